From an optimization exercise on the open Yosys and OpenROAD flow, aimed at small area, a short achievable clock period and few clock cycles per item; shortcuts taken in it are not production practice. At most, simulation tests tie the RTL to the original design; equivalence was not proved. The runs stand in the order in which they began. Some may have run side by side, so a run need not build on the results above it, and the first need not be the original design. Not every run is shown, and edits may drop behaviour that the tests do not exercise. Function not checked in runs 1, 3, 5, 6, 9, 10, 12, 13 and 15: the RTL went through the layout flow alone.

`flow/design.v`:
```
`timescale 1ns / 1ps
module divider_48cycle
#(
 parameter DIVISION_WIDTH   = 32,
 parameter QUOTIENT_WIDTH   = 32,
 parameter FRACTIONAL_WIDTH = 16
)
(
 input                                     clk,
 input                                     rstn,
 input                                     start,
 input       signed [DIVISION_WIDTH-1  :0] dividend,
 input       signed [DIVISION_WIDTH-1  :0] divisor,
 output reg     signed  [QUOTIENT_WIDTH+FRACTIONAL_WIDTH-1:0] division_out_o,
 output reg                                finish
    );
    function integer clogb2(input integer data_width);
		begin
			clogb2 = 0;
			data_width = data_width - 1;
			if(data_width) begin
			for (clogb2=1;data_width>1;clogb2=clogb2+1)
				data_width = data_width>>1;
			end
		end
	endfunction
   localparam COUNT_WIDTH = clogb2(DIVISION_WIDTH<<1);
   localparam IDLE = 2'd1;
   localparam CALC = 2'd2;
   reg  				[DIVISION_WIDTH-2                 :0] dividend_f;
   reg  				[DIVISION_WIDTH-2                 :0] divisor_f;
   reg  				[DIVISION_WIDTH-2                 :0] dividend_r;
   reg  				[DIVISION_WIDTH+FRACTIONAL_WIDTH-2:0] division_out_r;
   reg  				[COUNT_WIDTH-1                    :0] calc_count;
   reg  				[1                                :0] state;
	 reg                                        				calc_valid;
   wire                                       				sign_flag;
   wire 				[1                                :0] msb_bits;
	 wire	signed  [QUOTIENT_WIDTH+FRACTIONAL_WIDTH-1:0] division_out;
	 wire	signed 	[QUOTIENT_WIDTH-1  								:0] quotient;
	 wire         [FRACTIONAL_WIDTH-1								:0] fractional;
   assign msb_bits = {dividend[DIVISION_WIDTH-1],divisor[DIVISION_WIDTH-1]};
   always @(posedge clk)
     begin
       if(!rstn) begin
					state <= IDLE;
					dividend_f <= 0;
					divisor_f <= 0;	
					dividend_r <= 0;
					division_out_r <= 0;
					calc_valid <= 1'b0;
       end
       else begin
         case(state)
					IDLE:
					begin
						if(start) begin
							case(msb_bits)
						2'b00: begin
							dividend_f <= dividend[DIVISION_WIDTH-2:0];
							divisor_f <= divisor[DIVISION_WIDTH-2:0];
						end
						2'b01: begin
							dividend_f <= dividend[DIVISION_WIDTH-2:0];
							divisor_f <= (~(divisor[DIVISION_WIDTH-2:0])) + 1'b1;
						end
						2'b10: begin
							dividend_f <= (~(dividend[DIVISION_WIDTH-2:0])) + 1'b1;
							divisor_f <= divisor[DIVISION_WIDTH-2:0];
						end
						2'b11: begin
							dividend_f <= (~(dividend[DIVISION_WIDTH-2:0])) + 1'b1;
							divisor_f <= (~(divisor[DIVISION_WIDTH-2:0])) + 1'b1;
									end
						default: begin
							dividend_f <= dividend_f;
							divisor_f <= divisor_f; 
						end
								endcase
								dividend_r <= dividend[DIVISION_WIDTH-2];
								state <= CALC;
								calc_valid <= 1'b1;
									end
					end
					CALC:
					begin
						if(!finish) begin
								division_out_r <= division_out_r<<1;
								dividend_f <= dividend_f<<1;		 
							if(dividend_r >= divisor_f) begin
								division_out_r[0] <= 1'b1;
								dividend_r <= (dividend_r - divisor_f)<<1;
							end
							else begin
								division_out_r[0] <= 1'b0;
								dividend_r <= dividend_r<<1;
							end
								dividend_r[0] <= dividend_f[DIVISION_WIDTH-2];
						end
						else begin
								calc_valid <= 1'b0;
								state <= IDLE;
						end
					end
					default:
					begin
						state <= IDLE;
					end
					endcase
							end       
						end	     
   always @(posedge clk)
    begin
      if(!rstn)
        begin
					calc_count <= 0;
					finish <= 1'b0;
				end
			else begin 
				if(calc_valid)
          begin
						if(calc_count == DIVISION_WIDTH + FRACTIONAL_WIDTH)
							begin
								calc_count <= 0;
								finish <= 1'b1;
							end
						else begin
								calc_count <= calc_count + 1'b1;
								finish <= 1'b0;
							end       
					end
				else begin
						calc_count <= 0;
						finish <= 1'b0;
					end   
        end
    end
  assign sign_flag = ((dividend[(DIVISION_WIDTH-1)])^(divisor[(DIVISION_WIDTH-1)]));
	assign division_out = (sign_flag==1'b1)?{sign_flag,(~(division_out_r) + 1'b1)}:{sign_flag,division_out_r};
	always @(posedge clk)
		begin
			division_out_o <= division_out;
		end
endmodule
`timescale 1ns / 1ps
module kalman_filter_v3(
	input		wire														clk,
	input		wire														rstn,
	input		wire														valid,
	input		wire	signed	[DATA_WIDTH-1:0]	I_data_x,
	output	wire	signed	[DATA_WIDTH-1:0]	O_filter_data_x,
	output	reg															finish
  );
	parameter	DATA_WIDTH				=	32;
	parameter	MATRIX_WIDTH			= 32;
	parameter	FIX_POINT_WIDTH		=	16;
	parameter Q_value						=	32'h0000_1999; 
	parameter	FIRST_STAGE_R			= 32'h03e8_0000;
	parameter	SECOND_STAGE_R		=	32'h07d0_0000;
	parameter	THIRD_STAGE_R			=	32'h0bb8_0000;
	parameter	FOURTH_STAGE_R		=	32'h0fa0_0000;
	parameter	FIFTH_STAGE_R			=	32'h1388_0000;
	localparam	IDLE						=	3'd1;
	localparam	ESTIMATE				=	3'd2;
	localparam	KCOE						=	3'd3;
	localparam	UPDATE					=	3'd4;
	localparam	UPDATE_IDLE			=	3'd1;
	localparam	UPDATE_STEP1		=	3'd2;
	localparam	UPDATE_STEP2		=	3'd3;
	localparam	UPDATE_STEP3		=	3'd4;
	localparam	UPDATE_STEP4		= 3'd5;
	localparam	UPDATE_END			=	3'd6;
	reg signed	[MATRIX_WIDTH-1:0]	x_est[0:1];
	reg	signed	[MATRIX_WIDTH-1:0]	xp_est[0:3];
	reg	signed	[MATRIX_WIDTH-1:0]	xk[0:1];
	reg signed	[MATRIX_WIDTH-1:0]	x_update[0:1];
	reg	signed	[MATRIX_WIDTH-1:0]	p_update[0:3];
	reg	[2:0] main_current_state;
	reg [2:0] main_next_state;
	reg [2:0]	update_current_state;
	reg [2:0] update_next_state;
	reg	[DATA_WIDTH-1:0]	R_value;
	wire																						update_start;
	reg																							update_finish;
	reg																							divider_start;
	wire																						k0_divider_finish;
	wire																						k1_divider_finish;
	wire	signed [MATRIX_WIDTH-1:0]	k0_dividend_in,k1_dividend_in;
	wire	signed [MATRIX_WIDTH-1:0]	k0_divisor_in,k1_divisor_in;
	wire	signed [MATRIX_WIDTH+FIX_POINT_WIDTH-1:0]	k0_division_result,k1_division_result;
	function	integer r_value(input integer data);
		begin
			r_value = 0;
				if(data>32'h0028_0000)
					r_value = FIRST_STAGE_R;
				else if((data>32'h001e_0000))
					r_value = SECOND_STAGE_R;
				else if((data>32'h0014_0000))
					r_value = SECOND_STAGE_R;
				else if((data>32'h000a_0000))
					r_value = THIRD_STAGE_R;
				else if((data>32'h0005_0000))
					r_value = FOURTH_STAGE_R;
				else if((data>32'h0000_0000))
					r_value = FIFTH_STAGE_R;
				else r_value = r_value;
			end
	endfunction
	function	[31:0] abs_value(input [31:0] data);
		begin
			abs_value = 0;
			if(data[31])
				abs_value = -data; 
			else	abs_value = data;	
		end
	endfunction
	wire [DATA_WIDTH-1:0] abs_r_value = abs_value(x_update[0]-I_data_x);
	wire [DATA_WIDTH-1:0] R = r_value(abs_r_value);
	always @(posedge clk)
		begin
			if(!rstn) 
				main_current_state <= IDLE;
			else 
				main_current_state <= main_next_state;
		end
	always @(*)
		begin
			main_next_state = IDLE;
			case(main_current_state)
				IDLE: 
					begin
						if(valid)
							main_next_state = ESTIMATE;
						else
							main_next_state = IDLE;
					end
				ESTIMATE: 
					begin
						main_next_state = KCOE;
					end
				KCOE:
					begin
						if(k0_divider_finish)
							main_next_state = UPDATE;
						else
							main_next_state = KCOE;
					end
				UPDATE:
					begin
						if(update_finish)
							main_next_state = IDLE;
						else
							main_next_state = UPDATE;
					end
			endcase		
		end
	always @(posedge clk)
		begin
			if(!rstn)
				begin
					divider_start <= 1'b0;
					x_update[0] <= 'h0;
					x_update[1] <= 'h0;
					p_update[0] <= 'h0005_0000;
					p_update[1] <= 'h0;
					p_update[2] <= 'h0;
					p_update[3] <= 'h0005_0000;
					R_value <= 'h03e8_0000;
					xp_est[0] <= 'h0;
					xp_est[1] <= 'h0;
					xk[0] <= 'h0;
					xk[1] <= 'h0;
					R_value <= 'h0000_0000;	
				end
			else begin
				case(main_next_state)
					IDLE:
						begin
							divider_start <= 1'b0;
						end
					ESTIMATE:
						begin
							divider_start <= 1'b1;
							R_value <= R;
							x_est[0] <= x_update[0] + x_update[1];
							x_est[1] <= x_update[1];
							xp_est[0] <= p_update[0] + p_update[1] + p_update[2] + p_update[3] + Q_value;
							xp_est[1] <= p_update[1] + p_update[3];
							xp_est[2] <= p_update[2] + p_update[3];
							xp_est[3] <= p_update[3] + Q_value;
						end
					KCOE:
						begin
							divider_start <= 1'b0;
							xk[0] <= k0_division_result[MATRIX_WIDTH-1:0];
							xk[1] <= k1_division_result[MATRIX_WIDTH-1:0];
						end
					UPDATE:
						begin
							x_update[0] <= x_update_r4[0];
							x_update[1] <= x_update_r4[1];
							p_update[0] <= p_update_r3[0];
							p_update[1] <= p_update_r3[1];
							p_update[2] <= p_update_r3[2];
							p_update[3] <= p_update_r3[3];							
						end
				endcase		
			end			
		end
		assign update_start = k0_divider_finish;
		assign k0_dividend_in = xp_est[0];
		assign k0_divisor_in = xp_est[0] + R_value;
		assign k1_dividend_in = xp_est[2];
		assign k1_divisor_in = xp_est[0] + R_value;
		divider_48cycle U_k0_divider(
			.clk(clk), 
			.rstn(rstn), 
			.start(divider_start), 
			.dividend(k0_dividend_in), 
			.divisor(k0_divisor_in), 
			.division_out_o(k0_division_result), 
			.finish(k0_divider_finish)
		); 
		divider_48cycle U_k1_divider(
			.clk(clk), 
			.rstn(rstn), 
			.start(divider_start), 
			.dividend(k1_dividend_in), 
			.divisor(k1_divisor_in), 
			.division_out_o(k1_division_result), 
			.finish(k1_divider_finish)
		); 
	always @(posedge clk)
		begin
			if(!rstn)
				update_current_state <= UPDATE_IDLE;
			else
				update_current_state <= update_next_state;
		end
	always @(*)
		begin
			update_next_state = UPDATE_IDLE;
			case(update_current_state)
				UPDATE_IDLE:
					begin
						if(update_start)
							update_next_state = UPDATE_STEP1;
						else
							update_next_state = UPDATE_IDLE;
					end
				UPDATE_STEP1:
					begin
							update_next_state = UPDATE_STEP2;
					end
				UPDATE_STEP2:
					begin
							update_next_state = UPDATE_STEP3;
					end
				UPDATE_STEP3:
					begin
							update_next_state = UPDATE_STEP4;
					end	
				UPDATE_STEP4:
					begin
						update_next_state = UPDATE_END;
					end
				UPDATE_END:
					begin
						update_next_state = UPDATE_IDLE;
					end
				endcase				
		end
		reg signed [MATRIX_WIDTH-1									:0] x_update_r1[0:1];
		reg signed [MATRIX_WIDTH*2-1								:0]	x_update_r2[0:1];
		reg	signed [MATRIX_WIDTH+FIX_POINT_WIDTH-1	:0]	x_update_r3[0:1];
		reg signed [MATRIX_WIDTH-1									:0]	x_update_r4[0:1];
		reg	signed [MATRIX_WIDTH*2-1								:0]	p_update_r1[0:3];
		reg signed [MATRIX_WIDTH+FIX_POINT_WIDTH-1	:0]	p_update_r2[0:3];
		reg signed [MATRIX_WIDTH-1									:0]	p_update_r3[0:3];
		reg	step[0:0];
	always @(posedge clk)
		begin
			if(!rstn)
				begin
					finish	<= 1'b0;
					update_finish <= 1'b0;
					step[0] <= 1'b0;
					x_update_r1[0] <=	'h0;
					x_update_r1[1] <= 'h0;
					x_update_r2[0] <=	'h0;
					x_update_r2[1] <= 'h0;
					x_update_r3[0] <=	'h0;
					x_update_r3[1] <= 'h0;
					x_update_r4[0] <=	'h0;
					x_update_r4[1] <= 'h0;
				end
			else begin
					case(update_next_state)
						UPDATE_IDLE:
							begin
								step[0] <= 1'b1;
								finish	<= 1'b0;
								update_finish <= 1'b0;
							end
						UPDATE_STEP1:
							begin
								x_update_r1[0] <= I_data_x - x_est[0]; 
								x_update_r1[1] <= I_data_x;
							end
						UPDATE_STEP2:
							begin
								x_update_r2[0] <= x_update_r1[0] * xk[0];
								x_update_r2[1] <= x_update_r1[0] * xk[1];
								p_update_r1[0] <= xp_est[0] * xk[0];
								p_update_r1[1] <= xp_est[1] * xk[0];
								p_update_r1[2] <= xp_est[0] * xk[1];
								p_update_r1[3] <= xp_est[1] * xk[1];
							end
						UPDATE_STEP3:
							begin
								x_update_r3[0] <= x_update_r2[0]>>>16;
								x_update_r3[1] <= x_update_r2[1]>>>16;
								p_update_r2[0] <= p_update_r1[0]>>>16;
								p_update_r2[1] <= p_update_r1[1]>>>16;
								p_update_r2[2] <= p_update_r1[2]>>>16;
								p_update_r2[3] <= p_update_r1[3]>>>16;
							end
						UPDATE_STEP4:
							begin
								x_update_r4[0] <= x_est[0] + x_update_r3[0][31:0];
								x_update_r4[1] <= x_est[1] + x_update_r3[1][31:0];
								p_update_r3[0] <= xp_est[0] - p_update_r2[0];
								p_update_r3[1] <= xp_est[1] - p_update_r2[1];
								p_update_r3[2] <= xp_est[2] - p_update_r2[2];
								p_update_r3[3] <= xp_est[3] - p_update_r2[3][31:0];
							end
						UPDATE_END:
							begin
								update_finish <= 1'b1;
								finish	<= 1'b1;
							end
						endcase
				end
		end
	assign O_filter_data_x = x_update_r4[0];		
endmodule
```
`flow/run.sh`:
```
#!/bin/bash
# synth_recipe.tcl (not shown) runs the flow's synth.tcl, then flattens the netlist and writes it again
# the make line also repeats each setting of config.mk as NAME=value (left out here)
make -C /OpenROAD-flow-scripts/flow DESIGN_CONFIG=/design/flow/config.mk WORK_HOME=/design/flow/orfs CLKGATE_MAP_FILE= SYNTH_SCRIPT=/design/flow/synth_recipe.tcl finish
```
`flow/config.mk`:
```
export PLATFORM = sky130hd
export DESIGN_NAME = kalman_filter_v3
export DESIGN_NICKNAME = kalman_filter_v3
export VERILOG_FILES = /design/flow/design.v
export SDC_FILE = /design/flow/constraint.sdc
export NUM_CORES = 4
export LEC_CHECK = 0
export CAP_MARGIN = 20
export CORE_MARGIN = 2
export CORE_UTILIZATION = 40
export PLACE_DENSITY = 0.6
export SLEW_MARGIN = 20
```
`flow/constraint.sdc`:
```
create_clock -name core_clock -period 12.0 [get_ports {clk}]
set_input_delay 2.4000 -clock core_clock [delete_from_list [all_inputs] [get_ports {clk}]]
set_output_delay 2.4000 -clock core_clock [all_outputs]
set_load 0.01 [all_outputs]
```
==> summary.md, run 1 <==
| Metric | Value |
|---|---|
| Least-Margin Pin Slew | `around 1400 ps` |
| Post-synthesis sequential area ratio | `13.7%` |
| Vias in the first global route | `190,000` |
| First-pass DRT Iterations | `6` |
| CP Max Fanout | `47` |
| Highest clock rate | `0.101 GHz` |
| GRT Total Usage | `between 20% and 30%` |
| Layout cells sized above 1 | `3.59%` |
| First-pass GRT wire length | `1,170,000 um` |
| Reg2Reg Depth | `26` |
| DRT antenna net count | `0` |
| Mapped Cells | `around 27,000` |
| Num ports | `68` |
| Die area | `0.614 mm2` |
| Skew final | `between 150 and 200 ps` |
| R2R Path End | `p_update_r1[1][47]$_DFFE_PP_` |
| Number of synthesized register bits | `around 1,400` |
| Mapped Area | `0.243 mm2` |
| Worst hold slack | `between 300 and 400 ps` |
| Hold_buf cts | `0` |
| Number of port buffers | `67` |
| Post_cts resized | `0` |
| Prevailing post-synth register cell | `dfxtp_1` |
| Clk sinks | `between 1,000 and 1,500` |
| Cell variety after synth | `approximately 100` |
| H-tree depth | `4` |
| Post-synth EDFFs | `512` |
| Largest net degree at the start of global routing | `145` |
| Initial antenna violation count | `between 40 and 50` |
| Max_cap viols | `0` |
| Vias | `177,000` |
| Period utilization | `between 80% and 90%` |
| Clock slew at reported path FFs | `70 ps` |
| Most used cell, CP | `fa_1` |
| Commonest cells post-synth | `5,142 x inv_1, 5,103 x fa_1, 4,158 x nand2_1, 2,637 x and2_1, 1,471 x ha_1` |
| Overflow after GRT | `0` |
| Nets@finish | `32,200` |
| Dpl hpwl | `581,000 um` |
| CP max-delay cell | `o31ai_1` |
| Root Driver | `clkbuf_16` |
| Avg Inst Size Synth | `9.17 um2` |
| Layout Area Growth over Synthesis | `5.96%` |
| Setup bufs post-CTS | `0` |
| CP arrival | `between 10,000 and 15,000 ps` |
| Crit path from | `xk[0][8]$_SDFFE_PN0N_` |
| Clk buf depth | `4` |
| Slew Limit Fails | `0` |
| Ys Warns | `15` |
| CP top delay family | `adder cells` |
| Setup_tns | `0 ps` |
| Slew HR | `8.78%` |
| Unrepaired setup endpoints after global routing | `no` |
| R2R Setup Slk | `2100 ps` |
| Syn Nets | `33,100` |
| WL final | `756,000 um` |
| DRC violations left | `0` |
| Worst Setup End Kind | `register` |
| Hold WC Path Type | `reg -> reg` |
| Final hold vios | `0` |
| Cell with the most instances after synthesis | `inv_1` |
| Drt initial violations | `around 13,000` |
| GPL Wtd Cong | `around 0.94` |
| Worst-Skew Late Latency | `1000 ps` |
| CP Class | `reg -> reg` |
| Cts bufs inserted | `~180` |
| Levels on crit path | `26` |
| Fill cells | `around 59,000` |
| Initial Util | `40.1%` |
| Area leader, netlist | `fa_1` |
| Vias per cell | `5.24` |
| WL/cell | `22.3 um` |
| Required time of the critical path | `12,660 ps` |
| Die X | `784 um` |
| Synth top area share | `42.0%` |
| Tmin final | `9900 ps` |
| TritonCTS clock tree | `done` |
| # rows | `286` |
| Buf+Inv Stages, Crit Path | `4` |
| Status | `timing/DRC/antenna clean` |
| Ranking of synthesized cells by area | `fa_1 42%, inv_1 7.9%, ha_1 7.6%` |
| Final setup vio count | `0` |
| Critical Path Sink | `p_update_r1[1][47]$_DFFE_PP_` |
| CP startpoint kind | `register` |
| Worst reg2reg path startpoint | `xk[0][8]$_SDFFE_PN0N_` |
| Ys async rst share | `0%` |
| Die height | `784 um` |
| Core area | `0.606 mm2` |
| CP max stage delay | `660 ps` |
## layout by cell type (no fill, tap or decap), drive strengths merged, types with 25 or more instances in the layout
master         instances
a31oi                 48
mux2i                 53
nand4                 42
clkbuf               242
dfxtp                894
clkinv                44
or3                  127
nor3                 178
nand3                168
and2                2638
or2                   25
o21bai                59
a21boi                35
nor2                 674
nand2b               136
and3                  78
inv                 5159
o31ai                 31
xnor2                664
o21a                 126
nor4                  36
nor2b                153
edfxtp               512
o211ai                38
a211oi               122
xor2                 276
a311oi                49
o21ai                424
a21o                 153
clkdlybuf4s50         66
fa                  5103
nand2               4158
ha                  1471
a21oi               1063
buf                  358
## how the worst min path moves through the flow
stage / start / endpoint / slack, ps / depth (start not counted)
3_3_place_gp: p_update_r1[0][22]$_DFFE_PP_ / p_update_r2[0][6]$_DFFE_PP_ / 400 / 0
2_1_floorplan: U_k1_divider.division_out_r[0]$_SDFFE_PN0P_ / U_k1_divider.division_out_o[0]$_DFF_P_ / 360 / 0
3_5_place_dp: p_update_r1[0][33]$_DFFE_PP_ / p_update_r2[0][17]$_DFFE_PP_ / 400 / 0
5_1_grt: p_update_r1[3][17]$_DFFE_PP_ / p_update_r2[3][1]$_DFFE_PP_ / 300 / 0
6_report: p_update_r1[3][16]$_DFFE_PP_ / p_update_r2[3][0]$_DFFE_PP_ / 310 / 0
4_1_cts: p_update_r1[3][17]$_DFFE_PP_ / p_update_r2[3][1]$_DFFE_PP_ / 300 / 0
## cell type report
type | instances | area [um2] | share of cell area, %
clock buffers | 242 | 5010 | 1.94
flip-flops and latches | 1406 | 33600 | 13.0
diodes | 18 | 45.0 | 0.0175
clock inverters | 86 | 1070 | 0.417
well taps | 8064 | 10100 | 3.91
multi-input cells | 18400 | 185000 | 71.8
inverters | 5143 | 19300 | 7.50
repair buffers | 424 | 3490 | 1.35
## cell families (layout without fill, tap and decap cells)
group	count (synthesis)	count (layout)	share of synthesized area, %
AO/OA/AOI/OAI	2368	2368	5.94
XOR/XNOR	940	940	3.39
adder cells (fa/ha/maj)	6574	6574	49.6
buffers and inverters	6672	5895	10.3
flip-flops	1406	1406	13.7
multiplexers	56	56	0.232
other	0	18	0
AND/OR/NAND/NOR	8509	8509	16.9
## per-stage QoR
| stage | setup slack, ps | instance area [um2] | util, % | cells |
|---|---|---|---|---|
| floorplan | 3000 | 243000 | - | 26500 |
| CTS | 2160 | 258000 | 42.5 | 33800 |
| global placement | 2170 | 252000 | 41.5 | 33500 |
| global route | 1610 | 258000 | 42.5 | 33800 |
| detailed placement | 2150 | 252000 | 41.5 | 33500 |
| finish | 2100 | 258000 | 42.5 | 33800 |
## sequential cells by signal, indices dropped and copies added, names as in the netlist, 32 cells and up
register and flops:
U_k0_divider.division_out_o 32, U_k0_divider.division_out_r 32, U_k1_divider.division_out_o 32, U_k1_divider.division_out_r 32, p_update 128, p_update_r1 128
p_update_r2 128, p_update_r3 128, x_est 64, x_update 64, x_update_r1 32, x_update_r2 64
x_update_r3 64, x_update_r4 64, xk 64, xp_est 128
## routing by layer
metal | GRT usage [%] | share of wire (%)
met1 | 33.9 | 42
met2 | 40.5 | 46
met3 | 4.88 | 8.2
met4 | 7.76 | 3.6
met5 | 0 | 0.0060
Power of run 1 is not shown: the default activity estimate is doubtful for this run.
==> run 2: changes to the inputs <==
==> flow/design.v (replaced) <==
module divider_48cycle (
  input  [30:0] rem,
  input  [30:0] divisor,
  input         bin,
  output        q,
  output [30:0] rem_next
);
  wire [31:0] diff = {1'b0, rem} - {1'b0, divisor};
  assign q = ~diff[31];
  assign rem_next = q ? {diff[29:0], bin} : {rem[29:0], bin};
endmodule
module kalman_filter_v3 (
  input  wire               clk,
  input  wire               rstn,
  input  wire               valid,
  input  wire signed [31:0] I_data_x,
  output wire signed [31:0] O_filter_data_x,
  output reg                finish
);
  localparam [31:0] QV = 32'h0000_1999;
  localparam [3:0] S_IDLE  = 4'd0;
  localparam [3:0] S_R     = 4'd1;
  localparam [3:0] S_V     = 4'd2;
  localparam [3:0] S_FAST  = 4'd3;
  localparam [3:0] S_SLOW1 = 4'd4;
  localparam [3:0] S_SLOW2 = 4'd5;
  localparam [3:0] S_F     = 4'd6;
  localparam [3:0] S_FIN   = 4'd7;
  reg [3:0]  st;
  reg [5:0]  t;
  reg [31:0] x0, xe0, xe1, pe0, pe1, pe2, pe3;
  reg [31:0] z, e;
  reg [2:0]  rc;
  reg [30:0] vd, rem0, rem2;
  reg        sg0, sg2, fastok;
  reg        u31_0, unz_0, u31_2, unz_2;
  reg [47:0] s_x0, c_x0, s_x1, c_x1;
  reg [47:0] s_p0, c_p0, s_p1, c_p1, s_p2, c_p2, s_p3, c_p3;
  wire [31:0] d = x0 - z;
  wire gt40 = d[31] ? (d < (32'h0 - 32'h0028_0000)) : (d > 32'h0028_0000);
  wire gt20 = d[31] ? (d < (32'h0 - 32'h0014_0000)) : (d > 32'h0014_0000);
  wire gt10 = d[31] ? (d < (32'h0 - 32'h000a_0000)) : (d > 32'h000a_0000);
  wire gt5  = d[31] ? (d < (32'h0 - 32'h0005_0000)) : (d > 32'h0005_0000);
  wire gt0  = |d;
  wire [2:0] rc_n = gt40 ? 3'd1 : gt20 ? 3'd2 : gt10 ? 3'd3 :
                    gt5  ? 3'd4 : gt0  ? 3'd5 : 3'd0;
  reg [31:0] rv, rvn;    
  always @(*) begin
    case (rc)
      3'd1:    begin rv = 32'h03e8_0000; rvn = 32'hfc18_0001; end
      3'd2:    begin rv = 32'h07d0_0000; rvn = 32'hf830_0001; end
      3'd3:    begin rv = 32'h0bb8_0000; rvn = 32'hf448_0001; end
      3'd4:    begin rv = 32'h0fa0_0000; rvn = 32'hf060_0001; end
      3'd5:    begin rv = 32'h1388_0000; rvn = 32'hec78_0001; end
      default: begin rv = 32'h0000_0000; rvn = 32'h0000_0001; end
    endcase
  end
  wire [31:0] dsum  = pe0 + rv;
  wire [31:0] dnsum = ~pe0 + rvn;             
  wire [30:0] vd_n  = dsum[31] ? dnsum[30:0] : dsum[30:0];
  wire [30:0] dm0 = pe0[31] ? (~pe0[30:0] + 31'd1) : pe0[30:0];
  wire [30:0] dm2 = pe2[31] ? (~pe2[30:0] + 31'd1) : pe2[30:0];
  wire [31:0] nv0 = {pe0[30], dm0};
  wire [31:0] nv2 = {pe2[30], dm2};
  wire slow = (st == S_SLOW1) | (st == S_SLOW2);
  wire bin0 = slow & ~t[5] & nv0[~t[4:0]];
  wire bin2 = slow & ~t[5] & nv2[~t[4:0]];
  wire q0, q2;
  wire [30:0] rn0, rn2;
  divider_48cycle u_d0 (.rem(rem0), .divisor(vd), .bin(bin0), .q(q0), .rem_next(rn0));
  divider_48cycle u_d2 (.rem(rem2), .divisor(vd), .bin(bin2), .q(q2), .rem_next(rn2));
  wire early = (st == S_SLOW2) & (t < 6'd16);
  wire dg0 = early ? u31_0 : q0;
  wire dg2 = early ? u31_2 : q2;
  wire sp0 = sg0 & ~(u31_0 & ~unz_0);
  wire sp2 = sg2 & ~(u31_2 & ~unz_2);
  function [95:0] acc_step;
    input [47:0] s;
    input [47:0] c;
    input [31:0] m;
    input        ng;
    input        dg;
    reg   [32:0] ms;
    reg   [47:0] a, b, r;
    begin
      ms = {m[31], m} ^ {33{ng}};
      r  = {15'b0, ~(dg & ms[32]), dg ? ms[31:0] : 32'b0};
      a  = {s[46:0], dg & ng};
      b  = {c[46:0], 1'b0};
      acc_step = {a ^ b ^ r, (((a & b) | (a & r) | (b & r)) << 1)};
    end
  endfunction
  wire clr = (st == S_V) | ((st == S_SLOW1) & (t == 6'd47));
  always @(posedge clk) begin
    if (clr) begin
      {s_x0, c_x0} <= 96'b0; {s_x1, c_x1} <= 96'b0;
      {s_p0, c_p0} <= 96'b0; {s_p1, c_p1} <= 96'b0;
      {s_p2, c_p2} <= 96'b0; {s_p3, c_p3} <= 96'b0;
    end else begin
      {s_x0, c_x0} <= acc_step(s_x0, c_x0, e,   sp0, dg0);
      {s_x1, c_x1} <= acc_step(s_x1, c_x1, e,   sp2, dg2);
      {s_p0, c_p0} <= acc_step(s_p0, c_p0, pe0, sp0, dg0);
      {s_p1, c_p1} <= acc_step(s_p1, c_p1, pe1, sp0, dg0);
      {s_p2, c_p2} <= acc_step(s_p2, c_p2, pe0, sp2, dg2);
      {s_p3, c_p3} <= acc_step(s_p3, c_p3, pe1, sp2, dg2);
    end
  end
  wire [16:0] l_x0 = {1'b0, s_x0[15:0]} + {1'b0, c_x0[15:0]};
  wire [16:0] l_x1 = {1'b0, s_x1[15:0]} + {1'b0, c_x1[15:0]};
  wire [16:0] l_p0 = {1'b0, s_p0[15:0]} + {1'b0, c_p0[15:0]};
  wire [16:0] l_p1 = {1'b0, s_p1[15:0]} + {1'b0, c_p1[15:0]};
  wire [16:0] l_p2 = {1'b0, s_p2[15:0]} + {1'b0, c_p2[15:0]};
  wire [16:0] l_p3 = {1'b0, s_p3[15:0]} + {1'b0, c_p3[15:0]};
  always @(posedge clk) begin
    if (!rstn) begin
      st  <= S_IDLE;
      t   <= 6'd0;
      finish <= 1'b0;
      x0  <= 32'h0;
      xe0 <= 32'h0;
      xe1 <= 32'h0;
      pe0 <= 32'h000a_1999;
      pe1 <= 32'h0005_0000;
      pe2 <= 32'h0005_0000;
      pe3 <= 32'h0005_1999;
    end else begin
      finish <= 1'b0;
      case (st)
        S_IDLE: if (valid) st <= S_R;
        S_R:    st <= S_V;
        S_V: begin
          st <= S_FAST;
          t  <= 6'd32;
        end
        S_FAST: begin
          if (t == 6'd32 && (!fastok || q0 || q2)) begin
            st <= S_SLOW1;
            t  <= 6'd0;
          end else begin
            t <= t + 6'd1;
            if (t == 6'd47) st <= S_F;
          end
        end
        S_SLOW1: begin
          t <= (t == 6'd47) ? 6'd0 : t + 6'd1;
          if (t == 6'd47) st <= S_SLOW2;
        end
        S_SLOW2: begin
          t <= t + 6'd1;
          if (t == 6'd47) st <= S_F;
        end
        S_F: begin
          st <= S_FIN;
          finish <= 1'b1;
          x0  <= xe0 + s_x0[47:16] + c_x0[47:16] + 32'h0001_0000 + {31'b0, l_x0[16]};
          xe1 <= xe1 + s_x1[47:16] + c_x1[47:16] + 32'h0001_0000 + {31'b0, l_x1[16]};
          pe0 <= pe0 + ~s_p0[47:16] + ~c_p0[47:16] + 32'hffff_0001 + {31'b0, ~l_p0[16]};
          pe1 <= pe1 + ~s_p1[47:16] + ~c_p1[47:16] + 32'hffff_0001 + {31'b0, ~l_p1[16]};
          pe2 <= pe2 + ~s_p2[47:16] + ~c_p2[47:16] + 32'hffff_0001 + {31'b0, ~l_p2[16]};
          pe3 <= pe3 + ~s_p3[47:16] + ~c_p3[47:16] + 32'hffff_0001 + {31'b0, ~l_p3[16]};
        end
        S_FIN: begin
          st  <= S_IDLE;
          xe0 <= x0 + xe1;
          pe0 <= pe0 + pe1 + pe2 + pe3 + QV;
          pe1 <= pe1 + pe3;
          pe2 <= pe2 + pe3;
          pe3 <= pe3 + QV;
        end
        default: st <= S_IDLE;
      endcase
    end
  end
  always @(posedge clk) begin
    if (st == S_IDLE) z <= I_data_x;
    if (st == S_R) begin
      rc <= rc_n;
      e  <= z - xe0;
    end
    if (st == S_V) begin
      vd     <= vd_n;
      sg0    <= pe0[31] ^ dsum[31];
      sg2    <= pe2[31] ^ dsum[31];
      fastok <= ~pe0[30] & ~pe2[30] & ~vd_n[30];
      u31_0  <= 1'b0;
      u31_2  <= 1'b0;
      unz_0  <= 1'b0;
      unz_2  <= 1'b0;
      rem0   <= dm0;
      rem2   <= dm2;
    end
    if (st == S_FAST || st == S_SLOW1 || st == S_SLOW2) begin
      rem0 <= rn0;
      rem2 <= rn2;
    end
    if ((st == S_FAST && t == 6'd32 && (!fastok || q0 || q2)) ||
        (st == S_SLOW1 && t == 6'd47)) begin
      rem0 <= 31'b0;
      rem2 <= 31'b0;
    end
    if (st == S_SLOW1) begin
      if (t == 6'd16) begin
        u31_0 <= q0;
        u31_2 <= q2;
      end
      if (t > 6'd16) begin
        unz_0 <= unz_0 | q0;
        unz_2 <= unz_2 | q2;
      end
    end
  end
  assign O_filter_data_x = x0;
endmodule
==> summary.md, run 2 <==
| Metric | Value |
|---|---|
| Placed Instances | `about 10,000` |
| Clk sinks | `972` |
| Skew final | `56.7 ps` |
| Layout cells sized above 1 | `under 10%` |
| Highest clock rate | `0.150 GHz` |
| Die area | `0.188 mm2` |
| Hold WC Path Type | `reg -> reg` |
| CP Max Fanout | `4` |
| Vias | `59,400` |
| Most used cell, CP | `a21o_1` |
| Prevailing post-synth register cell | `dfxtp_1` |
| Hold Path Sink | `xe1[16]$_SDFFE_PN0P_` |
| CP arrival | `7380 ps` |
| Initial Util | `40.3%` |
| Post-synthesis sequential area ratio | `27.7%` |
| Dpl hpwl | `156,000 um` |
| Setup_tns | `0 ps` |
| Cell with the most instances after synthesis | `dfxtp_1` |
| Slew HR | `about 22%` |
| CP startpoint kind | `register` |
| Tmin final | `around 6700 ps` |
| Ys async rst share | `0%` |
| Slew Limit Fails | `0` |
| Post_cts resized | `0` |
| Die height | `about 430 um` |
| H-tree depth | `3` |
| Hold_buf cts | `0` |
| Area leader, netlist | `dfxtp_1` |
| Max_cap viols | `0` |
| Worst reg2reg path startpoint | `s_p0[2]$_SDFF_PP0_` |
| Number of synthesized register bits | `972` |
| WL final | `213,000 um` |
| Clk buf depth | `3` |
| Number of port buffers | `67` |
| Unrepaired setup endpoints after global routing | `no` |
| Mapped Cells | `8,213` |
| Final hold vios | `0` |
| Hold depth | `2` |
| DRT antenna net count | `0` |
| Required time of the critical path | `roughly 13,000 ps` |
| Syn Nets | `9,553` |
| First-pass DRT Iterations | `6` |
| Worst-Skew Late Latency | `790 ps` |
| CP max-delay cell | `a311oi_1` |
| Reg2Reg Depth | `29` |
| Synth top area share | `a little under a quarter` |
| R2R Setup Slk | `5330 ps` |
| Worst Setup End Kind | `register` |
| Final setup vio count | `0` |
| GPL Wtd Cong | `0.882` |
| Period utilization | `a little under three fifths` |
| GRT Total Usage | `22.7%` |
| Worst Hold Launch | `xe1[16]$_SDFFE_PN0P_` |
| First-pass GRT wire length | `339,000 um` |
| Ranking of synthesized cells by area | `dfxtp_1 24%, ha_1 15%, fa_1 12%` |
| Initial antenna violation count | `4` |
| CP max stage delay | `roughly 600 ps` |
| WL/cell | `20.0 um` |
| Drt initial violations | `4,191` |
| # rows | `157` |
| Cts bufs inserted | `between 100 and 150` |
| Status | `timing/DRC/antenna clean` |
| Worst hold slack | `roughly 490 ps` |
| Root Driver | `clkbuf_16` |
| R2R Path End | `pe0[31]$_SDFFE_PN0P_` |
| Post-synth EDFFs | `between 100 and 150` |
| Nets@finish | `9,425` |
| Overflow after GRT | `0` |
| CP Class | `reg -> reg` |
| Most frequent cells in the layout | `870 x dfxtp_1, 858 x ha_1, 655 x nor2_1` |
| Least-Margin Pin Slew | `1170 ps` |
| Cell variety after synth | `between 90 and 100` |
| Clock slew at reported path FFs | `60 ps` |
| Avg Inst Size Synth | `9.00 um2` |
| Finished Layout Cells | `10,700` |
| Setup bufs post-CTS | `0` |
| Num ports | `68` |
| Core area | `approximately 0.18 mm2` |
| TritonCTS clock tree | `done` |
| Ys Warns | `1` |
| Die X | `434 um` |
| Mapped Area | `0.0739 mm2` |
| Buf+Inv Stages, Crit Path | `2` |
| Largest net degree at the start of global routing | `272` |
| Vias in the first global route | `59,100` |
| Commonest cells post-synth | `871 x dfxtp_1, 858 x ha_1, 658 x nor2_1, 593 x and3_1, 584 x a21oi_1` |
| CP top delay family | `compound AO/OA/AOI/OAI gates` |
| DRC violations left | `0` |
| Vias per cell | `about 5.6` |
| Most common cell after layout, fill and taps aside | `dfxtp_1` |
| Layout Area Growth over Synthesis | `9.52%` |
## run 2: changes by cell type in the layout (fill, tap and decap cells not counted), moves of 72 or more
cell      delta
xnor2_1    -255
nand2_1   -3655
edfxtp_1   -411
ha_1       -613
buf_4      -292
nor2b_1     -72
and2_1    -2611
a21oi_1    -476
dfxtp_2     -97
fa_1      -4656
dfxtp_1    +135
and3_1     +515
inv_1     -4558
## run 2: worst max-delay path by stage
stage               cells past startpoint                from                   end  slack, ps
floorplan                              30  s_p1[2]$_SDFF_PP0_  pe1[29]$_SDFFE_PN0P_       6350
global placement                       30  s_p0[2]$_SDFF_PP0_  pe0[25]$_SDFFE_PN0P_       5120
detailed placement                     29  s_p0[2]$_SDFF_PP0_  pe0[31]$_SDFFE_PN0P_       5310
CTS                                    29  s_p0[2]$_SDFF_PP0_  pe0[31]$_SDFFE_PN0P_       5290
global route                           30  s_p0[2]$_SDFF_PP0_  pe0[25]$_SDFFE_PN0P_       4800
finish                                 29  s_p0[2]$_SDFF_PP0_  pe0[31]$_SDFFE_PN0P_       5330
## run 2: per-stage QoR
step / cell area, um2 / util, % / setup slack [ps]
2_1_floorplan: 73900 / - / 6350
3_3_place_gp: 76900 / 42.0 / 5120
3_5_place_dp: 76900 / 42.0 / 5310
4_1_cts: 80900 / 44.2 / 5290
5_1_grt: 80900 / 44.2 / 4800
6_report: 81000 / 44.2 / 5330
## run 2: worst register-to-register path, delay by kind of cell (launching register included)
family | cells | cell delay [ps]
adder cells (fa/ha/maj) | 4 | 1330
XOR/XNOR | 1 | 150
AO/OA/AOI/OAI | 19 | 4370
flip-flops | 1 | 330
buffers and inverters | 2 | 140
AND/OR/NAND/NOR | 3 | 310
## run 2: cells by family (layout without fill, tap and decap cells)
family                   count (synthesis)  in the layout  share of synthesized area, %
other                                    1              2                       0.00507
adder cells (fa/ha/maj)               1305           1305                          26.6
multiplexers                            50             50                         0.840
buffers and inverters                  975            950                          4.98
AO/OA/AOI/OAI                         1857           1857                          16.0
AND/OR/NAND/NOR                       2415           2415                          16.3
flip-flops                             972            972                          27.7
XOR/XNOR                               638            638                          7.56
## run 2: cell type report
cell class / instances / area, um2
fillers: 17700 / 102000
multi-input cells: 6266 / 49900
flip-flops and latches: 972 / 20500
clock buffers: 158 / 3300
well taps: 2464 / 3080
inverters: 604 / 2270
repair buffers: 125 / 1150
clock inverters: 63 / 751
diodes: 1 / 2.50
## run 2: metal layers
layer,up-vias,part of all wire [%],GRT usage (%)
met4,2,3.3,7.46
met3,351,5.2,2.68
li1,28600,-,-
met1,28900,47,31.8
met2,1557,45,36.2
met5,-,0.0056,0
Testbench counts for the RTL of run 2, summed over its fixed seeds: cycles 50,400, items 2,400.
Power of run 2 is not shown: the default activity estimate is doubtful for this run.
==> run 3: changes to the inputs <==
==> flow/design.v (replaced) <==
module divider_48cycle (
  input  [30:0] rem,
  input  [30:0] divisor,
  input         b1,
  input         b2,
  output        q1,
  output        q2,
  output [30:0] rem_next
);
  wire [31:0] a  = {1'b0, rem} - {1'b0, divisor};
  wire [30:0] c0 = {rem[29:0], b1};
  wire [31:0] b0 = {1'b0, c0} - {1'b0, divisor};
  wire [33:0] e1 = {2'b0, rem, b1} - {2'b0, divisor, 1'b0} - {3'b0, divisor};
  assign q1 = ~a[31];
  wire q2_0 = ~b0[31];
  wire q2_1 = a[30] ? (~e1[33] & (e1[32] | e1[31])) : ~e1[33];
  assign q2 = q1 ? q2_1 : q2_0;
  reg [29:0] hi;
  always @(*) begin
    case ({q1, q2})
      2'b00:   hi = c0[29:0];
      2'b01:   hi = b0[29:0];
      2'b10:   hi = {a[28:0], b1};
      default: hi = e1[29:0];
    endcase
  end
  assign rem_next = {hi, b2};
endmodule
module kalman_filter_v3 (
  input  wire               clk,
  input  wire               rstn,
  input  wire               valid,
  input  wire signed [31:0] I_data_x,
  output wire signed [31:0] O_filter_data_x,
  output reg                finish
);
  localparam [31:0] QV = 32'h0000_1999;
  localparam [2:0] S_IDLE  = 3'd0;
  localparam [2:0] S_RV    = 3'd1;
  localparam [2:0] S_FAST  = 3'd2;
  localparam [2:0] S_VN    = 3'd3;
  localparam [2:0] S_SLOW1 = 3'd4;
  localparam [2:0] S_SLOW2 = 3'd5;
  localparam [2:0] S_F     = 3'd6;
  localparam [2:0] S_FIN   = 3'd7;
  reg [2:0]  st;
  reg [5:0]  t;
  reg [31:0] x0, xe0, xe1, pe0, pe1, pe2, pe3;
  reg        cx0, cx1, cp0, cp1, cp2, cp3;
  reg [31:0] d, e;
  reg [2:0]  rc;
  reg [30:0] vd, rem0, rem2;
  reg        sg0, sg2, fastok, neg;
  reg        u31_0, unz_0, u31_2, unz_2;
  reg [47:0] s_x0, c_x0, s_x1, c_x1;
  reg [47:0] s_p0, c_p0, s_p1, c_p1, s_p2, c_p2, s_p3, c_p3;
  wire gt40 = d[31] ? (d < (32'h0 - 32'h0028_0000)) : (d > 32'h0028_0000);
  wire gt20 = d[31] ? (d < (32'h0 - 32'h0014_0000)) : (d > 32'h0014_0000);
  wire gt10 = d[31] ? (d < (32'h0 - 32'h000a_0000)) : (d > 32'h000a_0000);
  wire gt5  = d[31] ? (d < (32'h0 - 32'h0005_0000)) : (d > 32'h0005_0000);
  wire gt0  = |d;
  wire [2:0] rc_n = gt40 ? 3'd1 : gt20 ? 3'd2 : gt10 ? 3'd3 :
                    gt5  ? 3'd4 : gt0  ? 3'd5 : 3'd0;
  wire       vn   = (st == S_VN);
  wire [2:0] code = vn ? rc : rc_n;
  reg  [31:0] rv;
  always @(*) begin
    case ({vn, code})
      4'h1:    rv = 32'h03e8_0000;
      4'h2:    rv = 32'h07d0_0000;
      4'h3:    rv = 32'h0bb8_0000;
      4'h4:    rv = 32'h0fa0_0000;
      4'h5:    rv = 32'h1388_0000;
      4'h9:    rv = 32'hfc18_0001;
      4'ha:    rv = 32'hf830_0001;
      4'hb:    rv = 32'hf448_0001;
      4'hc:    rv = 32'hf060_0001;
      4'hd:    rv = 32'hec78_0001;
      4'h8, 4'he, 4'hf: rv = 32'h0000_0001;
      default: rv = 32'h0000_0000;
    endcase
  end
  wire [31:0] dsum = (pe0 ^ {32{vn}}) + rv;
  wire [30:0] dm0 = pe0[31] ? (~pe0[30:0] + 31'd1) : pe0[30:0];
  wire [30:0] dm2 = pe2[31] ? (~pe2[30:0] + 31'd1) : pe2[30:0];
  wire [31:0] nv0 = {pe0[30], dm0};
  wire [31:0] nv2 = {pe2[30], dm2};
  wire slow = (st == S_SLOW1) | (st == S_SLOW2);
  wire b1_0 = slow & ~t[5] & nv0[{~t[4:1], 1'b1}];
  wire b2_0 = slow & ~t[5] & nv0[{~t[4:1], 1'b0}];
  wire b1_2 = slow & ~t[5] & nv2[{~t[4:1], 1'b1}];
  wire b2_2 = slow & ~t[5] & nv2[{~t[4:1], 1'b0}];
  wire q1_0, q2_0, q1_2, q2_2;
  wire [30:0] rn0, rn2;
  divider_48cycle u_d0 (.rem(rem0), .divisor(vd), .b1(b1_0), .b2(b2_0),
                        .q1(q1_0), .q2(q2_0), .rem_next(rn0));
  divider_48cycle u_d2 (.rem(rem2), .divisor(vd), .b1(b1_2), .b2(b2_2),
                        .q1(q1_2), .q2(q2_2), .rem_next(rn2));
  wire early = (st == S_SLOW2) & (t < 6'd16);
  wire da0 = early ? u31_0 : q1_0;
  wire db0 = early ? u31_0 : q2_0;
  wire da2 = early ? u31_2 : q1_2;
  wire db2 = early ? u31_2 : q2_2;
  wire sp0 = sg0 & ~(u31_0 & ~unz_0);
  wire sp2 = sg2 & ~(u31_2 & ~unz_2);
  function [95:0] acc_step;
    input [47:0] s;
    input [47:0] c;
    input [31:0] m;
    input        ng;
    input        da;
    input        db;
    reg   [32:0] ms;
    reg   [47:0] a, b, r, s1, c1, r2;
    begin
      ms = {m[31], m} ^ {33{ng}};
      r  = {14'b0, ~(da & ms[32]), da ? ms[31:0] : 32'b0, 1'b0};
      a  = {s[45:0], da & ng, db & ng};
      b  = {c[45:0], 2'b0};
      s1 = a ^ b ^ r;
      c1 = ((a & b) | (a & r) | (b & r)) << 1;
      r2 = {15'b0, ~(db & ms[32]), db ? ms[31:0] : 32'b0};
      acc_step = {s1 ^ c1 ^ r2, (((s1 & c1) | (s1 & r2) | (c1 & r2)) << 1)};
    end
  endfunction
  wire clr = (st == S_RV) | ((st == S_SLOW1) & (t == 6'd46));
  always @(posedge clk) begin
    if (clr) begin
      {s_x0, c_x0} <= 96'b0; {s_x1, c_x1} <= 96'b0;
      {s_p0, c_p0} <= 96'b0; {s_p1, c_p1} <= 96'b0;
      {s_p2, c_p2} <= 96'b0; {s_p3, c_p3} <= 96'b0;
    end else begin
      {s_x0, c_x0} <= acc_step(s_x0, c_x0, e,   sp0, da0, db0);
      {s_x1, c_x1} <= acc_step(s_x1, c_x1, e,   sp2, da2, db2);
      {s_p0, c_p0} <= acc_step(s_p0, c_p0, pe0, sp0, da0, db0);
      {s_p1, c_p1} <= acc_step(s_p1, c_p1, pe1, sp0, da0, db0);
      {s_p2, c_p2} <= acc_step(s_p2, c_p2, pe0, sp2, da2, db2);
      {s_p3, c_p3} <= acc_step(s_p3, c_p3, pe1, sp2, da2, db2);
    end
  end
  wire [16:0] l_x0 = {1'b0, s_x0[15:0]} + {1'b0, c_x0[15:0]};
  wire [16:0] l_x1 = {1'b0, s_x1[15:0]} + {1'b0, c_x1[15:0]};
  wire [16:0] l_p0 = {1'b0, s_p0[15:0]} + {1'b0, c_p0[15:0]};
  wire [16:0] l_p1 = {1'b0, s_p1[15:0]} + {1'b0, c_p1[15:0]};
  wire [16:0] l_p2 = {1'b0, s_p2[15:0]} + {1'b0, c_p2[15:0]};
  wire [16:0] l_p3 = {1'b0, s_p3[15:0]} + {1'b0, c_p3[15:0]};
  wire abort = (t == 6'd32) & (~fastok | q1_0 | q1_2);
  always @(posedge clk) begin
    if (!rstn) begin
      st  <= S_IDLE;
      t   <= 6'd0;
      finish <= 1'b0;
      x0  <= 32'h0;
      xe0 <= 32'h0;
      xe1 <= 32'h0;
      pe0 <= 32'h000a_1999;
      pe1 <= 32'h0005_0000;
      pe2 <= 32'h0005_0000;
      pe3 <= 32'h0005_1999;
      cx0 <= 1'b0;
    end else begin
      finish <= 1'b0;
      case (st)
        S_IDLE: if (valid) st <= S_RV;
        S_RV: begin
          st <= S_FAST;
          t  <= 6'd32;
        end
        S_FAST: begin
          if (abort) begin
            st <= neg ? S_VN : S_SLOW1;
            t  <= 6'd0;
          end else begin
            t <= t + 6'd2;
            if (t == 6'd46) st <= S_F;
          end
        end
        S_VN: st <= S_SLOW1;
        S_SLOW1: begin
          t <= (t == 6'd46) ? 6'd0 : t + 6'd2;
          if (t == 6'd46) st <= S_SLOW2;
        end
        S_SLOW2: begin
          t <= t + 6'd2;
          if (t == 6'd46) st <= S_F;
        end
        S_F: begin
          st <= S_FIN;
          finish <= 1'b1;
          x0  <= xe0 + s_x0[47:16] + c_x0[47:16] + 32'h0001_0000;
          xe1 <= xe1 + s_x1[47:16] + c_x1[47:16] + 32'h0001_0000;
          pe0 <= pe0 + ~s_p0[47:16] + ~c_p0[47:16] + 32'hffff_0001;
          pe1 <= pe1 + ~s_p1[47:16] + ~c_p1[47:16] + 32'hffff_0001;
          pe2 <= pe2 + ~s_p2[47:16] + ~c_p2[47:16] + 32'hffff_0001;
          pe3 <= pe3 + ~s_p3[47:16] + ~c_p3[47:16] + 32'hffff_0001;
          cx0 <= l_x0[16];
        end
        S_FIN: begin
          st  <= S_IDLE;
          x0  <= x0 + {31'b0, cx0};
          xe1 <= xe1 + {31'b0, cx1};
          xe0 <= x0 + xe1 + {31'b0, cx0} + {31'b0, cx1};
          pe0 <= pe0 + pe1 + pe2 + pe3 + QV + {31'b0, cp0} + {31'b0, cp1}
                 + {31'b0, cp2} + {31'b0, cp3};
          pe1 <= pe1 + pe3 + {31'b0, cp1} + {31'b0, cp3};
          pe2 <= pe2 + pe3 + {31'b0, cp2} + {31'b0, cp3};
          pe3 <= pe3 + QV + {31'b0, cp3};
          cx0 <= 1'b0;
        end
        default: st <= S_IDLE;
      endcase
    end
  end
  always @(posedge clk) begin
    if (st == S_IDLE) begin
      d <= x0 - I_data_x;
      e <= I_data_x - xe0;
    end
    if (st == S_RV) begin
      rc     <= rc_n;
      sg0    <= pe0[31] ^ dsum[31];
      sg2    <= pe2[31] ^ dsum[31];
      neg    <= dsum[31];
      fastok <= ~pe0[30] & ~pe2[30] & ~dsum[31] & ~dsum[30];
      u31_0  <= 1'b0;
      u31_2  <= 1'b0;
      unz_0  <= 1'b0;
      unz_2  <= 1'b0;
    end
    if (st == S_RV || st == S_VN) vd <= dsum[30:0];
    if (st == S_RV) begin
      rem0 <= dm0;
      rem2 <= dm2;
    end
    if (st == S_FAST || slow) begin
      rem0 <= rn0;
      rem2 <= rn2;
    end
    if ((st == S_FAST && abort) || (st == S_SLOW1 && t == 6'd46)) begin
      rem0 <= 31'b0;
      rem2 <= 31'b0;
    end
    if (st == S_SLOW1) begin
      if (t == 6'd16) begin
        u31_0 <= q1_0;
        u31_2 <= q1_2;
        unz_0 <= q2_0;
        unz_2 <= q2_2;
      end
      if (t > 6'd16) begin
        unz_0 <= unz_0 | q1_0 | q2_0;
        unz_2 <= unz_2 | q1_2 | q2_2;
      end
    end
    if (st == S_F) begin
      cx1 <= l_x1[16];
      cp0 <= ~l_p0[16];
      cp1 <= ~l_p1[16];
      cp2 <= ~l_p2[16];
      cp3 <= ~l_p3[16];
    end
  end
  assign O_filter_data_x = x0 + {31'b0, cx0};
endmodule
==> summary.md, run 3 <==
| Metric | Value |
|---|---|
| Design area | `0.0967 mm2` |
| Hold depth | `2` |
| Post-Synth Adder-Cell Area | `approximately 31%` |
| Final setup vio count | `0` |
| H-tree depth | `3` |
| Slew Limit Fails | `0` |
| Syn Nets | `11,900` |
| WL final | `273,000 um` |
| CP Class | `reg -> reg` |
| Reg2Reg Depth | `27` |
| Initial antenna violation count | `3` |
| Ys Warns | `2` |
| First-pass GRT wire length | `between 400,000 and 500,000 um` |
| GPL Wtd Cong | `~0.95` |
| Overflow after GRT | `0` |
| Die height | `475 um` |
| Most common cell after layout, fill and taps aside | `ha_1` |
| Worst Setup End Kind | `register` |
| Cell area after placement | `about 0.093 mm2` |
| Hold Path Sink | `xe0[16]$_SDFFE_PN0P_` |
| DRC violations left | `0` |
| Layout cells sized above 1 | `4.34%` |
| Number of synthesized register bits | `977` |
| Worst reg2reg path startpoint | `pe0[9]$_SDFFE_PN0P_` |
| Highest clock rate | `0.123 GHz` |
| CP arrival | `8760 ps` |
| Post-synthesis sequential area ratio | `between 20% and 30%` |
| Most frequent cells in the layout | `1,153 x ha_1, 954 x nor2_1, 868 x inv_1` |
| Drt initial violations | `about 4,900` |
| Dpl hpwl | `206,000 um` |
| Initial Util | `just over 40%` |
| Worst-Skew Late Latency | `800 ps` |
| R2R Path End | `s_x0[32]$_SDFF_PP0_` |
| # rows | `approximately 170` |
| First-pass DRT Iterations | `7` |
| Fill cells | `21,400` |
| Main combinational cell family by area after synthesis | `adder cells` |
| Setup_tns | `0 ps` |
| Synth top area share | `19.6%` |
| Tmin final | `8140 ps` |
| Die X | `475 um` |
| Cell variety after synth | `slightly below 100` |
| Commonest cells post-synth | `1,153 x ha_1, 957 x nor2_1, 872 x inv_1, 870 x dfxtp_1, 750 x nand2_1` |
| Clk sinks | `977` |
| Multiplexer share of the synthesized area | `1.06%` |
| Cell with the most instances after synthesis | `ha_1` |
| Avg Inst Size Synth | `roughly 8.9 um2` |
| Ranking of synthesized cells by area | `dfxtp_1 20%, ha_1 16%, fa_1 14%` |
| Vias in the first global route | `73,200` |
| Max_cap viols | `0` |
| Layout Area Growth over Synthesis | `8.92%` |
| CP Max Fanout | `46` |
| Vias per cell | `5.56` |
| XOR/XNOR Fraction of Synth Area | `8.17%` |
| Largest net degree at the start of global routing | `201` |
| Die area | `around 0.23 mm2` |
| Worst Hold Launch | `xe0[16]$_SDFFE_PN0P_` |
| Cts bufs inserted | `119` |
| Core area | `0.220 mm2` |
| WL/cell | `about 21 um` |
| Num ports | `68` |
| Clock slew at reported path FFs | `around 60 ps` |
| Nets@finish | `11,800` |
| Unrepaired setup endpoints after global routing | `no` |
| Placed Instances | `about 13,000` |
| CP startpoint kind | `register` |
| Prevailing post-synth register cell | `dfxtp_1` |
| Root Driver | `clkbuf_16` |
| Crit path from | `pe0[9]$_SDFFE_PN0P_` |
| Mapped Area | `0.0888 mm2` |
| Status | `timing/DRC/antenna clean` |
| Clk buf depth | `3` |
| Hold_buf cts | `0` |
| Slew HR | `14.9%` |
| Util after Layout | `between 40% and 50%` |
| Synth Area in Compound Gates | `16.9%` |
| Finished Layout Cells | `roughly 13,000` |
| Number of port buffers | `67` |
| Mapped Cells | `about 10,000` |
| Required time of the critical path | `about 13,000 ps` |
| Skew final | `36.3 ps` |
| Area leader, netlist | `dfxtp_1` |
| R2R Setup Slk | `3860 ps` |
| DRT antenna net count | `0` |
| Final hold vios | `0` |
| Simple-gate share of the synthesized area | `14.5%` |
| Vias | `72,300` |
| Ys async rst share | `0%` |
| Period utilization | `~68%` |
| Least-Margin Pin Slew | `between 1000 and 1500 ps` |
| Post-synth EDFFs | `107` |
| TritonCTS clock tree | `done` |
| Post_cts resized | `0` |
| Hold WC Path Type | `reg -> reg` |
| Setup bufs post-CTS | `0` |
| GRT Total Usage | `23.8%` |
-- run 3: final cells by class --
| class | count | area, um2 | share of cell area, % |
|---|---|---|---|
| timing repair buffer | 169 | 1470 | 1.52 |
| tap | 2958 | 3700 | 3.83 |
| antenna | 3 | 7.51 | 0.00777 |
| clock inverter | 48 | 649 | 0.672 |
| clock buffer | 175 | 3450 | 3.57 |
| sequential | 977 | 20600 | 21.3 |
| multi-input combinational | 7796 | 63400 | 65.6 |
| inverter | 879 | 3300 | 3.42 |
-- run 3: through the flow --
step / hold slack, ps / setup slack [ps]
after floorplan: 432 / 5640
after global placement: 444 / 4040
after detailed placement: 446 / 3960
after CTS: 461 / 3880
after global routing: 503 / 3300
final: 456 / 3860
-- run 3: worst max-delay path, stage by stage (launching register included) --
cell       delay (ps)
dfxtp_1           510
or3_1             510
or4_1             500
nor2_1            170
nand3_1           130
o41ai_1           340
xnor2_1           210
a211oi_1          110
a2111oi_0         520
nor3_1            150
inv_1              80
ha_1              250
nor2b_1            80
o21ai_0           310
o221ai_1          310
a211oi_1          600
o22ai_1           220
o41a_1            410
a21oi_1           190
a21oi_1           120
nand2_1           210
o21a_1            300
a21oi_4            80
buf_4             320
buf_4             410
nand2_1           230
fa_1              450
nor2b_1           140
-- run 3: cells by family (layout without fill, tap and decap cells) --
| group | Yosys count | in the layout |
|---|---|---|
| XOR/XNOR | 827 | 827 |
| flip-flops | 977 | 977 |
| adder cells (fa/ha/maj) | 1791 | 1791 |
| multiplexers | 87 | 87 |
| AO/OA/AOI/OAI | 2309 | 2309 |
| buffers and inverters | 1255 | 1271 |
| other | 0 | 3 |
| AND/OR/NAND/NOR | 2782 | 2782 |
-- run 3: worst max-delay path by stage --
stage                               end
global placement    s_x1[31]$_SDFF_PP0_
finish              s_x0[32]$_SDFF_PP0_
floorplan           s_p1[32]$_SDFF_PP0_
global route        s_x0[32]$_SDFF_PP0_
detailed placement  s_p3[32]$_SDFF_PP0_
CTS                 s_x0[32]$_SDFF_PP0_
-- run 3: per-layer routing --
metal | GRT usage (%) | up-vias | wire length, um
met5 | 0 | - | 33
met4 | 11.0 | 4 | 13800
met3 | 2.97 | 550 | 14700
met2 | 40.4 | 2072 | 129000
met1 | 30.1 | 35200 | 116000
li1 | - | 34500 | -
Power of run 3 is not shown: the default activity estimate is doubtful for this run.
==> run 4: changes to the inputs <==
--- a/flow/design.v
+++ b/flow/design.v
@@ -49,5 +49,4 @@
   reg        cx0, cx1, cp0, cp1, cp2, cp3;
   reg [31:0] d, e;
-  reg [2:0]  rc;
   reg [30:0] vd, rem0, rem2;
   reg        sg0, sg2, fastok, neg;
@@ -60,26 +59,8 @@
   wire gt5  = d[31] ? (d < (32'h0 - 32'h0005_0000)) : (d > 32'h0005_0000);
   wire gt0  = |d;
-  wire [2:0] rc_n = gt40 ? 3'd1 : gt20 ? 3'd2 : gt10 ? 3'd3 :
-                    gt5  ? 3'd4 : gt0  ? 3'd5 : 3'd0;
-  wire       vn   = (st == S_VN);
-  wire [2:0] code = vn ? rc : rc_n;
-  reg  [31:0] rv;
-  always @(*) begin
-    case ({vn, code})
-      4'h1:    rv = 32'h03e8_0000;
-      4'h2:    rv = 32'h07d0_0000;
-      4'h3:    rv = 32'h0bb8_0000;
-      4'h4:    rv = 32'h0fa0_0000;
-      4'h5:    rv = 32'h1388_0000;
-      4'h9:    rv = 32'hfc18_0001;
-      4'ha:    rv = 32'hf830_0001;
-      4'hb:    rv = 32'hf448_0001;
-      4'hc:    rv = 32'hf060_0001;
-      4'hd:    rv = 32'hec78_0001;
-      4'h8, 4'he, 4'hf: rv = 32'h0000_0001;
-      default: rv = 32'h0000_0000;
-    endcase
-  end
-  wire [31:0] dsum = (pe0 ^ {32{vn}}) + rv;
+  wire [15:0] rv_hi = gt40 ? 16'h03e8 : gt20 ? 16'h07d0 : gt10 ? 16'h0bb8 :
+                      gt5  ? 16'h0fa0 : gt0  ? 16'h1388 : 16'h0000;
+  wire [31:0] dsum = {pe0[31:16] + rv_hi, pe0[15:0]};
+  wire [30:0] vneg = ~vd + 31'd1;
   wire [30:0] dm0 = pe0[31] ? (~pe0[30:0] + 31'd1) : pe0[30:0];
   wire [30:0] dm2 = pe2[31] ? (~pe2[30:0] + 31'd1) : pe2[30:0];
@@ -87,8 +68,16 @@
   wire [31:0] nv2 = {pe2[30], dm2};
   wire slow = (st == S_SLOW1) | (st == S_SLOW2);
-  wire b1_0 = slow & ~t[5] & nv0[{~t[4:1], 1'b1}];
-  wire b2_0 = slow & ~t[5] & nv0[{~t[4:1], 1'b0}];
-  wire b1_2 = slow & ~t[5] & nv2[{~t[4:1], 1'b1}];
-  wire b2_2 = slow & ~t[5] & nv2[{~t[4:1], 1'b0}];
+  reg  bq1_0, bq2_0, bq1_2, bq2_2;
+  wire [5:0] tn = (slow && t != 6'd46) ? t + 6'd2 : 6'd0;
+  always @(posedge clk) begin
+    bq1_0 <= ~tn[5] & nv0[{~tn[4:1], 1'b1}];
+    bq2_0 <= ~tn[5] & nv0[{~tn[4:1], 1'b0}];
+    bq1_2 <= ~tn[5] & nv2[{~tn[4:1], 1'b1}];
+    bq2_2 <= ~tn[5] & nv2[{~tn[4:1], 1'b0}];
+  end
+  wire b1_0 = slow & bq1_0;
+  wire b2_0 = slow & bq2_0;
+  wire b1_2 = slow & bq1_2;
+  wire b2_2 = slow & bq2_2;
   wire q1_0, q2_0, q1_2, q2_2;
   wire [30:0] rn0, rn2;
@@ -218,5 +207,4 @@
     end
     if (st == S_RV) begin
-      rc     <= rc_n;
       sg0    <= pe0[31] ^ dsum[31];
       sg2    <= pe2[31] ^ dsum[31];
@@ -228,5 +216,6 @@
       unz_2  <= 1'b0;
     end
-    if (st == S_RV || st == S_VN) vd <= dsum[30:0];
+    if (st == S_RV) vd <= dsum[30:0];
+    if (st == S_VN) vd <= vneg;
     if (st == S_RV) begin
       rem0 <= dm0;
==> summary.md, run 4 <==
| Metric | Value |
|---|---|
| Status | `timing/DRC/antenna clean` |
| CP Max Fanout | `60` |
| Post-synth EDFFs | `104` |
| Clk buf depth | `3` |
| Die height | `476 um` |
| Clk sinks | `~980` |
| Commonest cells post-synth | `1,146 x ha_1, 980 x nor2_1, 882 x inv_1, 874 x dfxtp_1, 765 x nand2_1` |
| Worst Hold Launch | `rem2[30]$_SDFFE_PP0P_` |
| Skew final | `26.4 ps` |
| Most common cell after layout, fill and taps aside | `ha_1` |
| Vias in the first global route | `74,600` |
| GPL Wtd Cong | `0.938` |
| Max_cap viols | `0` |
| R2R Path End | `s_x0[31]$_SDFF_PP0_` |
| Unrepaired setup endpoints after global routing | `no` |
| Worst-path cell chain | `inv_1, ha_1, nor2b_1, o21a_1, o21ai_0, a21oi_1, a41oi_1, a21boi_0, o21a_1, nor2_1, xnor2_1, ha_1, nand4_1, a221oi_1, a31oi_1, o31a_1, o21ai_2, nand2_2, a31oi_4, buf_4, buf_4, nand2_1, fa_1, nor2_1` |
| Dpl hpwl | `211,000 um` |
| CP arrival | `8470 ps` |
| Core area | `0.222 mm2` |
| CP Class | `reg -> reg` |
| Number of synthesized register bits | `978` |
| Cell with the most instances after synthesis | `ha_1` |
| Largest net degree at the start of global routing | `155` |
| Ranking of synthesized cells by area | `dfxtp_1 20%, ha_1 16%, fa_1 14%` |
| Number of port buffers | `67` |
| Post-synthesis sequential area ratio | `23.2%` |
| DRC violations left | `0` |
| Least-Margin Pin Slew | `1120 ps` |
| Cell variety after synth | `98` |
| Overflow after GRT | `0` |
| Die area | `between 0.2 and 0.25 mm2` |
| Hold Path Sink | `rem2[30]$_SDFFE_PP0P_` |
| Die X | `476 um` |
| Worst-Skew Late Latency | `around 810 ps` |
| First-pass DRT Iterations | `6` |
| CP max-delay cell | `buf_4` |
| Ys async rst share | `0%` |
| Prevailing post-synth register cell | `dfxtp_1` |
| CP top delay family | `compound AO/OA/AOI/OAI gates` |
| Reg2Reg Depth | `24` |
| Vias per cell | `5.57` |
| H-tree depth | `4` |
| Initial antenna violation count | `7` |
| First-pass GRT wire length | `432,000 um` |
| Hold depth | `2` |
| Required time of the critical path | `12,660 ps` |
| Layout Area Growth over Synthesis | `9.57%` |
| WL/cell | `approximately 21 um` |
| Clock slew at reported path FFs | `60 ps` |
| Hold WC Path Type | `reg -> reg` |
| Nets@finish | `11,800` |
| Avg Inst Size Synth | `8.86 um2` |
| Syn Nets | `about 12,000` |
| Hold_buf cts | `0` |
| Setup_tns | `0 ps` |
| Worst Setup End Kind | `register` |
| TritonCTS clock tree | `done` |
| DRT antenna net count | `0` |
| Num ports | `68` |
| Initial Util | `40.1%` |
| Slew Limit Fails | `0` |
| Vias | `72,700` |
| R2R Setup Slk | `4190 ps` |
| Worst reg2reg path startpoint | `vd[1]$_DFFE_PP_` |
| Final setup vio count | `0` |
| Layout cells sized above 1 | `under 10%` |
| Highest clock rate | `0.128 GHz` |
| Period utilization | `65.1%` |
| Most frequent cells in the layout | `1,146 x ha_1, 975 x nor2_1, 881 x inv_1` |
| Ys Warns | `2` |
| CP startpoint kind | `register` |
| Buf+Inv Stages, Crit Path | `3` |
| Tmin final | `7810 ps` |
| Cts bufs inserted | `130` |
| GRT Total Usage | `24.6%` |
| Area leader, netlist | `dfxtp_1` |
| Synth top area share | `19.7%` |
| Slew HR | `24.4%` |
| Post_cts resized | `0` |
| Setup bufs post-CTS | `0` |
| Mapped Area | `0.0890 mm2` |
| # rows | `173` |
| Drt initial violations | `between 4,000 and 5,000` |
| Crit path from | `vd[1]$_DFFE_PP_` |
| WL final | `278,000 um` |
| Root Driver | `clkbuf_16` |
| Mapped Cells | `10,000` |
| Final hold vios | `0` |
| CP max stage delay | `700 ps` |
[run 4: how the worst max path moves through the flow]
stage | to | slack, ps | depth (start not counted)
2_1_floorplan | s_p1[32]$_SDFF_PP0_ | 6210 | 24
3_3_place_gp | s_x0[31]$_SDFF_PP0_ | 4390 | 24
3_5_place_dp | s_x0[31]$_SDFF_PP0_ | 4320 | 24
4_1_cts | s_p1[32]$_SDFF_PP0_ | 4300 | 24
5_1_grt | s_x0[31]$_SDFF_PP0_ | 3710 | 24
6_report | s_x0[31]$_SDFF_PP0_ | 4190 | 24
[run 4: final cells by class]
type / count / area (um2)
Antenna cell: 2 / 5.00
Clock buffer: 184 / 3780
Clock inverter: 53 / 785
Fill cell: 21600 / 124000
Inverter: 886 / 3330
Multi-Input combinational cell: 7808 / 63700
Sequential cell: 978 / 20600
Tap cell: 2975 / 3720
Timing Repair Buffer: 167 / 1470
[run 4: cell families after synthesis]
logic type / Yosys count / synth area share (%)
xor gates and xnor gates: 797 / 7.85
adders and majority gates: 1785 / 30.5
muxes: 131 / 1.67
and+or+nand+nor: 2839 / 14.8
buffers and inverters: 1251 / 5.36
DFF: 978 / 23.2
AOI/OAI and AO/OA: 2256 / 16.6
[run 4: worst register-to-register path: cells and delay by family, from the launching register on]
kind                       cells  cell delay, ps
AOI/OAI and AO/OA             11            3260
buffers and inverters          3            1580
adders and majority gates      3            1260
and+or+nand+nor                6            1000
DFF                            1             470
xor gates and xnor gates       1             100
[run 4: metrics by stage]
stage,area [um2],cells,utilization (%),hold slack [ps],worst slack (ps)
finish,97500,13100,44.0,496,4190
floorplan,89000,10000,-,439,6210
detailed placement,92900,12800,41.9,476,4320
global placement,92900,12800,41.9,475,4390
global route,97500,13100,44.0,521,3710
CTS,97400,13100,44.0,498,4300
[run 4: routing by layer]
| metal | up-vias | GRT usage (%) | share of wire [%] |
|---|---|---|---|
| li1 | 34600 | - | - |
| met4 | 0 | 12.0 | 5.2 |
| met1 | 35600 | 30.7 | 43 |
| met5 | - | 0 | 0 |
| met3 | 530 | 3.04 | 5.0 |
| met2 | 2007 | 41.8 | 47 |
Testbench counts for the RTL of run 4, summed over its fixed seeds: cycles 28,800, items 2,400.
Power of run 4 is not shown: the default activity estimate is doubtful for this run.
==> run 5: changes to the inputs <==
--- a/flow/design.v
+++ b/flow/design.v
@@ -43,9 +43,8 @@
   localparam [2:0] S_SLOW2 = 3'd5;
   localparam [2:0] S_F     = 3'd6;
-  localparam [2:0] S_FIN   = 3'd7;
   reg [2:0]  st;
   reg [5:0]  t;
   reg [31:0] x0, xe0, xe1, pe0, pe1, pe2, pe3;
-  reg        cx0, cx1, cp0, cp1, cp2, cp3;
+  reg        cp0, cp1, cp2, cp3, pend;
   reg [31:0] d, e;
   reg [30:0] vd, rem0, rem2;
@@ -135,4 +134,6 @@
   wire [16:0] l_p3 = {1'b0, s_p3[15:0]} + {1'b0, c_p3[15:0]};
   wire abort = (t == 6'd32) & (~fastok | q1_0 | q1_2);
+  wire [31:0] x0_n = xe0 + s_x0[47:16] + c_x0[47:16] + 32'h0001_0000 + {31'b0, l_x0[16]};
+  wire last = (t == 6'd46) & ((st == S_FAST) | (st == S_SLOW2));
   always @(posedge clk) begin
     if (!rstn) begin
@@ -140,4 +141,5 @@
       t   <= 6'd0;
       finish <= 1'b0;
+      pend <= 1'b0;
       x0  <= 32'h0;
       xe0 <= 32'h0;
@@ -147,9 +149,19 @@
       pe2 <= 32'h0005_0000;
       pe3 <= 32'h0005_1999;
-      cx0 <= 1'b0;
     end else begin
-      finish <= 1'b0;
+      finish <= last;
       case (st)
-        S_IDLE: if (valid) st <= S_RV;
+        S_IDLE: begin
+          if (valid) st <= S_RV;
+          if (pend) begin
+            pend <= 1'b0;
+            xe0 <= x0 + xe1;
+            pe0 <= pe0 + pe1 + pe2 + pe3 + QV + {31'b0, cp0} + {31'b0, cp1}
+                   + {31'b0, cp2} + {31'b0, cp3};
+            pe1 <= pe1 + pe3 + {31'b0, cp1} + {31'b0, cp3};
+            pe2 <= pe2 + pe3 + {31'b0, cp2} + {31'b0, cp3};
+            pe3 <= pe3 + QV + {31'b0, cp3};
+          end
+        end
         S_RV: begin
           st <= S_FAST;
@@ -175,25 +187,12 @@
         end
         S_F: begin
-          st <= S_FIN;
-          finish <= 1'b1;
-          x0  <= xe0 + s_x0[47:16] + c_x0[47:16] + 32'h0001_0000;
-          xe1 <= xe1 + s_x1[47:16] + c_x1[47:16] + 32'h0001_0000;
+          st   <= S_IDLE;
+          pend <= 1'b1;
+          x0  <= x0_n;
+          xe1 <= xe1 + s_x1[47:16] + c_x1[47:16] + 32'h0001_0000 + {31'b0, l_x1[16]};
           pe0 <= pe0 + ~s_p0[47:16] + ~c_p0[47:16] + 32'hffff_0001;
           pe1 <= pe1 + ~s_p1[47:16] + ~c_p1[47:16] + 32'hffff_0001;
           pe2 <= pe2 + ~s_p2[47:16] + ~c_p2[47:16] + 32'hffff_0001;
           pe3 <= pe3 + ~s_p3[47:16] + ~c_p3[47:16] + 32'hffff_0001;
-          cx0 <= l_x0[16];
-        end
-        S_FIN: begin
-          st  <= S_IDLE;
-          x0  <= x0 + {31'b0, cx0};
-          xe1 <= xe1 + {31'b0, cx1};
-          xe0 <= x0 + xe1 + {31'b0, cx0} + {31'b0, cx1};
-          pe0 <= pe0 + pe1 + pe2 + pe3 + QV + {31'b0, cp0} + {31'b0, cp1}
-                 + {31'b0, cp2} + {31'b0, cp3};
-          pe1 <= pe1 + pe3 + {31'b0, cp1} + {31'b0, cp3};
-          pe2 <= pe2 + pe3 + {31'b0, cp2} + {31'b0, cp3};
-          pe3 <= pe3 + QV + {31'b0, cp3};
-          cx0 <= 1'b0;
         end
         default: st <= S_IDLE;
@@ -204,5 +203,5 @@
     if (st == S_IDLE) begin
       d <= x0 - I_data_x;
-      e <= I_data_x - xe0;
+      e <= I_data_x - x0 - xe1;
     end
     if (st == S_RV) begin
@@ -243,5 +242,4 @@
     end
     if (st == S_F) begin
-      cx1 <= l_x1[16];
       cp0 <= ~l_p0[16];
       cp1 <= ~l_p1[16];
@@ -250,4 +248,4 @@
     end
   end
-  assign O_filter_data_x = x0 + {31'b0, cx0};
+  assign O_filter_data_x = x0_n;
 endmodule
--- a/flow/config.mk
+++ b/flow/config.mk
@@ -10,3 +10,5 @@
 export CORE_UTILIZATION = 40
 export PLACE_DENSITY = 0.6
+export SETUP_SLACK_MARGIN = 5
 export SLEW_MARGIN = 20
+export TNS_END_PERCENT = 100
==> summary.md, run 5 <==
| Metric | Value |
|---|---|
| GRT Total Usage | `23.2%` |
| Vias in the first global route | `between 70,000 and 80,000` |
| Area leader, netlist | `dfxtp_1` |
| Status | `timing/DRC/antenna clean` |
| Post-synth EDFFs | `103` |
| R2R Setup Slk | `5200 ps` |
| First-pass DRT Iterations | `13` |
| Mapped Area | `0.0874 mm2` |
| Initial antenna violation count | `11` |
| Worst Setup End Kind | `output port` |
| Post-Synth Adder-Cell Area | `31.7%` |
| Skew final | `40.2 ps` |
| Clk buf depth | `3` |
| Number of port buffers | `67` |
| Ys Warns | `2` |
| CP Max Fanout | `3` |
| Initial Util | `about two fifths` |
| Clock slew at reported path FFs | `60 ps` |
| Multiplexer share of the synthesized area | `0.464%` |
| Vias per cell | `5.50` |
| Util after Layout | `44.4%` |
| Tmin final | `8230 ps` |
| Clk sinks | `977` |
| H-tree depth | `3` |
| Overflow after GRT | `0` |
| # rows | `171` |
| TritonCTS clock tree | `done` |
| Hold WC Path Type | `reg -> reg` |
| Prevailing post-synth register cell | `dfxtp_1` |
| Unrepaired setup endpoints after global routing | `yes` |
| Mapped Cells | `around 9,800` |
| Root Driver | `clkbuf_16` |
| Period utilization | `between 60% and 70%` |
| Layout cells sized above 1 | `6.23%` |
| Worst-Skew Late Latency | `790 ps` |
| Cell variety after synth | `101` |
| Synth Area in Compound Gates | `16.2%` |
| Post-synthesis sequential area ratio | `23.6%` |
| Dpl hpwl | `195,000 um` |
| DRC violations left | `0` |
| Worst hold slack | `456 ps` |
| Simple-gate share of the synthesized area | `14.6%` |
| WL/cell | `just over 20 um` |
| CP startpoint kind | `register` |
| Required time of the critical path | `9600 ps` |
| Ranking of synthesized cells by area | `dfxtp_1 20%, ha_1 16%, fa_1 15%` |
| Avg Inst Size Synth | `8.88 um2` |
| Main combinational cell family by area after synthesis | `adder cells` |
| XOR/XNOR Fraction of Synth Area | `between 7 and 8%` |
| CP Class | `reg -> out` |
| CP max-delay cell | `dfxtp_4` |
| Slew Limit Fails | `0` |
| Largest net degree at the start of global routing | `roughly 200` |
| Commonest cells post-synth | `1,148 x ha_1, 921 x nor2_1, 897 x inv_1, 874 x dfxtp_1, 838 x nand2_1` |
| CP max stage delay | `between 300 and 400 ps` |
| Setup_tns | `0 ps` |
| Drt initial violations | `just over 5,000` |
| Layout Area Growth over Synthesis | `10.3%` |
| GPL Wtd Cong | `~0.9` |
| Die X | `between 400 and 500 um` |
| Cell with the most instances after synthesis | `ha_1` |
| Number of synthesized register bits | `between 900 and 1,000` |
| Ys async rst share | `0%` |
| Nets@finish | `11,700` |
| Die area | `0.222 mm2` |
| Die height | `471 um` |
| Core area | `0.217 mm2` |
| Hold_buf cts | `0` |
| Max_cap viols | `0` |
| Synth top area share | `20.0%` |
| Vias | `a little over 70,000` |
| Least-Margin Pin Slew | `approximately 1200 ps` |
| Most common cell after layout, fill and taps aside | `ha_1` |
| Final setup vio count | `0` |
| Final hold vios | `0` |
| Num ports | `between 60 and 70` |
| Cts bufs inserted | `about 120` |
| CP arrival | `5830 ps` |
| First-pass GRT wire length | `408,000 um` |
| WL final | `259,000 um` |
| Slew HR | `20.1%` |
| DRT antenna net count | `0` |
| Highest clock rate | `0.121 GHz` |
| Most frequent cells in the layout | `1,144 x ha_1, 917 x nor2_1, 894 x inv_1` |
| Syn Nets | `11,700` |
run 5: changes by cell type after synthesis, sizes merged, moves of 25 or more:
cell / previous run / this run
nand2: 767 / 839
mux2i: 79 / 18
nor2: 982 / 923
xnor2: 583 / 528
xor2: 214 / 266
a221oi: 61 / 11
mux2: 42 / 4
nand3: 147 / 114
o22ai: 26 / 57
fa: 639 / 668
or2: 59 / 87
o31ai: 58 / 31
a31oi: 93 / 68
run 5: worst paths after layout:
path                        start                    to  cells after the start
max            s_x0[2]$_SDFF_PP0_   O_filter_data_x[31]                     30
min          xe0[16]$_SDFFE_PN0P_  xe0[16]$_SDFFE_PN0P_                      2
max reg2reg       vd[0]$_DFFE_PP_   s_x1[24]$_SDFF_PP0_                     30
min reg2reg  xe0[16]$_SDFFE_PN0P_  xe0[16]$_SDFFE_PN0P_                      2
run 5: cells by family after synthesis:
kind of cell	count (synthesis)
multiplexers	30
flip-flops	977
buffers and inverters	1248
adder cells (fa/ha/maj)	1816
XOR/XNOR	794
AND/OR/NAND/NOR	2767
AO/OA/AOI/OAI	2208
run 5: layout make-up:
| cell class | count | area [um2] |
|---|---|---|
| timing repair buffer | 240 | 2100 |
| tap | 2854 | 3570 |
| clock buffer | 155 | 3320 |
| multi-input combinational | 7616 | 62800 |
| fill | 21100 | 121000 |
| inverter | 902 | 3400 |
| antenna | 4 | 10.0 |
| sequential | 977 | 20600 |
| clock inverter | 69 | 622 |
run 5: per-stage QoR:
stage          instances  instance area [um2]  worst slack (ps)
2_1_floorplan       9840                87400              5010
3_3_place_gp       12500                91200              2890
3_5_place_dp       12500                91200              3030
4_1_cts            12800                95700              3560
5_1_grt            12800                96400              3490
6_report           12800                96400              3770
run 5: timing repair:
action / 4_1_cts / 5_1_grt
pin swaps: 52 / 54
gates resized for setup: 168 / 79
buffers inserted: 27 / 40
gates cloned: 1 / 2
setup endpoints to repair: 413 / 369
run 5: worst max-delay path, delay by kind of cell, from the launching register on:
family / cells / cell delay [ps]
simple gates: 4 / 300
flops: 1 / 350
compound gates: 20 / 3220
fa+ha+maj: 4 / 930
buf+inv: 2 / 260
run 5: per-layer routing:
layer  track usage (%)  part of all wire, %  vias up
li1                  -                    -    33600
met1              31.8                   46    34500
met2              37.7                   45     1887
met3              2.69                  5.5      446
met4              7.70                  3.5        0
met5                 0                    0        -
Power of run 5 is not shown: the default activity estimate is doubtful for this run.
==> run 6: changes to the inputs <==
--- a/flow/config.mk
+++ b/flow/config.mk
@@ -8,6 +8,6 @@
 export CAP_MARGIN = 20
 export CORE_MARGIN = 2
-export CORE_UTILIZATION = 40
-export PLACE_DENSITY = 0.6
+export CORE_UTILIZATION = 55
+export PLACE_DENSITY = 0.7
 export SETUP_SLACK_MARGIN = 5
 export SLEW_MARGIN = 20
==> summary.md, run 6 <==
| Metric | Value |
|---|---|
| Status | `timing/DRC/antenna clean` |
| Final hold vios | `0` |
| Slew Limit Fails | `0` |
| Prevailing post-synth register cell | `dfxtp_1` |
| Synth top area share | `20.0%` |
| Drt initial violations | `roughly 5,600` |
| CP startpoint kind | `register` |
| Mapped Area | `0.0874 mm2` |
| Number of synthesized register bits | `around 1,000` |
| Final setup vio count | `0` |
| Ys async rst share | `0%` |
| Initial antenna violation count | `5` |
| Worst Hold Launch | `xe0[16]$_SDFFE_PN0P_` |
| Most common cell after layout, fill and taps aside | `ha_1` |
| Skew final | `46.9 ps` |
| Largest net degree at the start of global routing | `225` |
| Reg2Reg Depth | `55` |
| First-pass DRT Iterations | `8` |
| Post-synthesis sequential area ratio | `23.6%` |
| Synth Area in Compound Gates | `about 16%` |
| Hold depth | `2` |
| Routed met3 length | `~17,000 um` |
| Slew HR | `a little over a fifth` |
| Post-Synth Adder-Cell Area | `a little under a third` |
| Worst-Skew Late Latency | `780 ps` |
| Avg Inst Size Synth | `about 8.9 um2` |
| Hold Path Sink | `xe0[16]$_SDFFE_PN0P_` |
| Layout Area Growth over Synthesis | `9.68%` |
| Period utilization | `a little over 70%` |
| Max_cap viols | `0` |
| Commonest cells post-synth | `1,148 x ha_1, 921 x nor2_1, 897 x inv_1, 874 x dfxtp_1, 838 x nand2_1` |
| Vias in the first global route | `72,500` |
| Root Driver | `clkbuf_16` |
| First-pass GRT wire length | `400,000 um` |
| Tmin final | `8460 ps` |
| Setup_tns | `0 ps` |
| Vias | `71,100` |
| Hold WC Path Type | `reg -> reg` |
| Highest clock rate | `0.118 GHz` |
| Buf+Inv Stages, Crit Path | `27` |
| Clock slew at reported path FFs | `roughly 60 ps` |
| Nets@finish | `roughly 12,000` |
| Required time of the critical path | `about 13,000 ps` |
| Cell variety after synth | `101` |
| Worst reg2reg path startpoint | `s_x0[2]$_SDFF_PP0_` |
| Core area | `roughly 0.16 mm2` |
| Cts bufs inserted | `118` |
| DRT met1 WL | `111,000 um` |
| GPL Wtd Cong | `0.929` |
| Top routing layer in use | `met4` |
| # rows | `146` |
| CP Class | `reg -> reg` |
| Die height | `403 um` |
| CP max stage delay | `350 ps` |
| Met2 wire len | `114,000 um` |
| Layout cells sized above 1 | `6.42%` |
| Hold_buf cts | `0` |
| GRT Total Usage | `31.1%` |
| DRT antenna net count | `0` |
| CP max-delay cell | `a211o_1` |
| H-tree depth | `3` |
| CP arrival | `9090 ps` |
| Syn Nets | `11,700` |
| Die X | `between 400 and 500 um` |
| R2R Path End | `x0[27]$_SDFFE_PN0P_` |
| Clk buf depth | `3` |
| Number of port buffers | `67` |
| Main combinational cell family by area after synthesis | `adder cells` |
| CP Max Fanout | `2` |
| Unrepaired setup endpoints after global routing | `yes` |
| Simple-gate share of the synthesized area | `14.6%` |
| Dpl hpwl | `189,000 um` |
| Overflow after GRT | `0` |
| Num ports | `68` |
| WL final | `253,000 um` |
| Die area | `between 0.15 and 0.2 mm2` |
| Ranking of synthesized cells by area | `dfxtp_1 20%, ha_1 16%, fa_1 15%` |
| WL/cell | `~21 um` |
| Vias per cell | `5.90` |
| Area leader, netlist | `dfxtp_1` |
| TritonCTS clock tree | `done` |
| XOR/XNOR Fraction of Synth Area | `~8.0%` |
| Cell with the most instances after synthesis | `ha_1` |
| Mapped Cells | `9,840` |
| CP top delay family | `buffers and inverters` |
| Most used cell, CP | `buf_4` |
| Initial Util | `55.3%` |
| Least-Margin Pin Slew | `1180 ps` |
| Fill cells | `13,400` |
| Clk sinks | `977` |
| Most frequent cells in the layout | `1,142 x ha_1, 916 x nor2_1, 892 x inv_1` |
| Worst hold slack | `478 ps` |
| Multiplexer share of the synthesized area | `0.464%` |
| Ys Warns | `2` |
| DRC violations left | `0` |
| R2R Setup Slk | `3540 ps` |
| Worst Setup End Kind | `register` |
| Post-synth EDFFs | `just over 100` |
-- run 6: cell count changes in the layout (fill, tap and decap cells not counted), sizes merged --
cell,delta
buf,+20
diode,-3
clkinvlp,+11
clkinv,-12
bufinv,+7
inv,-5
clkdlybuf4s15,-1
a21o,-1
bufbuf,+1
-- run 6: cells by family (layout without fill, tap and decap cells) --
group,Yosys count,count (layout)
AO/OA/AOI/OAI,2208,2208
XOR/XNOR,794,794
adder cells (fa/ha/maj),1816,1816
buffers and inverters,1248,1387
flip-flops,977,977
multiplexers,30,30
other,0,1
AND/OR/NAND/NOR,2767,2767
-- run 6: final cells by class --
type                    count  area, um2  area share [%]
diodes                      1       2.50         0.00261
clock buffers             155       3340            3.48
clock inverters            70        881           0.919
inverters                 902       3410            3.56
multi-input cells        7615      62700            65.5
flip-flops and latches    977      20600            21.5
well taps                2072       2590            2.71
repair buffers            260       2290            2.39
-- run 6: per-stage QoR --
step	area, um2	cells	setup WS [ps]	utilization [%]
finish	95800	12100	3540	60.6
global route	95800	12100	3310	60.6
CTS	95200	12000	3610	60.2
detailed placement	90200	11700	3240	57.1
global placement	90200	11700	3170	57.1
floorplan	87400	9840	5010	-
-- run 6: worst min-delay path, cell delays in order, from the launching register on --
cell	delay, ps
dfxtp_1	310
nand2_1	60
a21oi_1	60
-- run 6: worst max path at each step --
stage	startpoint	depth (start not counted)	to
2_1_floorplan	s_x0[2]$_SDFF_PP0_	28	O_filter_data_x[31]
4_1_cts	s_x0[2]$_SDFF_PP0_	28	O_filter_data_x[31]
3_5_place_dp	s_x0[2]$_SDFF_PP0_	27	O_filter_data_x[30]
5_1_grt	s_x0[2]$_SDFF_PP0_	55	x0[27]$_SDFFE_PN0P_
6_report	s_x0[2]$_SDFF_PP0_	55	x0[27]$_SDFFE_PN0P_
3_3_place_gp	s_x0[2]$_SDFF_PP0_	27	O_filter_data_x[30]
-- run 6: repair_timing --
item                       in CTS  in global routing
pin swaps                      58                 58
resized for setup             169                 74
gates cloned                    1                  4
setup endpoints to repair     401                407
setup buffers                  63                 32
-- run 6: routing by layer --
layer	vias up	global-route usage [%]
met5	-	0
met4	0	12.7
met3	511	3.79
met2	2394	50.1
met1	34500	42.4
li1	33600	-
Power of run 6 is not shown: the default activity estimate is doubtful for this run.
==> run 7: changes to the inputs <==
==> flow/design.v: back to that of run 4 <==
--- a/flow/config.mk
+++ b/flow/config.mk
@@ -8,6 +8,6 @@
 export CAP_MARGIN = 20
 export CORE_MARGIN = 2
-export CORE_UTILIZATION = 55
-export PLACE_DENSITY = 0.7
+export CORE_UTILIZATION = 40
+export PLACE_DENSITY = 0.6
 export SETUP_SLACK_MARGIN = 5
 export SLEW_MARGIN = 20
==> summary.md, run 7 <==
| Metric | Value |
|---|---|
| Initial Util | `40.1%` |
| Initial antenna violation count | `7` |
| WL/cell | `21.3 um` |
| DRT antenna net count | `0` |
| GPL Wtd Cong | `0.938` |
| First-pass GRT wire length | `432,000 um` |
| H-tree depth | `4` |
| Tmin final | `6690 ps` |
| Util after Layout | `44.1%` |
| GRT Total Usage | `around 25%` |
| Commonest cells post-synth | `1,146 x ha_1, 980 x nor2_1, 882 x inv_1, 874 x dfxtp_1, 765 x nand2_1` |
| Final hold vios | `0` |
| Cell variety after synth | `98` |
| Hold WC Path Type | `reg -> reg` |
| Post-synthesis sequential area ratio | `23.2%` |
| CP startpoint kind | `register` |
| Mapped Area | `0.0890 mm2` |
| Worst Hold Launch | `rem2[30]$_SDFFE_PP0P_` |
| Layout Area Growth over Synthesis | `9.85%` |
| Slew Limit Fails | `0` |
| Most frequent cells in the layout | `1,146 x ha_1, 975 x nor2_1, 880 x inv_1` |
| Slew HR | `a little under a quarter` |
| Required time of the critical path | `12,640 ps` |
| Syn Nets | `11,900` |
| Prevailing post-synth register cell | `dfxtp_1` |
| Drt initial violations | `4,964` |
| Die X | `476 um` |
| Ranking of synthesized cells by area | `dfxtp_1 20%, ha_1 16%, fa_1 14%` |
| Largest net degree at the start of global routing | `155` |
| Skew final | `28.1 ps` |
| Area leader, netlist | `dfxtp_1` |
| CP Class | `reg -> reg` |
| WL final | `about 280,000 um` |
| Worst hold slack | `495 ps` |
| # rows | `173` |
| Avg Inst Size Synth | `8.86 um2` |
| Cts bufs inserted | `130` |
| Root Driver | `clkbuf_16` |
| Layout cells sized above 1 | `5.15%` |
| CP Max Fanout | `38` |
| Crit path from | `vd[1]$_DFFE_PP_` |
| Clk sinks | `978` |
| First-pass DRT Iterations | `6` |
| Clock slew at reported path FFs | `~60 ps` |
| TritonCTS clock tree | `done` |
| Status | `timing/DRC/antenna clean` |
| Dpl hpwl | `~210,000 um` |
| Core area | `about 0.22 mm2` |
| Synth top area share | `19.7%` |
| Period utilization | `55.7%` |
| Unrepaired setup endpoints after global routing | `no` |
| Worst Setup End Kind | `register` |
| Vias per cell | `5.58` |
| Vias in the first global route | `around 75,000` |
| Cell with the most instances after synthesis | `ha_1` |
| Worst-Skew Late Latency | `810 ps` |
| Setup_tns | `0 ps` |
| R2R Setup Slk | `between 5000 and 6000 ps` |
| Ys Warns | `2` |
| Ys async rst share | `0%` |
| CP arrival | `7330 ps` |
| Number of synthesized register bits | `slightly below 1,000` |
| Die area | `0.226 mm2` |
| Final setup vio count | `0` |
| Number of port buffers | `67` |
| Vias | `between 70,000 and 80,000` |
| CP max-delay cell | `fa_1` |
| Die height | `476 um` |
| Highest clock rate | `approximately 0.15 GHz` |
| Least-Margin Pin Slew | `1130 ps` |
| Overflow after GRT | `0` |
| Worst reg2reg path startpoint | `vd[1]$_DFFE_PP_` |
| CP max stage delay | `540 ps` |
| Mapped Cells | `10,000` |
| Post-synth EDFFs | `approximately 100` |
| Num ports | `68` |
| Nets@finish | `11,800` |
| Max_cap viols | `0` |
| Most common cell after layout, fill and taps aside | `ha_1` |
| DRC violations left | `0` |
| Clk buf depth | `3` |
[run 7: cell types whose count changed in the layout (fill, tap and decap cells not counted), moves of 33 or more]
cell      change
nor2_1       +59
mux2i_1      +61
o22ai_1      -33
xor2_1       -50
nand3_1      +33
xnor2_1      +65
nand2_1      -70
buf_4        -63
a221oi_1     +49
mux2_2       +38
[run 7: worst max-delay path: cells and delay by family (launching register included)]
family                   cells  cell delay (ps)
flip-flops                   1              480
AND/OR/NAND/NOR              5              840
adder cells (fa/ha/maj)      3             1380
multiplexers                 1              180
AO/OA/AOI/OAI               11             2320
XOR/XNOR                     1              180
buffers and inverters        5             1030
[run 7: repair_timing]
action | 4_1_cts | 5_1_grt
hold buffers | 0 | 0
gates cloned | 0 | 1
setup endpoints to repair | 322 | 325
pin swaps | 0 | 2
gates resized for setup | 11 | 17
setup buffers | 4 | 6
[run 7: final cells by class]
class                   count  area (um2)
fillers                 21600      124000
multi-input cells        7808       63800
flip-flops and latches    978       20600
clock buffers             184        3780
well taps                2975        3720
inverters                 886        3340
repair buffers            178        1640
clock inverters            53         785
diodes                      3        7.51
[run 7: path summary, 6_finish.rpt]
kind,depth (start not counted),endpoint
setup / recovery,26,s_x1[15]$_SDFF_PP0_
hold / removal,2,rem2[30]$_SDFFE_PP0P_
setup reg to reg,26,s_x1[15]$_SDFF_PP0_
hold reg to reg,2,rem2[30]$_SDFFE_PP0P_
[run 7: logic make-up after synthesis]
family	count (synthesis)	share of synthesized area, %
simple gates	2839	14.8
compound gates	2256	16.6
fa+ha+maj	1785	30.5
buf+inv	1251	5.36
flops	978	23.2
xor+xnor	797	7.85
mux	131	1.67
[run 7: stage by stage]
step	worst slack (ps)	area, um2	cells
after floorplan	6210	89000	10000
after global placement	4390	92900	12800
after detailed placement	4320	92900	12800
after CTS	5020	97500	13100
after global routing	4980	97700	13100
final	5310	97700	13100
[run 7: layer usage]
layer  global-route usage, %  wire length, um
met1                    30.7           118000
met2                    41.8           131000
met3                    3.02            14400
met4                    12.0            14500
met5                       0                0
Testbench counts for the RTL of run 7, summed over its fixed seeds: cycles 28,800, items 2,400.
Power of run 7 is not shown: the default activity estimate is doubtful for this run.
==> run 8: changes to the inputs <==
--- a/flow/design.v
+++ b/flow/design.v
@@ -43,9 +43,8 @@
   localparam [2:0] S_SLOW2 = 3'd5;
   localparam [2:0] S_F     = 3'd6;
-  localparam [2:0] S_FIN   = 3'd7;
   reg [2:0]  st;
   reg [5:0]  t;
   reg [31:0] x0, xe0, xe1, pe0, pe1, pe2, pe3;
-  reg        cx0, cx1, cp0, cp1, cp2, cp3;
+  reg        cp0, cp1, cp2, cp3, pend;
   reg [31:0] d, e;
   reg [30:0] vd, rem0, rem2;
@@ -135,4 +134,19 @@
   wire [16:0] l_p3 = {1'b0, s_p3[15:0]} + {1'b0, c_p3[15:0]};
   wire abort = (t == 6'd32) & (~fastok | q1_0 | q1_2);
+  wire [31:0] x0_n = xe0 + s_x0[47:16] + c_x0[47:16] + 32'h0001_0000 + {31'b0, l_x0[16]};
+  wire        fs = (st == S_F);
+  wire [31:0] sh_x  = (fs ? xe1 : x0) + (fs ? s_x1[47:16] : xe1)
+                    + (fs ? c_x1[47:16] : 32'h0)
+                    + (fs ? 32'h0001_0000 : 32'h0) + {31'b0, fs & l_x1[16]};
+  wire [31:0] sh_p0 = pe0 + (fs ? ~s_p0[47:16] : pe1) + (fs ? ~c_p0[47:16] : pe2)
+                    + (fs ? 32'h0 : pe3) + (fs ? 32'hffff_0001 : QV)
+                    + {29'b0, fs ? 3'd0 : ({2'b0, cp0} + {2'b0, cp1} + {2'b0, cp2} + {2'b0, cp3})};
+  wire [31:0] sh_p1 = pe1 + (fs ? ~s_p1[47:16] : pe3) + (fs ? ~c_p1[47:16] : 32'h0)
+                    + (fs ? 32'hffff_0001 : 32'h0) + {30'b0, fs ? 2'd0 : ({1'b0, cp1} + {1'b0, cp3})};
+  wire [31:0] sh_p2 = pe2 + (fs ? ~s_p2[47:16] : pe3) + (fs ? ~c_p2[47:16] : 32'h0)
+                    + (fs ? 32'hffff_0001 : 32'h0) + {30'b0, fs ? 2'd0 : ({1'b0, cp2} + {1'b0, cp3})};
+  wire [31:0] sh_p3 = pe3 + (fs ? ~s_p3[47:16] : QV) + (fs ? ~c_p3[47:16] : 32'h0)
+                    + (fs ? 32'hffff_0001 : 32'h0) + {31'b0, ~fs & cp3};
+  wire last = (t == 6'd46) & ((st == S_FAST) | (st == S_SLOW2));
   always @(posedge clk) begin
     if (!rstn) begin
@@ -140,4 +154,5 @@
       t   <= 6'd0;
       finish <= 1'b0;
+      pend <= 1'b0;
       x0  <= 32'h0;
       xe0 <= 32'h0;
@@ -147,9 +162,18 @@
       pe2 <= 32'h0005_0000;
       pe3 <= 32'h0005_1999;
-      cx0 <= 1'b0;
     end else begin
-      finish <= 1'b0;
+      finish <= (st == S_F);
       case (st)
-        S_IDLE: if (valid) st <= S_RV;
+        S_IDLE: begin
+          if (valid) st <= S_RV;
+          if (pend) begin
+            pend <= 1'b0;
+            xe0 <= sh_x;
+            pe0 <= sh_p0;
+            pe1 <= sh_p1;
+            pe2 <= sh_p2;
+            pe3 <= sh_p3;
+          end
+        end
         S_RV: begin
           st <= S_FAST;
@@ -175,25 +199,12 @@
         end
         S_F: begin
-          st <= S_FIN;
-          finish <= 1'b1;
-          x0  <= xe0 + s_x0[47:16] + c_x0[47:16] + 32'h0001_0000;
-          xe1 <= xe1 + s_x1[47:16] + c_x1[47:16] + 32'h0001_0000;
-          pe0 <= pe0 + ~s_p0[47:16] + ~c_p0[47:16] + 32'hffff_0001;
-          pe1 <= pe1 + ~s_p1[47:16] + ~c_p1[47:16] + 32'hffff_0001;
-          pe2 <= pe2 + ~s_p2[47:16] + ~c_p2[47:16] + 32'hffff_0001;
-          pe3 <= pe3 + ~s_p3[47:16] + ~c_p3[47:16] + 32'hffff_0001;
-          cx0 <= l_x0[16];
-        end
-        S_FIN: begin
-          st  <= S_IDLE;
-          x0  <= x0 + {31'b0, cx0};
-          xe1 <= xe1 + {31'b0, cx1};
-          xe0 <= x0 + xe1 + {31'b0, cx0} + {31'b0, cx1};
-          pe0 <= pe0 + pe1 + pe2 + pe3 + QV + {31'b0, cp0} + {31'b0, cp1}
-                 + {31'b0, cp2} + {31'b0, cp3};
-          pe1 <= pe1 + pe3 + {31'b0, cp1} + {31'b0, cp3};
-          pe2 <= pe2 + pe3 + {31'b0, cp2} + {31'b0, cp3};
-          pe3 <= pe3 + QV + {31'b0, cp3};
-          cx0 <= 1'b0;
+          st   <= S_IDLE;
+          pend <= 1'b1;
+          x0  <= x0_n;
+          xe1 <= sh_x;
+          pe0 <= sh_p0;
+          pe1 <= sh_p1;
+          pe2 <= sh_p2;
+          pe3 <= sh_p3;
         end
         default: st <= S_IDLE;
@@ -204,5 +215,5 @@
     if (st == S_IDLE) begin
       d <= x0 - I_data_x;
-      e <= I_data_x - xe0;
+      e <= I_data_x - x0 - xe1;
     end
     if (st == S_RV) begin
@@ -243,5 +254,4 @@
     end
     if (st == S_F) begin
-      cx1 <= l_x1[16];
       cp0 <= ~l_p0[16];
       cp1 <= ~l_p1[16];
@@ -250,4 +260,4 @@
     end
   end
-  assign O_filter_data_x = x0 + {31'b0, cx0};
+  assign O_filter_data_x = x0;
 endmodule
==> summary.md, run 8 <==
| Metric | Value |
|---|---|
| Required time of the critical path | `~13,000 ps` |
| First-pass DRT Iterations | `6` |
| Slew HR | `approximately a fifth` |
| Cell variety after synth | `96` |
| Area leader, netlist | `dfxtp_1` |
| Initial antenna violation count | `5` |
| Hold WC Path Type | `reg -> reg` |
| Most common cell after layout, fill and taps aside | `nand2_1` |
| Nets@finish | `10,900` |
| Drt initial violations | `4,415` |
| Vias | `65,700` |
| Num ports | `68` |
| Die X | `458 um` |
| Vias in the first global route | `around 66,000` |
| Cts bufs inserted | `114` |
| Synth top area share | `about a fifth` |
| Post-synth EDFFs | `roughly 100` |
| CP Max Fanout | `~60` |
| Vias per cell | `5.42` |
| Die height | `458 um` |
| Least-Margin Pin Slew | `1190 ps` |
| Period utilization | `between 50% and 60%` |
| WL final | `around 240,000 um` |
| Root Driver | `clkbuf_16` |
| Ranking of synthesized cells by area | `dfxtp_1 21%, fa_1 17%, ha_1 13%` |
| CP max stage delay | `570 ps` |
| DRT antenna net count | `0` |
| Clk buf depth | `3` |
| Hold_buf cts | `0` |
| Number of port buffers | `67` |
| # rows | `roughly 170` |
| DRC violations left | `0` |
| Syn Nets | `11,000` |
| GRT Total Usage | `approximately 23%` |
| Largest net degree at the start of global routing | `205` |
| Most frequent cells in the layout | `981 x nand2_1, 931 x nor2_1, 903 x inv_1` |
| Layout Area Growth over Synthesis | `9.36%` |
| Core area | `0.205 mm2` |
| Unrepaired setup endpoints after global routing | `no` |
| R2R Setup Slk | `5400 ps` |
| Worst Setup End Kind | `register` |
| Slew Limit Fails | `0` |
| CP startpoint kind | `register` |
| Commonest cells post-synth | `983 x nand2_1, 936 x nor2_1, 908 x inv_1, 874 x dfxtp_1, 847 x ha_1` |
| Tmin final | `~6600 ps` |
| CP max-delay cell | `fa_1` |
| Avg Inst Size Synth | `between 8 and 9 um2` |
| Ys async rst share | `0%` |
| GPL Wtd Cong | `0.959` |
| Final setup vio count | `0` |
| Layout cells sized above 1 | `just under 5%` |
| Prevailing post-synth register cell | `dfxtp_1` |
| WL/cell | `20.0 um` |
| Status | `timing/DRC/antenna clean` |
| Cell with the most instances after synthesis | `nand2_1` |
| Clk sinks | `977` |
| Post-synthesis sequential area ratio | `25.0%` |
| Max_cap viols | `0` |
| Mapped Area | `0.0825 mm2` |
| CP Class | `reg -> reg` |
| Mapped Cells | `about 9,400` |
| Dpl hpwl | `184,000 um` |
| H-tree depth | `3` |
| TritonCTS clock tree | `done` |
| Ys Warns | `2` |
| Final hold vios | `0` |
| Number of synthesized register bits | `977` |
| Overflow after GRT | `0` |
| Highest clock rate | `about 0.15 GHz` |
| Worst-Skew Late Latency | `770 ps` |
| Skew final | `52.5 ps` |
| CP arrival | `about 7200 ps` |
| Clock slew at reported path FFs | `roughly 60 ps` |
| Die area | `between 0.2 and 0.25 mm2` |
| First-pass GRT wire length | `377,000 um` |
| Worst-path cell chain | `clkinvlp_4, ha_1, a211oi_1, o21ai_0, a21oi_1, o31a_1, o31ai_1, a21bo_2, a21oi_1, o21ai_0, xor2_1, ha_1, nor2b_1, nor4b_1, a211oi_1, buf_4, nor3_1, buf_4, a21oi_4, a21o_2, buf_12, nand2_1, fa_1, nor2_1` |
| Setup_tns | `0 ps` |
| Initial Util | `between 40% and 50%` |
-- run 8: cell count changes after synthesis, sizes merged, moves of 45 or more --
cell	before	now
a221oi	61	15
xnor2	583	473
a21o	267	209
a21oi	644	577
nor2	982	937
nand2	767	983
nand3	147	90
o21ai	416	502
ha	1146	847
fa	639	707
-- run 8: final timing paths --
kind | from | to | cells past startpoint
worst max-delay path | vd[2]$_DFFE_PP_ | s_x1[31]$_SDFF_PP0_ | 24
worst min register to register | pe3[12]$_SDFFE_PN1P_ | pe3[12]$_SDFFE_PN1P_ | 2
worst max register to register | vd[2]$_DFFE_PP_ | s_x1[31]$_SDFF_PP0_ | 24
worst min-delay path | pe3[12]$_SDFFE_PN1P_ | pe3[12]$_SDFFE_PN1P_ | 2
-- run 8: per-layer routing --
metal | global-route usage, % | share of wire [%] | vias up | wire [um]
li1 | - | - | 31500 | -
met1 | 30.1 | 44 | 32000 | 106000
met2 | 37.5 | 46 | 1783 | 112000
met3 | 2.89 | 5.8 | 417 | 14100
met4 | 9.41 | 4.6 | 0 | 11200
met5 | 0 | 0 | - | 0
-- run 8: logic make-up after synthesis --
group	share of synthesized area (%)
AO/OA/AOI/OAI	15.7
flip-flops	25.0
multiplexers	0.699
buffers and inverters	5.98
XOR/XNOR	7.03
AND/OR/NAND/NOR	15.6
adder cells (fa/ha/maj)	30.0
-- run 8: final cells by class --
cell class | instances | area [um2]
inverter | 910 | 3440
clock inverter | 35 | 444
timing repair buffer | 181 | 1700
fill | 20000 | 115000
clock buffer | 172 | 3460
sequential | 977 | 20600
multi-input combinational | 7146 | 57200
tap | 2688 | 3360
antenna | 4 | 10.0
-- run 8: timing repair --
action | CTS | global route
cloned | 1 | 1
resized for setup | 13 | 35
pin swaps | 0 | 1
setup buffers | 2 | 8
endpoints found under the setup margin | 324 | 392
-- run 8: worst max-delay path: cells and delay by family, from the launching register on --
| kind | cells | cell delay [ps] |
|---|---|---|
| compound gates | 11 | 2840 |
| fa+ha+maj | 3 | 1430 |
| buf+inv | 4 | 1000 |
| simple gates | 5 | 550 |
| flops | 1 | 440 |
| xor+xnor | 1 | 120 |
-- run 8: metrics by stage --
step / hold WS, ps / utilization (%) / area (um2) / cells / setup slack (ps)
after detailed placement: 456 / 42.0 / 85900 / 11900 / 4440
after CTS: 470 / 43.9 / 90000 / 12100 / 5030
final: 474 / 44.1 / 90200 / 12100 / 5400
after floorplan: 439 / - / 82500 / 9426 / 5060
after global routing: 498 / 44.0 / 90200 / 12100 / 5000
after global placement: 451 / 42.0 / 85900 / 11900 / 4530
Testbench counts for the RTL of run 8, summed over its fixed seeds: cycles 28,800, items 2,400.
Power of run 8 is not shown: the default activity estimate is doubtful for this run.
==> run 9: changes to the inputs <==
--- a/flow/design.v
+++ b/flow/design.v
@@ -45,5 +45,5 @@
   reg [2:0]  st;
   reg [5:0]  t;
-  reg [31:0] x0, xe0, xe1, pe0, pe1, pe2, pe3;
+  reg [31:0] x0, xe1, pe0, pe1, pe2, pe3;
   reg        cp0, cp1, cp2, cp3, pend;
   reg [31:0] d, e;
@@ -134,9 +134,7 @@
   wire [16:0] l_p3 = {1'b0, s_p3[15:0]} + {1'b0, c_p3[15:0]};
   wire abort = (t == 6'd32) & (~fastok | q1_0 | q1_2);
-  wire [31:0] x0_n = xe0 + s_x0[47:16] + c_x0[47:16] + 32'h0001_0000 + {31'b0, l_x0[16]};
+  wire [31:0] x0_n = x0 + xe1 + s_x0[47:16] + c_x0[47:16] + 32'h0001_0000 + {31'b0, l_x0[16]};
   wire        fs = (st == S_F);
-  wire [31:0] sh_x  = (fs ? xe1 : x0) + (fs ? s_x1[47:16] : xe1)
-                    + (fs ? c_x1[47:16] : 32'h0)
-                    + (fs ? 32'h0001_0000 : 32'h0) + {31'b0, fs & l_x1[16]};
+  wire [31:0] sh_x  = xe1 + s_x1[47:16] + c_x1[47:16] + 32'h0001_0000 + {31'b0, l_x1[16]};
   wire [31:0] sh_p0 = pe0 + (fs ? ~s_p0[47:16] : pe1) + (fs ? ~c_p0[47:16] : pe2)
                     + (fs ? 32'h0 : pe3) + (fs ? 32'hffff_0001 : QV)
@@ -156,5 +154,4 @@
       pend <= 1'b0;
       x0  <= 32'h0;
-      xe0 <= 32'h0;
       xe1 <= 32'h0;
       pe0 <= 32'h000a_1999;
@@ -169,5 +166,4 @@
           if (pend) begin
             pend <= 1'b0;
-            xe0 <= sh_x;
             pe0 <= sh_p0;
             pe1 <= sh_p1;
==> summary.md, run 9 <==
| Metric | Value |
|---|---|
| Mapped Cells | `9,113` |
| # rows | `164` |
| Setup_tns | `0 ps` |
| Vias | `63,800` |
| Final setup vio count | `0` |
| Hold_buf cts | `0` |
| Design area | `0.0886 mm2` |
| Number of synthesized register bits | `945` |
| Number of port buffers | `67` |
| TritonCTS clock tree | `done` |
| Post-synth EDFFs | `103` |
| Cell with the most instances after synthesis | `nand2_1` |
| Drt initial violations | `4,070` |
| Worst-Skew Late Latency | `approximately 750 ps` |
| CP Max Fanout | `35` |
| Cell area after placement | `0.0839 mm2` |
| Worst hold slack | `455 ps` |
| Commonest cells post-synth | `958 x nand2_1, 920 x nor2_1, 850 x ha_1, 842 x dfxtp_1, 837 x inv_1` |
| R2R Path End | `s_p2[0]$_SDFF_PP0_` |
| Nets@finish | `between 10,000 and 15,000` |
| CP startpoint kind | `register` |
| Max_cap viols | `0` |
| Cell variety after synth | `92` |
| Hold Path Sink | `xe1[16]$_SDFFE_PN0P_` |
| Worst reg2reg path startpoint | `vd[0]$_DFFE_PP_` |
| Clock slew at reported path FFs | `60 ps` |
| Num ports | `68` |
| Initial Util | `slightly above 40%` |
| Ys Warns | `2` |
| Least-Margin Pin Slew | `1120 ps` |
| Final hold vios | `0` |
| Layout Area Growth over Synthesis | `9.98%` |
| Unrepaired setup endpoints after global routing | `no` |
| Required time of the critical path | `12,580 ps` |
| Cts bufs inserted | `115` |
| Syn Nets | `10,700` |
| Area leader, netlist | `dfxtp_1` |
| GPL Wtd Cong | `0.941` |
| Period utilization | `between 50% and 60%` |
| Ranking of synthesized cells by area | `dfxtp_1 21%, fa_1 18%, ha_1 13%` |
| CP Class | `reg -> reg` |
| Tmin final | `6900 ps` |
| Prevailing post-synth register cell | `dfxtp_1` |
| CP top delay family | `compound AO/OA/AOI/OAI gates` |
| Most common cell after layout, fill and taps aside | `nand2_1` |
| Worst Setup End Kind | `register` |
| Worst Hold Launch | `xe1[16]$_SDFFE_PN0P_` |
| Die X | `453 um` |
| Synth top area share | `around a fifth` |
| Reg2Reg Depth | `27` |
| Most frequent cells in the layout | `952 x nand2_1, 913 x nor2_1, 847 x ha_1` |
| WL/cell | `approximately 20 um` |
| R2R Setup Slk | `about 5100 ps` |
| Status | `timing/DRC/antenna clean` |
| Ys async rst share | `0%` |
| Overflow after GRT | `0` |
| Clk sinks | `945` |
| H-tree depth | `3` |
| CP arrival | `7480 ps` |
| First-pass DRT Iterations | `5` |
| Die height | `453 um` |
| CP max-delay cell | `edfxtp_1` |
| Initial antenna violation count | `9` |
| CP max stage delay | `450 ps` |
| Highest clock rate | `0.145 GHz` |
| Dpl hpwl | `174,000 um` |
| DRT antenna net count | `0` |
| Clk buf depth | `3` |
| Die area | `about 0.2 mm2` |
| WL final | `235,000 um` |
| GRT Total Usage | `22.5%` |
| DRC violations left | `0` |
| Buf+Inv Stages, Crit Path | `4` |
| Largest net degree at the start of global routing | `233` |
| Avg Inst Size Synth | `8.84 um2` |
| Vias per cell | `between 5 and 6` |
| Hold WC Path Type | `reg -> reg` |
| Mapped Area | `about 0.081 mm2` |
| Layout cells sized above 1 | `5.51%` |
| Root Driver | `clkbuf_16` |
| Slew Limit Fails | `0` |
| Slew HR | `24.8%` |
| Levels on crit path | `27` |
| Hold depth | `2` |
| First-pass GRT wire length | `365,000 um` |
| Core area | `0.200 mm2` |
| Skew final | `31.1 ps` |
| Most used cell, CP | `ha_1` |
| Post-synthesis sequential area ratio | `24.8%` |
| Fill cells | `19,500` |
| Vias in the first global route | `about 65,000` |
[run 9: kinds of logic after synthesis]
kind of cell / count (synthesis) / synth area share, %
AOI/OAI and AO/OA: 1904 / 14.7
xor gates and xnor gates: 684 / 7.44
adders and majority gates: 1587 / 31.5
buffers and inverters: 1224 / 5.88
DFF: 945 / 24.8
muxes: 41 / 0.544
and+or+nand+nor: 2728 / 15.2
[run 9: final cells by class]
class,count,area (um2),share of cell area [%]
multi-input cells,6944,56300,63.6
flip-flops and latches,945,20000,22.5
clock buffers,155,3350,3.78
well taps,2656,3320,3.75
inverters,840,3170,3.58
repair buffers,174,1730,1.95
clock inverters,65,727,0.820
diodes,3,7.51,0.00847
[run 9: metrics by stage]
stage / instances / setup WS, ps / utilization (%)
6_report: 11800 / 5100 / 44.3
4_1_cts: 11800 / 4980 / 44.1
5_1_grt: 11800 / 4960 / 44.3
2_1_floorplan: 9113 / 5150 / -
3_5_place_dp: 11500 / 3930 / 41.9
3_3_place_gp: 11500 / 4010 / 41.9
[run 9: worst max path at each step]
| stage | startpoint | endpoint | slack, ps |
|---|---|---|---|
| 2_1_floorplan | st[2]$_SDFFE_PN0P_ | pe2[31]$_SDFFE_PN0P_ | 5150 |
| 3_3_place_gp | vd[1]$_DFFE_PP_ | s_x0[31]$_SDFF_PP0_ | 4010 |
| 3_5_place_dp | vd[1]$_DFFE_PP_ | s_p1[31]$_SDFF_PP0_ | 3930 |
| 4_1_cts | vd[0]$_DFFE_PP_ | s_p1[32]$_SDFF_PP0_ | 4980 |
| 5_1_grt | vd[0]$_DFFE_PP_ | s_p0[23]$_SDFF_PP0_ | 4960 |
| 6_report | vd[0]$_DFFE_PP_ | s_p2[0]$_SDFF_PP0_ | 5100 |
[run 9: metal layers]
layer	global-route usage, %	wire (um)	vias to the layer above
met5	0	12	-
met4	8.16	8830	2
met3	2.56	12500	395
met2	38.5	112000	1748
met1	29.1	101000	31300
li1	-	-	30300
[run 9: what timing repair did]
item / 4_1_cts / 5_1_grt
resized for setup: 37 / 44
setup buffers: 7 / 13
cloned: 1 / 4
pin swaps: 1 / 16
endpoints found under the setup margin: 445 / 423
[run 9: tightest hold or removal path: stages (launching register included)]
cell and delay (ps):
dfxtp_1 310, nand2_1 50, a21oi_1 50
Power of run 9 is not shown: the default activity estimate is doubtful for this run.
==> run 10: changes to the inputs <==
==> flow/flow/run.sh (new file) <==
#!/bin/bash
# Standard layout, with timing repair aiming for 8 ns of setup slack (the
# clock period and all constraints are the design's).
set -euo pipefail
bash standard.sh SETUP_SLACK_MARGIN=8 finish > standard_flow.log 2>&1
==> flow/standard.sh (new file) <==
#!/bin/bash
# synth_recipe.tcl (not shown) runs the flow's synth.tcl, then flattens the netlist and writes it again
# the make line also repeats each setting of config.mk as NAME=value (left out here)
make -C /OpenROAD-flow-scripts/flow DESIGN_CONFIG=/design/flow/config.mk WORK_HOME=/design/flow/orfs CLKGATE_MAP_FILE= SYNTH_SCRIPT=/design/flow/synth_recipe.tcl "${@:-finish}"
--- a/flow/config.mk
+++ b/flow/config.mk
@@ -10,5 +10,4 @@
 export CORE_UTILIZATION = 40
 export PLACE_DENSITY = 0.6
-export SETUP_SLACK_MARGIN = 5
 export SLEW_MARGIN = 20
 export TNS_END_PERCENT = 100
removed: flow/run.sh
==> summary.md, run 10 <==
| Metric | Value |
|---|---|
| CP max-delay cell | `fa_2` |
| Clk buf depth | `3` |
| Number of synthesized register bits | `945` |
| Ys Warns | `2` |
| # rows | `164` |
| Unrepaired setup endpoints after global routing | `yes` |
| Status | `timing/DRC/antenna clean` |
| Synth top area share | `around a fifth` |
| Most frequent cells in the layout | `881 x nand2_1, 830 x nor2_1, 807 x inv_1` |
| Largest net degree at the start of global routing | `186` |
| Skew final | `58.5 ps` |
| Initial Util | `40.3%` |
| Least-Margin Pin Slew | `around 1100 ps` |
| CP startpoint kind | `register` |
| Post-synthesis sequential area ratio | `between 20% and 30%` |
| Overflow after GRT | `0` |
| Tmin final | `~6500 ps` |
| TritonCTS clock tree | `done` |
| Post-synth EDFFs | `103` |
| Hold WC Path Type | `reg -> reg` |
| Syn Nets | `10,700` |
| Nets@finish | `11,100` |
| Initial antenna violation count | `6` |
| Layout Area Growth over Synthesis | `24.9%` |
| Ranking of synthesized cells by area | `dfxtp_1 21%, fa_1 18%, ha_1 13%` |
| Commonest cells post-synth | `958 x nand2_1, 920 x nor2_1, 850 x ha_1, 842 x dfxtp_1, 837 x inv_1` |
| WL/cell | `21.8 um` |
| Vias per cell | `between 5 and 6` |
| Final setup vio count | `0` |
| Clk sinks | `around 950` |
| Slew Limit Fails | `0` |
| Slew HR | `23.2%` |
| Prevailing post-synth register cell | `dfxtp_1` |
| Avg Inst Size Synth | `8.84 um2` |
| Period utilization | `between 50% and 60%` |
| DRT antenna net count | `0` |
| GPL Wtd Cong | `around 0.93` |
| Multi-input gate area | `0.0625 mm2` |
| Final hold vios | `0` |
| Vias in the first global route | `69,200` |
| Vias | `67,700` |
| First-pass DRT Iterations | `6` |
| Root Driver | `clkbuf_16` |
| Clock slew at reported path FFs | `roughly 70 ps` |
| Die area | `0.205 mm2` |
| Cts bufs inserted | `109` |
| Mapped Cells | `9,113` |
| Fill cells | `17,900` |
| DRC violations left | `0` |
| CP Class | `reg -> reg` |
| CP Max Fanout | `6` |
| Dpl hpwl | `~170,000 um` |
| Worst-Skew Late Latency | `780 ps` |
| Cell variety after synth | `a little over 90` |
| Drt initial violations | `approximately 4,300` |
| Worst Setup End Kind | `register` |
| Cell with the most instances after synthesis | `nand2_1` |
| Core area | `between 0.2 and 0.25 mm2` |
| Number of port buffers | `67` |
| Num ports | `68` |
| Ys async rst share | `0%` |
| Highest clock rate | `roughly 0.15 GHz` |
| Die height | `about 450 um` |
| WL final | `approximately 270,000 um` |
| Most common cell after layout, fill and taps aside | `nand2_1` |
| Sequential cell area | `0.0200 mm2` |
| Die X | `453 um` |
| H-tree depth | `3` |
| Hold_buf cts | `0` |
| Setup_tns | `0 ps` |
| Area leader, netlist | `dfxtp_1` |
| CP arrival | `7180 ps` |
| Layout cells sized above 1 | `20.5%` |
| Mapped Area | `0.0806 mm2` |
| First-pass GRT wire length | `about 400,000 um` |
| GRT Total Usage | `25.1%` |
| CP max stage delay | `440 ps` |
| Required time of the critical path | `12,710 ps` |
| Max_cap viols | `0` |
[run 10: worst paths after layout]
kind	startpoint	endpoint	slack, ps	depth (start not counted)
min reg2reg	xe1[16]$_SDFFE_PN0P_	xe1[16]$_SDFFE_PN0P_	460	2
max	rem0[0]$_SDFFE_PP0P_	s_x0[26]$_SDFF_PP0_	5540	32
max reg2reg	rem0[0]$_SDFFE_PP0P_	s_x0[26]$_SDFF_PP0_	5540	32
min	xe1[16]$_SDFFE_PN0P_	xe1[16]$_SDFFE_PN0P_	460	2
[run 10: repair_timing]
| item | CTS | global route |
|---|---|---|
| pin swaps | 421 | 436 |
| buffers inserted | 307 | 158 |
| setup endpoints to repair | 838 | 763 |
| gates cloned | 54 | 11 |
| resized for setup | 933 | 583 |
[run 10: worst max-delay path: cells and delay by family, from the launching register on]
family          cells  cell delay, ps
compound gates     13            2920
buf+inv             8            1080
flops               1             340
xor+xnor            1             200
fa+ha+maj           4            1270
simple gates        6             530
[run 10: final cells by class]
cell class                      count  area share, %
Tap cell                         2656           3.30
Clock inverter                     52          0.572
Inverter                          840           3.21
Clock buffer                      151           3.19
Timing Repair Buffer              671           7.59
Timing Repair inverter              5         0.0920
Multi-Input combinational cell   6950           62.1
Sequential cell                   945           19.9
Antenna cell                        5         0.0124
[run 10: cells by family after synthesis]
| logic type | count (synthesis) | synth area share, % |
|---|---|---|
| compound gates | 1904 | 14.7 |
| xor+xnor | 684 | 7.44 |
| fa+ha+maj | 1587 | 31.5 |
| buf+inv | 1224 | 5.88 |
| flops | 945 | 24.8 |
| mux | 41 | 0.544 |
| simple gates | 2728 | 15.2 |
[run 10: per-layer routing]
layer / vias to the layer above / track usage (%) / wire [um]
met5: - / 0 / 15
met4: 2 / 13.2 / 16100
met3: 650 / 3.39 / 16100
met2: 2150 / 42.2 / 126000
met1: 33500 / 31.4 / 109000
li1: 31400 / - / -
[run 10: through the flow]
stage               util (%)  hold slack, ps  cells  area, um2  setup WS, ps
global route            50.3             496  12300     101000          5360
detailed placement      42.7             451  11500      85400          4040
finish                  50.3             462  12300     101000          5540
floorplan                  -             432   9113      82500          6210
global placement        42.7             441  11500      85400          4190
CTS                     48.3             469  12100      96600          5780
Power of run 10 is not shown: the default activity estimate is doubtful for this run.
==> run 11: changes to the inputs <==
--- a/flow/design.v
+++ b/flow/design.v
@@ -45,5 +45,5 @@
   reg [2:0]  st;
   reg [5:0]  t;
-  reg [31:0] x0, xe1, pe0, pe1, pe2, pe3;
+  reg [31:0] x0, xe0, xe1, pe0, pe1, pe2, pe3;
   reg        cp0, cp1, cp2, cp3, pend;
   reg [31:0] d, e;
@@ -134,7 +134,9 @@
   wire [16:0] l_p3 = {1'b0, s_p3[15:0]} + {1'b0, c_p3[15:0]};
   wire abort = (t == 6'd32) & (~fastok | q1_0 | q1_2);
-  wire [31:0] x0_n = x0 + xe1 + s_x0[47:16] + c_x0[47:16] + 32'h0001_0000 + {31'b0, l_x0[16]};
+  wire [31:0] x0_n = xe0 + s_x0[47:16] + c_x0[47:16] + 32'h0001_0000 + {31'b0, l_x0[16]};
   wire        fs = (st == S_F);
-  wire [31:0] sh_x  = xe1 + s_x1[47:16] + c_x1[47:16] + 32'h0001_0000 + {31'b0, l_x1[16]};
+  wire [31:0] sh_x  = (fs ? xe1 : x0) + (fs ? s_x1[47:16] : xe1)
+                    + (fs ? c_x1[47:16] : 32'h0)
+                    + (fs ? 32'h0001_0000 : 32'h0) + {31'b0, fs & l_x1[16]};
   wire [31:0] sh_p0 = pe0 + (fs ? ~s_p0[47:16] : pe1) + (fs ? ~c_p0[47:16] : pe2)
                     + (fs ? 32'h0 : pe3) + (fs ? 32'hffff_0001 : QV)
@@ -154,4 +156,5 @@
       pend <= 1'b0;
       x0  <= 32'h0;
+      xe0 <= 32'h0;
       xe1 <= 32'h0;
       pe0 <= 32'h000a_1999;
@@ -166,4 +169,5 @@
           if (pend) begin
             pend <= 1'b0;
+            xe0 <= sh_x;
             pe0 <= sh_p0;
             pe1 <= sh_p1;
==> flow/flow/run.sh (replaced) <==
#!/bin/bash
# Standard layout, with timing repair aiming for 9 ns of setup slack (the
# clock period and all constraints are the design's).
set -euo pipefail
bash standard.sh SETUP_SLACK_MARGIN=9 finish > standard_flow.log 2>&1
==> summary.md, run 11 <==
| Metric | Value |
|---|---|
| Cts bufs inserted | `117` |
| Post-synth EDFFs | `103` |
| WL/cell | `23.1 um` |
| First-pass GRT wire length | `434,000 um` |
| Clk sinks | `approximately 980` |
| Max_cap viols | `0` |
| Worst-Skew Late Latency | `800 ps` |
| Ys async rst share | `0%` |
| Slew HR | `29.1%` |
| Post-synthesis sequential area ratio | `25.0%` |
| Dpl hpwl | `187,000 um` |
| Vias per cell | `5.62` |
| Fill cells | `17,600` |
| Drt initial violations | `5,393` |
| Overflow after GRT | `0` |
| Multiplexer share of the synthesized area | `0.699%` |
| Cell variety after synth | `96` |
| Hold WC Path Type | `reg -> reg` |
| Largest net degree at the start of global routing | `110` |
| # rows | `between 150 and 200` |
| WL final | `298,000 um` |
| Vias | `72,500` |
| Final hold vios | `0` |
| Vias in the first global route | `approximately 73,000` |
| Unrepaired setup endpoints after global routing | `yes` |
| Root Driver | `clkbuf_16` |
| Required time of the critical path | `12,640 ps` |
| Number of synthesized register bits | `977` |
| Core area | `0.205 mm2` |
| Initial antenna violation count | `4` |
| CP arrival | `6480 ps` |
| Ranking of synthesized cells by area | `dfxtp_1 21%, fa_1 17%, ha_1 13%` |
| Clk buf depth | `3` |
| Slew Limit Fails | `0` |
| Sequential cell area | `a little over 0.02 mm2` |
| Number of port buffers | `67` |
| Nets@finish | `~12,000` |
| H-tree depth | `3` |
| Tmin final | `5840 ps` |
| GRT Total Usage | `26.7%` |
| Synth top area share | `a little over a fifth` |
| CP Class | `reg -> reg` |
| Main combinational cell family by area after synthesis | `adder cells` |
| Mapped Cells | `approximately 9,400` |
| DRC violations left | `0` |
| Prevailing post-synth register cell | `dfxtp_1` |
| CP max-delay cell | `fa_2` |
| Status | `timing/DRC/antenna clean` |
| CP startpoint kind | `register` |
| GPL Wtd Cong | `0.924` |
| Least-Margin Pin Slew | `roughly 1100 ps` |
| Worst Setup End Kind | `register` |
| Clock slew at reported path FFs | `roughly 70 ps` |
| Most common cell after layout, fill and taps aside | `inv_1` |
| Die height | `roughly 460 um` |
| Syn Nets | `11,000` |
| Highest clock rate | `0.171 GHz` |
| XOR/XNOR Fraction of Synth Area | `7.03%` |
| Layout cells sized above 1 | `28.5%` |
| Synth Area in Compound Gates | `15.7%` |
| DRT antenna net count | `0` |
| Skew final | `88.1 ps` |
| Layout Area Growth over Synthesis | `33.9%` |
| Cell area after placement | `0.0882 mm2` |
| Setup_tns | `0 ps` |
| CP Max Fanout | `7` |
| Die X | `458 um` |
| TritonCTS clock tree | `done` |
| Multi-input gate area | `0.0676 mm2` |
| Initial Util | `40.3%` |
| Period utilization | `48.6%` |
| First-pass DRT Iterations | `6` |
| Final setup vio count | `0` |
| Design area | `0.110 mm2` |
| Simple-gate share of the synthesized area | `around 16%` |
| Num ports | `68` |
| CP max stage delay | `510 ps` |
| Most frequent cells in the layout | `836 x inv_1, 829 x nor2_1, 820 x dfxtp_1` |
| Ys Warns | `2` |
| Mapped Area | `0.0825 mm2` |
| Hold_buf cts | `0` |
| Die area | `approximately 0.21 mm2` |
| Commonest cells post-synth | `983 x nand2_1, 936 x nor2_1, 908 x inv_1, 874 x dfxtp_1, 847 x ha_1` |
| Avg Inst Size Synth | `8.75 um2` |
| Cell with the most instances after synthesis | `nand2_1` |
| Post-Synth Adder-Cell Area | `30.0%` |
| Area leader, netlist | `dfxtp_1` |
run 11: metal layers:
| layer | GRT usage (%) | up-vias | share of wire [%] |
|---|---|---|---|
| met5 | 0 | - | 0.0044 |
| met4 | 14.4 | 2 | 6.5 |
| met3 | 3.59 | 737 | 6.1 |
| met2 | 44.4 | 2464 | 47 |
| met1 | 33.5 | 36200 | 41 |
| li1 | - | 33100 | - |
run 11: layout make-up:
cell class              count  share of cell area, %
clock inverters            55                  0.674
diodes                      2                0.00453
repair inverters            6                 0.0873
repair buffers            946                   9.91
multi-input cells        7153                   61.2
flip-flops and latches    977                   18.8
well taps                2688                   3.05
inverters                 910                   3.22
clock buffers             166                   3.07
run 11: timing repair:
item | in CTS | in global routing
endpoints found under the setup margin | 923 | 893
gates resized for setup | 1571 | 936
buffers inserted | 496 | 229
endpoints found under the hold margin | 0 | 0
gates cloned | 61 | 27
pin swaps | 615 | 676
run 11: path summary, 6_finish.rpt:
kind                                            from                   end  slack [ps]  cells after the start
worst max-delay path                 vd[1]$_DFFE_PP_   s_x1[11]$_SDFF_PP0_        6160                     25
worst min-delay path            pe3[12]$_SDFFE_PN1P_  pe3[12]$_SDFFE_PN1P_         480                      2
worst max register to register       vd[1]$_DFFE_PP_   s_x1[11]$_SDFF_PP0_        6160                     25
worst min register to register  pe3[12]$_SDFFE_PN1P_  pe3[12]$_SDFFE_PN1P_         480                      2
run 11: cells by family after synthesis:
group | after synthesis
compound gates | 2037
xor+xnor | 662
fa+ha+maj | 1554
buf+inv | 1303
flops | 977
mux | 56
simple gates | 2837
run 11: worst max-delay path, delay by kind of cell, from the launching register on:
kind            cells  cell delay [ps]
simple gates        5              640
compound gates     10             2190
buf+inv             6              920
xor+xnor            1              190
fa+ha+maj           3             1310
flops               1              400
run 11: metrics by stage:
stage	worst slack, ps	instances	util [%]	hold slack [ps]
floorplan	6490	9426	-	436
global placement	4870	11900	43.1	450
detailed placement	4710	11900	43.1	459
CTS	6310	12600	50.8	477
global route	5990	12900	53.9	503
finish	6160	12900	53.9	475
Testbench counts for the RTL of run 11, summed over its fixed seeds: cycles 28,800, items 2,400.
Power of run 11 is not shown: the default activity estimate is doubtful for this run.
==> run 12: changes to the inputs <==
--- a/flow/design.v
+++ b/flow/design.v
@@ -47,5 +47,5 @@
   reg [31:0] x0, xe0, xe1, pe0, pe1, pe2, pe3;
   reg        cp0, cp1, cp2, cp3, pend;
-  reg [31:0] d, e;
+  reg [31:0] e;
   reg [30:0] vd, rem0, rem2;
   reg        sg0, sg2, fastok, neg;
@@ -53,11 +53,14 @@
   reg [47:0] s_x0, c_x0, s_x1, c_x1;
   reg [47:0] s_p0, c_p0, s_p1, c_p1, s_p2, c_p2, s_p3, c_p3;
-  wire gt40 = d[31] ? (d < (32'h0 - 32'h0028_0000)) : (d > 32'h0028_0000);
-  wire gt20 = d[31] ? (d < (32'h0 - 32'h0014_0000)) : (d > 32'h0014_0000);
-  wire gt10 = d[31] ? (d < (32'h0 - 32'h000a_0000)) : (d > 32'h000a_0000);
-  wire gt5  = d[31] ? (d < (32'h0 - 32'h0005_0000)) : (d > 32'h0005_0000);
-  wire gt0  = |d;
-  wire [15:0] rv_hi = gt40 ? 16'h03e8 : gt20 ? 16'h07d0 : gt10 ? 16'h0bb8 :
-                      gt5  ? 16'h0fa0 : gt0  ? 16'h1388 : 16'h0000;
+  wire [31:0] dn = x0 - I_data_x;
+  wire [4:0] gt_n;
+  assign gt_n[4] = dn[31] ? (dn < (32'h0 - 32'h0028_0000)) : (dn > 32'h0028_0000);
+  assign gt_n[3] = dn[31] ? (dn < (32'h0 - 32'h0014_0000)) : (dn > 32'h0014_0000);
+  assign gt_n[2] = dn[31] ? (dn < (32'h0 - 32'h000a_0000)) : (dn > 32'h000a_0000);
+  assign gt_n[1] = dn[31] ? (dn < (32'h0 - 32'h0005_0000)) : (dn > 32'h0005_0000);
+  assign gt_n[0] = |dn;
+  reg  [4:0] gt;
+  wire [15:0] rv_hi = gt[4] ? 16'h03e8 : gt[3] ? 16'h07d0 : gt[2] ? 16'h0bb8 :
+                      gt[1] ? 16'h0fa0 : gt[0] ? 16'h1388 : 16'h0000;
   wire [31:0] dsum = {pe0[31:16] + rv_hi, pe0[15:0]};
   wire [30:0] vneg = ~vd + 31'd1;
@@ -214,5 +217,5 @@
   always @(posedge clk) begin
     if (st == S_IDLE) begin
-      d <= x0 - I_data_x;
+      gt <= gt_n;
       e <= I_data_x - x0 - xe1;
     end
==> flow/flow/run.sh (replaced) <==
#!/bin/bash
# Standard layout, with timing repair aiming for 7 ns of setup slack (the
# clock period and all constraints are the design's).
set -euo pipefail
bash standard.sh SETUP_SLACK_MARGIN=7 finish > standard_flow.log 2>&1
==> summary.md, run 12 <==
| Metric | Value |
|---|---|
| Most common cell after layout, fill and taps aside | `inv_1` |
| Tmin final | `around 6200 ps` |
| Initial antenna violation count | `5` |
| Multiplexer share of the synthesized area | `approximately 1.2%` |
| CP arrival | `6760 ps` |
| Unrepaired setup endpoints after global routing | `yes` |
| First-pass DRT Iterations | `10` |
| Die area | `0.208 mm2` |
| Syn Nets | `approximately 11,000` |
| Commonest cells post-synth | `1,007 x nand2_1, 901 x inv_1, 891 x nor2_1, 874 x dfxtp_1, 847 x ha_1` |
| TritonCTS clock tree | `done` |
| Synth top area share | `21.4%` |
| Post-synthesis sequential area ratio | `24.2%` |
| Simple-gate share of the synthesized area | `15.7%` |
| Cell with the most instances after synthesis | `nand2_1` |
| Post-synth EDFFs | `76` |
| Mapped Cells | `9,376` |
| Most used cell, CP | `buf_6` |
| Slew HR | `27.0%` |
| R2R Path End | `s_x0[19]$_SDFF_PP0_` |
| Vias per cell | `around 5.6` |
| Dpl hpwl | `179,000 um` |
| Ys Warns | `2` |
| Hold depth | `2` |
| H-tree depth | `3` |
| DRT antenna net count | `0` |
| Clk buf depth | `3` |
| Worst Setup End Kind | `register` |
| Layout Area Growth over Synthesis | `22.7%` |
| R2R Setup Slk | `between 5000 and 6000 ps` |
| CP max stage delay | `530 ps` |
| Least-Margin Pin Slew | `1090 ps` |
| Clock slew at reported path FFs | `60 ps` |
| Layout cells sized above 1 | `18.0%` |
| Hold Path Sink | `xe0[16]$_SDFFE_PN0P_` |
| Reg2Reg Depth | `26` |
| Vias | `69,100` |
| Period utilization | `51.3%` |
| Most frequent cells in the layout | `872 x inv_1, 862 x dfxtp_1, 849 x nand2_1` |
| Slew Limit Fails | `0` |
| Worst reg2reg path startpoint | `vd[1]$_DFFE_PP_` |
| Skew final | `54.5 ps` |
| Num ports | `between 60 and 70` |
| WL final | `266,000 um` |
| Cell variety after synth | `93` |
| Prevailing post-synth register cell | `dfxtp_1` |
| Worst-Skew Late Latency | `just under 800 ps` |
| Number of synthesized register bits | `950` |
| Post-Synth Adder-Cell Area | `a little under a third` |
| Mapped Area | `roughly 0.08 mm2` |
| Max_cap viols | `0` |
| CP startpoint kind | `register` |
| Ranking of synthesized cells by area | `dfxtp_1 21%, fa_1 17%, ha_1 13%` |
| Die height | `456 um` |
| Initial Util | `40.3%` |
| CP max-delay cell | `fa_2` |
| Clk sinks | `950` |
| GPL Wtd Cong | `0.962` |
| Highest clock rate | `about 0.16 GHz` |
| # rows | `165` |
| Worst Hold Launch | `xe0[16]$_SDFFE_PN0P_` |
| XOR/XNOR Fraction of Synth Area | `between 7 and 8%` |
| Synth Area in Compound Gates | `15.5%` |
| Required time of the critical path | `12,610 ps` |
| Nets@finish | `11,300` |
| Number of port buffers | `67` |
| Overflow after GRT | `0` |
| Avg Inst Size Synth | `about 8.7 um2` |
| Die X | `~460 um` |
| Ys async rst share | `0%` |
| Final hold vios | `0` |
| Setup_tns | `0 ps` |
| Drt initial violations | `5,398` |
| Area leader, netlist | `dfxtp_1` |
| Hold WC Path Type | `reg -> reg` |
| Core area | `0.203 mm2` |
| Hold_buf cts | `0` |
| WL/cell | `21.4 um` |
| CP Class | `reg -> reg` |
| Largest net degree at the start of global routing | `208` |
| Main combinational cell family by area after synthesis | `adder cells` |
| Root Driver | `clkbuf_16` |
| First-pass GRT wire length | `~400,000 um` |
| Vias in the first global route | `69,200` |
| CP Max Fanout | `8` |
| Status | `timing/DRC/antenna clean` |
| Cts bufs inserted | `113` |
| DRC violations left | `0` |
| Final setup vio count | `0` |
| GRT Total Usage | `24.3%` |
## run 12: cell count changes in the layout (fill, tap and decap cells not counted), moves of 47 or more
| cell | before | now |
|---|---|---|
| a21oi_1 | 361 | 446 |
| a21oi_2 | 181 | 90 |
| buf_4 | 473 | 310 |
| buf_6 | 261 | 59 |
| fa_1 | 503 | 586 |
| fa_2 | 204 | 121 |
| ha_1 | 640 | 728 |
| ha_4 | 179 | 77 |
| nand2_1 | 767 | 849 |
| o21ai_0 | 273 | 342 |
| o21ai_2 | 79 | 32 |
## run 12: area by class of cell
type | count | area [um2]
Antenna cell | 5 | 12.5
Tap cell | 2672 | 3340
Multi-Input combinational cell | 7118 | 62800
Sequential cell | 950 | 19800
Inverter | 905 | 3480
Fill cell | 18400 | 102000
Clock buffer | 163 | 3240
Timing Repair Buffer | 567 | 6760
Timing Repair inverter | 6 | 143
Clock inverter | 49 | 684
## run 12: critical path, delay by kind of cell (launching register included)
kind,cells,cell delay (ps)
AOI/OAI and AO/OA,8,2330
adders and majority gates,3,1060
buffers and inverters,7,1010
and+or+nand+nor,6,630
muxes,2,550
DFF,1,400
## run 12: through the flow
step                area [um2]  hold WS (ps)  utilization [%]  setup WS (ps)  instances
floorplan                82800           436                -           6460       9376
global placement         85900           445             42.4           4580      11800
detailed placement       85900           449             42.4           4410      11800
CTS                      96400           457             47.5           6010      12300
global route            100000           483             49.5           5720      12400
finish                  100000           460             49.5           5850      12400
## run 12: per-layer routing
layer  global-route usage [%]  part of all wire [%]  up-vias
met5                        0                 0.010        -
met4                     10.1                   4.9        4
met3                     2.92                   5.6      614
met2                     41.5                    48     2295
met1                     31.0                    42    34100
li1                         -                     -    32100
## run 12: cell families after synthesis
kind of cell	Yosys count
and+or+nand+nor	2828
AOI/OAI and AO/OA	1988
adders and majority gates	1554
buffers and inverters	1310
DFF	950
xor gates and xnor gates	657
muxes	89
## run 12: how the worst max path moves through the flow
| stage | from | end | slack [ps] |
|---|---|---|---|
| 2_1_floorplan | vd[1]$_DFFE_PP_ | s_x0[32]$_SDFF_PP0_ | 6460 |
| 3_3_place_gp | vd[1]$_DFFE_PP_ | s_p2[9]$_SDFF_PP0_ | 4580 |
| 3_5_place_dp | vd[1]$_DFFE_PP_ | s_x1[26]$_SDFF_PP0_ | 4410 |
| 4_1_cts | vd[1]$_DFFE_PP_ | s_x0[19]$_SDFF_PP0_ | 6010 |
| 5_1_grt | vd[1]$_DFFE_PP_ | s_x0[19]$_SDFF_PP0_ | 5720 |
| 6_report | vd[1]$_DFFE_PP_ | s_x0[19]$_SDFF_PP0_ | 5850 |
## run 12: what timing repair did
action	CTS	global route
setup endpoints to repair	683	577
pin swaps	527	303
gates resized for setup	899	534
cloned	45	16
setup buffers	210	145
Power of run 12 is not shown: the default activity estimate is doubtful for this run.
==> run 13: changes to the inputs <==
--- a/flow/design.v
+++ b/flow/design.v
@@ -37,5 +37,5 @@
   localparam [31:0] QV = 32'h0000_1999;
   localparam [2:0] S_IDLE  = 3'd0;
-  localparam [2:0] S_RV    = 3'd1;
+  localparam [2:0] S_GO    = 3'd1;    
   localparam [2:0] S_FAST  = 3'd2;
   localparam [2:0] S_VN    = 3'd3;
@@ -46,5 +46,6 @@
   reg [5:0]  t;
   reg [31:0] x0, xe0, xe1, pe0, pe1, pe2, pe3;
-  reg        cp0, cp1, cp2, cp3, pend;
+  reg  [1:0] cp0, cp1, cp2, cp3;
+  reg        pend;
   reg [31:0] e;
   reg [30:0] vd, rem0, rem2;
@@ -60,8 +61,13 @@
   assign gt_n[1] = dn[31] ? (dn < (32'h0 - 32'h0005_0000)) : (dn > 32'h0005_0000);
   assign gt_n[0] = |dn;
-  reg  [4:0] gt;
-  wire [15:0] rv_hi = gt[4] ? 16'h03e8 : gt[3] ? 16'h07d0 : gt[2] ? 16'h0bb8 :
-                      gt[1] ? 16'h0fa0 : gt[0] ? 16'h1388 : 16'h0000;
-  wire [31:0] dsum = {pe0[31:16] + rv_hi, pe0[15:0]};
+  wire [15:0] ph = pe0[31:16];
+  wire [15:0] ca1 = ph + 16'h03e8;
+  wire [15:0] ca2 = ph + 16'h07d0;
+  wire [15:0] ca3 = ph + 16'h0bb8;
+  wire [15:0] ca4 = ph + 16'h0fa0;
+  wire [15:0] ca5 = ph + 16'h1388;
+  wire [15:0] dsum_hi = gt_n[4] ? ca1 : gt_n[3] ? ca2 : gt_n[2] ? ca3 :
+                        gt_n[1] ? ca4 : gt_n[0] ? ca5 : ph;
+  wire [31:0] dsum = {dsum_hi, pe0[15:0]};
   wire [30:0] vneg = ~vd + 31'd1;
   wire [30:0] dm0 = pe0[31] ? (~pe0[30:0] + 31'd1) : pe0[30:0];
@@ -100,20 +106,36 @@
     input [31:0] m;
     input        ng;
+    input        dp;
     input        da;
-    input        db;
     reg   [32:0] ms;
     reg   [47:0] a, b, r, s1, c1, r2;
     begin
       ms = {m[31], m} ^ {33{ng}};
-      r  = {14'b0, ~(da & ms[32]), da ? ms[31:0] : 32'b0, 1'b0};
-      a  = {s[45:0], da & ng, db & ng};
-      b  = {c[45:0], 2'b0};
+      r  = {13'b0, ~(dp & ms[32]), dp ? ms[31:0] : 32'b0, da & ng, 1'b0};
+      a  = {s[45:0], dp & ng, 1'b0};
+      b  = {c[45:0], dp & ng, 1'b0};
       s1 = a ^ b ^ r;
       c1 = ((a & b) | (a & r) | (b & r)) << 1;
-      r2 = {15'b0, ~(db & ms[32]), db ? ms[31:0] : 32'b0};
+      r2 = {14'b0, ~(da & ms[32]), da ? ms[31:0] : 32'b0, 1'b0};
       acc_step = {s1 ^ c1 ^ r2, (((s1 & c1) | (s1 & r2) | (c1 & r2)) << 1)};
     end
   endfunction
-  wire clr = (st == S_RV) | ((st == S_SLOW1) & (t == 6'd46));
+  function [33:0] last_row;
+    input [31:0] m;
+    input        ng;
+    input        dg;
+    reg   [32:0] ms;
+    begin
+      ms = {m[31], m} ^ {33{ng}};
+      last_row = {dg & ng, ~(dg & ms[32]), dg ? ms[31:0] : 32'b0};
+    end
+  endfunction
+  wire go  = (st == S_IDLE) & valid;
+  wire clr = go | ((st == S_SLOW1) & (t == 6'd46));
+  reg dp0, dp2;
+  always @(posedge clk) begin
+    dp0 <= ~clr & db0;
+    dp2 <= ~clr & db2;
+  end
   always @(posedge clk) begin
     if (clr) begin
@@ -122,33 +144,43 @@
       {s_p2, c_p2} <= 96'b0; {s_p3, c_p3} <= 96'b0;
     end else begin
-      {s_x0, c_x0} <= acc_step(s_x0, c_x0, e,   sp0, da0, db0);
-      {s_x1, c_x1} <= acc_step(s_x1, c_x1, e,   sp2, da2, db2);
-      {s_p0, c_p0} <= acc_step(s_p0, c_p0, pe0, sp0, da0, db0);
-      {s_p1, c_p1} <= acc_step(s_p1, c_p1, pe1, sp0, da0, db0);
-      {s_p2, c_p2} <= acc_step(s_p2, c_p2, pe0, sp2, da2, db2);
-      {s_p3, c_p3} <= acc_step(s_p3, c_p3, pe1, sp2, da2, db2);
-    end
-  end
-  wire [16:0] l_x0 = {1'b0, s_x0[15:0]} + {1'b0, c_x0[15:0]};
-  wire [16:0] l_x1 = {1'b0, s_x1[15:0]} + {1'b0, c_x1[15:0]};
-  wire [16:0] l_p0 = {1'b0, s_p0[15:0]} + {1'b0, c_p0[15:0]};
-  wire [16:0] l_p1 = {1'b0, s_p1[15:0]} + {1'b0, c_p1[15:0]};
-  wire [16:0] l_p2 = {1'b0, s_p2[15:0]} + {1'b0, c_p2[15:0]};
-  wire [16:0] l_p3 = {1'b0, s_p3[15:0]} + {1'b0, c_p3[15:0]};
+      {s_x0, c_x0} <= acc_step(s_x0, c_x0, e,   sp0, dp0, da0);
+      {s_x1, c_x1} <= acc_step(s_x1, c_x1, e,   sp2, dp2, da2);
+      {s_p0, c_p0} <= acc_step(s_p0, c_p0, pe0, sp0, dp0, da0);
+      {s_p1, c_p1} <= acc_step(s_p1, c_p1, pe1, sp0, dp0, da0);
+      {s_p2, c_p2} <= acc_step(s_p2, c_p2, pe0, sp2, dp2, da2);
+      {s_p3, c_p3} <= acc_step(s_p3, c_p3, pe1, sp2, dp2, da2);
+    end
+  end
+  wire [33:0] f_x0 = last_row(e,   sp0, dp0);
+  wire [33:0] f_x1 = last_row(e,   sp2, dp2);
+  wire [33:0] f_p0 = last_row(pe0, sp0, dp0);
+  wire [33:0] f_p1 = last_row(pe1, sp0, dp0);
+  wire [33:0] f_p2 = last_row(pe0, sp2, dp2);
+  wire [33:0] f_p3 = last_row(pe1, sp2, dp2);
+  wire [17:0] l_x0 = {2'b0, s_x0[15:0]} + {2'b0, c_x0[15:0]} + {2'b0, f_x0[15:0]} + {17'b0, f_x0[33]};
+  wire [17:0] l_x1 = {2'b0, s_x1[15:0]} + {2'b0, c_x1[15:0]} + {2'b0, f_x1[15:0]} + {17'b0, f_x1[33]};
+  wire [17:0] l_p0 = {2'b0, s_p0[15:0]} + {2'b0, c_p0[15:0]} + {2'b0, f_p0[15:0]} + {17'b0, f_p0[33]};
+  wire [17:0] l_p1 = {2'b0, s_p1[15:0]} + {2'b0, c_p1[15:0]} + {2'b0, f_p1[15:0]} + {17'b0, f_p1[33]};
+  wire [17:0] l_p2 = {2'b0, s_p2[15:0]} + {2'b0, c_p2[15:0]} + {2'b0, f_p2[15:0]} + {17'b0, f_p2[33]};
+  wire [17:0] l_p3 = {2'b0, s_p3[15:0]} + {2'b0, c_p3[15:0]} + {2'b0, f_p3[15:0]} + {17'b0, f_p3[33]};
   wire abort = (t == 6'd32) & (~fastok | q1_0 | q1_2);
-  wire [31:0] x0_n = xe0 + s_x0[47:16] + c_x0[47:16] + 32'h0001_0000 + {31'b0, l_x0[16]};
+  wire [31:0] x0_n = xe0 + s_x0[47:16] + c_x0[47:16] + {15'b0, f_x0[32:16]} + 32'h0001_0000
+                   + {30'b0, l_x0[17:16]};
   wire        fs = (st == S_F);
   wire [31:0] sh_x  = (fs ? xe1 : x0) + (fs ? s_x1[47:16] : xe1)
-                    + (fs ? c_x1[47:16] : 32'h0)
-                    + (fs ? 32'h0001_0000 : 32'h0) + {31'b0, fs & l_x1[16]};
+                    + (fs ? c_x1[47:16] : 32'h0) + (fs ? {15'b0, f_x1[32:16]} : 32'h0)
+                    + (fs ? 32'h0001_0000 : 32'h0) + {30'b0, fs ? l_x1[17:16] : 2'b0};
   wire [31:0] sh_p0 = pe0 + (fs ? ~s_p0[47:16] : pe1) + (fs ? ~c_p0[47:16] : pe2)
-                    + (fs ? 32'h0 : pe3) + (fs ? 32'hffff_0001 : QV)
-                    + {29'b0, fs ? 3'd0 : ({2'b0, cp0} + {2'b0, cp1} + {2'b0, cp2} + {2'b0, cp3})};
+                    + (fs ? ~{15'b0, f_p0[32:16]} : pe3) + (fs ? 32'hffff_0003 : QV)
+                    - {28'b0, fs ? 4'd0 : ({2'b0, cp0} + {2'b0, cp1} + {2'b0, cp2} + {2'b0, cp3})};
   wire [31:0] sh_p1 = pe1 + (fs ? ~s_p1[47:16] : pe3) + (fs ? ~c_p1[47:16] : 32'h0)
-                    + (fs ? 32'hffff_0001 : 32'h0) + {30'b0, fs ? 2'd0 : ({1'b0, cp1} + {1'b0, cp3})};
+                    + (fs ? ~{15'b0, f_p1[32:16]} : 32'h0) + (fs ? 32'hffff_0003 : 32'h0)
+                    - {29'b0, fs ? 3'd0 : ({1'b0, cp1} + {1'b0, cp3})};
   wire [31:0] sh_p2 = pe2 + (fs ? ~s_p2[47:16] : pe3) + (fs ? ~c_p2[47:16] : 32'h0)
-                    + (fs ? 32'hffff_0001 : 32'h0) + {30'b0, fs ? 2'd0 : ({1'b0, cp2} + {1'b0, cp3})};
+                    + (fs ? ~{15'b0, f_p2[32:16]} : 32'h0) + (fs ? 32'hffff_0003 : 32'h0)
+                    - {29'b0, fs ? 3'd0 : ({1'b0, cp2} + {1'b0, cp3})};
   wire [31:0] sh_p3 = pe3 + (fs ? ~s_p3[47:16] : QV) + (fs ? ~c_p3[47:16] : 32'h0)
-                    + (fs ? 32'hffff_0001 : 32'h0) + {31'b0, ~fs & cp3};
+                    + (fs ? ~{15'b0, f_p3[32:16]} : 32'h0) + (fs ? 32'hffff_0003 : 32'h0)
+                    - {30'b0, fs ? 2'd0 : cp3};
   wire last = (t == 6'd46) & ((st == S_FAST) | (st == S_SLOW2));
   always @(posedge clk) begin
@@ -169,5 +201,8 @@
       case (st)
         S_IDLE: begin
-          if (valid) st <= S_RV;
+          if (valid) begin
+            st <= S_FAST;
+            t  <= 6'd32;
+          end
           if (pend) begin
             pend <= 1'b0;
@@ -178,8 +213,4 @@
             pe3 <= sh_p3;
           end
-        end
-        S_RV: begin
-          st <= S_FAST;
-          t  <= 6'd32;
         end
         S_FAST: begin
@@ -216,9 +247,6 @@
   end
   always @(posedge clk) begin
-    if (st == S_IDLE) begin
-      gt <= gt_n;
-      e <= I_data_x - x0 - xe1;
-    end
-    if (st == S_RV) begin
+    if (st == S_IDLE) e <= I_data_x - x0 - xe1;
+    if (go) begin
       sg0    <= pe0[31] ^ dsum[31];
       sg2    <= pe2[31] ^ dsum[31];
@@ -230,7 +258,7 @@
       unz_2  <= 1'b0;
     end
-    if (st == S_RV) vd <= dsum[30:0];
+    if (go) vd <= dsum[30:0];
     if (st == S_VN) vd <= vneg;
-    if (st == S_RV) begin
+    if (go) begin
       rem0 <= dm0;
       rem2 <= dm2;
@@ -257,8 +285,8 @@
     end
     if (st == S_F) begin
-      cp0 <= ~l_p0[16];
-      cp1 <= ~l_p1[16];
-      cp2 <= ~l_p2[16];
-      cp3 <= ~l_p3[16];
+      cp0 <= l_p0[17:16];
+      cp1 <= l_p1[17:16];
+      cp2 <= l_p2[17:16];
+      cp3 <= l_p3[17:16];
     end
   end
==> summary.md, run 13 <==
| Metric | Value |
|---|---|
| Status | `timing/DRC/antenna clean` |
| Clk sinks | `939` |
| First-pass GRT wire length | `449,000 um` |
| Period utilization | `62.6%` |
| Worst Hold Launch | `xe0[16]$_SDFFE_PN0P_` |
| DRC violations left | `0` |
| Slew Limit Fails | `0` |
| GRT Total Usage | `26.0%` |
| Cell with the most instances after synthesis | `ha_1` |
| Final setup vio count | `0` |
| Initial antenna violation count | `5` |
| Vias in the first global route | `74,200` |
| Vias | `73,700` |
| Worst-Skew Late Latency | `800 ps` |
| Ranking of synthesized cells by area | `dfxtp_1 20%, fa_1 19%, ha_1 14%` |
| Vias per cell | `5.54` |
| Highest clock rate | `0.133 GHz` |
| Initial Util | `40.3%` |
| TritonCTS clock tree | `done` |
| Dpl hpwl | `207,000 um` |
| R2R Path End | `x0[31]$_SDFFE_PN0P_` |
| Fill cells | `19,900` |
| Cell variety after synth | `about 120` |
| Most frequent cells in the layout | `888 x inv_1, 877 x ha_1, 854 x dfxtp_1` |
| Clk buf depth | `3` |
| Hold Path Sink | `xe0[16]$_SDFFE_PN0P_` |
| Num ports | `between 60 and 70` |
| WL final | `298,000 um` |
| Clock slew at reported path FFs | `60 ps` |
| First-pass DRT Iterations | `8` |
| GR Util met2 | `between 40% and 50%` |
| H-tree depth | `3` |
| CP Max Fanout | `3` |
| DRT antenna net count | `0` |
| Overflow after GRT | `0` |
| Mapped Cells | `~10,000` |
| CP max-delay cell | `fa_1` |
| Max_cap viols | `0` |
| Required time of the critical path | `approximately 13,000 ps` |
| Layout Area Growth over Synthesis | `22.8%` |
| Root Driver | `clkbuf_16` |
| Most common cell after layout, fill and taps aside | `inv_1` |
| Slew HR | `20.4%` |
| GR Util met1 | `between 30% and 40%` |
| Least-Margin Pin Slew | `between 1000 and 1500 ps` |
| Die area | `0.223 mm2` |
| Drt initial violations | `5,437` |
| Area leader, netlist | `dfxtp_1` |
| Number of synthesized register bits | `~940` |
| Core area | `around 0.22 mm2` |
| Skew final | `54.2 ps` |
| Worst Setup End Kind | `register` |
| Worst reg2reg path startpoint | `unz_0$_DFF_P_` |
| Die X | `472 um` |
| Hold depth | `2` |
| Number of port buffers | `67` |
| GRT busiest layer | `met2` |
| Tmin final | `7510 ps` |
| Ys Warns | `2` |
| Post-synth EDFFs | `75` |
| Nets@finish | `12,200` |
| GPL Wtd Cong | `0.951` |
| Layout cells sized above 1 | `18.0%` |
| CP startpoint kind | `register` |
| Syn Nets | `11,700` |
| CP max stage delay | `approximately 520 ps` |
| Avg Inst Size Synth | `8.86 um2` |
| WL/cell | `about 22 um` |
| Synth top area share | `19.8%` |
| Mapped Area | `0.0875 mm2` |
| Most used cell, CP | `a21o_1` |
| Reg2Reg Depth | `38` |
| Setup_tns | `0 ps` |
| Ys async rst share | `0%` |
| R2R Setup Slk | `roughly 4500 ps` |
| Met3 usage | `4.15%` |
| Ant diodes | `0` |
| Hold WC Path Type | `reg -> reg` |
| Commonest cells post-synth | `955 x ha_1, 929 x inv_1, 891 x nor2_1, 864 x dfxtp_1, 835 x fa_1` |
| Final hold vios | `0` |
| Crit path from | `unz_0$_DFF_P_` |
| Unrepaired setup endpoints after global routing | `yes` |
| Die height | `472 um` |
| Post-synthesis sequential area ratio | `22.3%` |
| Cts bufs inserted | `117` |
| CP arrival | `around 8200 ps` |
| # rows | `171` |
| Largest net degree at the start of global routing | `204` |
| CP Class | `reg -> reg` |
| Prevailing post-synth register cell | `dfxtp_1` |
-- run 13: changes by cell type after synthesis, sizes merged, moves of 20 or more --
cell	delta
nor2b	-101
ha	+108
and2	+543
a21o	-32
mux2	-23
nand2	-183
nand2b	+47
or2	-69
fa	+128
clkbuf	-20
inv	+30
nor3	+31
o221ai	+23
mux2i	-20
-- run 13: routing by layer --
metal	part of all wire, %	up-vias
met5	0.0037	-
met4	4.8	2
met3	6.7	642
met2	45	2418
met1	43	36500
li1	-	34100
-- run 13: layout make-up --
class                   count  area [um2]  area share (%)
multi-input cells        7599       68900            64.1
flip-flops and latches    939       19600            18.2
repair buffers            751        7840            7.30
inverters                 945        3620            3.37
well taps                2854        3570            3.32
clock buffers             167        3400            3.16
clock inverters            48         526           0.489
repair inverters            3        33.8          0.0314
-- run 13: worst max-delay path, delay by kind of cell (launching register included) --
| family | cells | cell delay [ps] |
|---|---|---|
| xor+xnor | 1 | 170 |
| compound gates | 23 | 4260 |
| buf+inv | 1 | 50 |
| fa+ha+maj | 5 | 1650 |
| mux | 1 | 150 |
| flops | 1 | 320 |
| simple gates | 7 | 770 |
-- run 13: through the flow --
stage	util, %	hold slack [ps]	std cells	area (um2)	setup slack (ps)
2_1_floorplan	-	434	9875	88900	4750
3_3_place_gp	42.3	451	12500	92000	3420
3_5_place_dp	42.3	452	12500	92000	3300
4_1_cts	47.8	460	13100	104000	4380
5_1_grt	49.5	492	13300	108000	4160
6_report	49.5	461	13300	108000	4490
-- run 13: how the worst max path moves through the flow --
stage,endpoint,cells after the start
floorplan,x0[31]$_SDFFE_PN0P_,39
global placement,x0[31]$_SDFFE_PN0P_,38
detailed placement,x0[31]$_SDFFE_PN0P_,37
CTS,x0[31]$_SDFFE_PN0P_,38
global route,x0[31]$_SDFFE_PN0P_,38
finish,x0[31]$_SDFFE_PN0P_,38
-- run 13: what timing repair did --
| action | in CTS | in global routing |
|---|---|---|
| setup buffers | 413 | 167 |
| hold buffers | 0 | 0 |
| gates resized for setup | 917 | 485 |
| endpoints found under the hold margin | 0 | 0 |
| setup endpoints to repair | 713 | 650 |
| pin swaps | 454 | 382 |
| cloned | 35 | 5 |
-- run 13: kinds of logic (layout without fill, tap and decap cells) --
family	count (synthesis)	count (layout)	synth area share, %
buffers and inverters	1347	1914	5.83
xor gates and xnor gates	668	668	6.68
and+or+nand+nor	3120	3129	17.3
AOI/OAI and AO/OA	1960	1961	14.4
adders and majority gates	1790	1790	32.8
DFF	939	939	22.3
muxes	51	51	0.742
Power of run 13 is not shown: the default activity estimate is doubtful for this run.
==> run 14: changes to the inputs <==
==> flow/design.v: back to that of run 8 <==
==> summary.md, run 14 <==
| Metric | Value |
|---|---|
| Nets@finish | `11,200` |
| Most common cell after layout, fill and taps aside | `nor2_1` |
| Reg2Reg Depth | `27` |
| # rows | `166` |
| Slew Limit Fails | `0` |
| Ys async rst share | `0%` |
| Vias | `68,800` |
| Finished Layout Cells | `12,400` |
| Final hold vios | `0` |
| Num ports | `68` |
| Die X | `458 um` |
| Tmin final | `between 5000 and 6000 ps` |
| Cell with the most instances after synthesis | `nand2_1` |
| Final setup vio count | `0` |
| Fill cells | `approximately 19,000` |
| CP max stage delay | `roughly 510 ps` |
| Unrepaired setup endpoints after global routing | `yes` |
| Clk sinks | `between 900 and 1,000` |
| Main combinational cell family by area after synthesis | `adder cells` |
| DRC violations left | `0` |
| Worst Setup End Kind | `register` |
| Die area | `0.210 mm2` |
| Highest clock rate | `0.171 GHz` |
| Clock slew at reported path FFs | `~60 ps` |
| Max_cap viols | `0` |
| Multiplexer share of the synthesized area | `0.699%` |
| First-pass GRT wire length | `406,000 um` |
| XOR/XNOR Fraction of Synth Area | `about 7%` |
| CP arrival | `6480 ps` |
| CP Max Fanout | `7` |
| Most used cell, CP | `buf_12` |
| Syn Nets | `11,000` |
| Least-Margin Pin Slew | `1210 ps` |
| Slew HR | `19.3%` |
| Layout Area Growth over Synthesis | `19.9%` |
| Worst-Skew Late Latency | `790 ps` |
| Number of port buffers | `67` |
| Period utilization | `48.6%` |
| Avg Inst Size Synth | `8.75 um2` |
| Commonest cells post-synth | `983 x nand2_1, 936 x nor2_1, 908 x inv_1, 874 x dfxtp_1, 847 x ha_1` |
| Area leader, netlist | `dfxtp_1` |
| Most frequent cells in the layout | `891 x nor2_1, 884 x inv_1, 866 x dfxtp_1` |
| Dpl hpwl | `187,000 um` |
| Placed Instances | `11,900` |
| H-tree depth | `3` |
| Cell variety after synth | `96` |
| Status | `timing/DRC/antenna clean` |
| Die height | `458 um` |
| Post-synthesis sequential area ratio | `25.0%` |
| Prevailing post-synth register cell | `dfxtp_1` |
| CP startpoint kind | `register` |
| Synth Area in Compound Gates | `15.7%` |
| Setup_tns | `0 ps` |
| Ys Warns | `2` |
| GRT Total Usage | `24.8%` |
| Hold depth | `2` |
| Initial antenna violation count | `3` |
| GPL Wtd Cong | `0.932` |
| Simple-gate share of the synthesized area | `15.6%` |
| Clk buf depth | `3` |
| Number of synthesized register bits | `977` |
| Ranking of synthesized cells by area | `dfxtp_1 21%, fa_1 17%, ha_1 13%` |
| CP max-delay cell | `fa_2` |
| Post-Synth Adder-Cell Area | `30.0%` |
| WL/cell | `between 20 and 25 um` |
| Cts bufs inserted | `approximately 120` |
| Skew final | `between 90 and 100 ps` |
| Largest net degree at the start of global routing | `155` |
| Required time of the critical path | `~13,000 ps` |
| Mapped Area | `0.0825 mm2` |
| Hold WC Path Type | `reg -> reg` |
| Hold_buf cts | `0` |
| Synth top area share | `about a fifth` |
| WL final | `272,000 um` |
| Root Driver | `clkbuf_16` |
| Initial Util | `40.3%` |
| Overflow after GRT | `0` |
| Vias per cell | `5.53` |
| R2R Setup Slk | `roughly 6000 ps` |
| Vias in the first global route | `a little under 70,000` |
| Core area | `0.205 mm2` |
| TritonCTS clock tree | `done` |
| Post-synth EDFFs | `between 100 and 150` |
| Layout cells sized above 1 | `15.6%` |
| DRT antenna net count | `0` |
| First-pass DRT Iterations | `5` |
| Drt initial violations | `4,987` |
| Mapped Cells | `roughly 9,400` |
| CP Class | `reg -> reg` |
run 14: cell families (layout without fill, tap and decap cells):
kind of cell | after synthesis | after routing
muxes | 56 | 56
other | 0 | 1
adders and majority gates | 1554 | 1554
DFF | 977 | 977
buffers and inverters | 1303 | 1626
xor gates and xnor gates | 662 | 662
and+or+nand+nor | 2837 | 2838
AOI/OAI and AO/OA | 2037 | 2037
run 14: path summary, 6_finish.rpt:
kind	start	endpoint
setup / recovery	vd[8]$_DFFE_PP_	s_p3[8]$_SDFF_PP0_
hold / removal	pe3[8]$_SDFFE_PN1P_	pe3[8]$_SDFFE_PN1P_
setup reg to reg	vd[8]$_DFFE_PP_	s_p3[8]$_SDFF_PP0_
hold reg to reg	pe3[8]$_SDFFE_PN1P_	pe3[8]$_SDFFE_PN1P_
run 14: metal layers:
metal,global-route usage [%],part of all wire [%],vias to the layer above
met2,41.6,47,2109
met1,31.9,42,34000
met4,11.2,5.3,4
li1,-,-,32100
met5,0,0.012,-
met3,3.14,5.7,552
run 14: layout make-up:
cell class	count	area [um2]	area share, %
Inverter	910	3510	3.55
Multi-Input combinational cell	7147	61400	62.1
Tap cell	2688	3360	3.40
Antenna cell	1	2.50	0.00253
Timing Repair Buffer	497	5770	5.83
Clock inverter	61	841	0.850
Timing Repair inverter	4	72.6	0.0734
Clock buffer	154	3290	3.33
Sequential cell	977	20600	20.8
run 14: critical path, delay by kind of cell (launching register included):
kind                     cells  cell delay (ps)
XOR/XNOR                     1              170
buffers and inverters        6              970
adder cells (fa/ha/maj)      3             1130
AO/OA/AOI/OAI               12             2430
flip-flops                   1              390
AND/OR/NAND/NOR              5              640
run 14: metrics by stage:
stage | setup slack (ps) | utilization (%) | hold slack (ps) | instance area, um2
final | 6160 | 48.3 | 473 | 98900
after global routing | 5990 | 48.3 | 505 | 98900
after CTS | 6260 | 46.6 | 476 | 95400
after detailed placement | 4640 | 42.2 | 462 | 86400
after global placement | 4730 | 42.2 | 451 | 86400
after floorplan | 6490 | - | 439 | 83200
run 14: repair_timing:
action	in CTS	in global routing
pin swaps	326	361
setup endpoints to repair	699	582
buffers inserted	172	119
resized for setup	607	573
gates cloned	33	16
Testbench counts for the RTL of run 14, summed over its fixed seeds: cycles 28,800, items 2,400.
Power of run 14 is not shown: the default activity estimate is doubtful for this run.
==> run 15: changes to the inputs <==
--- a/flow/design.v
+++ b/flow/design.v
@@ -46,6 +46,7 @@
   reg [5:0]  t;
   reg [31:0] x0, xe0, xe1, pe0, pe1, pe2, pe3;
-  reg        cp0, cp1, cp2, cp3, pend;
-  reg [31:0] d, e;
+  reg  [1:0] cp0, cp1, cp2, cp3;
+  reg        pend;
+  reg [31:0] e;
   reg [30:0] vd, rem0, rem2;
   reg        sg0, sg2, fastok, neg;
@@ -53,11 +54,14 @@
   reg [47:0] s_x0, c_x0, s_x1, c_x1;
   reg [47:0] s_p0, c_p0, s_p1, c_p1, s_p2, c_p2, s_p3, c_p3;
-  wire gt40 = d[31] ? (d < (32'h0 - 32'h0028_0000)) : (d > 32'h0028_0000);
-  wire gt20 = d[31] ? (d < (32'h0 - 32'h0014_0000)) : (d > 32'h0014_0000);
-  wire gt10 = d[31] ? (d < (32'h0 - 32'h000a_0000)) : (d > 32'h000a_0000);
-  wire gt5  = d[31] ? (d < (32'h0 - 32'h0005_0000)) : (d > 32'h0005_0000);
-  wire gt0  = |d;
-  wire [15:0] rv_hi = gt40 ? 16'h03e8 : gt20 ? 16'h07d0 : gt10 ? 16'h0bb8 :
-                      gt5  ? 16'h0fa0 : gt0  ? 16'h1388 : 16'h0000;
+  wire [31:0] dn = x0 - I_data_x;
+  wire [4:0] gt_n;
+  assign gt_n[4] = dn[31] ? (dn < (32'h0 - 32'h0028_0000)) : (dn > 32'h0028_0000);
+  assign gt_n[3] = dn[31] ? (dn < (32'h0 - 32'h0014_0000)) : (dn > 32'h0014_0000);
+  assign gt_n[2] = dn[31] ? (dn < (32'h0 - 32'h000a_0000)) : (dn > 32'h000a_0000);
+  assign gt_n[1] = dn[31] ? (dn < (32'h0 - 32'h0005_0000)) : (dn > 32'h0005_0000);
+  assign gt_n[0] = |dn;
+  reg  [4:0] gt;
+  wire [15:0] rv_hi = gt[4] ? 16'h03e8 : gt[3] ? 16'h07d0 : gt[2] ? 16'h0bb8 :
+                      gt[1] ? 16'h0fa0 : gt[0] ? 16'h1388 : 16'h0000;
   wire [31:0] dsum = {pe0[31:16] + rv_hi, pe0[15:0]};
   wire [30:0] vneg = ~vd + 31'd1;
@@ -97,20 +101,35 @@
     input [31:0] m;
     input        ng;
+    input        dp;
     input        da;
-    input        db;
     reg   [32:0] ms;
     reg   [47:0] a, b, r, s1, c1, r2;
     begin
       ms = {m[31], m} ^ {33{ng}};
-      r  = {14'b0, ~(da & ms[32]), da ? ms[31:0] : 32'b0, 1'b0};
-      a  = {s[45:0], da & ng, db & ng};
-      b  = {c[45:0], 2'b0};
+      r  = {13'b0, ~(dp & ms[32]), dp ? ms[31:0] : 32'b0, da & ng, 1'b0};
+      a  = {s[45:0], dp & ng, 1'b0};
+      b  = {c[45:0], dp & ng, 1'b0};
       s1 = a ^ b ^ r;
       c1 = ((a & b) | (a & r) | (b & r)) << 1;
-      r2 = {15'b0, ~(db & ms[32]), db ? ms[31:0] : 32'b0};
+      r2 = {14'b0, ~(da & ms[32]), da ? ms[31:0] : 32'b0, 1'b0};
       acc_step = {s1 ^ c1 ^ r2, (((s1 & c1) | (s1 & r2) | (c1 & r2)) << 1)};
+    end
+  endfunction
+  function [33:0] last_row;
+    input [31:0] m;
+    input        ng;
+    input        dg;
+    reg   [32:0] ms;
+    begin
+      ms = {m[31], m} ^ {33{ng}};
+      last_row = {dg & ng, ~(dg & ms[32]), dg ? ms[31:0] : 32'b0};
     end
   endfunction
   wire clr = (st == S_RV) | ((st == S_SLOW1) & (t == 6'd46));
+  reg dp0, dp2;
+  always @(posedge clk) begin
+    dp0 <= ~clr & db0;
+    dp2 <= ~clr & db2;
+  end
   always @(posedge clk) begin
     if (clr) begin
@@ -119,33 +138,43 @@
       {s_p2, c_p2} <= 96'b0; {s_p3, c_p3} <= 96'b0;
     end else begin
-      {s_x0, c_x0} <= acc_step(s_x0, c_x0, e,   sp0, da0, db0);
-      {s_x1, c_x1} <= acc_step(s_x1, c_x1, e,   sp2, da2, db2);
-      {s_p0, c_p0} <= acc_step(s_p0, c_p0, pe0, sp0, da0, db0);
-      {s_p1, c_p1} <= acc_step(s_p1, c_p1, pe1, sp0, da0, db0);
-      {s_p2, c_p2} <= acc_step(s_p2, c_p2, pe0, sp2, da2, db2);
-      {s_p3, c_p3} <= acc_step(s_p3, c_p3, pe1, sp2, da2, db2);
-    end
-  end
-  wire [16:0] l_x0 = {1'b0, s_x0[15:0]} + {1'b0, c_x0[15:0]};
-  wire [16:0] l_x1 = {1'b0, s_x1[15:0]} + {1'b0, c_x1[15:0]};
-  wire [16:0] l_p0 = {1'b0, s_p0[15:0]} + {1'b0, c_p0[15:0]};
-  wire [16:0] l_p1 = {1'b0, s_p1[15:0]} + {1'b0, c_p1[15:0]};
-  wire [16:0] l_p2 = {1'b0, s_p2[15:0]} + {1'b0, c_p2[15:0]};
-  wire [16:0] l_p3 = {1'b0, s_p3[15:0]} + {1'b0, c_p3[15:0]};
+      {s_x0, c_x0} <= acc_step(s_x0, c_x0, e,   sp0, dp0, da0);
+      {s_x1, c_x1} <= acc_step(s_x1, c_x1, e,   sp2, dp2, da2);
+      {s_p0, c_p0} <= acc_step(s_p0, c_p0, pe0, sp0, dp0, da0);
+      {s_p1, c_p1} <= acc_step(s_p1, c_p1, pe1, sp0, dp0, da0);
+      {s_p2, c_p2} <= acc_step(s_p2, c_p2, pe0, sp2, dp2, da2);
+      {s_p3, c_p3} <= acc_step(s_p3, c_p3, pe1, sp2, dp2, da2);
+    end
+  end
+  wire [33:0] f_x0 = last_row(e,   sp0, dp0);
+  wire [33:0] f_x1 = last_row(e,   sp2, dp2);
+  wire [33:0] f_p0 = last_row(pe0, sp0, dp0);
+  wire [33:0] f_p1 = last_row(pe1, sp0, dp0);
+  wire [33:0] f_p2 = last_row(pe0, sp2, dp2);
+  wire [33:0] f_p3 = last_row(pe1, sp2, dp2);
+  wire [17:0] l_x0 = {2'b0, s_x0[15:0]} + {2'b0, c_x0[15:0]} + {2'b0, f_x0[15:0]} + {17'b0, f_x0[33]};
+  wire [17:0] l_x1 = {2'b0, s_x1[15:0]} + {2'b0, c_x1[15:0]} + {2'b0, f_x1[15:0]} + {17'b0, f_x1[33]};
+  wire [17:0] l_p0 = {2'b0, s_p0[15:0]} + {2'b0, c_p0[15:0]} + {2'b0, f_p0[15:0]} + {17'b0, f_p0[33]};
+  wire [17:0] l_p1 = {2'b0, s_p1[15:0]} + {2'b0, c_p1[15:0]} + {2'b0, f_p1[15:0]} + {17'b0, f_p1[33]};
+  wire [17:0] l_p2 = {2'b0, s_p2[15:0]} + {2'b0, c_p2[15:0]} + {2'b0, f_p2[15:0]} + {17'b0, f_p2[33]};
+  wire [17:0] l_p3 = {2'b0, s_p3[15:0]} + {2'b0, c_p3[15:0]} + {2'b0, f_p3[15:0]} + {17'b0, f_p3[33]};
   wire abort = (t == 6'd32) & (~fastok | q1_0 | q1_2);
-  wire [31:0] x0_n = xe0 + s_x0[47:16] + c_x0[47:16] + 32'h0001_0000 + {31'b0, l_x0[16]};
+  wire [31:0] x0_n = xe0 + s_x0[47:16] + c_x0[47:16] + {15'b0, f_x0[32:16]} + 32'h0001_0000
+                   + {30'b0, l_x0[17:16]};
   wire        fs = (st == S_F);
   wire [31:0] sh_x  = (fs ? xe1 : x0) + (fs ? s_x1[47:16] : xe1)
-                    + (fs ? c_x1[47:16] : 32'h0)
-                    + (fs ? 32'h0001_0000 : 32'h0) + {31'b0, fs & l_x1[16]};
+                    + (fs ? c_x1[47:16] : 32'h0) + (fs ? {15'b0, f_x1[32:16]} : 32'h0)
+                    + (fs ? 32'h0001_0000 : 32'h0) + {30'b0, fs ? l_x1[17:16] : 2'b0};
   wire [31:0] sh_p0 = pe0 + (fs ? ~s_p0[47:16] : pe1) + (fs ? ~c_p0[47:16] : pe2)
-                    + (fs ? 32'h0 : pe3) + (fs ? 32'hffff_0001 : QV)
-                    + {29'b0, fs ? 3'd0 : ({2'b0, cp0} + {2'b0, cp1} + {2'b0, cp2} + {2'b0, cp3})};
+                    + (fs ? ~{15'b0, f_p0[32:16]} : pe3) + (fs ? 32'hffff_0003 : QV)
+                    - {28'b0, fs ? 4'd0 : ({2'b0, cp0} + {2'b0, cp1} + {2'b0, cp2} + {2'b0, cp3})};
   wire [31:0] sh_p1 = pe1 + (fs ? ~s_p1[47:16] : pe3) + (fs ? ~c_p1[47:16] : 32'h0)
-                    + (fs ? 32'hffff_0001 : 32'h0) + {30'b0, fs ? 2'd0 : ({1'b0, cp1} + {1'b0, cp3})};
+                    + (fs ? ~{15'b0, f_p1[32:16]} : 32'h0) + (fs ? 32'hffff_0003 : 32'h0)
+                    - {29'b0, fs ? 3'd0 : ({1'b0, cp1} + {1'b0, cp3})};
   wire [31:0] sh_p2 = pe2 + (fs ? ~s_p2[47:16] : pe3) + (fs ? ~c_p2[47:16] : 32'h0)
-                    + (fs ? 32'hffff_0001 : 32'h0) + {30'b0, fs ? 2'd0 : ({1'b0, cp2} + {1'b0, cp3})};
+                    + (fs ? ~{15'b0, f_p2[32:16]} : 32'h0) + (fs ? 32'hffff_0003 : 32'h0)
+                    - {29'b0, fs ? 3'd0 : ({1'b0, cp2} + {1'b0, cp3})};
   wire [31:0] sh_p3 = pe3 + (fs ? ~s_p3[47:16] : QV) + (fs ? ~c_p3[47:16] : 32'h0)
-                    + (fs ? 32'hffff_0001 : 32'h0) + {31'b0, ~fs & cp3};
+                    + (fs ? ~{15'b0, f_p3[32:16]} : 32'h0) + (fs ? 32'hffff_0003 : 32'h0)
+                    - {30'b0, fs ? 2'd0 : cp3};
   wire last = (t == 6'd46) & ((st == S_FAST) | (st == S_SLOW2));
   always @(posedge clk) begin
@@ -214,5 +243,5 @@
   always @(posedge clk) begin
     if (st == S_IDLE) begin
-      d <= x0 - I_data_x;
+      gt <= gt_n;
       e <= I_data_x - x0 - xe1;
     end
@@ -254,8 +283,8 @@
     end
     if (st == S_F) begin
-      cp0 <= ~l_p0[16];
-      cp1 <= ~l_p1[16];
-      cp2 <= ~l_p2[16];
-      cp3 <= ~l_p3[16];
+      cp0 <= l_p0[17:16];
+      cp1 <= l_p1[17:16];
+      cp2 <= l_p2[17:16];
+      cp3 <= l_p3[17:16];
     end
   end
==> summary.md, run 15 <==
| Metric | Value |
|---|---|
| Vias in the first global route | `74,200` |
| Fill cells | `19,400` |
| Unrepaired setup endpoints after global routing | `yes` |
| Mapped Area | `0.0866 mm2` |
| Setup_tns | `0 ps` |
| Post-synth EDFFs | `80` |
| Most common cell after layout, fill and taps aside | `nor2_1` |
| Nets@finish | `around 12,000` |
| Root Driver | `clkbuf_16` |
| Number of port buffers | `between 60 and 70` |
| First-pass GRT wire length | `approximately 420,000 um` |
| Drt initial violations | `roughly 4,900` |
| Synth top area share | `approximately a fifth` |
| CP max stage delay | `510 ps` |
| Syn Nets | `11,600` |
| Skew final | `48.9 ps` |
| Mapped Cells | `9,756` |
| Util after Layout | `49.4%` |
| R2R Setup Slk | `approximately 5400 ps` |
| H-tree depth | `3` |
| Status | `timing/DRC/antenna clean` |
| Ys Warns | `2` |
| DRC violations left | `0` |
| Final hold vios | `0` |
| Largest net degree at the start of global routing | `282` |
| Commonest cells post-synth | `964 x nor2_1, 953 x ha_1, 945 x inv_1, 864 x dfxtp_1, 836 x fa_1` |
| Dpl hpwl | `between 150,000 and 200,000 um` |
| GPL Wtd Cong | `0.931` |
| GRT Total Usage | `24.2%` |
| Cts bufs inserted | `114` |
| Layout cells sized above 1 | `between 15 and 20%` |
| Slew Limit Fails | `0` |
| Most used cell, CP | `a21o_1` |
| CP startpoint kind | `register` |
| CP Max Fanout | `3` |
| Highest clock rate | `0.151 GHz` |
| DRT met1 WL | `114,000 um` |
| TritonCTS clock tree | `done` |
| Top routing layer in use | `met5` |
| Initial antenna violation count | `6` |
| Clk buf depth | `3` |
| Worst-Skew Late Latency | `790 ps` |
| # rows | `170` |
| Hold WC Path Type | `reg -> reg` |
| Die X | `between 400 and 500 um` |
| Clk sinks | `roughly 940` |
| Post-synthesis sequential area ratio | `22.7%` |
| Ys async rst share | `0%` |
| Number of synthesized register bits | `944` |
| DRT antenna net count | `0` |
| CP arrival | `7270 ps` |
| Die area | `0.220 mm2` |
| Tmin final | `6620 ps` |
| Num ports | `a little under 70` |
| Multi-input gate area | `roughly 0.07 mm2` |
| Prevailing post-synth register cell | `dfxtp_1` |
| Area leader, netlist | `dfxtp_1` |
| Cell with the most instances after synthesis | `nor2_1` |
| Met2 wire len | `~130,000 um` |
| Layout Area Growth over Synthesis | `22.6%` |
| Routed met3 length | `approximately 13,000 um` |
| Avg Inst Size Synth | `approximately 8.9 um2` |
| Design area | `roughly 0.11 mm2` |
| Cell area after placement | `0.0909 mm2` |
| CP max-delay cell | `fa_1` |
| Final setup vio count | `0` |
| Vias | `71,400` |
| CP Class | `reg -> reg` |
| Slew HR | `20.5%` |
| Die height | `between 400 and 500 um` |
| Core area | `0.215 mm2` |
| Sequential cell area | `0.0197 mm2` |
| Overflow after GRT | `0` |
| Vias per cell | `5.44` |
| Ranking of synthesized cells by area | `dfxtp_1 20%, fa_1 19%, ha_1 14%` |
| WL final | `275,000 um` |
| WL/cell | `around 21 um` |
| Most frequent cells in the layout | `898 x nor2_1, 888 x inv_1, 854 x ha_1, 854 x dfxtp_1, 801 x fa_1` |
| Max_cap viols | `0` |
| First-pass DRT Iterations | `6` |
| Period utilization | `55.2%` |
| Cell variety after synth | `96` |
| Least-Margin Pin Slew | `1190 ps` |
| Required time of the critical path | `12,660 ps` |
| Worst Setup End Kind | `register` |
| Clock slew at reported path FFs | `60 ps` |
| Initial Util | `40.3%` |
-- run 15: layout make-up --
type / instances / share of cell area [%]
Sequential cell: 944 / 18.6
Timing Repair Buffer: 680 / 6.71
Timing Repair inverter: 3 / 0.0342
Antenna cell: 1 / 0.00236
Clock buffer: 147 / 3.05
Clock inverter: 64 / 0.786
Inverter: 952 / 3.44
Multi-Input combinational cell: 7492 / 64.1
Tap cell: 2838 / 3.34
-- run 15: final timing paths --
kind,cells after the start,end,from
max,34,xe1[31]$_SDFFE_PN0P_,unz_2$_DFF_P_
min,2,xe0[16]$_SDFFE_PN0P_,xe0[16]$_SDFFE_PN0P_
max reg2reg,34,xe1[31]$_SDFFE_PN0P_,unz_2$_DFF_P_
min reg2reg,2,xe0[16]$_SDFFE_PN0P_,xe0[16]$_SDFFE_PN0P_
-- run 15: critical path: cells and delay by family (launching register included) --
kind,cells,cell delay [ps]
and+or+nand+nor,7,830
adders and majority gates,5,1760
xor gates and xnor gates,1,140
DFF,1,330
buffers and inverters,3,210
AOI/OAI and AO/OA,18,3210
-- run 15: kinds of logic after synthesis --
logic type      count (synthesis)  share of synthesized area, %
buf+inv                      1331                          5.80
compound gates               2036                          15.0
simple gates                 2942                          16.1
flops                         944                          22.7
xor+xnor                      675                          6.83
mux                            39                         0.464
fa+ha+maj                    1789                          33.1
-- run 15: layer usage --
layer	track usage [%]	vias to the layer above
li1	-	33500
met1	30.1	35300
met2	41.9	2019
met3	2.46	564
met4	11.2	4
met5	0	-
-- run 15: per-stage QoR --
step                      std cells  worst slack, ps  hold slack, ps
after floorplan                9756             5690             436
after global placement        12300             4350             457
after detailed placement      12300             4240             456
after CTS                     13000             5330             465
after global routing          13100             5110             496
final                         13100             5380             464
-- run 15: what timing repair did --
action	in CTS	in global routing
pin swaps	473	407
endpoints found under the setup margin	591	507
buffers inserted	376	155
resized for setup	844	481
hold buffers	0	0
cloned	35	1
Power of run 15 is not shown: the default activity estimate is doubtful for this run.
==> run 16: changes to the inputs <==
--- a/flow/design.v
+++ b/flow/design.v
@@ -2,4 +2,5 @@
   input  [30:0] rem,
   input  [30:0] divisor,
+  input  [32:0] divisor3,
   input         b1,
   input         b2,
@@ -11,5 +12,5 @@
   wire [30:0] c0 = {rem[29:0], b1};
   wire [31:0] b0 = {1'b0, c0} - {1'b0, divisor};
-  wire [33:0] e1 = {2'b0, rem, b1} - {2'b0, divisor, 1'b0} - {3'b0, divisor};
+  wire [33:0] e1 = {2'b0, rem, b1} - {1'b0, divisor3};
   assign q1 = ~a[31];
   wire q2_0 = ~b0[31];
@@ -46,8 +47,8 @@
   reg [5:0]  t;
   reg [31:0] x0, xe0, xe1, pe0, pe1, pe2, pe3;
-  reg  [1:0] cp0, cp1, cp2, cp3;
-  reg        pend;
+  reg        cp0, cp1, cp2, cp3, pend;
   reg [31:0] e;
   reg [30:0] vd, rem0, rem2;
+  reg [32:0] v3;
   reg        sg0, sg2, fastok, neg;
   reg        u31_0, unz_0, u31_2, unz_2;
@@ -66,6 +67,18 @@
   wire [31:0] dsum = {pe0[31:16] + rv_hi, pe0[15:0]};
   wire [30:0] vneg = ~vd + 31'd1;
-  wire [30:0] dm0 = pe0[31] ? (~pe0[30:0] + 31'd1) : pe0[30:0];
-  wire [30:0] dm2 = pe2[31] ? (~pe2[30:0] + 31'd1) : pe2[30:0];
+  wire [30:0] v3in = (st == S_VN) ? vneg : dsum[30:0];
+  wire [32:0] v3_n = {2'b0, v3in} + {1'b0, v3in, 1'b0};
+  reg  [30:0] lo0, lo2;
+  integer j;
+  always @(*) begin
+    lo0[0] = 1'b0;
+    lo2[0] = 1'b0;
+    for (j = 1; j < 31; j = j + 1) begin
+      lo0[j] = lo0[j-1] | pe0[j-1];
+      lo2[j] = lo2[j-1] | pe2[j-1];
+    end
+  end
+  wire [30:0] dm0 = pe0[30:0] ^ ({31{pe0[31]}} & lo0);
+  wire [30:0] dm2 = pe2[30:0] ^ ({31{pe2[31]}} & lo2);
   wire [31:0] nv0 = {pe0[30], dm0};
   wire [31:0] nv2 = {pe2[30], dm2};
@@ -85,7 +98,7 @@
   wire q1_0, q2_0, q1_2, q2_2;
   wire [30:0] rn0, rn2;
-  divider_48cycle u_d0 (.rem(rem0), .divisor(vd), .b1(b1_0), .b2(b2_0),
+  divider_48cycle u_d0 (.rem(rem0), .divisor(vd), .divisor3(v3), .b1(b1_0), .b2(b2_0),
                         .q1(q1_0), .q2(q2_0), .rem_next(rn0));
-  divider_48cycle u_d2 (.rem(rem2), .divisor(vd), .b1(b1_2), .b2(b2_2),
+  divider_48cycle u_d2 (.rem(rem2), .divisor(vd), .divisor3(v3), .b1(b1_2), .b2(b2_2),
                         .q1(q1_2), .q2(q2_2), .rem_next(rn2));
   wire early = (st == S_SLOW2) & (t < 6'd16);
@@ -101,35 +114,20 @@
     input [31:0] m;
     input        ng;
-    input        dp;
     input        da;
+    input        db;
     reg   [32:0] ms;
     reg   [47:0] a, b, r, s1, c1, r2;
     begin
       ms = {m[31], m} ^ {33{ng}};
-      r  = {13'b0, ~(dp & ms[32]), dp ? ms[31:0] : 32'b0, da & ng, 1'b0};
-      a  = {s[45:0], dp & ng, 1'b0};
-      b  = {c[45:0], dp & ng, 1'b0};
+      r  = {14'b0, ~(da & ms[32]), da ? ms[31:0] : 32'b0, 1'b0};
+      a  = {s[45:0], da & ng, db & ng};
+      b  = {c[45:0], 2'b0};
       s1 = a ^ b ^ r;
       c1 = ((a & b) | (a & r) | (b & r)) << 1;
-      r2 = {14'b0, ~(da & ms[32]), da ? ms[31:0] : 32'b0, 1'b0};
+      r2 = {15'b0, ~(db & ms[32]), db ? ms[31:0] : 32'b0};
       acc_step = {s1 ^ c1 ^ r2, (((s1 & c1) | (s1 & r2) | (c1 & r2)) << 1)};
-    end
-  endfunction
-  function [33:0] last_row;
-    input [31:0] m;
-    input        ng;
-    input        dg;
-    reg   [32:0] ms;
-    begin
-      ms = {m[31], m} ^ {33{ng}};
-      last_row = {dg & ng, ~(dg & ms[32]), dg ? ms[31:0] : 32'b0};
     end
   endfunction
   wire clr = (st == S_RV) | ((st == S_SLOW1) & (t == 6'd46));
-  reg dp0, dp2;
-  always @(posedge clk) begin
-    dp0 <= ~clr & db0;
-    dp2 <= ~clr & db2;
-  end
   always @(posedge clk) begin
     if (clr) begin
@@ -138,43 +136,33 @@
       {s_p2, c_p2} <= 96'b0; {s_p3, c_p3} <= 96'b0;
     end else begin
-      {s_x0, c_x0} <= acc_step(s_x0, c_x0, e,   sp0, dp0, da0);
-      {s_x1, c_x1} <= acc_step(s_x1, c_x1, e,   sp2, dp2, da2);
-      {s_p0, c_p0} <= acc_step(s_p0, c_p0, pe0, sp0, dp0, da0);
-      {s_p1, c_p1} <= acc_step(s_p1, c_p1, pe1, sp0, dp0, da0);
-      {s_p2, c_p2} <= acc_step(s_p2, c_p2, pe0, sp2, dp2, da2);
-      {s_p3, c_p3} <= acc_step(s_p3, c_p3, pe1, sp2, dp2, da2);
-    end
-  end
-  wire [33:0] f_x0 = last_row(e,   sp0, dp0);
-  wire [33:0] f_x1 = last_row(e,   sp2, dp2);
-  wire [33:0] f_p0 = last_row(pe0, sp0, dp0);
-  wire [33:0] f_p1 = last_row(pe1, sp0, dp0);
-  wire [33:0] f_p2 = last_row(pe0, sp2, dp2);
-  wire [33:0] f_p3 = last_row(pe1, sp2, dp2);
-  wire [17:0] l_x0 = {2'b0, s_x0[15:0]} + {2'b0, c_x0[15:0]} + {2'b0, f_x0[15:0]} + {17'b0, f_x0[33]};
-  wire [17:0] l_x1 = {2'b0, s_x1[15:0]} + {2'b0, c_x1[15:0]} + {2'b0, f_x1[15:0]} + {17'b0, f_x1[33]};
-  wire [17:0] l_p0 = {2'b0, s_p0[15:0]} + {2'b0, c_p0[15:0]} + {2'b0, f_p0[15:0]} + {17'b0, f_p0[33]};
-  wire [17:0] l_p1 = {2'b0, s_p1[15:0]} + {2'b0, c_p1[15:0]} + {2'b0, f_p1[15:0]} + {17'b0, f_p1[33]};
-  wire [17:0] l_p2 = {2'b0, s_p2[15:0]} + {2'b0, c_p2[15:0]} + {2'b0, f_p2[15:0]} + {17'b0, f_p2[33]};
-  wire [17:0] l_p3 = {2'b0, s_p3[15:0]} + {2'b0, c_p3[15:0]} + {2'b0, f_p3[15:0]} + {17'b0, f_p3[33]};
+      {s_x0, c_x0} <= acc_step(s_x0, c_x0, e,   sp0, da0, db0);
+      {s_x1, c_x1} <= acc_step(s_x1, c_x1, e,   sp2, da2, db2);
+      {s_p0, c_p0} <= acc_step(s_p0, c_p0, pe0, sp0, da0, db0);
+      {s_p1, c_p1} <= acc_step(s_p1, c_p1, pe1, sp0, da0, db0);
+      {s_p2, c_p2} <= acc_step(s_p2, c_p2, pe0, sp2, da2, db2);
+      {s_p3, c_p3} <= acc_step(s_p3, c_p3, pe1, sp2, da2, db2);
+    end
+  end
+  wire [16:0] l_x0 = {1'b0, s_x0[15:0]} + {1'b0, c_x0[15:0]};
+  wire [16:0] l_x1 = {1'b0, s_x1[15:0]} + {1'b0, c_x1[15:0]};
+  wire [16:0] l_p0 = {1'b0, s_p0[15:0]} + {1'b0, c_p0[15:0]};
+  wire [16:0] l_p1 = {1'b0, s_p1[15:0]} + {1'b0, c_p1[15:0]};
+  wire [16:0] l_p2 = {1'b0, s_p2[15:0]} + {1'b0, c_p2[15:0]};
+  wire [16:0] l_p3 = {1'b0, s_p3[15:0]} + {1'b0, c_p3[15:0]};
   wire abort = (t == 6'd32) & (~fastok | q1_0 | q1_2);
-  wire [31:0] x0_n = xe0 + s_x0[47:16] + c_x0[47:16] + {15'b0, f_x0[32:16]} + 32'h0001_0000
-                   + {30'b0, l_x0[17:16]};
+  wire [31:0] x0_n = xe0 + s_x0[47:16] + c_x0[47:16] + 32'h0001_0000 + {31'b0, l_x0[16]};
   wire        fs = (st == S_F);
   wire [31:0] sh_x  = (fs ? xe1 : x0) + (fs ? s_x1[47:16] : xe1)
-                    + (fs ? c_x1[47:16] : 32'h0) + (fs ? {15'b0, f_x1[32:16]} : 32'h0)
-                    + (fs ? 32'h0001_0000 : 32'h0) + {30'b0, fs ? l_x1[17:16] : 2'b0};
+                    + (fs ? c_x1[47:16] : 32'h0)
+                    + (fs ? 32'h0001_0000 : 32'h0) + {31'b0, fs & l_x1[16]};
   wire [31:0] sh_p0 = pe0 + (fs ? ~s_p0[47:16] : pe1) + (fs ? ~c_p0[47:16] : pe2)
-                    + (fs ? ~{15'b0, f_p0[32:16]} : pe3) + (fs ? 32'hffff_0003 : QV)
-                    - {28'b0, fs ? 4'd0 : ({2'b0, cp0} + {2'b0, cp1} + {2'b0, cp2} + {2'b0, cp3})};
+                    + (fs ? 32'h0 : pe3) + (fs ? 32'hffff_0001 : QV)
+                    + {29'b0, fs ? 3'd0 : ({2'b0, cp0} + {2'b0, cp1} + {2'b0, cp2} + {2'b0, cp3})};
   wire [31:0] sh_p1 = pe1 + (fs ? ~s_p1[47:16] : pe3) + (fs ? ~c_p1[47:16] : 32'h0)
-                    + (fs ? ~{15'b0, f_p1[32:16]} : 32'h0) + (fs ? 32'hffff_0003 : 32'h0)
-                    - {29'b0, fs ? 3'd0 : ({1'b0, cp1} + {1'b0, cp3})};
+                    + (fs ? 32'hffff_0001 : 32'h0) + {30'b0, fs ? 2'd0 : ({1'b0, cp1} + {1'b0, cp3})};
   wire [31:0] sh_p2 = pe2 + (fs ? ~s_p2[47:16] : pe3) + (fs ? ~c_p2[47:16] : 32'h0)
-                    + (fs ? ~{15'b0, f_p2[32:16]} : 32'h0) + (fs ? 32'hffff_0003 : 32'h0)
-                    - {29'b0, fs ? 3'd0 : ({1'b0, cp2} + {1'b0, cp3})};
+                    + (fs ? 32'hffff_0001 : 32'h0) + {30'b0, fs ? 2'd0 : ({1'b0, cp2} + {1'b0, cp3})};
   wire [31:0] sh_p3 = pe3 + (fs ? ~s_p3[47:16] : QV) + (fs ? ~c_p3[47:16] : 32'h0)
-                    + (fs ? ~{15'b0, f_p3[32:16]} : 32'h0) + (fs ? 32'hffff_0003 : 32'h0)
-                    - {30'b0, fs ? 2'd0 : cp3};
+                    + (fs ? 32'hffff_0001 : 32'h0) + {31'b0, ~fs & cp3};
   wire last = (t == 6'd46) & ((st == S_FAST) | (st == S_SLOW2));
   always @(posedge clk) begin
@@ -250,5 +238,5 @@
       sg2    <= pe2[31] ^ dsum[31];
       neg    <= dsum[31];
-      fastok <= ~pe0[30] & ~pe2[30] & ~dsum[31] & ~dsum[30];
+      fastok <= ~pe0[31] & ~pe0[30] & ~pe2[31] & ~pe2[30] & ~dsum[31] & ~dsum[30];
       u31_0  <= 1'b0;
       u31_2  <= 1'b0;
@@ -258,7 +246,8 @@
     if (st == S_RV) vd <= dsum[30:0];
     if (st == S_VN) vd <= vneg;
+    if (st == S_RV || st == S_VN) v3 <= v3_n;
     if (st == S_RV) begin
-      rem0 <= dm0;
-      rem2 <= dm2;
+      rem0 <= pe0[30:0];
+      rem2 <= pe2[30:0];
     end
     if (st == S_FAST || slow) begin
@@ -283,8 +272,8 @@
     end
     if (st == S_F) begin
-      cp0 <= l_p0[17:16];
-      cp1 <= l_p1[17:16];
-      cp2 <= l_p2[17:16];
-      cp3 <= l_p3[17:16];
+      cp0 <= ~l_p0[16];
+      cp1 <= ~l_p1[16];
+      cp2 <= ~l_p2[16];
+      cp3 <= ~l_p3[16];
     end
   end
==> summary.md, run 16 <==
| Metric | Value |
|---|---|
| Multi-input gate area | `around 0.065 mm2` |
| Die height | `463 um` |
| Worst reg2reg path startpoint | `st[1]$_SDFFE_PN0P_` |
| Number of synthesized register bits | `approximately 980` |
| Reg2Reg Depth | `25` |
| R2R Path End | `pe0[31]$_SDFFE_PN0P_` |
| Worst Hold Launch | `pe1[4]$_SDFFE_PN0P_` |
| Drt initial violations | `around 5,000` |
| Nets@finish | `11,500` |
| Most frequent cells in the layout | `1,006 x inv_1, 876 x nand2_1, 862 x dfxtp_1` |
| Fill cells | `a little under 20,000` |
| Prevailing post-synth register cell | `dfxtp_1` |
| Post-synth EDFFs | `about 110` |
| # rows | `168` |
| First-pass GRT wire length | `423,000 um` |
| Buf+Inv Stages, Crit Path | `3` |
| Ranking of synthesized cells by area | `dfxtp_1 21%, fa_1 17%, ha_1 13%` |
| Final setup vio count | `0` |
| Most used cell, CP | `o21ai_2` |
| Skew final | `roughly 47 ps` |
| Util after Layout | `49.0%` |
| Most common cell after layout, fill and taps aside | `inv_1` |
| CP top delay family | `compound AO/OA/AOI/OAI gates` |
| Area leader, netlist | `dfxtp_1` |
| Layout Check Fails | `slew limit` |
| WL final | `279,000 um` |
| Root Driver | `clkbuf_16` |
| DRC violations left | `0` |
| Final hold vios | `0` |
| Synth top area share | `20.8%` |
| Worst-Skew Late Latency | `760 ps` |
| Avg Inst Size Synth | `8.75 um2` |
| Cell with the most instances after synthesis | `inv_1` |
| DRT antenna net count | `0` |
| Required time of the critical path | `12,640 ps` |
| Die area | `0.214 mm2` |
| Highest clock rate | `0.184 GHz` |
| Core area | `0.209 mm2` |
| CP max stage delay | `about 520 ps` |
| Slew Limit Fails | `120` |
| Hold Path Sink | `pe1[4]$_SDFFE_PN0P_` |
| Setup_tns | `0 ps` |
| Period utilization | `45.3%` |
| CP arrival | `6080 ps` |
| Ys Warns | `2` |
| Tmin final | `~5400 ps` |
| GRT Total Usage | `between 20% and 30%` |
| Commonest cells post-synth | `1,029 x inv_1, 895 x nand2_1, 879 x ha_1, 874 x dfxtp_1, 731 x nor2b_1` |
| Clock slew at reported path FFs | `60 ps` |
| Vias per cell | `approximately 5.5` |
| First-pass DRT Iterations | `7` |
| Mapped Area | `0.0842 mm2` |
| Layout Area Growth over Synthesis | `21.8%` |
| CP max-delay cell | `a2111o_1` |
| Initial antenna violation count | `11` |
| Ys async rst share | `0%` |
| WL/cell | `21.8 um` |
| Clk buf depth | `3` |
| Sequential cell area | `0.0208 mm2` |
| Layout cells sized above 1 | `17.0%` |
| Cts bufs inserted | `116` |
| Vias | `70,500` |
| Largest net degree at the start of global routing | `~170` |
| Dpl hpwl | `188,000 um` |
| R2R Setup Slk | `6570 ps` |
| Initial Util | `40.2%` |
| Syn Nets | `11,300` |
| CP Max Fanout | `6` |
| Vias in the first global route | `around 72,000` |
| Clk sinks | `982` |
| Hold depth | `2` |
| Num ports | `68` |
| Overflow after GRT | `0` |
| Max_cap viols | `0` |
| Mapped Cells | `just under 10,000` |
| GPL Wtd Cong | `0.941` |
| CP startpoint kind | `register` |
| Worst Setup End Kind | `register` |
| Status | `failed layout checks` |
| Hold WC Path Type | `reg -> reg` |
| Die X | `463 um` |
| TritonCTS clock tree | `done` |
| Least-Margin Pin Slew | `1850 ps` |
| Post-synthesis sequential area ratio | `24.6%` |
| Slew HR | `-23.2%` |
| H-tree depth | `3` |
| Unrepaired setup endpoints after global routing | `yes` |
| CP Class | `reg -> reg` |
| Cell variety after synth | `89` |
| Number of port buffers | `67` |
==> run 16: cell count changes in the layout (fill, tap and decap cells not counted), moves of 65 or more <==
cell	before	now
nor2b_1	46	462
o21ai_0	329	429
a21oi_2	130	62
fa_1	801	519
buf_6	169	59
nand2_1	725	876
nor2_1	898	567
nor2_4	27	92
inv_1	888	1006
nor2b_4	8	251
and2_1	577	45
fa_2	35	189
buf_4	366	245
==> run 16: final cells by class <==
type / instances / share of cell area (%)
multi-input cells: 7233 / 62.9
inverters: 1032 / 3.81
clock inverters: 37 / 0.528
repair inverters: 8 / 0.117
well taps: 2805 / 3.42
clock buffers: 178 / 3.36
diodes: 5 / 0.0122
flip-flops and latches: 982 / 20.2
repair buffers: 484 / 5.63
==> run 16: logic make-up (layout without fill, tap and decap cells) <==
kind of cell	after synthesis	count (layout)	synth area share (%)
xor gates and xnor gates	635	635	6.61
muxes	31	33	0.380
AOI/OAI and AO/OA	2093	2096	15.6
and+or+nand+nor	2879	2882	16.5
DFF	982	982	24.6
buffers and inverters	1424	1739	6.40
adders and majority gates	1587	1587	29.9
other	0	5	0
==> run 16: per-stage QoR <==
stage                     setup slack, ps  area [um2]  hold WS (ps)  std cells
after global routing                 6400      103000           499      12800
final                                6570      103000           475      12800
after detailed placement             4550       88100           462      12200
after CTS                            6590       99200           470      12700
after global placement               4670       88100           458      12200
after floorplan                      6480       84900           444       9631
==> run 16: timing repair <==
action / in CTS / in global routing
setup buffers: 195 / 103
setup endpoints to repair: 707 / 542
hold buffers: 0 / 0
cloned: 51 / 5
gates resized for setup: 1072 / 566
pin swaps: 454 / 316
==> run 16: per-layer routing <==
| metal | part of all wire [%] | wire length, um | track usage (%) |
|---|---|---|---|
| met3 | 6.3 | 17600 | 3.38 |
| met4 | 4.4 | 12300 | 9.96 |
| met1 | 42 | 117000 | 32.4 |
| met2 | 47 | 132000 | 42.5 |
| met5 | 0.018 | 51 | 0 |
==> run 16: worst register-to-register path: stages, from the launching register on <==
cell	delay [ps]
dfxtp_4	340
nor2b_4	200
nand2_8	130
buf_12	170
buf_16	140
nand2_4	70
o21ai_2	60
fa_1	500
fa_1	430
fa_1	500
ha_4	200
inv_2	50
fa_2	210
nor2b_4	50
o21ai_2	170
a21boi_2	90
o21ai_2	180
a31o_4	210
a21oi_4	70
a2111o_1	520
a31oi_4	290
nor2_2	70
a21oi_2	210
o21ai_2	100
and2_1	150
a311o_1	250
==> run 16: worst max path at each step <==
stage | end | slack, ps | depth (start not counted) | from
after floorplan | gt[1]$_DFFE_PP_ | 6480 | 15 | I_data_x[0]
after global placement | s_x1[31]$_SDFF_PP0_ | 4670 | 23 | st[2]$_SDFFE_PN0P_
after detailed placement | s_x1[31]$_SDFF_PP0_ | 4550 | 23 | st[2]$_SDFFE_PN0P_
after CTS | x0[29]$_SDFFE_PN0P_ | 6590 | 31 | s_x0[2]$_SDFF_PP0_
after global routing | pe0[31]$_SDFFE_PN0P_ | 6400 | 25 | st[1]$_SDFFE_PN0P_
final | pe0[31]$_SDFFE_PN0P_ | 6570 | 25 | st[1]$_SDFFE_PN0P_
Testbench counts for the RTL of run 16, summed over its fixed seeds: cycles 28,800, items 2,400.
Power of run 16 is not shown: the default activity estimate is doubtful for this run.
==> run 17: changes to the inputs <==
==> flow/flow/run.sh (replaced) <==
#!/bin/bash
# Standard layout, with timing repair aiming for 8 ns of setup slack (the
# clock period and all constraints are the design's).
set -euo pipefail
bash standard.sh SETUP_SLACK_MARGIN=8 finish > standard_flow.log 2>&1
==> summary.md, run 17 <==
| Metric | Value |
|---|---|
| H-tree depth | `3` |
| R2R Path End | `pe0[31]$_SDFFE_PN0P_` |
| Most frequent cells in the layout | `980 x inv_1, 857 x nand2_1, 835 x dfxtp_1` |
| Layout cells sized above 1 | `22.9%` |
| Routed met3 length | `roughly 15,000 um` |
| Die height | `463 um` |
| Ys Warns | `2` |
| DRT antenna net count | `0` |
| Initial antenna violation count | `5` |
| Initial Util | `40.2%` |
| Tmin final | `5470 ps` |
| Post-synth EDFFs | `108` |
| Root Driver | `clkbuf_16` |
| Hold depth | `2` |
| CP max-delay cell | `fa_1` |
| Highest clock rate | `around 0.18 GHz` |
| Hold_buf cts | `0` |
| Drt initial violations | `5,316` |
| Core area | `roughly 0.21 mm2` |
| Hold WC Path Type | `reg -> reg` |
| TritonCTS clock tree | `done` |
| Period utilization | `a little under half` |
| WL/cell | `22.1 um` |
| Mapped Cells | `9,631` |
| Layout Area Growth over Synthesis | `27.9%` |
| Sequential cell area | `0.0208 mm2` |
| Die X | `463 um` |
| Vias per cell | `between 5 and 6` |
| Met2 wire len | `between 100,000 and 150,000 um` |
| Worst Hold Launch | `pe1[4]$_SDFFE_PN0P_` |
| Avg Inst Size Synth | `8.75 um2` |
| Die area | `0.214 mm2` |
| Cell with the most instances after synthesis | `inv_1` |
| Largest net degree at the start of global routing | `110` |
| GRT Total Usage | `about a quarter` |
| Hold Path Sink | `pe1[4]$_SDFFE_PN0P_` |
| R2R Setup Slk | `roughly 6500 ps` |
| DRC violations left | `0` |
| Max_cap viols | `0` |
| Slew HR | `5.45%` |
| Ranking of synthesized cells by area | `dfxtp_1 21%, fa_1 17%, ha_1 13%` |
| Required time of the critical path | `12,620 ps` |
| Least-Margin Pin Slew | `1420 ps` |
| Vias in the first global route | `73,500` |
| Reg2Reg Depth | `25` |
| Number of synthesized register bits | `982` |
| Clock slew at reported path FFs | `70 ps` |
| CP arrival | `6100 ps` |
| CP Class | `reg -> reg` |
| Post-synthesis sequential area ratio | `24.6%` |
| Syn Nets | `11,300` |
| Worst reg2reg path startpoint | `st[1]$_SDFFE_PN0P_` |
| Final setup vio count | `0` |
| GPL Wtd Cong | `slightly above 0.9` |
| Area leader, netlist | `dfxtp_1` |
| Crit path from | `st[1]$_SDFFE_PN0P_` |
| Multi-input gate area | `~0.067 mm2` |
| Worst Setup End Kind | `register` |
| Cts bufs inserted | `between 100 and 150` |
| DRT met1 WL | `120,000 um` |
| CP top delay family | `adder cells` |
| Mapped Area | `0.0842 mm2` |
| # rows | `168` |
| CP Max Fanout | `8` |
| Top routing layer in use | `met5` |
| Worst-Skew Late Latency | `770 ps` |
| Unrepaired setup endpoints after global routing | `yes` |
| Slew Limit Fails | `0` |
| Vias | `71,000` |
| CP startpoint kind | `register` |
| Most common cell after layout, fill and taps aside | `inv_1` |
| Skew final | `35.3 ps` |
| Final hold vios | `0` |
| Overflow after GRT | `0` |
| Commonest cells post-synth | `1,029 x inv_1, 895 x nand2_1, 879 x ha_1, 874 x dfxtp_1, 731 x nor2b_1` |
| Ys async rst share | `0%` |
| Prevailing post-synth register cell | `dfxtp_1` |
| Num ports | `68` |
| First-pass GRT wire length | `approximately 430,000 um` |
| Cell variety after synth | `89` |
| CP max stage delay | `between 500 and 600 ps` |
| Dpl hpwl | `186,000 um` |
| Number of port buffers | `67` |
| Clk buf depth | `3` |
| WL final | `286,000 um` |
| Clk sinks | `between 900 and 1,000` |
| Setup_tns | `0 ps` |
| Fill cells | `18,900` |
| Buf+Inv Stages, Crit Path | `3` |
| Status | `timing/DRC/antenna clean` |
| Nets@finish | `11,700` |
| First-pass DRT Iterations | `6` |
| Synth top area share | `about a fifth` |
-- run 17: routing by layer --
layer	vias to the layer above	track usage, %
met3	592	3.17
met5	-	0
li1	33000	-
met2	2070	44.1
met4	2	11.4
met1	35300	32.4
-- run 17: metrics by stage --
stage	hold WS [ps]	setup WS, ps	area, um2	utilization (%)	instances
floorplan	444	6480	88200	-	9631
global placement	460	4470	90800	43.4	12200
detailed placement	460	4410	90800	43.4	12200
CTS	468	6600	103000	49.3	12800
global route	502	6410	108000	51.5	12900
finish	472	6530	108000	51.5	12900
-- run 17: how the worst max path moves through the flow --
| stage | depth (start not counted) | endpoint |
|---|---|---|
| 6_report | 25 | pe0[31]$_SDFFE_PN0P_ |
| 2_1_floorplan | 15 | gt[1]$_DFFE_PP_ |
| 5_1_grt | 25 | pe0[27]$_SDFFE_PN0P_ |
| 4_1_cts | 25 | pe0[31]$_SDFFE_PN0P_ |
| 3_5_place_dp | 22 | s_x1[24]$_SDFF_PP0_ |
| 3_3_place_gp | 22 | s_x1[24]$_SDFF_PP0_ |
-- run 17: cell families after synthesis --
| family | after synthesis | synth area share [%] |
|---|---|---|
| AOI/OAI and AO/OA | 2093 | 15.6 |
| xor gates and xnor gates | 635 | 6.61 |
| and+or+nand+nor | 2879 | 16.5 |
| buffers and inverters | 1424 | 6.40 |
| adders and majority gates | 1587 | 29.9 |
| muxes | 31 | 0.380 |
| DFF | 982 | 24.6 |
-- run 17: final cells by class --
cell class                 count  area share [%]
inverter                    1032            3.64
tap                         2805            3.26
timing repair buffer         665            7.68
sequential                   982            19.3
timing repair inverter         6          0.0685
clock inverter                67           0.872
antenna                        1         0.00232
multi-input combinational   7237            62.1
clock buffer                 153            3.06
-- run 17: worst reg2reg max path, delay by kind of cell, from the launching register on --
family / cells / cell delay [ps]
DFF: 1 / 360
buffers and inverters: 3 / 350
adders and majority gates: 5 / 1990
and+or+nand+nor: 5 / 710
AOI/OAI and AO/OA: 12 / 1930
-- run 17: repair_timing --
item / in CTS / in global routing
gates resized for setup: 909 / 721
setup endpoints to repair: 884 / 823
gates cloned: 72 / 12
setup buffers: 330 / 132
pin swaps: 401 / 350
Power of run 17 is not shown: the default activity estimate is doubtful for this run.
==> run 18: changes to the inputs <==
==> flow/flow/run.sh (replaced) <==
#!/bin/bash
# Standard layout, with timing repair aiming for 7 ns of setup slack (the
# clock period and all constraints are the design's).
set -euo pipefail
bash standard.sh SETUP_SLACK_MARGIN=7 finish > standard_flow.log 2>&1
--- a/flow/config.mk
+++ b/flow/config.mk
@@ -10,4 +10,4 @@
 export CORE_UTILIZATION = 40
 export PLACE_DENSITY = 0.6
-export SLEW_MARGIN = 20
+export SLEW_MARGIN = 40
 export TNS_END_PERCENT = 100
==> summary.md, run 18 <==
| Metric | Value |
|---|---|
| Cell area after placement | `0.0882 mm2` |
| Finished Layout Cells | `12,800` |
| Cell variety after synth | `89` |
| Most common cell after layout, fill and taps aside | `inv_1` |
| Skew final | `53.1 ps` |
| Ys async rst share | `0%` |
| Number of synthesized register bits | `982` |
| Slew HR | `28.0%` |
| Vias per cell | `5.51` |
| Synth top area share | `20.8%` |
| Number of port buffers | `67` |
| Placed Instances | `12,200` |
| Nets@finish | `11,500` |
| Final hold vios | `0` |
| Root Driver | `clkbuf_16` |
| Least-Margin Pin Slew | `1080 ps` |
| Setup WS pre-CTS | `4590 ps` |
| Vias | `70,300` |
| Setup_tns | `0 ps` |
| Vias in the first global route | `just over 70,000` |
| Dpl hpwl | `188,000 um` |
| GRT Total Usage | `24.9%` |
| Area leader, netlist | `dfxtp_1` |
| Avg Inst Size Synth | `8.75 um2` |
| CP arrival | `about 6000 ps` |
| CP startpoint kind | `register` |
| # rows | `between 150 and 200` |
| Largest net degree at the start of global routing | `172` |
| First-pass DRT Iterations | `8` |
| Commonest cells post-synth | `1,029 x inv_1, 895 x nand2_1, 879 x ha_1, 874 x dfxtp_1, 731 x nor2b_1` |
| GPL Wtd Cong | `0.941` |
| Mapped Area | `around 0.084 mm2` |
| Drt initial violations | `4,878` |
| CP Class | `reg -> reg` |
| Prevailing post-synth register cell | `dfxtp_1` |
| Die area | `0.214 mm2` |
| Clock slew at reported path FFs | `60 ps` |
| Final setup margin | `6510 ps` |
| Ranking of synthesized cells by area | `dfxtp_1 21%, fa_1 17%, ha_1 13%` |
| Fill cells | `19,400` |
| Highest clock rate | `0.182 GHz` |
| Syn Nets | `11,300` |
| H-tree depth | `3` |
| Ys Warns | `2` |
| R2R Setup Slk | `~6500 ps` |
| Hold_buf cts | `0` |
| Post-synthesis sequential area ratio | `24.6%` |
| Hold WC Path Type | `reg -> reg` |
| CP Max Fanout | `8` |
| Cts bufs inserted | `approximately 120` |
| Die X | `about 460 um` |
| Layout Area Growth over Synthesis | `21.1%` |
| Cell with the most instances after synthesis | `inv_1` |
| Required time of the critical path | `between 10,000 and 15,000 ps` |
| Worst Setup End Kind | `register` |
| WL/cell | `about 22 um` |
| Most frequent cells in the layout | `1,008 x inv_1, 875 x nand2_1, 859 x dfxtp_1` |
| Period utilization | `45.8%` |
| Die height | `between 400 and 500 um` |
| WL final | `approximately 280,000 um` |
| Hold depth | `2` |
| Clk buf depth | `3` |
| Initial Util | `40.2%` |
| Max_cap viols | `0` |
| Status | `timing/DRC/antenna clean` |
| Reg2Reg Depth | `23` |
| Mapped Cells | `9,631` |
| Final setup vio count | `0` |
| Slew Limit Fails | `0` |
| Unrepaired setup endpoints after global routing | `yes` |
| DRT antenna net count | `0` |
| DRC violations left | `0` |
| Post-synth EDFFs | `about 110` |
| Design area | `~0.1 mm2` |
| Overflow after GRT | `0` |
| TritonCTS clock tree | `done` |
| Layout cells sized above 1 | `between 10% and 20%` |
| Worst-Skew Late Latency | `between 700 and 800 ps` |
| Tmin final | `around 5500 ps` |
| Core area | `0.209 mm2` |
| First-pass GRT wire length | `418,000 um` |
| Clk sinks | `982` |
| Initial antenna violation count | `7` |
| Num ports | `slightly below 70` |
==> run 18: worst paths after layout <==
check | start | end
setup reg to reg | st[1]$_SDFFE_PN0P_ | pe0[31]$_SDFFE_PN0P_
setup / recovery | st[1]$_SDFFE_PN0P_ | pe0[31]$_SDFFE_PN0P_
hold / removal | xe0[27]$_SDFFE_PN0P_ | xe0[27]$_SDFFE_PN0P_
hold reg to reg | xe0[27]$_SDFFE_PN0P_ | xe0[27]$_SDFFE_PN0P_
==> run 18: worst max-delay path: stages (launching register included) <==
cell and delay (ps):
dfxtp_4 340, nor2b_4 160, buf_12 150, nand2_8 80
buf_12 150, buf_16 150, o21ai_4 130, fa_1 450
fa_1 490, fa_1 580, ha_4 230, nor2b_4 130
o21ai_2 180, a21boi_2 90, o21ai_2 200, a31o_4 200
a21oi_4 70, a2111o_1 520, a31oi_4 260, nor2_2 70
a21oi_2 220, o21ai_2 80, and2_1 170, a311o_1 250
==> run 18: cells by family after synthesis <==
| logic type | count (synthesis) | synth area share (%) |
|---|---|---|
| AND/OR/NAND/NOR | 2879 | 16.5 |
| AO/OA/AOI/OAI | 2093 | 15.6 |
| adder cells (fa/ha/maj) | 1587 | 29.9 |
| buffers and inverters | 1424 | 6.40 |
| flip-flops | 982 | 24.6 |
| XOR/XNOR | 635 | 6.61 |
| multiplexers | 31 | 0.380 |
==> run 18: timing repair <==
action,4_1_cts,5_1_grt
endpoints found under the hold margin,0,0
setup endpoints to repair,698,537
cloned,39,12
gates resized for setup,843,741
buffers inserted,192,96
pin swaps,387,386
==> run 18: routing by layer <==
layer  vias up  part of all wire (%)  GRT usage (%)
met4         4                   4.3           9.24
met1     34800                    42           32.4
met2      2253                    47           42.0
met5         -                 0.012              0
li1      32600                     -              -
met3       540                   6.4           3.28
==> run 18: cell type report <==
type	count	area (um2)	area share, %
well taps	2805	3510	3.44
clock buffers	174	3400	3.33
diodes	4	10.0	0.00981
multi-input cells	7234	64300	63.0
inverters	1032	3910	3.83
clock inverters	40	463	0.454
flip-flops and latches	982	20800	20.4
repair buffers	478	5610	5.50
repair inverters	4	53.8	0.0527
==> run 18: metrics by stage <==
stage / util [%] / hold slack [ps]
finish: 48.7 / 479
global route: 48.7 / 499
CTS: 46.7 / 470
detailed placement: 42.1 / 462
global placement: 42.1 / 458
floorplan: - / 444
Power of run 18 is not shown: the default activity estimate is doubtful for this run.
==> run 19: changes to the inputs <==
==> flow/flow/run.sh (replaced) <==
#!/bin/bash
# Standard layout, with timing repair aiming for 6 ns of setup slack (the
# clock period and all constraints are the design's).
set -euo pipefail
bash standard.sh SETUP_SLACK_MARGIN=6 finish > standard_flow.log 2>&1
==> summary.md, run 19 <==
| Metric | Value |
|---|---|
| Setup_tns | `0 ps` |
| Mapped Cells | `9,631` |
| Required time of the critical path | `between 10,000 and 15,000 ps` |
| Hold WC Path Type | `reg -> reg` |
| Highest clock rate | `0.169 GHz` |
| Worst reg2reg path startpoint | `vd[1]$_DFFE_PP_` |
| Worst-Skew Late Latency | `780 ps` |
| Mapped Area | `0.0842 mm2` |
| Largest net degree at the start of global routing | `174` |
| CP arrival | `6520 ps` |
| Cell with the most instances after synthesis | `inv_1` |
| Number of synthesized register bits | `982` |
| Num ports | `68` |
| Nets@finish | `about 11,000` |
| H-tree depth | `3` |
| CP startpoint kind | `register` |
| Max_cap viols | `0` |
| Initial Util | `40.2%` |
| Hold_buf cts | `0` |
| Final setup vio count | `0` |
| Die X | `463 um` |
| Avg Inst Size Synth | `slightly below 9 um2` |
| Hold Path Sink | `pe1[4]$_SDFFE_PN0P_` |
| Area leader, netlist | `dfxtp_1` |
| Worst Hold Launch | `pe1[4]$_SDFFE_PN0P_` |
| Least-Margin Pin Slew | `between 900 and 1000 ps` |
| WL final | `257,000 um` |
| Layout Area Growth over Synthesis | `11.1%` |
| Cell area after placement | `0.0879 mm2` |
| # rows | `around 170` |
| Core area | `0.209 mm2` |
| Setup WS pre-CTS | `approximately 3900 ps` |
| Post-synthesis sequential area ratio | `24.6%` |
| Ys async rst share | `0%` |
| First-pass GRT wire length | `395,000 um` |
| Final setup margin | `just over 6000 ps` |
| Initial antenna violation count | `7` |
| Root Driver | `clkbuf_16` |
| Synth top area share | `20.8%` |
| Most frequent cells in the layout | `1,025 x inv_1, 890 x nand2_1, 875 x ha_1` |
| Clk sinks | `982` |
| R2R Path End | `s_p3[12]$_SDFF_PP0_` |
| Period utilization | `49.4%` |
| Skew final | `between 40 and 50 ps` |
| Prevailing post-synth register cell | `dfxtp_1` |
| Die area | `~0.21 mm2` |
| Most common cell after layout, fill and taps aside | `inv_1` |
| Number of port buffers | `67` |
| Ranking of synthesized cells by area | `dfxtp_1 21%, fa_1 17%, ha_1 13%` |
| Cts bufs inserted | `118` |
| Status | `timing/DRC/antenna clean` |
| WL/cell | `20.6 um` |
| Post-synth EDFFs | `approximately 110` |
| Design area | `0.0936 mm2` |
| Reg2Reg Depth | `20` |
| DRT antenna net count | `0` |
| Util after Layout | `44.7%` |
| Hold depth | `2` |
| TritonCTS clock tree | `done` |
| Die height | `463 um` |
| Overflow after GRT | `0` |
| CP Max Fanout | `32` |
| Ys Warns | `2` |
| Unrepaired setup endpoints after global routing | `yes` |
| Worst Setup End Kind | `register` |
| Cell variety after synth | `89` |
| Tmin final | `around 5900 ps` |
| Clock slew at reported path FFs | `roughly 60 ps` |
| GPL Wtd Cong | `0.926` |
| Vias in the first global route | `slightly below 70,000` |
| GRT Total Usage | `23.4%` |
| CP Class | `reg -> reg` |
| Vias | `67,700` |
| R2R Setup Slk | `6080 ps` |
| Slew HR | `38.0%` |
| Syn Nets | `11,300` |
| Slew Limit Fails | `0` |
| Commonest cells post-synth | `1,029 x inv_1, 895 x nand2_1, 879 x ha_1, 874 x dfxtp_1, 731 x nor2b_1` |
| Clk buf depth | `3` |
| Vias per cell | `between 5 and 6` |
| First-pass DRT Iterations | `8` |
| Dpl hpwl | `187,000 um` |
| DRC violations left | `0` |
| Drt initial violations | `4,934` |
| Layout cells sized above 1 | `under 10%` |
| Final hold vios | `0` |
## run 19: cell counts after synthesis
Identical to the previous run, type by type.
## run 19: logic make-up (layout without fill, tap and decap cells)
group / Yosys count / in the layout / share of synthesized area (%)
and+or+nand+nor: 2879 / 2881 / 16.5
AOI/OAI and AO/OA: 2093 / 2094 / 15.6
adders and majority gates: 1587 / 1587 / 29.9
buffers and inverters: 1424 / 1469 / 6.40
DFF: 982 / 982 / 24.6
xor gates and xnor gates: 635 / 635 / 6.61
muxes: 31 / 32 / 0.380
other: 0 / 4 / 0
## run 19: routing by layer
metal / vias up / global-route usage [%] / share of wire (%)
li1: 32100 / - / -
met1: 33300 / 31.0 / 44
met2: 1884 / 39.3 / 47
met3: 422 / 2.66 / 5.4
met4: 0 / 8.15 / 3.7
met5: - / 0 / 0
## run 19: worst max-delay path, stage by stage, from the launching register on
cell and delay, ps:
edfxtp_1 460, clkinvlp_4 220, buf_12 180, fa_1 450, a211o_1 330, a21oi_2 210, nor3b_2 110, nor3_2 260
nor3b_2 130, a311o_1 460, a2111oi_4 500, o21ai_2 140, xnor2_2 160, o2111a_1 260, buf_6 190, nor2_4 260
a21o_4 360, buf_16 300, nor2_1 110, fa_1 470, nor2b_1 130
## run 19: timing repair
action                     CTS  global route
gates resized for setup    100           101
cloned                       7             5
setup buffers               23            25
setup endpoints to repair  549           408
pin swaps                   18            36
## run 19: worst max-delay path by stage
stage | cells past startpoint | endpoint | slack [ps] | start
2_1_floorplan | 25 | pe3[31]$_SDFFE_PN0P_ | 5960 | st[1]$_SDFFE_PN0P_
3_3_place_gp | 24 | pe2[31]$_SDFFE_PN0P_ | 3970 | st[1]$_SDFFE_PN0P_
3_5_place_dp | 24 | pe2[31]$_SDFFE_PN0P_ | 3860 | st[1]$_SDFFE_PN0P_
4_1_cts | 19 | s_p0[0]$_SDFF_PP0_ | 5910 | vd[1]$_DFFE_PP_
5_1_grt | 20 | s_x1[16]$_SDFF_PP0_ | 5930 | vd[1]$_DFFE_PP_
6_report | 20 | s_p3[12]$_SDFF_PP0_ | 6080 | vd[1]$_DFFE_PP_
## run 19: cell type report
type                    count  area (um2)
repair inverters            1        11.3
repair buffers            211        2210
clock buffers             173        3590
fillers                 20500      116000
well taps                2805        3510
multi-input cells        7229       58900
flip-flops and latches    982       20800
inverters                1032        3910
clock inverters            52         694
diodes                      4        10.0
## run 19: through the flow
| step | instances | hold slack (ps) |
|---|---|---|
| 6_report | 12500 | 467 |
| 5_1_grt | 12500 | 487 |
| 4_1_cts | 12500 | 470 |
| 3_5_place_dp | 12200 | 463 |
| 3_3_place_gp | 12200 | 459 |
| 2_1_floorplan | 9631 | 444 |
Power of run 19 is not shown: the default activity estimate is doubtful for this run.

## afterwards: timing with drivers on the ports
No port has a modelled driver above. Below, the same layouts with a new extraction and two added sets of constraints.
Step 1 sets driving cells, clkbuf_16 on the clock port and buf_2 on the other inputs (assumed; they add their load-dependent delay and slew).
Step 2, shift: input delay + t, output delay - t, t = (earliest + latest rising clock arrival at the registers) / 2. This alone moves slack from input paths to output paths.
Slacks: ideal ports / drivers / drivers and shift; pairs: ideal ports / drivers.
run	t, ns	setup slack, ns	latest minus earliest clock arrival (ns)
run 1	1.049	2.097 / 2.097 / 2.097	0.169 / 0.169
run 2	0.849	5.325 / 5.325 / 5.325	0.058 / 0.058
run 3	0.869	3.859 / 3.859 / 3.859	0.036 / 0.036
run 4	0.888	4.186 / 4.186 / 4.186	0.029 / 0.030
run 5	0.854	3.767 / 3.685 / 4.539	0.040 / 0.040
run 6	0.837	3.539 / 3.539 / 3.539	0.051 / 0.051
run 7	0.889	5.312 / 5.277 / 5.178	0.030 / 0.029
run 8	0.832	5.399 / 5.399 / 5.203	0.052 / 0.053
run 9	0.819	5.102 / 5.102 / 5.102	0.033 / 0.033
run 10	0.841	5.537 / 5.537 / 5.537	0.060 / 0.060
run 11	0.842	6.163 / 6.163 / 6.163	0.088 / 0.088
run 12	0.831	5.848 / 5.848 / 5.848	0.055 / 0.055
run 13	0.871	4.490 / 4.490 / 4.490	0.055 / 0.055
run 14	0.831	6.162 / 6.162 / 6.162	0.090 / 0.090
run 15	0.867	5.381 / 5.381 / 5.381	0.049 / 0.049
run 16	0.828	6.567 / 6.567 / 5.881	0.047 / 0.047
run 17	0.837	6.526 / 6.526 / 5.905	0.035 / 0.035
run 18	0.829	6.507 / 6.507 / 5.820	0.053 / 0.053
run 19	0.839	6.076 / 6.076 / 5.363	0.048 / 0.048
For run 19, which loses most, drivers alone change the setup slack by 0.000 ns; drivers and shift together by -0.713 ns.
